Source: an optimization exercise on an open RTL-to-GDS flow (aim: small area). Production flows keep margins and buffers that such runs may drop.
The RTL was checked by simulation tests, not by an equivalence proof against the original design.
Order is by start time. A run may have started before the one above it ended, and the first run may already hold edits.
Some runs may be left out. An edit can pass the tests and still lose a function that they never use.
Power is estimated from default activity; no workload was simulated.

## design/flow/run.sh

```bash
#!/bin/bash
# synth_recipe.tcl (not shown) runs the flow's synth.tcl, then flattens the netlist and writes it again
# the make line also repeats each setting of config.mk as NAME=value (left out here)
make -C /OpenROAD-flow-scripts/flow DESIGN_CONFIG=/design/flow/config.mk WORK_HOME=/design/flow/orfs CLKGATE_MAP_FILE= SYNTH_SCRIPT=/design/flow/synth_recipe.tcl finish
```

## design/flow/config.mk

```make
export PLATFORM = sky130hd
export DESIGN_NAME = proc
export DESIGN_NICKNAME = proc
export VERILOG_FILES = /design/flow/design.v
export SDC_FILE = /design/flow/constraint.sdc
export NUM_CORES = 4
export LEC_CHECK = 0
export CAP_MARGIN = 20
export CELL_PAD_IN_SITES_DETAIL_PLACEMENT = 1
export CELL_PAD_IN_SITES_GLOBAL_PLACEMENT = 2
export CORE_MARGIN = 2
export CORE_UTILIZATION = 30
export PLACE_DENSITY = 0.5
export SLEW_MARGIN = 20
```

## design/flow/constraint.sdc

```tcl
create_clock -name core_clock -period 18.0 [get_ports {clk}]
set_input_delay 3.6000 -clock core_clock [delete_from_list [all_inputs] [get_ports {clk}]]
set_output_delay 3.6000 -clock core_clock [all_outputs]
set_load 0.01 [all_outputs]
```

## design/flow/design.v

```verilog
module ALUControl(ALUOp, SpecOps, ALUControl, err);
input[3:0] ALUOp;
input[1:0] SpecOps;
output reg[13:0] ALUControl;
output reg err;
always @ (ALUOp, SpecOps)
casex({ALUOp, SpecOps})
6'b0000_??: begin
ALUControl = 14'b00000000000000;
err = 1'b0;
end
6'b0001_??: begin
ALUControl = 14'b00000110110000;
err = 1'b0;
end
6'b0010_??: begin
ALUControl = 14'b00000111110110;
err = 1'b0;
end
6'b0011_??: begin
ALUControl = 14'b00000101110000;
err = 1'b0;
end
6'b0100_00: begin
ALUControl = 14'b00000010110000;
err = 1'b0;
end
6'b0100_01: begin
ALUControl = 14'b10000010110000;
err = 1'b0;
end
6'b0100_10: begin
ALUControl = 14'b00000100110000;
err = 1'b0;
end
6'b0100_11: begin
ALUControl = 14'b01000011110000;
err = 1'b0;
end
6'b0101_00: begin
ALUControl = 14'b00000000110000;
err = 1'b0;
end
6'b0101_01: begin
ALUControl = 14'b00000000110100;
err = 1'b0;
end
6'b0101_10: begin
ALUControl = 14'b00000000111000;
err = 1'b0;
end
6'b0101_11: begin
ALUControl = 14'b00000000111100;
err = 1'b0;
end
6'b0110_??: begin
ALUControl = 14'b00100000010000;
err = 1'b0;
end
6'b0111_??: begin
ALUControl = 14'b00101000010000;
err = 1'b0;
end
6'b1000_??: begin
ALUControl = 14'b00111000010000;
err = 1'b0;
end
6'b1001_??: begin
ALUControl = 14'b00110000010000;
err = 1'b0;
end
6'b1010_??: begin
ALUControl = 14'b00000001110000;
err = 1'b0;
end
6'b1011_??: begin
ALUControl = 14'b10000000010000;
err = 1'b0;
end
6'b1100_??: begin
ALUControl = 14'b10011000100001;
err = 1'b0;
end
6'b1101_??: begin
ALUControl = 14'b10000000100000;
err = 1'b0;
end
6'b1110_??: begin
ALUControl = 14'b00100010110000;
err = 1'b0;
end
default: begin
ALUControl = 14'b00000000000000;
err = 1'b1;
end
endcase
endmodule
module Alu (
	A,
	B,
	AluControl,
	Flag,
	Out);
input [15:0] A,B;
input [13:0] AluControl;
output [15:0] Out;
output Flag;
wire [15:0] ATwosComp0,ATwosComp1, AluInput1;
assign ATwosComp0 = ~A;
fulladder16 TwoCompAdd (.A(ATwosComp0), .B(16'd1),.SUM(ATwosComp1));
mux2_1 AluInput1Mux [15:0] (.InA(A), .InB(ATwosComp1), .S(AluControl[13]), .Out(AluInput1));
wire [15:0] BOnesComp,AluInput2;
assign BOnesComp = ~B;
mux2_1 AluInput2Mux [15:0] (.InA(B), .InB(BOnesComp), .S(AluControl[12]), .Out(AluInput2));
wire [3:0] ShifterCntWire;
wire [15:0] ShifterOut;
mux2_1 ShifterCntMux [3:0] (.InA(AluInput2[3:0]), .InB(4'b1000), .S(AluControl[1]), .Out(ShifterCntWire));
shifter AluShifter (.In(AluInput1),.Cnt(ShifterCntWire),.Op(AluControl[3:2]),.Out(ShifterOut));
wire [15:0] CLAInputBMuxOut, CLASum;
wire CLACout, CLAOverflow;
mux2_1 CLAInputBMux [15:0] (.InA(AluInput2), .InB(16'b0000_0000_0000_0000), .S(AluControl[11]), .Out(CLAInputBMuxOut));
CLA_16_bit AluCLA (.A(AluInput1), .B(CLAInputBMuxOut), .Cin(1'b0), .sign(1'b1), .Sum(CLASum), .Cout(CLACout), .OFL(CLAOverflow));
wire [15:0] AndAluInput1and2;
assign AndAluInput1and2 = AluInput1 & AluInput2;
wire [15:0] XorAluInput1and2;
assign XorAluInput1and2 = AluInput1 ^ AluInput2;
wire [15:0] OrAluInput2andShifterOut, AluInput2LSB8;
assign AluInput2LSB8 = {8'b0000_0000,AluInput2[7:0]};
assign OrAluInput2andShifterOut = AluInput2LSB8 | ShifterOut;
wire [15:0] BTROut;
BTR AluBTR (.A(AluInput1),.B(BTROut));
wire EQ, NEQ, GE, LT, SelFlagMuxOut;
assign LT = CLASum[15]; 
assign GE = ~CLASum[15];
assign EQ = ~|CLASum[15:0];
assign NEQ = ~EQ;
mux4_1 selFlagMux (.InA(EQ), .InB(NEQ), .InC(GE), .InD(LT), .S(AluControl[10:9]), .Out(SelFlagMuxOut));
assign Flag = SelFlagMuxOut;
wire LE;
assign LE = ~LT | EQ;
wire LT2;
assign LT2 = NEQ & GE;
mux2_1 LT2SelMux	(.InA(LT2), .InB(~(AluInput1[15] & AluInput2[15])), .S(AluInput1[15] & AluInput2[15]), .Out(LT2SelMuxOut));
mux2_1 LESelMux	(.InA(LE), .InB(~(AluInput1[15] & AluInput2[15])), .S(AluInput1[15] & AluInput2[15]), .Out(LESelMuxOut));
mux2_1 LT2SelMux2	(.InA(LT2SelMuxOut), .InB(~AluInput1[15] & ~AluInput2[15] & NEQ), .S(~AluInput1[15] & ~AluInput2[15] & NEQ), .Out(LT2SelMuxOut2));
mux2_1 LESelMux2	(.InA(LESelMuxOut), .InB(~AluInput1[15] & ~AluInput2[15]), .S(~AluInput1[15] & ~AluInput2[15]), .Out(LESelMuxOut2));
mux2_1 LT2SelMux3	(.InA(LT2SelMuxOut2), .InB(A[15] & AluInput1[15] & NEQ), .S(A[15] & AluInput1[15] & NEQ), .Out(LT2SelMuxOut3));
mux2_1 LESelMux3	(.InA(LESelMuxOut2), .InB(A[15] & AluInput1[15] & CLASum[15]), .S(A[15] & AluInput1[15] & CLASum[15]), .Out(LESelMuxOut3));
wire SL;
mux2_1 SLMux (.InA(LESelMuxOut3), .InB(LT2SelMuxOut3), .S(AluControl[0]), .Out(SL));
wire [15:0] SelFuncMuxOut;
wire [15:0] CLACout16;
assign CLACout16 = {{15'b000000000000000}, CLACout};
mux8_1 SelFuncMux (.InA(ShifterOut),.InB(CLACout16),.InC(CLASum),.InD(AndAluInput1and2), .InE(XorAluInput1and2), .InF(BTROut), .InG(AluInput2), .InH(OrAluInput2andShifterOut), .S(AluControl[8:6]), .Out(SelFuncMuxOut));
mux4_1 AluOutMux [15:0] (.InA(1'b0), .InB({{15{1'd0}},SelFlagMuxOut}), .InC({{15{1'd0}},SL}), .InD(SelFuncMuxOut), .S(AluControl[5:4]), .Out(Out));
endmodule
module BTR(
	A,
	B
	);
input [15:0] A;
output [15:0] B;
assign B = {A[0],A[1],A[2],A[3],A[4],A[5],A[6],A[7],A[8],A[9],A[10],A[11],A[12],A[13],A[14],A[15]};
endmodule
module CLA_4_bit(output [3:0] S,output Cout,PG,GG,input [3:0] A,B,input Cin);
    wire [3:0] C,P,G;
    assign G = A & B;  
    assign P = A ^ B;  
    assign C[0] = Cin;
    assign C[1] = G[0] | (P[0] & C[0]);
    assign C[2] = G[1] | (P[1] & G[0]) | (P[1] & P[0] & C[0]);
    assign C[3] = G[2] | (P[2] & G[1]) | (P[2] & P[1] & G[0]) |             (P[2] & P[1] & P[0] & C[0]);
    assign Cout = G[3] | (P[3] & G[2]) | (P[3] & P[2] & G[1]) | (P[3] & P[2] & P[1] & G[0]) |(P[3] & P[2] & P[1] & P[0] & C[0]);
    assign S = P ^ C;
    assign PG = P[3] & P[2] & P[1] & P[0];
    assign GG = G[3] | (P[3] & G[2]) | (P[3] & P[2] & G[1]) | (P[3] & P[2] & P[1] & G[0]);
endmodule
module CLA_16_bit(input [15:0] A,B,input Cin, input sign, output [15:0] Sum,output Cout, output OFL);
wire c3,p3,g3, c7,p7,g7, c11,p11,g11, p15,g15;  
CLA_4_bit CLA1(Sum[3:0],c3,p3,g3,A[3:0],B[3:0],Cin);
CLA_4_bit CLA2(Sum[7:4],c7,p7,g7,A[7:4],B[7:4],c3);
CLA_4_bit CLA3(Sum[11:8],c11,p11,g11,A[11:8],B[11:8],c7);
CLA_4_bit CLA4(Sum[15:12],Cout,p15,g15,A[15:12],B[15:12],c11);
assign OFL = ((A[15]&B[15])^Sum[15]);
endmodule
module	DataForwardingUnit( RegWrite_EM, Rd_EM, Rs_DE, Rt_DE, forwardA,forwardB, RegWrite_MW, Rd_MW, Rs_EM, RsV_EM, Rs_MW, RsV_MW, ReadMem_EM,RsV_DE,RdV_EM,RtV_DE, RdV_MW);
input wire [2:0] Rd_EM, Rs_DE, Rt_DE, Rd_MW, Rs_EM, Rs_MW;
input wire RegWrite_EM, RegWrite_MW, ReadMem_EM, RsV_EM, RsV_MW,RsV_DE,RdV_EM,RtV_DE, RdV_MW;
output wire [1:0] forwardA,forwardB;
wire RsMatchEM, RtMatchEM, RsMatchMW,RtMatchMW;
assign RsMatchEM = (RegWrite_EM & (Rs_DE==Rd_EM) & RsV_DE & RdV_EM) ? 1 : 0;
assign RtMatchEM = (RegWrite_EM & (Rt_DE==Rd_EM) & RtV_DE & RdV_EM) ? 1 : 0;
assign RsMatchMW = (RegWrite_MW & (Rs_DE==Rd_MW) & RsV_DE & RdV_MW) ? 1 : 0;
assign RtMatchMW = (RegWrite_MW & (Rt_DE==Rd_MW) & RtV_DE & RdV_MW) ? 1 : 0;
assign LoadEM = (ReadMem_EM & RegWrite_EM & RsV_EM & (Rs_DE==Rs_EM)) ? 1 : 0;
assign forwardA = (LoadEM)? 2'b11 : (RsMatchEM) ? 2'b10 : (RsMatchMW) ? 2'b01 : 2'b00; 
assign forwardB = (RtMatchEM) ? 2'b10 : (RtMatchMW) ? 2'b01 : 2'b00;
endmodule
module HazardDetectionUnit(
	input MemToRegE,  
	input [2:0] RsD,  
	input [2:0] RtD,  
	input [2:0] RdE,  
	input [2:0] RdM,  
	input [2:0] RdWB, 
	input [2:0] RsE,
	input [2:0] RtE,
	input [2:0] RsM,
	input [2:0] RsWB,
	input RsVM,
	input MemToRegM,  
	input MemToRegWB,
	input MemReadE,
	input MemReadM,
	input MemReadWB,
	input MemWriteE,
	input MemWriteM,
	input MemWriteWB,
	input RsVD,  
	input RtVD,  
	input RdVE,  
	input RdVM,  
	input RdVWB,  
	input RsVE,
	input RtVE,
	input RsVWB,
	input BranchD,
	input BranchE,
	input JumpD,
	input JumpE,
	input BranchEF,
	input RegWriteM,
	input WriteRegE,
	input DataMemStall,
	output StallF,
	output StallD,
	output FlushE,
	output BranchNOPF,  
	output BranchTaken	
);
wire RAWStall, LWStall1;
assign RAWStall = LWStall1; 
assign LWStall1 = ((MemReadE | MemReadM));
assign StallF = RAWStall | JumpD | DataMemStall;  
assign StallD = RAWStall | BranchTaken | DataMemStall;
assign FlushE = RAWStall | BranchTaken;
assign BranchNOPF = JumpD | JumpE;
assign BranchTaken = BranchEF;
endmodule
module I_Decode(
	PCInc_DEq,
	ReadData1_DEq,
	ReadData2_DEq,
	ALUControl_DEq,
	JumpR_DEq,
	Jump_DEq,
	Branch_DEq,
	MemWrite_DEq,
	MemRead_DEq,
	MemToReg_DEq,
	Halt_DEq,
	WriteRegOutq,
	WriteRegEnOutq,
	Rs_D,
	Rt_D,
	Rs_DEq,
	Rt_DEq,
	Rd_E,
	RsV,
	RtV,
	RdV,
	RsV_DEq,
	RtV_DEq,
	err,
	Branch_DEd,
	Jump_DEd,
	AluSrc_DEq,
	AluSrc2_DEq,
	AluSrc3_DEq,
	Imm16_DEq,
	Inst_DEq,
	clk,
	rst,
	PCInc_F,
	WriteData_W,
	Inst_F,
	WriteRegIn,
	WriteRegEnIn,
	Inst_F_Valid,
	Flush_E,
	DataMemStall
	);
input WriteRegEnIn, Inst_F_Valid, Flush_E, clk, rst,DataMemStall;
input[15:0] PCInc_F, WriteData_W, Inst_F;
input[2:0] WriteRegIn;
output[15:0]   PCInc_DEq,Imm16_DEq, ReadData2_DEq, ReadData1_DEq,Inst_DEq;
output[13:0] ALUControl_DEq;
output[2:0] WriteRegOutq, Rs_D, Rt_D, Rd_E, Rs_DEq, Rt_DEq;
output JumpR_DEq, Jump_DEq, Branch_DEq, MemWrite_DEq, MemRead_DEq, MemToReg_DEq, Halt_DEq, WriteRegEnOutq, RsV, RtV, RdV, err, Jump_DEd, Branch_DEd, AluSrc_DEq, AluSrc2_DEq, AluSrc3_DEq, RsV_DEq, RtV_DEq;
wire[15:0] ReadData1, ReadData2, Imm16_D, SLBIExtRes, PCInc_D, ReadData2_D, ReadData1_D,  PCInc_DEd, Imm16_DEd, ReadData2_DEd, ReadData1_DEd,Inst_DEd, PCInc_DEd1, Imm16_DEd1, ReadData2_DEd1, ReadData1_DEd1,Inst_DEd1;
wire[13:0] ALUControl_D, ALUControl_DEd, ALUControl_DEd1;
wire[2:0] WriteRegOut, Rd_D, WriteRegOutd, Rs_E_temp, Rt_E_temp, Rs_Ed,Rt_Ed, WriteRegOutd1,Rs_Ed1,Rt_Ed1,Rd_D_temp;
wire[3:0] ALUOp;
wire[1:0] RegDst, ImmSel, ALUSpecSel1, ALUSpecSel1Res, ALUSpecSel2Res;
wire AluSrc_D, AluSrc2_D, AluSrc3_D, SLBIExt, ALUSpecSel2, JumpR_D, Jump_D, Branch_D, MemWrite_D, MemRead_D,MemToReg_D, Halt_D, WriteRegEnOut, JumpR_DEd, MemWrite_DEd, MemRead_DEd, MemToReg_DEd, Halt_DEd,RdV_temp,WriteRegEnOutd,AluSrc_DEd, AluSrc2_DEd, AluSrc3_DEd,RsV_DEd,RtV_DEd,RdV_d, errReg, errALU, AluSrc_DEd1, AluSrc2_DEd1, AluSrc3_DEd1, JumpR_DEd1, Jump_DEd1, Branch_DEd1, MemWrite_DEd1, MemRead_DEd1, MemToReg_DEd1, Halt_DEd1, WriteRegEnOutd1, RdV_d1,RsV_DEd1,RtV_DEd1;
wire [4:0] opCode;
wire Inst_F_ValidW = Inst_F_Valid;
assign err = errReg | errALU;
mux2_1 opCodeMux [4:0] (.InA(5'b00001),.InB(Inst_F[15:11]),.S(Inst_F_ValidW),.Out(opCode));  
control Control (.OpCode(opCode), .RegDst(RegDst), .MemRead(MemRead_D), .MemToReg(MemToReg_D), .AluOp(ALUOp), .MemWrite(MemWrite_D), .AluSrc(AluSrc_D), .AluSrc2(AluSrc2_D), .AluSrc3(AluSrc3_D), .RegWrite(WriteRegEnOut), .Jump(Jump_D), .Branch(Branch_D), .JumpR(JumpR_D), .Halt(Halt_D), .ImmSel(ImmSel[1:0]), .SLBIExt(SLBIExt), .AluSpecSel1(ALUSpecSel1), .AluSpecSel2(ALUSpecSel2));
mux4_1 RegDSTMux[2:0] (.InA(Inst_F[7:5]), .InB(Inst_F[10:8]), .InC(Inst_F[4:2]), .InD(3'b111), .S(RegDst[1:0]), .Out(WriteRegOut));
mux4_1 ImmSelMux[15:0] (.InA(SLBIExtRes[15:0]), .InB({11'd0,Inst_F[4:0]}), .InC({{11{Inst_F[4]}},Inst_F[4:0]}), .InD({12'd0,Inst_F[3:0]}), .S(ImmSel[1:0]), .Out(Imm16_D[15:0]));
mux4_1 ALUSpecSel1Mux[1:0] (.InA(2'b00), .InB(2'b01), .InC(2'b10), .InD(2'b11), .S(ALUSpecSel1[1:0]), .Out(ALUSpecSel1Res[1:0])); 
mux2_1 SBLIExtMux[15:0] (.InA({{8{Inst_F[7]}},Inst_F[7:0]}), .InB({8'd0, Inst_F[7:0]}), .S(SLBIExt), .Out(SLBIExtRes));
mux2_1 ALUSpecSel2Mux[1:0] (.InA(Inst_F[1:0]), .InB(ALUSpecSel1Res[1:0]), .S(ALUSpecSel2), .Out(ALUSpecSel2Res[1:0]));
rf_bypass Registers (.read1data(ReadData1), .read2data(ReadData2), .err(errReg), .clk(clk), .rst(rst), .read1regsel(Inst_F[10:8]), .read2regsel(Inst_F[7:5]), .writeregsel(WriteRegIn), .writedata(WriteData_W), .write(WriteRegEnIn & ~DataMemStall));
ALUControl ALUCont (.ALUOp(ALUOp), .SpecOps(ALUSpecSel2Res[1:0]), .ALUControl(ALUControl_D), .err(errALU));
RegIdentifier RegID (.Inst(Inst_F), .Rs(Rs_D), .Rt(Rt_D), .Rd(Rd_D), .RsV(RsV1), .RtV(RtV1), .RdV(RdV_temp));
assign RsV = RsV1;
assign RtV = RtV1;
assign PCInc_D = PCInc_F;
assign ReadData2_D = ReadData2;
assign ReadData1_D = ReadData1;
assign Rs_E_temp = Rs_D;
assign Rt_E_temp = Rt_D;
mux2_1 DE_StallMux[116:0] (
	.InA({PCInc_D, AluSrc_D, AluSrc2_D, AluSrc3_D, Imm16_D, ReadData2_D, ReadData1_D,ALUControl_D, JumpR_D, Jump_D, Branch_D, MemWrite_D, MemRead_D, MemToReg_D, Halt_D, WriteRegOut, 			WriteRegEnOut,RdV_temp,Rs_E_temp,Rt_E_temp,RsV1,RtV1,Inst_F}), 
	.InB(117'd0), 
	.S(Flush_E), 
	.Out({PCInc_DEd1, AluSrc_DEd1, AluSrc2_DEd1, AluSrc3_DEd1, Imm16_DEd1, ReadData2_DEd1,ReadData1_DEd1,
	ALUControl_DEd1, JumpR_DEd1, Jump_DEd1, Branch_DEd1, MemWrite_DEd1, MemRead_DEd1, MemToReg_DEd1, Halt_DEd1, WriteRegOutd1, WriteRegEnOutd1,RdV_d1,Rs_Ed1,Rt_Ed1,RsV_DEd1,RtV_DEd1,Inst_DEd1}));
mux2_1 DE_DataMemStall[119:0] (
	.InA({PCInc_DEd1, AluSrc_DEd1, AluSrc2_DEd1, AluSrc3_DEd1, Imm16_DEd1, ReadData2_DEd1, ReadData1_DEd1,
	ALUControl_DEd1, JumpR_DEd1, Jump_DEd1, Branch_DEd1, MemWrite_DEd1, MemRead_DEd1, MemToReg_DEd1, Halt_DEd1, WriteRegOutd1, WriteRegEnOutd1, RdV_d1,Rs_Ed1,Rt_Ed1,RsV_DEd1,RtV_DEd1,Inst_DEd1,Rd_D}),
	.InB({PCInc_DEq, AluSrc_DEq, AluSrc2_DEq, AluSrc3_DEq, Imm16_DEq, ReadData2_DEq, ReadData1_DEq,
	ALUControl_DEq, JumpR_DEq, Jump_DEq, Branch_DEq, MemWrite_DEq, MemRead_DEq, MemToReg_DEq, Halt_DEq, WriteRegOutq, WriteRegEnOutq, RdV,Rs_DEq,Rt_DEq,RsV_DEq,RtV_DEq,Inst_DEq,Rd_E}),
	.S(DataMemStall),
	.Out({PCInc_DEd, AluSrc_DEd, AluSrc2_DEd, AluSrc3_DEd, Imm16_DEd, ReadData2_DEd, ReadData1_DEd,
	ALUControl_DEd, JumpR_DEd, Jump_DEd, Branch_DEd, MemWrite_DEd, MemRead_DEd, MemToReg_DEd, Halt_DEd, WriteRegOutd, WriteRegEnOutd, RdV_d,Rs_Ed,Rt_Ed,RsV_DEd,RtV_DEd,Inst_DEd,Rd_D_temp}));
dff Decode_Execute_dff[119:0] (
	.q({PCInc_DEq, AluSrc_DEq, AluSrc2_DEq, AluSrc3_DEq, Imm16_DEq, ReadData2_DEq, ReadData1_DEq,
	ALUControl_DEq, JumpR_DEq, Jump_DEq, Branch_DEq, MemWrite_DEq, MemRead_DEq, MemToReg_DEq, Halt_DEq, WriteRegOutq, WriteRegEnOutq, RdV,Rs_DEq,Rt_DEq,RsV_DEq,RtV_DEq,Inst_DEq, Rd_E}),
	.d({PCInc_DEd, AluSrc_DEd, AluSrc2_DEd, AluSrc3_DEd, Imm16_DEd, ReadData2_DEd, ReadData1_DEd,
	ALUControl_DEd, JumpR_DEd, Jump_DEd, Branch_DEd, MemWrite_DEd, MemRead_DEd, MemToReg_DEd, Halt_DEd, WriteRegOutd, WriteRegEnOutd, RdV_d,Rs_Ed,Rt_Ed,RsV_DEd,RtV_DEd,Inst_DEd, Rd_D_temp}),
	.clk(clk),
	.rst(rst));
endmodule
module I_Execute(
	NextPC_E,
	AluResult_EMq,
	AluInput2ForwardMuxOutq,
	MemWrite_EMq,
	MemRead_EMq,
	MemToReg_EMq,
	Halt_EMq,
	WriteReg_EMq,
	WriteRegEn_EMq,
	Rd_EMq,
	RdV_EMq,
	err,
	BranchEF,
	Rs_M,
	RsV_M,
	Rs_E,
	RsV_E,
	JumpReg_D,
	JumpImm_D,
	PCInc_D,
	ReadData1_D,
	ReadData2_D,
	Imm16_D,
	AluSrc_D,
	AluSrc2_D, 
	AluSrc3_D,
	AluControl_D,
	JumpR_D,
	Jump_D,
	Branch_D,
	MemWrite_D,
	MemRead_D,
	MemToReg_D,
	Halt_D,
	WriteRegIn,
	WriteRegEnIn,
	RdIn,
	RdVIn,
	AluResultM,
	AluResultWB,
	clk,
	rst,
	Inst_D,
	WriteData_W, 
	ALUResult_E, 
	Rt_E,
	WriteReg_MW,
	Rd_MW,
	Rs_MW,
	RsV_MW,
	DataMemStall,
	RtV_E,
	RdV_M,
	RdV_WB
);
input [15:0] Inst_D,PCInc_D,ReadData2_D, Imm16_D, ReadData1_D,AluResultWB,AluResultM, WriteData_W, ALUResult_E;
input [13:0] AluControl_D;
input [2:0] WriteRegIn, RdIn, Rs_E, Rt_E, Rd_MW, Rs_MW;
input JumpR_D,Jump_D,Branch_D,MemWrite_D,MemRead_D,MemToReg_D,Halt_D, WriteRegEnIn, RdVIn, clk, rst, AluSrc_D,AluSrc2_D, AluSrc3_D, RsV_E, WriteReg_MW, RsV_MW,DataMemStall,RtV_E,RdV_M,RdV_WB;
output[15:0] JumpReg_D,JumpImm_D,NextPC_E,AluResult_EMq,AluInput2ForwardMuxOutq;
output[2:0] WriteReg_EMq, Rd_EMq, Rs_M;
output MemWrite_EMq,MemRead_EMq,MemToReg_EMq, Halt_EMq, WriteRegEn_EMq, RdV_EMq, err, RsV_M;
output BranchEF;
wire Flag;
wire [1:0] ForwardA, ForwardB;
wire [15:0] PCBranch_D, AluResult_E, AluInput1ForwardMuxOut, AluInput2ForwardMuxOut;
wire [15:0] AluResult_E_temp, AluInput2ForwardMuxOut_temp;
wire MemWrite_E_temp, MemRead_E_temp, MemToReg_E_temp, Halt_E_temp, WriteRegEnIn_temp,RdVIn_temp,RsV_E_temp; 
wire [2:0] WriteRegIn_temp, RdIn_temp, Rs_E_temp;
assign MemWrite_E = MemWrite_D;
assign MemRead_E = MemRead_D;
assign MemToReg_E = MemToReg_D;
assign Halt_E = Halt_D;
assign WriteRegOut = WriteRegIn;
assign WriteRegEnOut = WriteRegEnIn;
assign RdOut = RdIn;
assign RdVOut = RdVIn;
assign err = 1'b0;
wire [15:0] Source1toSource3, AluInput1, AluInput2,sign_extended11_16;
mux2_1 ALUSource[15:0] (.InA(AluInput2ForwardMuxOut), .InB(Imm16_D), .S(AluSrc_D), .Out(Source1toSource3));
mux2_1 ALUSource2[15:0] (.InA(AluInput1ForwardMuxOut), .InB(PCInc_D), .S(AluSrc2_D), .Out(AluInput1));
mux2_1 ALUSource3[15:0] (.InA(Source1toSource3), .InB(16'd0), .S(AluSrc3_D), .Out(AluInput2));
SignExtend11_16 sign_extender11_16(.in(Inst_D[10:0]), .out(sign_extended11_16)); 
fulladder16 Adder1( .A(sign_extended11_16), .B(PCInc_D), .SUM(JumpImm_D));
fulladder16 Adder2( .A(Imm16_D), .B(AluInput1ForwardMuxOut), .SUM(JumpReg_D));
fulladder16 Adder3( .A(PCInc_D), .B(Imm16_D), .SUM(PCBranch_D));
Alu ALU (.A(AluInput1), .B(AluInput2), .AluControl(AluControl_D), .Flag(Flag), .Out(AluResult_E));
assign BranchEF = Branch_D && Flag;
wire [15:0] BranchMuxOut;
mux2_1 BranchMux [15:0] (.InA(PCInc_D),.InB(PCBranch_D), .S(BranchEF), .Out(BranchMuxOut));
wire [15:0] JumpMuxOut;
mux2_1 JumpRMux [15:0] (.InA(JumpImm_D), .InB(JumpReg_D), .S(JumpR_D), .Out(JumpMuxOut));
mux2_1 BranchOrJumpMux [15:0] (.InA(BranchMuxOut), .InB(JumpMuxOut), .S(Jump_D), .Out(NextPC_E));
DataForwardingUnit DFU (.RegWrite_EM(WriteRegEn_EMq), .Rd_EM(Rd_EMq), .Rs_DE(Rs_E), .Rt_DE(Rt_E), .RegWrite_MW(WriteReg_MW), .Rd_MW(Rd_MW), .forwardA(ForwardA), .forwardB(ForwardB), .Rs_EM(Rs_M), .RsV_EM(RsV_M), .Rs_MW(Rs_MW), .RsV_MW(RsV_MW), .ReadMem_EM(MemRead_E),.RsV_DE(RsV_E),.RdV_EM(RdV_M),.RtV_DE(RtV_E), .RdV_MW(RdV_WB));
mux4_1 ALUIn1ForwardMux [15:0] (.InA(ReadData1_D), .InB(WriteData_W), .InC(ALUResult_E), .InD(AluResultM), .S(ForwardA[1:0]), .Out(AluInput1ForwardMuxOut));
mux4_1 ALUIn2ForwardMux [15:0] (.InA(ReadData2_D), .InB(WriteData_W), .InC(ALUResult_E), .InD(16'd0), .S(ForwardB[1:0]), .Out(AluInput2ForwardMuxOut));
mux2_1 ExStallMux [47:0] (
	.InA({AluResult_E, AluInput2ForwardMuxOut, MemWrite_E, MemRead_E, MemToReg_E, Halt_E, WriteRegIn, WriteRegEnIn, RdIn, RdVIn, Rs_E, RsV_E}), 
	.InB({AluResult_EMq, AluInput2ForwardMuxOutq, MemWrite_EMq, MemRead_EMq, MemToReg_EMq, Halt_EMq, WriteReg_EMq, WriteRegEn_EMq, Rd_EMq, RdV_EMq,Rs_M,RsV_M}), 
	.S(DataMemStall), 
	.Out({AluResult_E_temp, AluInput2ForwardMuxOut_temp, MemWrite_E_temp, MemRead_E_temp, MemToReg_E_temp, Halt_E_temp, WriteRegIn_temp, WriteRegEnIn_temp, RdIn_temp, RdVIn_temp, Rs_E_temp, RsV_E_temp}));
dff Execute_Memory_dff[47:0] (
	.q({AluResult_EMq, AluInput2ForwardMuxOutq, MemWrite_EMq, MemRead_EMq, MemToReg_EMq, Halt_EMq, WriteReg_EMq, WriteRegEn_EMq, Rd_EMq, RdV_EMq,Rs_M,RsV_M}),
	.d({AluResult_E_temp, AluInput2ForwardMuxOut_temp, MemWrite_E_temp, MemRead_E_temp, MemToReg_E_temp, Halt_E_temp, WriteRegIn_temp, WriteRegEnIn_temp, RdIn_temp, RdVIn_temp, Rs_E_temp, RsV_E_temp}),
	.clk(clk),
	.rst(rst));
endmodule
module I_Fetch(
	err,
	PCInc_FDq,
	Inst_FDq,
	Inst_F_Validq,
	NextPC_E,
	Stall_F,
	Branch,
	Jump,
	clk,
	rst,
	BranchNOPF,
	Stall_D,
	DataMemStall,
	imem_addr,
	imem_wdata,
	imem_wr,
	imem_rd,
	imem_rdata
	);
input [15:0] NextPC_E;
input Stall_F, Branch, Jump, clk, rst, BranchNOPF, Stall_D, DataMemStall;
output [15:0] PCInc_FDq, Inst_FDq;
output err, Inst_F_Validq;
output [15:0] imem_addr, imem_wdata;
output imem_wr, imem_rd;
input [15:0] imem_rdata;
wire [15:0] PC, PC_Dff, PC_MuxOut, PC_Temp, Inst_F,Inst_F_Temp,Inst_F_Temp2, PCInc_F, PCInc_FDd, Inst_FDd,Inst_FDd_temp,NextPC_E2,NextPC_E3,NextPC_E4,NextPC_E5,NextPC_E6,PC_Dff_temp;
wire Inst_F_Validd;
wire CacheHit,Done,InstMemStall,valid,cacheBranch,cacheBranch2,cacheBranch3,cacheBranch4,cacheBranch5,cacheBranch6,cacheBranch7, DataMemStall_q,specialSignal,specialSignal2,specialSignal3,specialSignal4,specialSignal5,specialSignal6;
assign Inst_F_Validd = 1'b1;
assign cacheBranch = (Branch & InstMemStall) | (Jump & InstMemStall);
fulladder16 Adder1( .A(PC), .B(16'd2), .SUM(PCInc_F));
mem_system InstrMemory (.DataOut(Inst_F), .Done(Done), .Stall(InstMemStall), .CacheHit(CacheHit), .err(err), .Addr(PC_Temp), .DataIn(16'b0), .Rd(1'b1), .Wr(1'b0), .createdump(1'b0), .clk(clk), .rst(rst),.valid(valid), .mem_addr(imem_addr), .mem_wdata(imem_wdata), .mem_wr(imem_wr), .mem_rd(imem_rd), .mem_rdata(imem_rdata));
dff PC_reg [15:0] (.q(PC[15:0]), .d(PC_Dff[15:0]), .clk(clk), .rst(rst));
mux2_1 PCMux1 [15:0] (.InA(PCInc_FDd), .InB(NextPC_E), .S((Branch | Jump)), .Out(PC_MuxOut));
mux2_1 PCMux2 [15:0] (.InA(PC_MuxOut), .InB(PC), .S((Stall_F & ~Branch) | (InstMemStall & ~Branch & ~Jump) | (~startDffOut) | (~CacheHit & ~valid & ~Jump & ~Branch) | cacheBranch6), .Out(PC_Dff_temp));
mux2_1 PCMux4 [15:0] (.InA(PC_Dff_temp), .InB(NextPC_E6), .S(specialSignal6), .Out(PC_Dff));
 mux2_1 PCMux3 [15:0] (.InA(PC), .InB(16'b0), .S(cacheBranch | cacheBranch2 | cacheBranch3 |
cacheBranch4 | cacheBranch5 | cacheBranch6), .Out(PC_Temp));
mux2_1 Inst_F_Stall_Mux [15:0] (.InA(16'b0000100000000000), .InB(Inst_F), .S(StartDff2Out), .Out(Inst_F_Temp));
mux2_1 Inst_F_Stall_Mux2 [15:0] (.InA(16'b0000100000000000), .InB(Inst_F_Temp), .S(valid), .Out(Inst_F_Temp2));
mux4_1 FD_StallMux[15:0] (.InA(Inst_F_Temp2), .InB(Inst_FDq), .InC(16'b0000100000000000), .InD(Inst_FDq), .S({BranchNOPF,(Stall_D | InstMemStall)}), .Out(Inst_FDd_temp));
mux2_1 FD_StallMux3[15:0] (.InA(Inst_FDd_temp), .InB(16'b0000100000000000), .S((Branch | (InstMemStall & ~Stall_D)) | cacheBranch6), .Out(Inst_FDd));
mux2_1 FD_StallMux2[15:0] (.InA(PCInc_F), .InB(PCInc_FDq), .S((Stall_D | InstMemStall) | (~CacheHit & ~valid)), .Out(PCInc_FDd));
dff DataMemStall_dff (
	.q(DataMemStall_q),
	.d(DataMemStall),
	.clk(clk),
	.rst(rst));
dff Fetch_Decode_dff[32:0] (
	.q({PCInc_FDq, Inst_FDq,Inst_F_Validq}),
	.d({PCInc_FDd, Inst_FDd,Inst_F_Validd}),
	.clk(clk),
	.rst(rst));
dff start_dff (
	.q(startDffOut),
	.d(1'b1),
	.clk(clk),
	.rst(rst));
dff start_dff2 (
	.q(StartDff2Out),
	.d(startDffOut),
	.clk(clk),
	.rst(rst));
dff branch_stall_dff0 (
	.q(cacheBranch2),
	.d(cacheBranch),
	.clk(clk),
	.rst(rst));
dff branch_stall_dff1 (
	.q(cacheBranch3),
	.d(cacheBranch2),
	.clk(clk),
	.rst(rst));
dff branch_stall_dff2 (
	.q(cacheBranch4),
	.d(cacheBranch3),
	.clk(clk),
	.rst(rst));
dff branch_stall_dff3 (
	.q(cacheBranch5),
	.d(cacheBranch4),
	.clk(clk),
	.rst(rst));
dff branch_stall_dff4 (
	.q(cacheBranch6),
	.d(cacheBranch5),
	.clk(clk),
	.rst(rst));
dff branch_stall_dff5 (
	.q(cacheBranch7),
	.d(cacheBranch6),
	.clk(clk),
	.rst(rst));
assign specialSignal = DataMemStall_q & Jump & cacheBranch6 & cacheBranch5 & cacheBranch4 & cacheBranch3 & cacheBranch2 & ~cacheBranch & Done & ~DataMemStall & ~CacheHit;
dff branch_stall2_dff1 [16:0] (
	.q({specialSignal2,NextPC_E2}),
	.d({specialSignal,NextPC_E}),
	.clk(clk),
	.rst(rst));
dff branch_stall2_dff2 [16:0] (
	.q({specialSignal3,NextPC_E3}),
	.d({specialSignal2,NextPC_E2}),
	.clk(clk),
	.rst(rst));
dff branch_stall2_dff3 [16:0] (
	.q({specialSignal4,NextPC_E4}),
	.d({specialSignal3,NextPC_E3}),
	.clk(clk),
	.rst(rst));
dff branch_stall2_dff4 [16:0] (
	.q({specialSignal5,NextPC_E5}),
	.d({specialSignal4,NextPC_E4}),
	.clk(clk),
	.rst(rst));
dff branch_stall2_dff5 [16:0] (
	.q({specialSignal6,NextPC_E6}),
	.d({specialSignal5,NextPC_E5}),
	.clk(clk),
	.rst(rst));
endmodule
module I_Memory(
	MemReadData_M,
	AluResult_M,
	MemToReg_M,
	WriteRegOut,
	WriteRegEnOut,
	Halt_W,
	Rd_M,
	RdV_M,
	MemRead_M,
	Rs_WB,
	RsV_WB,
	MemWrite_M,
	err,
	DataMemStall,
	AluResult_E,
	ReadData2_E,
	MemWrite_E,
	MemRead_E,
	MemToReg_E,
	Halt_E,
	WriteRegIn,
	WriteRegEnIn,
	Halt_WIn,
	Rs_M,
	RsV_M,
	Rd_EM,
	RdV_EM,
	clk,
	rst,
	dmem_addr,
	dmem_wdata,
	dmem_wr,
	dmem_rd,
	dmem_rdata
);
input [15:0] AluResult_E,ReadData2_E;
input 	MemWrite_E,MemRead_E,MemToReg_E, Halt_E, WriteRegEnIn, Halt_WIn, clk, rst, RsV_M, RdV_EM;
input [2:0] WriteRegIn, Rs_M, Rd_EM;
output[15:0] MemReadData_M,AluResult_M;
output MemToReg_M, WriteRegEnOut, Halt_W, err,RdV_M,RsV_WB,MemRead_M,MemWrite_M,DataMemStall;
output [2:0] WriteRegOut, Rd_M,Rs_WB;
output [15:0] dmem_addr, dmem_wdata;
output dmem_wr, dmem_rd;
input [15:0] dmem_rdata;
wire [15:0] MemReadData_M_Temp, MemReadData_M_Temp_dffd, MemReadData_M_Temp_dffq,MemReadData_M_Temp2;
wire [15:0]MemReadData_M_Tempd, AluResult_Ed;
wire [2:0] WriteRegInd,Rd_EMd,Rs_Md;
wire MemToReg_Ed,WriteRegEnInd,Halt_Ed,RdV_EMd,MemRead_Ed,MemWrite_Ed,RsV_Md,valid;
wire Done,CacheHit;
wire MemToReg_M_dup, MemToReg_Ed_dup;  
wire [15:0] AluResult_E_hold,ReadData2_E_hold,AluResult_E_mem,ReadData2_E_mem,AluResult_E_loop,ReadData2_E_loop;
wire MemWrite_E_hold,MemRead_E_hold, Halt_E_hold, Halt_WIn_hold,MemWrite_E_mem,MemRead_E_mem, Halt_E_mem, Halt_WIn_mem,MemWrite_E_loop,MemRead_E_loop, Halt_E_loop, Halt_WIn_loop;
mux2_1 DataMemInMux2[35:0] (.InA({AluResult_E,ReadData2_E,MemWrite_E,MemRead_E, Halt_E, Halt_WIn}), .InB({AluResult_E_hold,ReadData2_E_hold,MemWrite_E_hold,MemRead_E_hold, Halt_E_hold, Halt_WIn_hold}),.S(DataMemStall), .Out({AluResult_E_loop,ReadData2_E_loop,MemWrite_E_loop,MemRead_E_loop, Halt_E_loop, Halt_WIn_loop}));
dff Hold_stall_dff[35:0] (
	.q({AluResult_E_hold,ReadData2_E_hold,MemWrite_E_hold,MemRead_E_hold, Halt_E_hold, Halt_WIn_hold}),
	.d({AluResult_E_loop,ReadData2_E_loop,MemWrite_E_loop,MemRead_E_loop, Halt_E_loop, Halt_WIn_loop}),
	.clk(clk),
	.rst(rst));
mux2_1 DataMemInMux[35:0] (.InA({AluResult_E,ReadData2_E,MemWrite_E,MemRead_E, Halt_E, Halt_WIn}), .InB({AluResult_E_hold,ReadData2_E_hold,MemWrite_E_hold,MemRead_E_hold, Halt_E_hold, Halt_WIn_hold}),.S(DataMemStall), .Out({AluResult_E_mem,ReadData2_E_mem,MemWrite_E_mem,MemRead_E_mem, Halt_E_mem, Halt_WIn_mem}));
mem_system DataMemory (.DataOut(MemReadData_M_Temp), .Done(Done), .Stall(DataMemStall), .CacheHit(CacheHit), .err(err), .Addr(AluResult_E_mem), .DataIn(ReadData2_E_mem), .Rd(MemRead_E_mem), .Wr(MemWrite_E_mem & ~Halt_E_mem), .createdump(Halt_WIn_mem), .clk(clk), .rst(rst), .valid(valid), .mem_addr(dmem_addr), .mem_wdata(dmem_wdata), .mem_wr(dmem_wr), .mem_rd(dmem_rd), .mem_rdata(dmem_rdata));
dff Memory_Write_dff[48:0] (
	.q({MemReadData_M, AluResult_M, MemToReg_M, WriteRegOut, WriteRegEnOut, Halt_W,Rd_M,RdV_M,MemToReg_M_dup,MemRead_M,MemWrite_M,Rs_WB,RsV_WB}),
	.d({MemReadData_M_Tempd, AluResult_Ed, MemToReg_Ed, WriteRegInd, WriteRegEnInd, Halt_Ed,Rd_EMd,RdV_EMd,MemToReg_Ed_dup,MemRead_Ed,MemWrite_Ed,Rs_Md,RsV_Md}),
	.clk(clk),
	.rst(rst));
mux2_1 DataMemStallMux[48:0] (.InA({MemReadData_M_Temp, AluResult_E, MemToReg_E, WriteRegIn, WriteRegEnIn, Halt_E,Rd_EM,RdV_EM,MemToReg_E,MemRead_E,MemWrite_E,Rs_M,RsV_M}), .InB({MemReadData_M, AluResult_M, MemToReg_M, WriteRegOut, WriteRegEnOut, Halt_W,Rd_M,RdV_M,MemToReg_M_dup,MemRead_M,MemWrite_M,Rs_WB,RsV_WB}),.S(DataMemStall), .Out({MemReadData_M_Temp2, AluResult_Ed, MemToReg_Ed, WriteRegInd, WriteRegEnInd, Halt_Ed,Rd_EMd,RdV_EMd,MemToReg_Ed_dup,MemRead_Ed,MemWrite_Ed,Rs_Md,RsV_Md}));
mux2_1 done_value_Mux[15:0] (.InA(MemReadData_M_Temp2), .InB(MemReadData_M_Temp),.S(DataMemStall&valid), .Out(MemReadData_M_Tempd));
endmodule
module I_WriteBack(
	WriteData_W,
	WriteRegOut,
	WriteRegEnOut,
	Halt_Out,
	MemReadData_M,
	AluResult_M,
	MemToReg_M,
	WriteRegIn,
	WriteRegEnIn,
	Halt_W
);
input [15:0] 	MemReadData_M, AluResult_M;
input 	MemToReg_M, WriteRegEnIn, Halt_W;
input [2:0] WriteRegIn;
output[15:0] WriteData_W;
output[2:0] WriteRegOut;
output WriteRegEnOut, Halt_Out;
assign WriteRegOut = WriteRegIn;
assign WriteRegEnOut = WriteRegEnIn;
assign Halt_Out = Halt_W;
mux2_1 WBMux [15:0] (.InA(AluResult_M), .InB(MemReadData_M), .S(MemToReg_M), .Out(WriteData_W));
endmodule
module Rotate_Rshifter (In, Cnt, Out);
   input [15:0] In;
   input [3:0]  Cnt;
   output [15:0] Out;
   wire [15:0] First_Out, Second_Out, Third_Out;
mux2_1 MUX1[15:0] (In[15:0], {In[0], In[15:1]}, Cnt[0], First_Out[15:0]);
mux2_1 MUX2[15:0] (First_Out[15:0], {First_Out[1:0], First_Out[15:2]}, Cnt[1], Second_Out[15:0]);
mux2_1 MUX3[15:0] (Second_Out[15:0], {Second_Out[3:0], Second_Out[15:4]}, Cnt[2], Third_Out[15:0]);
mux2_1 MUX4[15:0] (Third_Out[15:0], {Third_Out[7:0], Third_Out[15:8]}, Cnt[3], Out[15:0]);
endmodule
module RegIdentifier(Inst, Rs, Rt, Rd, RsV, RtV, RdV);
input [15:0] Inst;
output reg [2:0] Rs, Rt, Rd;
output reg RsV, RtV, RdV;
always @ (Inst)
case(Inst[15:11])
5'b00000: begin
Rs = 3'b000; 
Rt = 3'b000;
Rd = 3'b000;
RsV = 1'b0;
RtV = 1'b0;
RdV = 1'b0;
end
5'b00001: begin
Rs = 3'b000;
Rt = 3'b000;
Rd = 3'b000;
RsV = 1'b0;
RtV = 1'b0;
RdV = 1'b0;
end
5'b00010: begin
Rs = 3'b000;
Rt = 3'b000;
Rd = 3'b000;
RsV = 1'b0;
RtV = 1'b0;
RdV = 1'b0;
end
5'b00011: begin  
Rs = 3'b000;
Rt = 3'b000;
Rd = 3'b000;
RsV = 1'b0;
RtV = 1'b0;
RdV = 1'b0;
end
5'b00100: begin
Rs = 3'b000;
Rt = 3'b000;
Rd = 3'b000;
RsV = 1'b0;
RtV = 1'b0;
RdV = 1'b0;
end
5'b00101: begin  
Rs = Inst[10:8];
Rt = 3'b000;
Rd = 3'b000;
RsV = 1'b1;
RtV = 1'b0;
RdV = 1'b0;
end
5'b00110: begin  
Rs = 3'b000;
Rt = 3'b111;
Rd = 3'b111;   
RsV = 1'b0;
RtV = 1'b1;
RdV = 1'b1;
end
5'b00111: begin   
Rs = Inst[10:8];
Rt = 3'b111;
Rd = 3'b111;     
RsV = 1'b1;
RtV = 1'b1;
RdV = 1'b1;
end
5'b01000: begin
Rs = Inst[10:8];
Rt = 3'b000;
Rd = Inst[7:5];
RsV = 1'b1;
RtV = 1'b0;
RdV = 1'b1;
end
5'b01001: begin
Rs = Inst[10:8];
Rt = 3'b000;
Rd = Inst[7:5];
RsV = 1'b1;
RtV = 1'b0;
RdV = 1'b1;
end
5'b01010: begin
Rs = Inst[10:8];
Rt = 3'b000;
Rd = Inst[7:5];
RsV = 1'b1;
RtV = 1'b0;
RdV = 1'b1;
end
5'b01011: begin
Rs = Inst[10:8];
Rt = 3'b000;
Rd = Inst[7:5];
RsV = 1'b1;
RtV = 1'b0;
RdV = 1'b1;
end
5'b01100: begin  
Rs = Inst[10:8];
Rt = 3'b000;
Rd = 3'b000;
RsV = 1'b1;
RtV = 1'b0;
RdV = 1'b0;
end
5'b01101: begin
Rs = Inst[10:8];
Rt = 3'b000;
Rd = 3'b000;
RsV = 1'b1;
RtV = 1'b0;
RdV = 1'b0;
end
5'b01110: begin
Rs = Inst[10:8];
Rt = 3'b000;
Rd = 3'b000;
RsV = 1'b1;
RtV = 1'b0;
RdV = 1'b0;
end
5'b01111: begin
Rs = Inst[10:8];
Rt = 3'b000;
Rd = 3'b000;
RsV = 1'b1;
RtV = 1'b0;
RdV = 1'b0;
end
5'b10000: begin 
Rs = Inst[10:8];
Rt = Inst[7:5];
Rd = Inst[7:5];
RsV = 1'b1;
RtV = 1'b1;
RdV = 1'b1;
end
5'b10001: begin  
Rs = Inst[10:8];
Rt = Inst[7:5];
Rd = Inst[7:5];
RsV = 1'b1;
RtV = 1'b1;
RdV = 1'b1;
end
5'b10010: begin 
Rs = Inst[10:8];
Rt = 3'b000;
Rd = Inst[10:8];
RsV = 1'b1;
RtV = 1'b0;
RdV = 1'b1;
end
5'b10011: begin 
Rs = Inst[10:8];
Rt = Inst[7:5];
Rd = Inst[10:8]; 
RsV = 1'b1;
RtV = 1'b1;
RdV = 1'b1;
end
5'b10100: begin
Rs = Inst[10:8];
Rt = 3'b000;
Rd = Inst[7:5];
RsV = 1'b1;
RtV = 1'b0;
RdV = 1'b1;
end
5'b10101: begin
Rs = Inst[10:8];
Rt = 3'b000;
Rd = Inst[7:5];
RsV = 1'b1;
RtV = 1'b0;
RdV = 1'b1;
end
5'b10110: begin
Rs = Inst[10:8];
Rt = 3'b000;
Rd = Inst[7:5];
RsV = 1'b1;
RtV = 1'b0;
RdV = 1'b1;
end
5'b10111: begin
Rs = Inst[10:8];
Rt = 3'b000;
Rd = Inst[7:5];
RsV = 1'b1;
RtV = 1'b0;
RdV = 1'b1;
end
5'b11000: begin  
Rs = 3'b000;
Rt = 3'b000;
Rd = Inst[10:8];
RsV = 1'b0;
RtV = 1'b0;
RdV = 1'b1;
end
5'b11001: begin  
Rs = Inst[10:8];
Rt = 3'b000;
Rd = Inst[4:2];
RsV = 1'b1;
RtV = 1'b0;
RdV = 1'b1;
end
5'b11010: begin
Rs = Inst[10:8];
Rt = Inst[7:5];
Rd = Inst[4:2];
RsV = 1'b1;
RtV = 1'b1;
RdV = 1'b1;
end
5'b11011: begin
Rs = Inst[10:8];
Rt = Inst[7:5];
Rd = Inst[4:2];
RsV = 1'b1;
RtV = 1'b1;
RdV = 1'b1;
end
5'b11100: begin
Rs = Inst[10:8];
Rt = Inst[7:5];
Rd = Inst[4:2];
RsV = 1'b1;
RtV = 1'b1;
RdV = 1'b1;
end
5'b11101: begin
Rs = Inst[10:8];
Rt = Inst[7:5];
Rd = Inst[4:2];
RsV = 1'b1;
RtV = 1'b1;
RdV = 1'b1;
end
5'b11110: begin
Rs = Inst[10:8];
Rt = Inst[7:5];
Rd = Inst[4:2];
RsV = 1'b1;
RtV = 1'b1;
RdV = 1'b1;
end
5'b11111: begin
Rs = Inst[10:8];
Rt = Inst[7:5];
Rd = Inst[4:2];
RsV = 1'b1;
RtV = 1'b1;
RdV = 1'b1;
end
default: begin
Rs = 3'b000;
Rt = 3'b000;
Rd = 3'b000;
RsV = 1'b0;
RtV = 1'b0;
RdV = 1'b0;
end
endcase
endmodule
module fulladder4( A, B, C, SUM, CO);
input [3:0] A, B;
input C;
output [3:0] SUM;
output CO;
wire int1, int2, int3;
adder ADD1(A[0], B[0], C, SUM[0], int1);
adder ADD2(A[1], B[1], int1, SUM[1], int2);
adder ADD3(A[2], B[2], int2, SUM[2], int3);
adder ADD4(A[3], B[3], int3, SUM[3], CO);
endmodule
module fulladder16( A, B, SUM);
input [15:0] A, B;
output [15:0] SUM;
wire int1, int2, int3, CO;
fulladder4 ADD1(A[3:0], B[3:0],1'b0, SUM[3:0], int1);
fulladder4 ADD2(A[7:4], B[7:4], int1, SUM[7:4], int2);
fulladder4 ADD3(A[11:8], B[11:8], int2, SUM[11:8], int3);
fulladder4 ADD4(A[15:12], B[15:12], int3, SUM[15:12], CO);
endmodule
module SignExtend11_16 (in, out);
input[10:0] in;
output[15:0] out;
assign out = {{5{in[10]}},in[10:0]};
endmodule
module adder(A, B, Cin, S, Cout);
input A, B, Cin;
output S, Cout;
wire int1, int2, int3, int4, int5, int6;
xor2 XOR1 (A, B, int1);
xor2 XOR2 (int1, Cin, S);
nand2 NAND1 (Cin, int1, int2);
nand2 NAND2 (A, B, int3);
nor2  NOR1  (int4, int5, int6);
not1 NOT1 (int2, int4);
not1 NOT2 (int3, int5);
not1 NOT3 (int6, Cout);
endmodule
module cache #(
              parameter cache_id = 0,   
              parameter IW = 4,         
              parameter TW = 13 - IW    
              ) (
              input enable,
              input clk,
              input rst,
              input createdump,
              input [TW-1:0] tag_in,
              input [IW-1:0] index,
              input [2:0] offset,
              input [15:0] data_in,
              input comp,
              input write,
              input valid_in,
              output [TW-1:0] tag_out,
              output [15:0] data_out,
              output hit,
              output dirty,
              output valid,
              output err
              );
   wire [4:0]        ram0_id = (cache_id<<3) + 0;  
   wire [4:0]        ram1_id = (cache_id<<3) + 1;
   wire [4:0]        ram2_id = (cache_id<<3) + 2;
   wire [4:0]        ram3_id = (cache_id<<3) + 3;
   wire [4:0]        ram4_id = (cache_id<<3) + 4;
   wire [4:0]        ram5_id = (cache_id<<3) + 5;
   wire [15:0]       w0, w1, w2, w3;
   assign            go = enable & ~rst;
   assign            match = (tag_in == tag_out);
   assign            err = offset[0];  
   assign            wr_word0 = go & write & ~offset[2] & ~offset[1] & (match | ~comp);
   assign            wr_word1 = go & write & ~offset[2] &  offset[1] & (match | ~comp);
   assign            wr_word2 = go & write &  offset[2] & ~offset[1] & (match | ~comp);
   assign            wr_word3 = go & write &  offset[2] &  offset[1] & (match | ~comp);
   assign            wr_dirty = go & write & (match | ~comp);
   assign            wr_tag   = go & write & ~comp;
   assign            wr_valid = go & write & ~comp;
   assign            dirty_in = comp;   
   memc #(16, IW) mem_w0 (w0,      index, data_in,  wr_word0, clk, rst, createdump, ram0_id);
   memc #(16, IW) mem_w1 (w1,      index, data_in,  wr_word1, clk, rst, createdump, ram1_id);
   memc #(16, IW) mem_w2 (w2,      index, data_in,  wr_word2, clk, rst, createdump, ram2_id);
   memc #(16, IW) mem_w3 (w3,      index, data_in,  wr_word3, clk, rst, createdump, ram3_id);
   memc #(TW, IW) mem_tg (tag_out, index, tag_in,   wr_tag,   clk, rst, createdump, ram4_id);
   memc #( 1, IW) mem_dr (dirtybit,index, dirty_in, wr_dirty, clk, rst, createdump, ram5_id);
   memv #(IW)  mem_vl (validbit,index, valid_in, wr_valid, clk, rst, createdump, ram0_id);
   assign            hit = go & match;
   assign            dirty = go & (~write | (comp & ~match)) & dirtybit;
   assign            data_out = (write | ~go)? 16'h0000 :
                     offset[2] ? (offset[1] ? w3 : w2) : (offset[1] ? w1 : w0) ;
   assign            valid = go & validbit & (~write | comp);
endmodule
module cache_2way #(
              parameter mem_type = 0,
              parameter IW = 4,         
              parameter TW = 13 - IW    
              ) (
              input enable,
              input clk,
              input rst,
              input createdump,
              input [TW-1:0] tag_in,
              input [IW-1:0] index,
              input [2:0] offset,
              input [15:0] data_in,
              input comp,
              input write,
              input valid_in,
              output [TW-1:0] tag_out,
              output [15:0] data_out,
              output hit,
              output dirty,
              output valid,
              output err
              );
   wire 	     A;
   wire              A_now;
   wire 	     v0;
   wire 	     v1;
   wire 	     d0;
   wire 	     d1;
   wire 	     vw;
   wire [TW-1:0]     c0_tag_out;
   wire [TW-1:0]     c1_tag_out;
   wire [15:0] 	     c0_data_out;
   wire [15:0] 	     c1_data_out;
   wire 	     c0_hit;
   wire 	     c1_hit;
   wire 	     c0_err;
   wire 	     c1_err;
   wire [15:0] 	     comp_data_out;
   wire 	     v0_ffed;
   wire 	     v1_ffed;
   dffe victim_way(
		.d(~vw),
		.q(vw),
		.en(comp & hit & valid),
		.clk(clk),
		.rst(rst)
		);
   dffe v0_ff(
      	   .d(v0),
	   .q(v0_ffed),
	   .en(comp),
	   .clk(clk),
	   .rst(rst)
	   );
   dffe v1_ff(
      	   .d(v1),
	   .q(v1_ffed),
	   .en(comp),
	   .clk(clk),
	   .rst(rst)
	   );
   assign A = (v0_ffed & vw) | (v0_ffed & ~v1_ffed);
   assign A_now = (v0 & vw) | (v0 & ~v1);
   cache #(0 + mem_type, IW) c0(
      .enable(comp ? enable : ~A),
      .clk(clk),
      .rst(rst),
      .createdump(createdump),
      .tag_in(tag_in),
      .index(index),
      .offset(offset),
      .data_in(data_in),
      .comp(comp),
      .write(write),
      .valid_in(valid_in),
      .tag_out(c0_tag_out),
      .data_out(c0_data_out),
      .hit(c0_hit),
      .dirty(d0),
      .valid(v0),
      .err(c0_err)
   );
   cache #(2 + mem_type, IW) c1(
      .enable(comp ? enable : A),
      .clk(clk),
      .rst(rst),
      .createdump(createdump),
      .tag_in(tag_in),
      .index(index),
      .offset(offset),
      .data_in(data_in),
      .comp(comp),
      .write(write),
      .valid_in(valid_in),
      .tag_out(c1_tag_out),
      .data_out(c1_data_out),
      .hit(c1_hit),
      .dirty(d1),
      .valid(v1),
      .err(c1_err)
   );
   assign err = (c0_err | c1_err) & enable;
   assign hit = c0_hit | c1_hit;
   assign valid = (c0_hit & v0) | (c1_hit & v1);
   assign dirty = A_now ? d1 : d0;
   assign tag_out = A ? c1_tag_out : c0_tag_out;
   assign comp_data_out = (c0_data_out & {16{c0_hit & v0}}) | (c1_data_out & {16{c1_hit & v1}});
   assign data_out = comp ? comp_data_out : (A ? c1_data_out : c0_data_out);
endmodule
module control(OpCode, RegDst, MemRead, MemToReg, AluOp, MemWrite, AluSrc, AluSrc2, AluSrc3, RegWrite, Jump, Branch, JumpR, Halt, ImmSel, SLBIExt, AluSpecSel1, AluSpecSel2);
input[4:0] OpCode;
output reg[1:0] RegDst, ImmSel, AluSpecSel1;
output reg MemRead, MemToReg, MemWrite, AluSrc, AluSrc2, AluSrc3, RegWrite, Jump, Branch, JumpR, Halt, SLBIExt, AluSpecSel2;
output reg[3:0] AluOp;
always @ (OpCode)
case(OpCode)
5'b00000: begin
RegDst = 2'b00;
MemRead = 1'b0;
MemToReg = 1'b0;
AluOp = 4'b0000;
MemWrite = 1'b0;
AluSrc = 1'b0;
AluSrc2 = 1'b0;
AluSrc3 = 1'b0;
RegWrite = 1'b0;
Jump = 1'b0;
Branch =1'b0;
JumpR = 1'b0;
Halt = 1'b1;
ImmSel = 2'b00;
SLBIExt = 1'b0;
AluSpecSel1 = 2'b00;
AluSpecSel2 = 1'b0;
end
5'b00001: begin
RegDst = 2'b00;
MemRead = 1'b0;
MemToReg = 1'b0;
AluOp = 4'b0000;
MemWrite = 1'b0;
AluSrc = 1'b0;
AluSrc2 = 1'b0;
AluSrc3 = 1'b0;
RegWrite = 1'b0;
Jump = 1'b0;
Branch =1'b0;
JumpR = 1'b0;
Halt = 1'b0;
ImmSel = 2'b00;
SLBIExt = 1'b0;
AluSpecSel1 = 2'b00;
AluSpecSel2 = 1'b0;
end
5'b00100: begin
RegDst = 2'b00;
MemRead = 1'b0;
MemToReg = 1'b0;
AluOp = 4'b0000;
MemWrite = 1'b0;
AluSrc = 1'b0;
AluSrc2 = 1'b0;
AluSrc3 = 1'b0;
RegWrite = 1'b0;
Jump = 1'b1;
Branch =1'b0;
JumpR = 1'b0;
Halt = 1'b0;
ImmSel = 2'b00;
SLBIExt = 1'b0;
AluSpecSel1 = 2'b00;
AluSpecSel2 = 1'b0;
end
5'b00101: begin
RegDst = 2'b00;
MemRead = 1'b0;
MemToReg = 1'b0;
AluOp = 4'b0000;
MemWrite = 1'b0;
AluSrc = 1'b0;
AluSrc2 = 1'b0;
AluSrc3 = 1'b0;
RegWrite = 1'b0;
Jump = 1'b1;
Branch =1'b0;
JumpR = 1'b1;
Halt = 1'b0;
ImmSel = 2'b00;
SLBIExt = 1'b0;
AluSpecSel1 = 2'b00;
AluSpecSel2 = 1'b0;
end
5'b00110: begin
RegDst = 2'b11;
MemRead = 1'b0;
MemToReg = 1'b0;
AluOp = 4'b1110;
MemWrite = 1'b0;
AluSrc = 1'b0;
AluSrc2 = 1'b1;
AluSrc3 = 1'b1;
RegWrite = 1'b1;
Jump = 1'b1;
Branch =1'b0;
JumpR = 1'b0;
Halt = 1'b0;
ImmSel = 2'b00;
SLBIExt = 1'b0;
AluSpecSel1 = 2'b00;
AluSpecSel2 = 1'b0;
end
5'b00111: begin
RegDst = 2'b11;
MemRead = 1'b0;
MemToReg = 1'b0;
AluOp = 4'b1110;
MemWrite = 1'b0;
AluSrc = 1'b0;
AluSrc2 = 1'b1;
AluSrc3 = 1'b1;
RegWrite = 1'b1;
Jump = 1'b1;
Branch =1'b0;
JumpR = 1'b1;
Halt = 1'b0;
ImmSel = 2'b00;
SLBIExt = 1'b0;
AluSpecSel1 = 2'b00;
AluSpecSel2 = 1'b0;
end
5'b01000: begin
RegDst = 2'b00;
MemRead = 1'b0;
MemToReg = 1'b0;
AluOp = 4'b0100;
MemWrite = 1'b0;
AluSrc = 1'b1;
AluSrc2 = 1'b0;
AluSrc3 = 1'b0;
RegWrite = 1'b1;
Jump = 1'b0;
Branch =1'b0;
JumpR = 1'b0;
Halt = 1'b0;
ImmSel = 2'b10;
SLBIExt = 1'b0;
AluSpecSel1 = 2'b00;
AluSpecSel2 = 1'b1;
end
5'b01001: begin
RegDst = 2'b00;
MemRead = 1'b0;
MemToReg = 1'b0;
AluOp = 4'b0100;
MemWrite = 1'b0;
AluSrc = 1'b1;
AluSrc2 = 1'b0;
AluSrc3 = 1'b0;
RegWrite = 1'b1;
Jump = 1'b0;
Branch =1'b0;
JumpR = 1'b0;
Halt = 1'b0;
ImmSel = 2'b10;
SLBIExt = 1'b0;
AluSpecSel1 = 2'b01;
AluSpecSel2 = 1'b1;
end
5'b01010: begin
RegDst = 2'b00;
MemRead = 1'b0;
MemToReg = 1'b0;
AluOp = 4'b0100;
MemWrite = 1'b0;
AluSrc = 1'b1;
AluSrc2 = 1'b0;
AluSrc3 = 1'b0;
RegWrite = 1'b1;
Jump = 1'b0;
Branch =1'b0;
JumpR = 1'b0;
Halt = 1'b0;
ImmSel = 2'b01;
SLBIExt = 1'b0;
AluSpecSel1 = 2'b10;
AluSpecSel2 = 1'b1;
end
5'b01011: begin
RegDst = 2'b00;
MemRead = 1'b0;
MemToReg = 1'b0;
AluOp = 4'b0100;
MemWrite = 1'b0;
AluSrc = 1'b1;
AluSrc2 = 1'b0;
AluSrc3 = 1'b0;
RegWrite = 1'b1;
Jump = 1'b0;
Branch =1'b0;
JumpR = 1'b0;
Halt = 1'b0;
ImmSel = 2'b01;
SLBIExt = 1'b0;
AluSpecSel1 = 2'b11;
AluSpecSel2 = 1'b1;
end
5'b01100: begin
RegDst = 2'b00;
MemRead = 1'b0;
MemToReg = 1'b0;
AluOp = 4'b0110;
MemWrite = 1'b0;
AluSrc = 1'b0;
AluSrc2 = 1'b0;
AluSrc3 = 1'b0;
RegWrite = 1'b0;
Jump = 1'b0;
Branch =1'b1;
JumpR = 1'b0;
Halt = 1'b0;
ImmSel = 2'b00;
SLBIExt = 1'b0;
AluSpecSel1 = 2'b00;
AluSpecSel2 = 1'b0;
end
5'b01101: begin
RegDst = 2'b00;
MemRead = 1'b0;
MemToReg = 1'b0;
AluOp = 4'b0111;
MemWrite = 1'b0;
AluSrc = 1'b0;
AluSrc2 = 1'b0;
AluSrc3 = 1'b0;
RegWrite = 1'b0;
Jump = 1'b0;
Branch =1'b1;
JumpR = 1'b0;
Halt = 1'b0;
ImmSel = 2'b00;
SLBIExt = 1'b0;
AluSpecSel1 = 2'b00;
AluSpecSel2 = 1'b0;
end
5'b01110: begin
RegDst = 2'b00;
MemRead = 1'b0;
MemToReg = 1'b0;
AluOp = 4'b1000;
MemWrite = 1'b0;
AluSrc = 1'b0;
AluSrc2 = 1'b0;
AluSrc3 = 1'b0;
RegWrite = 1'b0;
Jump = 1'b0;
Branch =1'b1;
JumpR = 1'b0;
Halt = 1'b0;
ImmSel = 2'b00;
SLBIExt = 1'b0;
AluSpecSel1 = 2'b00;
AluSpecSel2 = 1'b0;
end
5'b01111: begin
RegDst = 2'b00;
MemRead = 1'b0;
MemToReg = 1'b0;
AluOp = 4'b1001;
MemWrite = 1'b0;
AluSrc = 1'b0;
AluSrc2 = 1'b0;
AluSrc3 = 1'b0;
RegWrite = 1'b0;
Jump = 1'b0;
Branch =1'b1;
JumpR = 1'b0;
Halt = 1'b0;
ImmSel = 2'b00;
SLBIExt = 1'b0;
AluSpecSel1 = 2'b00;
AluSpecSel2 = 1'b0;
end
5'b10000: begin
RegDst = 2'b00;
MemRead = 1'b0;
MemToReg = 1'b0;
AluOp = 4'b0100;
MemWrite = 1'b1;
AluSrc = 1'b1;
AluSrc2 = 1'b0;
AluSrc3 = 1'b0;
RegWrite = 1'b0;
Jump = 1'b0;
Branch =1'b0;
JumpR = 1'b0;
Halt = 1'b0;
ImmSel = 2'b10;
SLBIExt = 1'b0;
AluSpecSel1 = 2'b00;
AluSpecSel2 = 1'b1;
end
5'b10001: begin
RegDst = 2'b00;
MemRead = 1'b1;
MemToReg = 1'b1;
AluOp = 4'b0100;
MemWrite = 1'b0;
AluSrc = 1'b1;
AluSrc2 = 1'b0;
AluSrc3 = 1'b0;
RegWrite = 1'b1;
Jump = 1'b0;
Branch =1'b0;
JumpR = 1'b0;
Halt = 1'b0;
ImmSel = 2'b10;
SLBIExt = 1'b0;
AluSpecSel1 = 2'b00;
AluSpecSel2 = 1'b1;
end
5'b10010: begin
RegDst = 2'b01;
MemRead = 1'b0;
MemToReg = 1'b0;
AluOp = 4'b0010;
MemWrite = 1'b0;
AluSrc = 1'b1;
AluSrc2 = 1'b0;
AluSrc3 = 1'b0;
RegWrite = 1'b1;
Jump = 1'b0;
Branch =1'b0;
JumpR = 1'b0;
Halt = 1'b0;
ImmSel = 2'b00;
SLBIExt = 1'b1;
AluSpecSel1 = 2'b00;
AluSpecSel2 = 1'b0;
end
5'b10011: begin
RegDst = 2'b01;
MemRead = 1'b0;
MemToReg = 1'b0;
AluOp = 4'b0100;
MemWrite = 1'b1;
AluSrc = 1'b1;
AluSrc2 = 1'b0;
AluSrc3 = 1'b0;
RegWrite = 1'b1;
Jump = 1'b0;
Branch =1'b0;
JumpR = 1'b0;
Halt = 1'b0;
ImmSel = 2'b10;
SLBIExt = 1'b0;
AluSpecSel1 = 2'b00;
AluSpecSel2 = 1'b1;
end
5'b10100: begin
RegDst = 2'b00;
MemRead = 1'b0;
MemToReg = 1'b0;
AluOp = 4'b0101;
MemWrite = 1'b0;
AluSrc = 1'b1;
AluSrc2 = 1'b0;
AluSrc3 = 1'b0;
RegWrite = 1'b1;
Jump = 1'b0;
Branch =1'b0;
JumpR = 1'b0;
Halt = 1'b0;
ImmSel = 2'b11;
SLBIExt = 1'b0;
AluSpecSel1 = 2'b00;
AluSpecSel2 = 1'b1;
end
5'b10101: begin
RegDst = 2'b00;
MemRead = 1'b0;
MemToReg = 1'b0;
AluOp = 4'b0101;
MemWrite = 1'b0;
AluSrc = 1'b1;
AluSrc2 = 1'b0;
AluSrc3 = 1'b0;
RegWrite = 1'b1;
Jump = 1'b0;
Branch =1'b0;
JumpR = 1'b0;
Halt = 1'b0;
ImmSel = 2'b11;
SLBIExt = 1'b0;
AluSpecSel1 = 2'b01;
AluSpecSel2 = 1'b1;
end
5'b10110: begin
RegDst = 2'b00;
MemRead = 1'b0;
MemToReg = 1'b0;
AluOp = 4'b0101;
MemWrite = 1'b0;
AluSrc = 1'b1;
AluSrc2 = 1'b0;
AluSrc3 = 1'b0;
RegWrite = 1'b1;
Jump = 1'b0;
Branch =1'b0;
JumpR = 1'b0;
Halt = 1'b0;
ImmSel = 2'b11;
SLBIExt = 1'b0;
AluSpecSel1 = 2'b10;
AluSpecSel2 = 1'b1;
end
5'b10111: begin
RegDst = 2'b00;
MemRead = 1'b0;
MemToReg = 1'b0;
AluOp = 4'b0101;
MemWrite = 1'b0;
AluSrc = 1'b1;
AluSrc2 = 1'b0;
AluSrc3 = 1'b0;
RegWrite = 1'b1;
Jump = 1'b0;
Branch =1'b0;
JumpR = 1'b0;
Halt = 1'b0;
ImmSel = 2'b11;
SLBIExt = 1'b0;
AluSpecSel1 = 2'b11;
AluSpecSel2 = 1'b1;
end
5'b11000: begin
RegDst = 2'b01;
MemRead = 1'b0;
MemToReg = 1'b0;
AluOp = 4'b0001;
MemWrite = 1'b0;
AluSrc = 1'b1;
AluSrc2 = 1'b0;
AluSrc3 = 1'b0;
RegWrite = 1'b1;
Jump = 1'b0;
Branch =1'b0;
JumpR = 1'b0;
Halt = 1'b0;
ImmSel = 2'b00;
SLBIExt = 1'b0;
AluSpecSel1 = 2'b00;
AluSpecSel2 = 1'b0;
end
5'b11001: begin
RegDst = 2'b10;
MemRead = 1'b0;
MemToReg = 1'b0;
AluOp = 4'b0011;
MemWrite = 1'b0;
AluSrc = 1'b0;
AluSrc2 = 1'b0;
AluSrc3 = 1'b0;
RegWrite = 1'b1;
Jump = 1'b0;
Branch =1'b0;
JumpR = 1'b0;
Halt = 1'b0;
ImmSel = 2'b00;
SLBIExt = 1'b0;
AluSpecSel1 = 2'b00;
AluSpecSel2 = 1'b0;
end
5'b11010: begin
RegDst = 2'b10;
MemRead = 1'b0;
MemToReg = 1'b0;
AluOp = 4'b0101;
MemWrite = 1'b0;
AluSrc = 1'b0;
AluSrc2 = 1'b0;
AluSrc3 = 1'b0;
RegWrite = 1'b1;
Jump = 1'b0;
Branch =1'b0;
JumpR = 1'b0;
Halt = 1'b0;
ImmSel = 2'b00;
SLBIExt = 1'b0;
AluSpecSel1 = 2'b00;
AluSpecSel2 = 1'b0;
end
5'b11011: begin
RegDst = 2'b10;
MemRead = 1'b0;
MemToReg = 1'b0;
AluOp = 4'b0100;
MemWrite = 1'b0;
AluSrc = 1'b0;
AluSrc2 = 1'b0;
AluSrc3 = 1'b0;
RegWrite = 1'b1;
Jump = 1'b0;
Branch =1'b0;
JumpR = 1'b0;
Halt = 1'b0;
ImmSel = 2'b00;
SLBIExt = 1'b0;
AluSpecSel1 = 2'b00;
AluSpecSel2 = 1'b0;
end
5'b11100: begin
RegDst = 2'b10;
MemRead = 1'b0;
MemToReg = 1'b0;
AluOp = 4'b1011;
MemWrite = 1'b0;
AluSrc = 1'b0;
AluSrc2 = 1'b0;
AluSrc3 = 1'b0;
RegWrite = 1'b1;
Jump = 1'b0;
Branch =1'b0;
JumpR = 1'b0;
Halt = 1'b0;
ImmSel = 2'b00;
SLBIExt = 1'b0;
AluSpecSel1 = 2'b00;
AluSpecSel2 = 1'b0;
end
5'b11101: begin
RegDst = 2'b10;
MemRead = 1'b0;
MemToReg = 1'b0;
AluOp = 4'b1100;
MemWrite = 1'b0;
AluSrc = 1'b0;
AluSrc2 = 1'b0;
AluSrc3 = 1'b0;
RegWrite = 1'b1;
Jump = 1'b0;
Branch =1'b0;
JumpR = 1'b0;
Halt = 1'b0;
ImmSel = 2'b00;
SLBIExt = 1'b0;
AluSpecSel1 = 2'b00;
AluSpecSel2 = 1'b0;
end
5'b11110: begin
RegDst = 2'b10;
MemRead = 1'b0;
MemToReg = 1'b0;
AluOp = 4'b1101;
MemWrite = 1'b0;
AluSrc = 1'b0;
AluSrc2 = 1'b0;
AluSrc3 = 1'b0;
RegWrite = 1'b1;
Jump = 1'b0;
Branch =1'b0;
JumpR = 1'b0;
Halt = 1'b0;
ImmSel = 2'b00;
SLBIExt = 1'b0;
AluSpecSel1 = 2'b00;
AluSpecSel2 = 1'b0;
end
5'b11111: begin
RegDst = 2'b10;
MemRead = 1'b0;
MemToReg = 1'b0;
AluOp = 4'b1010;
MemWrite = 1'b0;
AluSrc = 1'b0;
AluSrc2 = 1'b0;
AluSrc3 = 1'b0;
RegWrite = 1'b1;
Jump = 1'b0;
Branch =1'b0;
JumpR = 1'b0;
Halt = 1'b0;
ImmSel = 2'b00;
SLBIExt = 1'b0;
AluSpecSel1 = 2'b00;
AluSpecSel2 = 1'b0;
end
default: begin
RegDst = 1'b0;
MemRead = 1'b0;
MemToReg = 1'b0;
AluOp = 4'b0000;
MemWrite = 1'b0;
AluSrc = 1'b0;
AluSrc2 = 1'b0;
AluSrc3 = 1'b0;
RegWrite = 1'b0;
Jump = 1'b0;
Branch =1'b0;
JumpR = 1'b0;
Halt = 1'b0;
ImmSel = 2'b00;
SLBIExt = 1'b0;
AluSpecSel1 = 2'b00;
AluSpecSel2 = 1'b0;
end
endcase
endmodule
module decoder3_8 (in,out, sel);
input [2:0] in;
input sel;
output [7:0] out;
wire [7:0] wOut;
assign wOut  =  	(in == 3'b000 ) ? 8'b0000_0001 : 
(in == 3'b001 ) ? 8'b0000_0010 : 
(in == 3'b010 ) ? 8'b0000_0100 : 
(in == 3'b011 ) ? 8'b0000_1000 : 
(in == 3'b100 ) ? 8'b0001_0000 : 
(in == 3'b101 ) ? 8'b0010_0000 : 
(in == 3'b110 ) ? 8'b0100_0000 : 
(in == 3'b111 ) ? 8'b1000_0000 : 8'h00;
mux2_1 selMux [7:0] (.InA(8'b0000_0000),.InB(wOut[7:0]), .S(sel), .Out(out));
endmodule
module dff (q, d, clk, rst);
    output         q;
    input          d;
    input          clk;
    input          rst;
    reg            state;
    assign q = state;
    always @(posedge clk) begin
      state <= rst? 1'b0 : d;
    end
endmodule
module dffe (q, d, en, clk, rst);
    input d;
    input en;
    input clk;
    input rst;
    output q;
    wire  de;
    assign de = en ? d : q;
    dff flop(
        .q(q),
        .d(de),
        .clk(clk),
        .rst(rst)
    );
endmodule
module Rotate_Lshifter (In, Cnt, Out);
   input [15:0] In;
   input [3:0]  Cnt;
   output [15:0] Out;
   wire [15:0] First_Out, Second_Out, Third_Out;
mux2_1 MUX1[15:0] (In[15:0], {In[14:0], In[15]}, Cnt[0], First_Out[15:0]);
mux2_1 MUX2[15:0] (First_Out[15:0], {First_Out[13:0], First_Out[15:14]}, Cnt[1], Second_Out[15:0]);
mux2_1 MUX3[15:0] (Second_Out[15:0], {Second_Out[11:0], Second_Out[15:12]}, Cnt[2], Third_Out[15:0]);
mux2_1 MUX4[15:0] (Third_Out[15:0], {Third_Out[7:0], Third_Out[15:8]}, Cnt[3], Out[15:0]);
endmodule
module Shift_Lshifter (In, Cnt, Out);
   input [15:0] In;
   input [3:0]  Cnt;
   output [15:0] Out;
   wire [15:0] First_Out, Second_Out, Third_Out;
mux2_1 MUX1[15:0] (In[15:0], {In[14:0], 1'd0}, Cnt[0], First_Out[15:0]);
mux2_1 MUX2[15:0] (First_Out[15:0], {First_Out[13:0], {2{1'b0}}}, Cnt[1], Second_Out[15:0]);
mux2_1 MUX3[15:0] (Second_Out[15:0], {Second_Out[11:0], {4{1'b0}}}, Cnt[2], Third_Out[15:0]);
mux2_1 MUX4[15:0] (Third_Out[15:0], {Third_Out[7:0], {8{1'b0}}}, Cnt[3], Out[15:0]);
endmodule
module mem_system( 
   DataOut, Done, Stall, CacheHit, err, 
   Addr, DataIn, Rd, Wr, createdump, clk, rst,valid,
   mem_addr, mem_wdata, mem_wr, mem_rd, mem_rdata
   );
   input [15:0] Addr;
   input [15:0] DataIn;
   input        Rd;
   input        Wr;
   input        createdump;
   input        clk;
   input        rst;
   output [15:0] DataOut;
   output Done;
   output Stall;
   output CacheHit;
   output err;
   output valid;
   output [15:0] mem_addr;
   output [15:0] mem_wdata;
   output        mem_wr;
   output        mem_rd;
   input  [15:0] mem_rdata;
   parameter mem_type = 0;
   parameter IW = 4;           
   localparam TW = 13 - IW;    
   wire          cache_ctrl_over;
   wire   [1:0]  cache_offset;
   wire   [TW-1:0] cache_tag_out;
   wire          cache_err;
   wire          ctrl_err;
   wire          cache_wr;
   wire          hit;
   wire          valid;
   wire          dirty;
   wire          comp;
   wire   [1:0]  mem_offset;
   wire          mem_addr_sel;
   wire   [15:0] mem_data_out;
   wire          mem_rd;
   wire          mem_wr;
   assign mem_addr = mem_addr_sel ?
            {Addr[15:3], mem_offset, 1'b0}
          : {cache_tag_out, Addr[IW+2:3], mem_offset, 1'b0};
   assign mem_wdata    = DataOut;
   assign mem_data_out = mem_rdata;
   cache_2way #(0 + mem_type, IW) c0(
      .enable(Wr | Rd),
      .clk(clk),
      .rst(rst),
      .createdump(createdump),
      .tag_in(Addr[15:IW+3]),
      .index(Addr[IW+2:3]),
      .offset(cache_ctrl_over ? {cache_offset, 1'b0} : Addr[2:0]),
      .data_in(cache_ctrl_over ? mem_data_out : DataIn),
      .comp(comp),
      .write(cache_ctrl_over ? cache_wr : Wr),
      .valid_in(1'b1),
      .tag_out(cache_tag_out),
      .data_out(DataOut),
      .hit(hit),
      .dirty(dirty),
      .valid(valid),
      .err(cache_err)
   );
   mem_system_ctrl ctrl0(
      .clk(clk),
      .rst(rst),
      .wr(Wr),
      .rd(Rd),
      .hit(hit & valid),
      .dirty(dirty),
      .cache_ctrl_over(cache_ctrl_over),
      .cache_offset(cache_offset),
      .comp(comp),
      .cache_wr(cache_wr),
      .mem_addr_sel(mem_addr_sel),
      .mem_offset(mem_offset),
      .stall(Stall),
      .mem_wr(mem_wr),
      .mem_rd(mem_rd),
      .done(Done),
      .cache_hit(CacheHit),
      .err(ctrl_err)
   );
   assign err = cache_err | ctrl_err;
endmodule  
module mem_system_ctrl(clk,rst,wr,rd,hit,
                       cache_ctrl_over,cache_offset,comp,cache_wr,done,cache_hit,
                       mem_addr_sel,mem_offset,stall,err,dirty,mem_wr,mem_rd);
   input         clk;
   input         rst;
   input         wr;
   input         rd;
   input         hit;
   input         dirty;
   output        cache_ctrl_over;
   output  [1:0] cache_offset;
   output        comp;
   output        cache_wr;
   output        mem_addr_sel;
   output  [1:0] mem_offset;
   output        stall;
   output        mem_rd;
   output        mem_wr;
   output        err;
   output        done;
   output        cache_hit;
   wire    [3:0] state;
   wire    [3:0] next_state;
   statereg   state_reg(.state          (state),
                        .next_state     (next_state),
                        .clk            (clk),
                        .rst            (rst)
   );
   statelogic state_log(.wr             (wr),
                        .rd             (rd),
                        .hit            (hit),
                        .dirty          (dirty),
                        .state          (state),
                        .next_state     (next_state),
                        .cache_ctrl_over(cache_ctrl_over),
                        .cache_offset   (cache_offset),
                        .comp           (comp),
                        .cache_wr       (cache_wr),
                        .mem_addr_sel   (mem_addr_sel),
                        .mem_offset     (mem_offset),
                        .stall          (stall),
                        .mem_wr         (mem_wr),
                        .mem_rd         (mem_rd),
			.done           (done),
			.cache_hit      (cache_hit),
                        .err            (err)
   );
endmodule
module memc (data_out, addr, data_in, write, clk, rst, createdump, file_id);
   parameter Size = 1;
   parameter IW = 4;
   output [Size-1:0] data_out;
   input [IW-1:0]    addr;
   input [Size-1:0]  data_in;
   input             write;
   input             clk;
   input             rst;
   input             createdump;
   input [4:0]       file_id;
   reg [Size-1:0]    mem [0:(1<<IW)-1];
   integer           i;
   assign            data_out = (write | rst)? 0 : mem[addr];
   always @(posedge clk) begin
      if (rst) begin
         for (i=0; i<(1<<IW); i=i+1) begin
            mem[i] <= 0;
         end
      end
      if (!rst && write) mem[addr] <= data_in;
   end
endmodule
module memv (data_out, addr, data_in, write, clk, rst, createdump, file_id);
   parameter IW = 4;
   output data_out;
   input [IW-1:0] addr;
   input       data_in;
   input       write;
   input       clk;
   input       rst;
   input       createdump;
   input [4:0] file_id;
   reg         mem [0:(1<<IW)-1];
   integer     i;
   assign      data_out = (write | rst)? 0 : mem[addr];
   always @(posedge clk) begin
      if (rst) begin
         for (i=0; i<(1<<IW); i=i+1) begin
            mem[i] <= 1'b0;  
         end
      end
      if (!rst && write) mem[addr] <= data_in;
   end
endmodule
module mux2_1 (InA, InB, S, Out);
input InA;
input InB;
input S;
output Out;
wire int1, int2, int3;
nand2 NAND1 (InA,int1,int2);
nand2 NAND2 (S,InB,int3);
nand2 NAND3 (int2,int3,Out);
not1 notGate (S,int1);
endmodule
module mux4_1 (InA, InB, InC, InD, S, Out);
input InA;
input InB;
input InC;
input InD;
input [1:0] S;
output Out;
wire int1, int2;
mux2_1 MUX1 (InA, InB, S[0], int1);
mux2_1 MUX2 (InC, InD, S[0], int2);
mux2_1 MUX3 (int1, int2, S[1], Out);
endmodule
module mux8_1 (InA, InB, InC, InD, InE, InF, InG, InH, S, Out);
input[15:0] InA, InB, InC, InD, InE, InF, InG, InH;
input[2:0] S;
output[15:0] Out;
wire[15:0] out1, out2;
mux4_1 mux41 [15:0] (.InA(InA), .InB(InB), .InC(InC), .InD(InD), .S(S[1:0]), .Out(out1));
mux4_1 mux42 [15:0] (.InA(InE), .InB(InF), .InC(InG), .InD(InH), .S(S[1:0]), .Out(out2));
mux2_1 mux21 [15:0] (.InA(out1), .InB(out2), .S(S[2]), .Out(Out));
endmodule
module nand2 (in1,in2,out);
input in1,in2;
output out;
assign out = ~(in1 & in2);
endmodule
module nor2 (in1,in2,out);
input in1,in2;
output out;
assign out = ~(in1 | in2);
endmodule
module not1 (in1,out);
input in1;
output out;
assign out = ~in1;
endmodule
module reg_16bit(input [15:0] In, input clk, input rst, input en, output [15:0] out);
wire [15:0] muxToReg;
mux2_1 mux0 (.InA(out[0]), .InB(In[0]), .S(en), .Out(muxToReg[0]));
dff dff0(.q(out[0]), .d(muxToReg[0]),.clk(clk), .rst(rst));
mux2_1 mux1 (.InA(out[1]), .InB(In[1]), .S(en), .Out(muxToReg[1]));
dff dff1(.q(out[1]), .d(muxToReg[1]),.clk(clk), .rst(rst));
mux2_1 mux2 (.InA(out[2]), .InB(In[2]), .S(en), .Out(muxToReg[2]));
dff dff2(.q(out[2]), .d(muxToReg[2]),.clk(clk), .rst(rst));
mux2_1 mux3 (.InA(out[3]), .InB(In[3]), .S(en), .Out(muxToReg[3]));
dff dff3(.q(out[3]), .d(muxToReg[3]),.clk(clk), .rst(rst));
mux2_1 mux4 (.InA(out[4]), .InB(In[4]), .S(en), .Out(muxToReg[4]));
dff dff4(.q(out[4]), .d(muxToReg[4]),.clk(clk), .rst(rst));
mux2_1 mux5 (.InA(out[5]), .InB(In[5]), .S(en), .Out(muxToReg[5]));
dff dff5(.q(out[5]), .d(muxToReg[5]),.clk(clk), .rst(rst));
mux2_1 mux6 (.InA(out[6]), .InB(In[6]), .S(en), .Out(muxToReg[6]));
dff dff6(.q(out[6]), .d(muxToReg[6]),.clk(clk), .rst(rst));
mux2_1 mux7 (.InA(out[7]), .InB(In[7]), .S(en), .Out(muxToReg[7]));
dff dff7(.q(out[7]), .d(muxToReg[7]),.clk(clk), .rst(rst));
mux2_1 mux8 (.InA(out[8]), .InB(In[8]), .S(en), .Out(muxToReg[8]));
dff dff8(.q(out[8]), .d(muxToReg[8]),.clk(clk), .rst(rst));
mux2_1 mux9 (.InA(out[9]), .InB(In[9]), .S(en), .Out(muxToReg[9]));
dff dff9(.q(out[9]), .d(muxToReg[9]),.clk(clk), .rst(rst));
mux2_1 mux10 (.InA(out[10]), .InB(In[10]), .S(en), .Out(muxToReg[10]));
dff dff10(.q(out[10]), .d(muxToReg[10]),.clk(clk), .rst(rst));
mux2_1 mux11 (.InA(out[11]), .InB(In[11]), .S(en), .Out(muxToReg[11]));
dff dff11(.q(out[11]), .d(muxToReg[11]),.clk(clk), .rst(rst));
mux2_1 mux12 (.InA(out[12]), .InB(In[12]), .S(en), .Out(muxToReg[12]));
dff dff12(.q(out[12]), .d(muxToReg[12]),.clk(clk), .rst(rst));
mux2_1 mux13 (.InA(out[13]), .InB(In[13]), .S(en), .Out(muxToReg[13]));
dff dff13(.q(out[13]), .d(muxToReg[13]),.clk(clk), .rst(rst));
mux2_1 mux14 (.InA(out[14]), .InB(In[14]), .S(en), .Out(muxToReg[14]));
dff dff14(.q(out[14]), .d(muxToReg[14]),.clk(clk), .rst(rst));
mux2_1 mux15 (.InA(out[15]), .InB(In[15]), .S(en), .Out(muxToReg[15]));
dff dff15(.q(out[15]), .d(muxToReg[15]),.clk(clk), .rst(rst));
endmodule
module rf (
           read1data, read2data, err,
           clk, rst, read1regsel, read2regsel, writeregsel, writedata, write
           );
   input clk, rst;
   input [2:0] read1regsel;
   input [2:0] read2regsel;
   input [2:0] writeregsel;
   input [15:0] writedata;
   input        write;
   output [15:0] read1data;
   output [15:0] read2data;
   output        err;
   assign err = 1'b0;
   wire [15:0] regOut0, regOut1,regOut2,regOut3,regOut4,regOut5,regOut6,regOut7;
   wire [7:0] en;
   reg_16bit R0 (.In(writedata), .clk(clk), .rst(rst), .en(en[0]), .out(regOut0));
   reg_16bit R1 (.In(writedata), .clk(clk), .rst(rst), .en(en[1]), .out(regOut1));
   reg_16bit R2 (.In(writedata), .clk(clk), .rst(rst), .en(en[2]), .out(regOut2));
   reg_16bit R3 (.In(writedata), .clk(clk), .rst(rst), .en(en[3]), .out(regOut3));
   reg_16bit R4 (.In(writedata), .clk(clk), .rst(rst), .en(en[4]), .out(regOut4));
   reg_16bit R5 (.In(writedata), .clk(clk), .rst(rst), .en(en[5]), .out(regOut5));
   reg_16bit R6 (.In(writedata), .clk(clk), .rst(rst), .en(en[6]), .out(regOut6));
   reg_16bit R7 (.In(writedata), .clk(clk), .rst(rst), .en(en[7]), .out(regOut7));
   decoder3_8 enDecoder(writeregsel,en, write);
   mux8_1 muxRead1Data (.InA(regOut0), .InB(regOut1), .InC(regOut2), .InD(regOut3), .InE(regOut4), .InF(regOut5), .InG(regOut6), .InH(regOut7), .S(read1regsel), .Out(read1data));    
   mux8_1 muxRead2Data (.InA(regOut0), .InB(regOut1), .InC(regOut2), .InD(regOut3), .InE(regOut4), .InF(regOut5), .InG(regOut6), .InH(regOut7), .S(read2regsel), .Out(read2data));
endmodule
module rf_bypass (
           read1data, read2data, err,
           clk, rst, read1regsel, read2regsel, writeregsel, writedata, write
           );
   input clk, rst;
   input [2:0] read1regsel;
   input [2:0] read2regsel;
   input [2:0] writeregsel;
   input [15:0] writedata;
   input        write;
   output [15:0] read1data;
   output [15:0] read2data;
   output        err;
	wire [15:0] r1, r2;
	wire sel1, sel2;
   rf RF(.read1data(r1), .read2data(r2), .err(err), .clk(clk), .rst(rst), 
   			.read1regsel(read1regsel), .read2regsel(read2regsel), .writeregsel(writeregsel), 
   			.writedata(writedata), .write(write));
   assign sel1 = (read1regsel == writeregsel) & write;
   assign sel2 = (read2regsel == writeregsel) & write; 
   mux2_1 MUX1 [15:0](.InA(r1[15:0]), .InB(writedata[15:0]), .S(sel1), .Out(read1data[15:0]));
   mux2_1 MUX2 [15:0](.InA(r2[15:0]), .InB(writedata[15:0]), .S(sel2), .Out(read2data[15:0]));
endmodule
module Logical_Rshifter (In, Cnt, Out);
   input [15:0] In;
   input [3:0]  Cnt;
   output [15:0] Out;
   wire [15:0] First_Out, Second_Out, Third_Out;
mux2_1 MUX1[15:0] (In[15:0], {1'd0, In[15:1]}, Cnt[0], First_Out[15:0]);
mux2_1 MUX2[15:0] (First_Out[15:0], {{2{1'd0}}, First_Out[15:2]}, Cnt[1], Second_Out[15:0]);
mux2_1 MUX3[15:0] (Second_Out[15:0], {{4{1'd0}}, Second_Out[15:4]}, Cnt[2], Third_Out[15:0]);
mux2_1 MUX4[15:0] (Third_Out[15:0], {{8{1'd0}}, Third_Out[15:8]}, Cnt[3], Out[15:0]);
endmodule
module shifter (In, Cnt, Op, Out);
   input [15:0] In;
   input [3:0]  Cnt;
   input [1:0]  Op;
   output [15:0] Out;
   wire[15:0] out1, out2, out3, out4;
Rotate_Lshifter ROTATE_L (In[15:0], Cnt[3:0], out1[15:0]);
Shift_Lshifter SHIFT_L (In[15:0], Cnt[3:0], out2[15:0]);
Rotate_Rshifter ROR (In[15:0], Cnt[3:0], out3[15:0]);
Logical_Rshifter LOGICAL_R (In[15:0], Cnt[3:0], out4[15:0]);
mux4_1 MUX_FINAL[15:0] (out1[15:0], out2[15:0], out3[15:0], out4[15:0], Op[1:0], Out[15:0]);
endmodule
module statelogic(wr,rd,hit,dirty,state,
                  next_state,cache_ctrl_over,cache_offset,comp,done,cache_hit,
                  cache_wr,mem_addr_sel,mem_offset,stall,mem_wr,mem_rd,err);
   input         wr;
   input         rd;
   input         hit;
   input         dirty;
   input   [3:0] state;
   output reg [3:0] next_state;
   output        cache_ctrl_over;
   output  [1:0] cache_offset;
   output        comp;
   output        cache_wr;
   output        mem_addr_sel;
   output  [1:0] mem_offset;
   output        stall;
   output        mem_wr;
   output        mem_rd;
   output        done;
   output        cache_hit;
   output reg    err;
   always @(state,wr,rd,hit,dirty)
      begin
         err = 1'b0;
         casex({state,wr,rd,hit,dirty})
            8'b0000_0_0_?_?:
               next_state <= 4'b0000;
            8'b0000_?_?_1_?:
               next_state <= 4'b0000;
            8'b0000_1_?_0_1:
               next_state <= 4'b0001;
            8'b0000_?_1_0_1:
               next_state <= 4'b0001;
            8'b0000_1_?_0_0:
               next_state <= 4'b0101;
            8'b0000_?_1_0_0:
               next_state <= 4'b0101;
            8'b0001_?_?_?_?:
               next_state <= 4'b0010;
            8'b0010_?_?_?_?:
               next_state <= 4'b0011;
            8'b0011_?_?_?_?:
               next_state <= 4'b0100;
            8'b0100_?_?_?_?:
               next_state <= 4'b0101;
            8'b0101_?_?_?_?:
               next_state <= 4'b0110;
            8'b0110_?_?_?_?:
               next_state <= 4'b0111;
            8'b0111_?_?_?_?:
               next_state <= 4'b1000;
            8'b1000_?_?_?_?:
               next_state <= 4'b1001;
            8'b1001_?_?_?_?:
               next_state <= 4'b1010;
            8'b1010_?_?_?_?:
               next_state <= 4'b1011;
	    8'b1011_?_?_?_?:
               next_state <= 4'b1100;
            8'b1100_0_0_?_?:
               next_state <= 4'b0000;
            8'b1100_?_?_1_?:
               next_state <= 4'b0000;
            8'b1100_1_?_0_1:
               next_state <= 4'b0001;
            8'b1100_?_1_0_1:
               next_state <= 4'b0001;
            8'b1100_1_?_0_0:
               next_state <= 4'b0101;
            8'b1100_?_1_0_0:
               next_state <= 4'b0101;
            default: begin
               next_state <= 4'b1111;
               err = 1'b1;
            end
         endcase
      end
   assign cache_ctrl_over = (state == 4'h1)|(state == 4'h2)|
                            (state == 4'h3)|(state == 4'h4)| 
                            (state == 4'h7)|(state == 4'h8)| 
                            (state == 4'h9)|(state == 4'hA);
   assign cache_offset[1] = (state == 4'h3)|(state == 4'h4)| 
                            (state == 4'h9)|(state == 4'hA);
   assign cache_offset[0] = (state == 4'h2)|(state == 4'h4)|
                            (state == 4'h8)|(state == 4'hA);
   assign comp            = (state == 4'h0)|(state == 4'hB)|
                            (state == 4'hC);
   assign cache_wr        = (state != 4'h1)&(state != 4'h2)&
                            (state != 4'h3)&(state != 4'h4);
   assign mem_addr_sel    = (state == 4'h5)|(state == 4'h6)|
                            (state == 4'h7)|(state == 4'h8);
   assign mem_offset[1]   = (state == 4'h3)|(state == 4'h4)|
                            (state == 4'h7)|(state == 4'h8);
   assign mem_offset[0]   = (state == 4'h2)|(state == 4'h4)|
                            (state == 4'h6)|(state == 4'h8);
   assign stall           = (state != 4'h0)&(state != 4'hC);
   assign mem_wr          = (state == 4'h1)|(state == 4'h2)|
                            (state == 4'h3)|(state == 4'h4);
   assign mem_rd          = (state == 4'h5)|(state == 4'h6)|
                            (state == 4'h7)|(state == 4'h8); 
   assign done            = ((state == 4'h0)&hit)
                              |(state == 4'hC);
   assign cache_hit       = ((state == 4'h0)&hit);
endmodule
module statereg (clk,rst,next_state,state);
   input         clk;
   input         rst;
   input   [3:0] next_state;
   output  [3:0] state;
   dff state_flops[3:0] (.d  (next_state),
                         .q  (state),
                         .clk(clk),
                         .rst(rst)
   );
endmodule
module xor2 (in1,in2,out);
input in1,in2;
output out;
assign out = in1 ^ in2;
endmodule
module proc ( 
   err, 
   imem_addr, imem_wdata, imem_wr, imem_rd,
   dmem_addr, dmem_wdata, dmem_wr, dmem_rd,
   clk, rst, imem_rdata, dmem_rdata
   );
   input clk;
   input rst;
   output err;
   output [15:0] imem_addr, imem_wdata;
   output        imem_wr, imem_rd;
   input  [15:0] imem_rdata;
   output [15:0] dmem_addr, dmem_wdata;
   output        dmem_wr, dmem_rd;
   input  [15:0] dmem_rdata;
wire[15:0] PCInc_FDq, Inst_FDq, NextPC_EF, JumpReg_DE, JumpImm_DE, PCInc_DE,
	 ReadData2_DE, ReadData1_DE,  WriteData_WD, ALUResult_EM, AluInput2ForwardMuxOut_EM,
		MemReadData_MWq, ALUResult_MWq, Imm16_D,Inst_D;
wire [13:0] ALUControl_DE; 
wire 	JumpR_DE, Jump_DE, Branch_DE,Jump_D, Branch_D, MemWrite_DE, MemRead_DE, MemToReg_DE, Halt_DE, MemWrite_EM,
		MemRead_EM, MemToReg_EM, Halt_EM, Stall_D, Flush_E, BranchNOPF;
wire [2:0] WriteReg_DE, WriteReg_EM, WriteReg_MWq, WriteReg_WD, Rs_D, Rt_D, Rd_E, Rd_EM,Rd_MWq, Rs_E,Rt_E,Rs_M,Rs_WB;
wire WriteRegEn_DE, WriteRegEn_EM, WriteRegEn_MWq, WriteRegEn_WD, Stall_F, RsV_DE, RtV_DE, RdV_DE, RdV_EM, Inst_F_Validq, Halt_MWq, Halt_WM, BranchEF, AluSrc_D, AluSrc2_D, AluSrc3_D,RdV_MWq,MemWrite_MWq,BranchTaken,RsV_M,RsV_WB, errF, errD, errE, errM,DataMemStall;
assign err = errF | errD | errE | errM;
I_Fetch IF (
	.err(errF),
	.PCInc_FDq(PCInc_FDq),
	.Inst_FDq(Inst_FDq),
	.Inst_F_Validq(Inst_F_Validq),  
	.NextPC_E(NextPC_EF),
	.Stall_F(Stall_F),
	.Branch(BranchTaken),
	.Jump(Jump_DE),
	.clk(clk),
	.rst(rst),
	.BranchNOPF(BranchNOPF),
	.Stall_D(Stall_D),
	.DataMemStall(DataMemStall),
	.imem_addr(imem_addr),
	.imem_wdata(imem_wdata),
	.imem_wr(imem_wr),
	.imem_rd(imem_rd),
	.imem_rdata(imem_rdata)
	);
I_Decode ID (
	.PCInc_DEq(PCInc_DE),
	.ReadData1_DEq(ReadData1_DE),
	.ReadData2_DEq(ReadData2_DE),
	.ALUControl_DEq(ALUControl_DE),
	.JumpR_DEq(JumpR_DE),
	.Jump_DEq(Jump_DE),
	.Branch_DEq(Branch_DE),
	.MemWrite_DEq(MemWrite_DE),
	.MemRead_DEq(MemRead_DE),
	.MemToReg_DEq(MemToReg_DE),
	.Halt_DEq(Halt_DE),
	.WriteRegOutq(WriteReg_DE),
	.WriteRegEnOutq(WriteRegEn_DE),
	.Rs_D(Rs_D),
	.Rt_D(Rt_D),
	.Rd_E(Rd_E),
	.Rs_DEq(Rs_E),
	.Rt_DEq(Rt_E), 
	.RsV(RsV_E),
	.RtV(RtV),
	.RdV(RdV_DE),
	.RsV_DEq(RsV_DE),
	.RtV_DEq(RtV_DE),	
	.err(errD),
	.Branch_DEd(Branch_D),
	.Jump_DEd(Jump_D),
	.AluSrc_DEq(AluSrc_D), 
	.AluSrc2_DEq(AluSrc2_D),
	.AluSrc3_DEq(AluSrc3_D),
 	.Imm16_DEq(Imm16_D),
	.Inst_DEq(Inst_D),
	.PCInc_F(PCInc_FDq),
	.WriteData_W(WriteData_WD),
	.Inst_F(Inst_FDq),
	.WriteRegIn(WriteReg_WD),
	.WriteRegEnIn(WriteRegEn_WD),
	.Inst_F_Valid(Inst_F_Validq),
	.clk(clk),
	.rst(rst),
	.Flush_E(Flush_E),
	.DataMemStall(DataMemStall)
	);
I_Execute EX (
	.NextPC_E(NextPC_EF),
	.AluResult_EMq(ALUResult_EM),
	.AluInput2ForwardMuxOutq(AluInput2ForwardMuxOut_EM),
	.MemWrite_EMq(MemWrite_EM),
	.MemRead_EMq(MemRead_EM),
	.MemToReg_EMq(MemToReg_EM),
	.Halt_EMq(Halt_EM),
	.WriteReg_EMq(WriteReg_EM),
	.WriteRegEn_EMq(WriteRegEn_EM),
	.Rd_EMq(Rd_EM),
	.RdV_EMq(RdV_EM),
	.err(errE),
	.BranchEF(BranchEF),
	.Rs_M(Rs_M),
	.RsV_M(RsV_M),
	.JumpReg_D(JumpReg_DE),
	.JumpImm_D(JumpImm_DE),
	.PCInc_D(PCInc_DE),
	.ReadData1_D(ReadData1_DE),
	.ReadData2_D(ReadData2_DE),
	.AluControl_D(ALUControl_DE),
	.JumpR_D(JumpR_DE),
	.Jump_D(Jump_DE),
	.Branch_D(Branch_DE),
	.MemWrite_D(MemWrite_DE),
	.MemRead_D(MemRead_DE),
	.MemToReg_D(MemToReg_DE),
	.Halt_D(Halt_DE),
	.WriteRegIn(WriteReg_DE),
	.WriteRegEnIn(WriteRegEn_DE),
	.RdIn(Rd_E),
	.RdVIn(RdV_DE),
	.AluSrc_D(AluSrc_D),
	.AluSrc2_D(AluSrc2_D),
	.AluSrc3_D(AluSrc3_D),
	.Imm16_D(Imm16_D),
	.AluResultWB(ALUResult_MWq),
	.AluResultM(ALUResult_EM),
	.clk(clk),
	.rst(rst),
	.Inst_D(Inst_D),
	.Rs_E(Rs_E),
	.RsV_E(RsV_DE),
	.WriteData_W(WriteData_WD), 
	.ALUResult_E(ALUResult_EM), 
	.Rt_E(Rt_E),
	.WriteReg_MW(WriteRegEn_MWq),
	.Rd_MW(Rd_MWq),
	.Rs_MW(Rs_WB),
	.RsV_MW(RsV_WB),
	.DataMemStall(DataMemStall),
	.RtV_E(RtV_DE),
	.RdV_M(RdV_EM),
	.RdV_WB(RdV_MWq)
);
I_Memory MEM (
	.MemReadData_M(MemReadData_MWq),
	.AluResult_M(ALUResult_MWq),
	.MemToReg_M(MemToReg_MWq),
	.WriteRegOut(WriteReg_MWq),
	.WriteRegEnOut(WriteRegEn_MWq),
	.Halt_W(Halt_MWq),
	.Rd_M(Rd_MWq),
	.RdV_M(RdV_MWq),
	.MemRead_M(MemRead_MWq),
	.Rs_WB(Rs_WB),
	.RsV_WB(RsV_WB),
	.MemWrite_M(MemWrite_MWq),
	.err(errM),
	.DataMemStall(DataMemStall),
	.AluResult_E(ALUResult_EM),
	.ReadData2_E(AluInput2ForwardMuxOut_EM),
	.MemWrite_E(MemWrite_EM),
	.MemRead_E(MemRead_EM),
	.MemToReg_E(MemToReg_EM),
	.Halt_E(Halt_EM),
	.WriteRegIn(WriteReg_EM),
	.WriteRegEnIn(WriteRegEn_EM),
	.Halt_WIn(Halt_WM),
	.Rs_M(Rs_M),
	.RsV_M(RsV_M),
	.Rd_EM(Rd_EM),
	.RdV_EM(RdV_EM),
	.clk(clk),
	.rst(rst),
	.dmem_addr(dmem_addr),
	.dmem_wdata(dmem_wdata),
	.dmem_wr(dmem_wr),
	.dmem_rd(dmem_rd),
	.dmem_rdata(dmem_rdata)
);
I_WriteBack WB (
	.WriteData_W(WriteData_WD),
	.WriteRegOut(WriteReg_WD),
	.WriteRegEnOut(WriteRegEn_WD),
	.Halt_Out(Halt_WM),
	.MemReadData_M(MemReadData_MWq),
	.AluResult_M(ALUResult_MWq),
	.MemToReg_M(MemToReg_MWq),
	.WriteRegIn(WriteReg_MWq),
	.WriteRegEnIn(WriteRegEn_MWq),
	.Halt_W(Halt_MWq)
);
HazardDetectionUnit hdu(
	.MemToRegE(MemToReg_DE),  
	.RsD(Rs_D),  
	.RtD(Rt_D),  
	.RdE(Rd_E),  
	.RdM(Rd_EM),  
	.RdWB(Rd_MWq),  
	.RsE(Rs_E),
	.RtE(Rt_E),
	.RsM(Rs_M),
	.RsVM(RsV_M),
	.RsWB(Rs_WB),
	.RsVWB(RsV_WB),
	.MemToRegM(MemToReg_EM),  
	.MemToRegWB(MemToReg_MWq),
	.MemReadE(MemRead_DE),
	.MemReadM(MemRead_EM),
	.MemReadWB(MemRead_MWq),
	.MemWriteE(MemWrite_DE),
	.MemWriteM(MemWrite_EM),
	.MemWriteWB(MemWrite_MWq),
	.RegWriteM(WriteRegEn_EM),
	.RsVD(RsV_DE),  
	.RtVD(RtV_DE),  
	.RdVE(RdV_DE),  
	.RdVM(RdV_EM),  
	.RdVWB(RdV_MWq),  
	.RsVE(RsV_DE),
	.RtVE(RtV_DE),
	.WriteRegE(WriteRegEn_DE),
	.BranchD(Branch_D),
	.BranchE(Branch_DE),
	.BranchEF(BranchEF),
	.JumpD(Jump_D),
	.JumpE(Jump_DE),
	.StallF(Stall_F),
	.StallD(Stall_D),
	.FlushE(Flush_E),
	.BranchNOPF(BranchNOPF), 
	.BranchTaken(BranchTaken),
	.DataMemStall(DataMemStall)
	);
endmodule  
```

==> results of run 1 <==
-- worst reg2reg max path, delay by kind of cell (launching register included) --
family | cells | cell delay, ns
buffers and inverters | 6 | 1.71
multiplexers | 3 | 1.17
XOR/XNOR | 1 | 0.12
adder cells (fa/ha/maj) | 13 | 2.97
AO/OA/AOI/OAI | 7 | 1.64
flip-flops | 1 | 0.46
AND/OR/NAND/NOR | 8 | 4.80
-- power breakdown --
group          switching (mW)  internal, mW  total, mW
sequential              0.156          13.8       14.0
combinational            5.72         0.992       6.72
clock                    5.71          7.27       13.0
-- per-layer routing --
metal / up-vias / global-route usage / routed length, um
li1: 78700 / - / -
met1: 94600 / 0.375 / 508000
met2: 4073 / 0.414 / 497000
met3: 1018 / 0.0274 / 46300
met4: 6 / 0.0521 / 24300
met5: - / 0 / 47
-- Yosys cell counts (17+ instances only) --
cell,count
sky130_fd_sc_hd__a211oi_1,229
sky130_fd_sc_hd__a21oi_1,334
sky130_fd_sc_hd__a222oi_1,35
sky130_fd_sc_hd__a22o_1,135
sky130_fd_sc_hd__a22oi_1,189
sky130_fd_sc_hd__a311oi_1,448
sky130_fd_sc_hd__a31oi_1,71
sky130_fd_sc_hd__a32o_1,25
sky130_fd_sc_hd__and2_1,24
sky130_fd_sc_hd__and3_1,192
sky130_fd_sc_hd__buf_1,164
sky130_fd_sc_hd__buf_2,80
sky130_fd_sc_hd__buf_4,48
sky130_fd_sc_hd__clkbuf_1,1855
sky130_fd_sc_hd__dfxtp_1,576
sky130_fd_sc_hd__edfxtp_1,4736
sky130_fd_sc_hd__fa_1,46
sky130_fd_sc_hd__ha_1,64
sky130_fd_sc_hd__inv_1,161
sky130_fd_sc_hd__mux2_2,108
sky130_fd_sc_hd__mux2i_1,618
sky130_fd_sc_hd__mux4_2,118
sky130_fd_sc_hd__nand2_1,3973
sky130_fd_sc_hd__nand2b_1,30
sky130_fd_sc_hd__nand3_1,1232
sky130_fd_sc_hd__nand3b_1,17
sky130_fd_sc_hd__nand4_1,44
sky130_fd_sc_hd__nor2_1,5283
sky130_fd_sc_hd__nor2b_1,121
sky130_fd_sc_hd__nor3_1,70
sky130_fd_sc_hd__nor4_1,35
sky130_fd_sc_hd__o211ai_1,49
sky130_fd_sc_hd__o21a_1,36
sky130_fd_sc_hd__o21ai_0,334
sky130_fd_sc_hd__o21ai_1,32
sky130_fd_sc_hd__o221ai_1,460
sky130_fd_sc_hd__o22ai_1,89
sky130_fd_sc_hd__o311ai_0,20
sky130_fd_sc_hd__o31ai_1,54
sky130_fd_sc_hd__or2_2,22
sky130_fd_sc_hd__or3_1,18
sky130_fd_sc_hd__or4_1,29
sky130_fd_sc_hd__xnor2_1,50
sky130_fd_sc_hd__xor2_1,39
-- repair_timing --
item                                    in CTS  in global routing
pin swaps                                    0                  2
gates resized for setup                      6                 12
cloned                                       0                  1
endpoints found under the setup margin       7                 16
buffers inserted                             0                  4
hold endpoints to repair                     0                  0
-- path summary, 6_finish.rpt --
path / cells after the start / slack [ns] / from / endpoint
setup reg to reg: 38 / 4.77 / flip-flop / IF.InstrMemory.c0.c0.mem_w1.mem[11][11]$_SDFFCE_PN0P_
setup / recovery: 39 / 0.41 / flip-flop / imem_wdata[8]
hold reg to reg: 1 / 0.43 / IF.branch_stall2_dff1[10].state$_SDFF_PP0_ / IF.branch_stall2_dff2[10].state$_SDFF_PP0_
hold / removal: 1 / 0.43 / IF.branch_stall2_dff1[10].state$_SDFF_PP0_ / IF.branch_stall2_dff2[10].state$_SDFF_PP0_
-- metrics by stage --
stage          hold WS [ns]  cell area, um^2
6_report              0.430           275000
5_1_grt               0.447           275000
4_1_cts               0.432           275000
3_5_place_dp          0.424           254000
3_3_place_gp          0.415           254000
2_1_floorplan         0.414           241000
-- final cells by class --
type / instances / area share
clock inverters: 339 / 0.0107
diodes: 9 / 0.0000819
repair buffers: 791 / 0.0249
flip-flops and latches: 5312 / 0.559
inverters: 171 / 0.00248
multi-input cells: 15000 / 0.290
clock buffers: 855 / 0.0638
well taps: 10600 / 0.0482
-- cells by family after synthesis --
family	Yosys count
simple gates	11100
flops	5312
compound gates	2751
buf+inv	2326
mux	845
fa+ha+maj	110
xor+xnor	89
other cells	1
==> run summary, run 1 <==
The number of buffers and inverters on the critical path is 7. After synthesis, the largest family of logic cells by area is simple AND/OR/NAND/NOR gates. The total count of hold-check failures in the final report came out at 0. The first global-routing pass estimated ~1500000 um of wire.

The final period demand of the worst path came out at ~18 ns. The placement row count came out at 329. The share of the synthesized area in compound gates (AO/OA/AOI/OAI) came to 0.0853. Dividing the final minimum period by the clock period gives 0.977. The pre-CTS worst setup slack came out at 1.20 ns. For this run, the leading register cell type out of synthesis is sky130_fd_sc_hd__edfxtp_1. TritonCTS built the clock tree. Broken down by cell family, the worst path's largest delay share belongs to compound AO/OA/AOI/OAI gates. The delay of the slowest cell on the worst path came out at 0.90 ns. The combined area of the multi-input logic cells is 0.0799 mm^2. The basic-gate share of the synthesized area counting and, or, nand and nor cells is 0.187.

The count of nets left with antenna violations once routing finished came out at 0. In this run, post-CTS hold repair placed 0 buffers. The setup TNS is 0 ns. The share of synthesized flip-flops with an asynchronous set or reset came out at 0. The worst vdd rail ir drop came out at around 180 uV. The number of antenna violations at the first check in global routing is 80.

After synthesis, the cell types taking the most area are sky130_fd_sc_hd__edfxtp_1, sky130_fd_sc_hd__nor2_1, sky130_fd_sc_hd__nand2_1, sky130_fd_sc_hd__dfxtp_1, sky130_fd_sc_hd__clkbuf_1. The achievable frequency came out at between 0.05 and 0.06 GHz. The die width is 900 um. Setup violations remaining at the end of the flow were counted as 0. The half-perimeter wire length after detailed placement is 683000 um.

Of the total synthesized cell area, the portion taken by XOR and XNOR cells is 0.00323. The clock transition at the registers of the reported paths is 0.07 ns. The post-route clock skew came out at 0.0937 ns. The number of cells in the design after placement came out at 31800. The worst hold path belongs to the class reg2reg. The largest net degree at the start of global routing came out at about 160. The leakage dissipation is 92.9 nW.

The maximum clock path buffer count came out at 4. The buffer type at the clock tree root is sky130_fd_sc_hd__clkbuf_16. The y dimension of the die came out at 900 um. Across every metal layer, demand over resource in global routing totals 0.257. STA classifies the critical path endpoint as an output port. The number of remaining DRC errors is 0. The final layout net count came out at between 20000 and 25000.

The worst setup path is launched from a flip-flop. The routed length per placed instance came out at 32.6 um. Of the post-synthesis cell area, the dominant cell type holds 0.590.

The number of search-and-repair iterations in the first detailed-routing pass is 6. The utilization of the core after routing came out at 0.343. The via count of the first global-routing pass came out at ~180k. The cell count after synthesis came out at 22600. The critical path is of the reg2out type. The library cell occupying the most area in the post-synthesis netlist is sky130_fd_sc_hd__edfxtp_1. For this design the ratio of total power to cell area is ~120 mW/mm^2. The number of fill cells came out at 87200. The number of vias per cell is between 5 and 6. The share of the yosys chip area belonging to registers is 0.638.

The run finished with no timing, DRC or antenna violations. The number of H-tree branching levels is 6. For this run, the number of Yosys warnings is 56. In this run, synthesis produced a sequential element count of 5312. At the worst endpoint, the arrival time is 13.99 ns. The footprint of the flip-flops and latches came out at 0.154 mm^2.

Setup repair after global routing left no endpoint under its margin. The initial utilization of the core area, before any placement, comes to 0.301. The final-report max-slew violation count came out at 0. The core area is 0.802 mm^2. The detailed router placed 178000 vias in this run. The global placement routability congestion is around 0.84. The count of buffers added on input and output ports is 100. The number of top-level pins came out at 103. The netlist area before placement is 0.241 mm^2. The fraction of layout cells with a size suffix above 1 came out at 0.0940. The die covers 0.811 mm^2. Across all setup checks in the final design, the least slack found is 0.412 ns. Yosys mapped a number of flops with a built-in enable equal to 4736. The slowest stage of the critical path belongs to the cell sky130_fd_sc_hd__o221ai_1. The initial detailed-routing violation count is around 16000. Leaving out fill and tap cells, the most frequent cell in the layout is sky130_fd_sc_hd__nor2_1.

The clock buffer count from CTS came out at 661. The largest fanout of any net on the critical path is just over 90. The synthesis-to-layout area growth came out at 14.1%.

The max-capacitance violation count came out at 0. The final wirelength is 1080000 um. The post-synthesis share of cell area spent on full adders, half adders and majority gates came out at 0.00714.

The max-slew headroom at the worst pin came out at 0.164. The overall power is roughly 34 mW. In this design, the critical path's most frequently occurring cell is sky130_fd_sc_hd__ha_1. The worst-margin pin slew came out at 1.25 ns. The clock insertion delay at the later pin of the skew report is 1.14 ns. The mean instance size in the synthesized netlist is 10.7 um^2. The number of different library cells in the post-synthesis netlist came out at 106. The count of non-filler cells in the finished layout came out at 33000.

The worst path required time is 14.40 ns. The top cell types in the final layout, fill and taps aside, are sky130_fd_sc_hd__nor2_1, sky130_fd_sc_hd__edfxtp_1, sky130_fd_sc_hd__nand2_1. Counting every sink on the clock net gives approximately 5300. The mux share of post-synthesis cell area came out at 0.0418. The total overflow left after global routing is 0.
==> inputs of run 2 (changes only) <==
--- a/design/flow/design.v
+++ b/design/flow/design.v
@@ -488,3 +488,3 @@
 fulladder16 Adder1( .A(PC), .B(16'd2), .SUM(PCInc_F));
-mem_system InstrMemory (.DataOut(Inst_F), .Done(Done), .Stall(InstMemStall), .CacheHit(CacheHit), .err(err), .Addr(PC_Temp), .DataIn(16'b0), .Rd(1'b1), .Wr(1'b0), .createdump(1'b0), .clk(clk), .rst(rst),.valid(valid), .mem_addr(imem_addr), .mem_wdata(imem_wdata), .mem_wr(imem_wr), .mem_rd(imem_rd), .mem_rdata(imem_rdata));
+mem_system #(.HAS_DIRTY(0)) InstrMemory (.DataOut(Inst_F), .Done(Done), .Stall(InstMemStall), .CacheHit(CacheHit), .err(err), .Addr(PC_Temp), .DataIn(16'b0), .Rd(1'b1), .Wr(1'b0), .createdump(1'b0), .clk(clk), .rst(rst),.valid(valid), .mem_addr(imem_addr), .mem_wdata(imem_wdata), .mem_wr(imem_wr), .mem_rd(imem_rd), .mem_rdata(imem_rdata));
 dff PC_reg [15:0] (.q(PC[15:0]), .d(PC_Dff[15:0]), .clk(clk), .rst(rst));
@@ -989,56 +989,2 @@
 endmodule
-module cache #(
-              parameter cache_id = 0,   
-              parameter IW = 4,         
-              parameter TW = 13 - IW    
-              ) (
-              input enable,
-              input clk,
-              input rst,
-              input createdump,
-              input [TW-1:0] tag_in,
-              input [IW-1:0] index,
-              input [2:0] offset,
-              input [15:0] data_in,
-              input comp,
-              input write,
-              input valid_in,
-              output [TW-1:0] tag_out,
-              output [15:0] data_out,
-              output hit,
-              output dirty,
-              output valid,
-              output err
-              );
-   wire [4:0]        ram0_id = (cache_id<<3) + 0;  
-   wire [4:0]        ram1_id = (cache_id<<3) + 1;
-   wire [4:0]        ram2_id = (cache_id<<3) + 2;
-   wire [4:0]        ram3_id = (cache_id<<3) + 3;
-   wire [4:0]        ram4_id = (cache_id<<3) + 4;
-   wire [4:0]        ram5_id = (cache_id<<3) + 5;
-   wire [15:0]       w0, w1, w2, w3;
-   assign            go = enable & ~rst;
-   assign            match = (tag_in == tag_out);
-   assign            err = offset[0];  
-   assign            wr_word0 = go & write & ~offset[2] & ~offset[1] & (match | ~comp);
-   assign            wr_word1 = go & write & ~offset[2] &  offset[1] & (match | ~comp);
-   assign            wr_word2 = go & write &  offset[2] & ~offset[1] & (match | ~comp);
-   assign            wr_word3 = go & write &  offset[2] &  offset[1] & (match | ~comp);
-   assign            wr_dirty = go & write & (match | ~comp);
-   assign            wr_tag   = go & write & ~comp;
-   assign            wr_valid = go & write & ~comp;
-   assign            dirty_in = comp;   
-   memc #(16, IW) mem_w0 (w0,      index, data_in,  wr_word0, clk, rst, createdump, ram0_id);
-   memc #(16, IW) mem_w1 (w1,      index, data_in,  wr_word1, clk, rst, createdump, ram1_id);
-   memc #(16, IW) mem_w2 (w2,      index, data_in,  wr_word2, clk, rst, createdump, ram2_id);
-   memc #(16, IW) mem_w3 (w3,      index, data_in,  wr_word3, clk, rst, createdump, ram3_id);
-   memc #(TW, IW) mem_tg (tag_out, index, tag_in,   wr_tag,   clk, rst, createdump, ram4_id);
-   memc #( 1, IW) mem_dr (dirtybit,index, dirty_in, wr_dirty, clk, rst, createdump, ram5_id);
-   memv #(IW)  mem_vl (validbit,index, valid_in, wr_valid, clk, rst, createdump, ram0_id);
-   assign            hit = go & match;
-   assign            dirty = go & (~write | (comp & ~match)) & dirtybit;
-   assign            data_out = (write | ~go)? 16'h0000 :
-                     offset[2] ? (offset[1] ? w3 : w2) : (offset[1] ? w1 : w0) ;
-   assign            valid = go & validbit & (~write | comp);
-endmodule
 module cache_2way #(
@@ -1046,3 +992,4 @@
               parameter IW = 4,         
-              parameter TW = 13 - IW    
+              parameter TW = 13 - IW,   
+              parameter HAS_DIRTY = 1   
               ) (
@@ -1066,88 +1013,92 @@
               );
-   wire 	     A;
-   wire              A_now;
-   wire 	     v0;
-   wire 	     v1;
-   wire 	     d0;
-   wire 	     d1;
-   wire 	     vw;
-   wire [TW-1:0]     c0_tag_out;
-   wire [TW-1:0]     c1_tag_out;
-   wire [15:0] 	     c0_data_out;
-   wire [15:0] 	     c1_data_out;
-   wire 	     c0_hit;
-   wire 	     c1_hit;
-   wire 	     c0_err;
-   wire 	     c1_err;
-   wire [15:0] 	     comp_data_out;
-   wire 	     v0_ffed;
-   wire 	     v1_ffed;
-   dffe victim_way(
-		.d(~vw),
-		.q(vw),
-		.en(comp & hit & valid),
-		.clk(clk),
-		.rst(rst)
-		);
-   dffe v0_ff(
-      	   .d(v0),
-	   .q(v0_ffed),
-	   .en(comp),
-	   .clk(clk),
-	   .rst(rst)
-	   );
-   dffe v1_ff(
-      	   .d(v1),
-	   .q(v1_ffed),
-	   .en(comp),
-	   .clk(clk),
-	   .rst(rst)
-	   );
-   assign A = (v0_ffed & vw) | (v0_ffed & ~v1_ffed);
-   assign A_now = (v0 & vw) | (v0 & ~v1);
-   cache #(0 + mem_type, IW) c0(
-      .enable(comp ? enable : ~A),
-      .clk(clk),
-      .rst(rst),
-      .createdump(createdump),
-      .tag_in(tag_in),
-      .index(index),
-      .offset(offset),
-      .data_in(data_in),
-      .comp(comp),
-      .write(write),
-      .valid_in(valid_in),
-      .tag_out(c0_tag_out),
-      .data_out(c0_data_out),
-      .hit(c0_hit),
-      .dirty(d0),
-      .valid(v0),
-      .err(c0_err)
-   );
-   cache #(2 + mem_type, IW) c1(
-      .enable(comp ? enable : A),
-      .clk(clk),
-      .rst(rst),
-      .createdump(createdump),
-      .tag_in(tag_in),
-      .index(index),
-      .offset(offset),
-      .data_in(data_in),
-      .comp(comp),
-      .write(write),
-      .valid_in(valid_in),
-      .tag_out(c1_tag_out),
-      .data_out(c1_data_out),
-      .hit(c1_hit),
-      .dirty(d1),
-      .valid(v1),
-      .err(c1_err)
-   );
-   assign err = (c0_err | c1_err) & enable;
-   assign hit = c0_hit | c1_hit;
-   assign valid = (c0_hit & v0) | (c1_hit & v1);
+   localparam NS = 1 << IW;
+   reg [15:0]   dat0 [0:4*NS-1];
+   reg [15:0]   dat1 [0:4*NS-1];
+   reg [TW-1:0] tg0 [0:NS-1];
+   reg [TW-1:0] tg1 [0:NS-1];
+   reg [NS-1:0] vl0, vl1, dr0, dr1;
+   reg          vw, v0_ffed, v1_ffed;
+   wire [NS-1:0]   ssel = {{(NS-1){1'b0}}, 1'b1} << index;
+   wire [3:0]      wsel = 4'b0001 << offset[2:1];
+   wire [4*NS-1:0] lsel = {{(4*NS-1){1'b0}}, 1'b1} << {index, offset[2:1]};
+   reg [TW-1:0] tr0, tr1;
+   reg [15:0]   x0, x1;
+   integer i;
+   always @* begin
+      tr0 = 0; tr1 = 0; x0 = 0; x1 = 0;
+      for (i = 0; i < NS; i = i + 1) begin
+         tr0 = tr0 | (tg0[i] & {TW{ssel[i]}});
+         tr1 = tr1 | (tg1[i] & {TW{ssel[i]}});
+      end
+      for (i = 0; i < 4*NS; i = i + 1) begin
+         x0 = x0 | (dat0[i] & {16{lsel[i]}});
+         x1 = x1 | (dat1[i] & {16{lsel[i]}});
+      end
+   end
+   wire vr0 = |(vl0 & ssel);
+   wire vr1 = |(vl1 & ssel);
+   wire dr0r = HAS_DIRTY ? |(dr0 & ssel) : 1'b0;
+   wire dr1r = HAS_DIRTY ? |(dr1 & ssel) : 1'b0;
+   wire A = v0_ffed & (vw | ~v1_ffed);
+   wire go0 = (comp ? enable : ~A) & ~rst;
+   wire go1 = (comp ? enable : A) & ~rst;
+   wire wtag0 = go0 & write & ~comp;
+   wire wtag1 = go1 & write & ~comp;
+   wire [TW-1:0] to0 = (wtag0 | rst) ? {TW{1'b0}} : tr0;
+   wire [TW-1:0] to1 = (wtag1 | rst) ? {TW{1'b0}} : tr1;
+   wire match0 = (tag_in == to0);
+   wire match1 = (tag_in == to1);
+   wire wdat0 = go0 & write & (match0 | ~comp);
+   wire wdat1 = go1 & write & (match1 | ~comp);
+   wire hit0 = go0 & match0;
+   wire hit1 = go1 & match1;
+   wire v0 = go0 & (~write | comp) & vr0;
+   wire v1 = go1 & (~write | comp) & vr1;
+   wire d0 = go0 & (~write | (comp & ~match0)) & dr0r;
+   wire d1 = go1 & (~write | (comp & ~match1)) & dr1r;
+   wire g0 = ~write & go0 & (~comp | (match0 & vr0));
+   wire g1 = ~write & go1 & (~comp | (match1 & vr1));
+   assign data_out = (x0 & {16{g0}}) | (x1 & {16{g1}});
+   assign err = offset[0] & enable;
+   assign hit = hit0 | hit1;
+   assign valid = (hit0 & v0) | (hit1 & v1);
+   wire A_now = v0 & (vw | ~v1);
    assign dirty = A_now ? d1 : d0;
-   assign tag_out = A ? c1_tag_out : c0_tag_out;
-   assign comp_data_out = (c0_data_out & {16{c0_hit & v0}}) | (c1_data_out & {16{c1_hit & v1}});
-   assign data_out = comp ? comp_data_out : (A ? c1_data_out : c0_data_out);
+   assign tag_out = A ? to1 : to0;
+   always @(posedge clk) begin
+      if (rst) begin
+         vw <= 1'b0; v0_ffed <= 1'b0; v1_ffed <= 1'b0;
+      end else begin
+         if (comp & hit & valid) vw <= ~vw;
+         if (comp) begin
+            v0_ffed <= v0;
+            v1_ffed <= v1;
+         end
+      end
+   end
+   wire [15:0]   din_r = rst ? 16'h0000 : data_in;
+   wire [TW-1:0] tin_r = rst ? {TW{1'b0}} : tag_in;
+   wire          vin_r = ~rst & valid_in;
+   wire          din_d = ~rst & comp;
+   integer j;
+   always @(posedge clk) begin
+      for (j = 0; j < 4*NS; j = j + 1) begin
+         if (rst | (wdat0 & lsel[j])) dat0[j] <= din_r;
+         if (rst | (wdat1 & lsel[j])) dat1[j] <= din_r;
+      end
+      for (j = 0; j < NS; j = j + 1) begin
+         if (rst | (wtag0 & ssel[j])) begin
+            tg0[j] <= tin_r;
+            vl0[j] <= vin_r;
+         end
+         if (rst | (wtag1 & ssel[j])) begin
+            tg1[j] <= tin_r;
+            vl1[j] <= vin_r;
+         end
+         if (HAS_DIRTY) begin
+            if (rst | (wdat0 & ssel[j])) dr0[j] <= din_d;
+            if (rst | (wdat1 & ssel[j])) dr1[j] <= din_d;
+         end
+      end
+   end
 endmodule
@@ -1837,2 +1788,3 @@
    parameter IW = 4;           
+   parameter HAS_DIRTY = 1;    
    localparam TW = 13 - IW;    
@@ -1858,3 +1810,3 @@
    assign mem_data_out = mem_rdata;
-   cache_2way #(0 + mem_type, IW) c0(
+   cache_2way #(0 + mem_type, IW, 13 - IW, HAS_DIRTY) c0(
       .enable(Wr | Rd),
@@ -1947,47 +1899,2 @@
 endmodule
-module memc (data_out, addr, data_in, write, clk, rst, createdump, file_id);
-   parameter Size = 1;
-   parameter IW = 4;
-   output [Size-1:0] data_out;
-   input [IW-1:0]    addr;
-   input [Size-1:0]  data_in;
-   input             write;
-   input             clk;
-   input             rst;
-   input             createdump;
-   input [4:0]       file_id;
-   reg [Size-1:0]    mem [0:(1<<IW)-1];
-   integer           i;
-   assign            data_out = (write | rst)? 0 : mem[addr];
-   always @(posedge clk) begin
-      if (rst) begin
-         for (i=0; i<(1<<IW); i=i+1) begin
-            mem[i] <= 0;
-         end
-      end
-      if (!rst && write) mem[addr] <= data_in;
-   end
-endmodule
-module memv (data_out, addr, data_in, write, clk, rst, createdump, file_id);
-   parameter IW = 4;
-   output data_out;
-   input [IW-1:0] addr;
-   input       data_in;
-   input       write;
-   input       clk;
-   input       rst;
-   input       createdump;
-   input [4:0] file_id;
-   reg         mem [0:(1<<IW)-1];
-   integer     i;
-   assign      data_out = (write | rst)? 0 : mem[addr];
-   always @(posedge clk) begin
-      if (rst) begin
-         for (i=0; i<(1<<IW); i=i+1) begin
-            mem[i] <= 1'b0;  
-         end
-      end
-      if (!rst && write) mem[addr] <= data_in;
-   end
-endmodule
 module mux2_1 (InA, InB, S, Out);
==> run summary, run 2 <==
The final layout net count is 13800 (was 22000). The effective utilization at floorplan is 0.301 (about the same). The achievable frequency is 0.0578 GHz (was 0.0569 GHz). The fraction of the cycle the final worst path needs came out at 0.962 (was 0.977). The number of setup violations in the final report came out at 0 (unchanged). The class of the tightest hold or removal check is reg2reg (unchanged). The die width is 828 um (was 900 um). The total count of hold-check failures in the final report was 0 (unchanged). The leading cell type by number of instances after synthesis is sky130_fd_sc_hd__edfxtp_1 (was sky130_fd_sc_hd__nor2_1). The instance count of the mapped netlist came out at 13100 (was 22600). The number of top-level pins was 103 (unchanged). The global-route wire length before repair is 1340000 um (was 1500000 um). The number of flops mapped to enable cells by yosys came out at 4768 (was 4736).

The die area is 0.686 mm^2 (was 0.811 mm^2). The pre-CTS worst setup slack was 1.16 ns (was 1.20 ns). The quantity of I/O buffers inserted on ports is 100 (unchanged). RSZ-0062 raised after global routing: no (unchanged). The sum of overflow across all layers after global routing was 0 (unchanged). The final instance area is 0.240 mm^2 (was 0.275 mm^2). The library cell appearing most often on the critical path is sky130_fd_sc_hd__ha_1 (unchanged). The number of H-tree branching levels came out at 6 (unchanged). The number of cells in the design after placement came to 22000 (was 31800). The overall power came to 34.7 mW (was 33.7 mW). Status: complete, no violations (unchanged). The clock tree from TritonCTS was yes (unchanged). The final period demand of the worst path is 17.31 ns (was 17.59 ns). The worst path required time is 14.40 ns (about the same).

The detailed-routed wire length on met3 is 78000 um (was 46300 um). The share of the yosys chip area belonging to registers came to 0.753 (was 0.638). The fraction of layout cells with a size suffix above 1 came out at 0.160 (was 0.0940).

The netlist area before placement came out at 0.204 mm^2 (was 0.241 mm^2). The class of the most critical setup path was reg2out (unchanged). The post-route clock skew is 0.0931 ns (was 0.0937 ns). The library cell occupying the most area in the post-synthesis netlist is sky130_fd_sc_hd__edfxtp_1 (unchanged). The synthesis-to-layout area growth came out at 18.0% (was 14.1%). The type of destination of the critical path is an output port (unchanged). The number of search-and-repair iterations in the first detailed-routing pass came out at 6 (unchanged). The placement row count is 302 (was 329). The final-report max-slew violation count is 0 (unchanged). The buffer type at the clock tree root is sky130_fd_sc_hd__clkbuf_16 (unchanged).

The total routed wire length on the met1 layer is 425000 um (was 508000 um). The areal power density over the cells is 144 mW/mm^2 (was 122 mW/mm^2). The highest layer used for signal routing was met5 (unchanged). The Yosys warning count came out at 38 (was 56).

The mean instance size in the synthesized netlist is 15.6 um^2 (was 10.7 um^2). The worst vdd rail ir drop was 116 uV (was 176 uV). The type of origin of the critical path is a flip-flop (unchanged). The count of antenna-violating nets left after detailed routing was 0 (unchanged). The maximum clock path buffer count came out at 4 (unchanged). The combined area of the multi-input logic cells came out at 0.0487 mm^2 (was 0.0799 mm^2).

The max-slew headroom at the worst pin is 0.178 (was 0.164). The via count is 140000 (was 178000). The largest net degree at the start of global routing came to 93 (was 164).

The delay of the slowest cell on the worst path is 0.89 ns (was 0.90 ns). The detailed route wirelength on metal2 came out at 477000 um (was 497000 um). The largest fanout of any net on the critical path is 33 (was 92). The global-route usage over all layers came to 0.285 (was 0.257). The setup TNS came to 0 ns (unchanged).

The placed standard-cell area came out at 0.221 mm^2 (was 0.254 mm^2). The footprint of the flip-flops and latches came out at 0.153 mm^2 (was 0.154 mm^2). Most frequent cells in the layout: sky130_fd_sc_hd__edfxtp_1, sky130_fd_sc_hd__a22oi_1, sky130_fd_sc_hd__buf_4 (was sky130_fd_sc_hd__nor2_1, sky130_fd_sc_hd__edfxtp_1, sky130_fd_sc_hd__nand2_1). The number of different library cells in the post-synthesis netlist is 95 (was 106). The number of synthesized register bits came to 5280 (was 5312).

The via count of the first global-routing pass is 137000 (was 178000). The slowest cell on the critical path is sky130_fd_sc_hd__a2111oi_2 (was sky130_fd_sc_hd__o221ai_1). Biggest area contributors in the synthesized netlist: sky130_fd_sc_hd__edfxtp_1, sky130_fd_sc_hd__dfxtp_1, sky130_fd_sc_hd__a22o_1, sky130_fd_sc_hd__a22oi_1, sky130_fd_sc_hd__a221oi_1 (was sky130_fd_sc_hd__edfxtp_1, sky130_fd_sc_hd__nor2_1, sky130_fd_sc_hd__nand2_1, sky130_fd_sc_hd__dfxtp_1, sky130_fd_sc_hd__clkbuf_1). The clock transition at the registers of the reported paths is 0.06 ns (was 0.07 ns). The number of antenna violations at the first check in global routing is 84 (was 80). The leakage dissipation came out at 81.0 nW (was 92.9 nW). The number of vias per cell is 6.07 (was 5.40). The max-capacitance violation count is 0 (unchanged). The final worst setup slack is 0.685 ns (was 0.412 ns). The number of fill cells came out at 68300 (was 87200).

The core area came out at 0.676 mm^2 (was 0.802 mm^2). The count of non-filler cells in the finished layout came out at 23100 (was 33000). The data arrival time of the critical path came to 13.71 ns (was 13.99 ns). The y dimension of the die came out at 828 um (was 900 um). The clock insertion delay at the later pin of the skew report came to 1.12 ns (was 1.14 ns).

The main flop type after synthesis was sky130_fd_sc_hd__edfxtp_1 (unchanged). The kind of cell adding the most delay to the critical path was simple AND/OR/NAND/NOR gates (was compound AO/OA/AOI/OAI gates). The number of clock sinks seen by CTS is 5280 (was 5312).

The final wirelength came out at 1020000 um (was 1080000 um). The initial detailed-routing violation count is 20600 (was 16300). The share of synthesized flip-flops with an asynchronous set or reset is 0 (unchanged). The number of remaining DRC errors came out at 0 (unchanged).

The worst-margin pin slew came to 1.23 ns (was 1.25 ns). The share of Yosys cell area claimed by the top area cell type is 0.703 (was 0.590). The routed length per placed instance came to 43.9 um (was 32.6 um).

Leading cell types by count after synthesis: sky130_fd_sc_hd__edfxtp_1, sky130_fd_sc_hd__nor2_1, sky130_fd_sc_hd__a22oi_1 (was sky130_fd_sc_hd__nor2_1, sky130_fd_sc_hd__edfxtp_1, sky130_fd_sc_hd__nand2_1). The most common library cell in the layout ignoring fill and taps was sky130_fd_sc_hd__edfxtp_1 (was sky130_fd_sc_hd__nor2_1). The critical path buffer and inverter count is 6 (was 7). The clock buffer count from CTS is 602 (was 661). The global placement routability congestion came to 0.854 (was 0.843). The half-perimeter wire length after detailed placement came out at 620000 um (was 683000 um).
==> run 2: cell count changes after synthesis, moves of 637 or more <==
cell,delta
sky130_fd_sc_hd__a221oi_1,+671
sky130_fd_sc_hd__a22o_1,+637
sky130_fd_sc_hd__a22oi_1,+661
sky130_fd_sc_hd__clkbuf_1,-1112
sky130_fd_sc_hd__nand2_1,-3189
sky130_fd_sc_hd__nand3_1,-1076
sky130_fd_sc_hd__nor2_1,-4333
==> run 2: through the flow <==
step	hold slack [ns]	utilization
6_report	0.433	0.355
5_1_grt	0.452	0.355
4_1_cts	0.439	0.355
3_5_place_dp	0.425	0.327
3_3_place_gp	0.418	0.326
2_1_floorplan	0.414	-
==> run 2: worst paths after layout <==
path	start	endpoint	slack, ns	cells past startpoint
max	flip-flop	imem_wdata[12]	0.69	44
min	IF.branch_stall2_dff1[0].state$_SDFF_PP0_	IF.branch_stall2_dff2[0].state$_SDFF_PP0_	0.43	1
max reg2reg	flip-flop	IF.Fetch_Decode_dff[13].state$_SDFF_PP0_	5.47	45
min reg2reg	IF.branch_stall2_dff1[0].state$_SDFF_PP0_	IF.branch_stall2_dff2[0].state$_SDFF_PP0_	0.43	1
==> run 2: kinds of logic after synthesis <==
group,count (synthesis),share of synthesized area
mux,212,0.0148
xor+xnor,81,0.00348
compound gates,3549,0.136
simple gates,2786,0.0635
other cells,1,0.0000184
flops,5280,0.753
buf+inv,1056,0.0207
fa+ha+maj,111,0.00851
==> run 2: what timing repair did <==
item | 4_1_cts | 5_1_grt
endpoints found under the setup margin | 2 | 15
gates cloned | 0 | 1
pin swaps | 0 | 5
buffers inserted | 0 | 3
hold buffers | 0 | 0
gates resized for setup | 2 | 11
==> run 2: per-layer routing <==
metal | vias up | global-route usage
met4 | 34 | 0.0845
met3 | 1507 | 0.0427
met5 | - | 0
met1 | 77200 | 0.393
met2 | 7395 | 0.465
li1 | 54400 | -
==> run 2: cell type report <==
cell class | instances | area share
multi-input combinational | 6742 | 0.202
sequential | 5280 | 0.638
inverter | 134 | 0.00212
antenna | 17 | 0.000177
clock inverter | 322 | 0.0124
tap | 8968 | 0.0467
clock buffer | 774 | 0.0671
timing repair buffer | 905 | 0.0308
==> run 2: power breakdown <==
part | internal [mW] | total [mW] | leakage [nW] | switching, mW
clock network | 6.91 | 12.2 | 9.31 | 5.31
registers | 16.2 | 16.7 | 51.6 | 0.501
logic | 0.909 | 5.77 | 20.2 | 4.87
total | 24.0 | 34.7 | 81.0 | 10.7
==> inputs of run 3 (changes only) <==
--- a/design/flow/design.v
+++ b/design/flow/design.v
@@ -433,3 +433,5 @@
 fulladder16 Adder2( .A(Imm16_D), .B(AluInput1ForwardMuxOut), .SUM(JumpReg_D));
-fulladder16 Adder3( .A(PCInc_D), .B(Imm16_D), .SUM(PCBranch_D));
+wire [15:0] PCRelOffset = Jump_D ? sign_extended11_16 : Imm16_D;
+wire [15:0] PCRel_D;
+fulladder16 Adder3( .A(PCInc_D), .B(PCRelOffset), .SUM(PCRel_D));
 Alu ALU (.A(AluInput1), .B(AluInput2), .AluControl(AluControl_D), .Flag(Flag), .Out(AluResult_E));
@@ -437,5 +439,5 @@
 wire [15:0] BranchMuxOut;
-mux2_1 BranchMux [15:0] (.InA(PCInc_D),.InB(PCBranch_D), .S(BranchEF), .Out(BranchMuxOut));
+mux2_1 BranchMux [15:0] (.InA(PCInc_D),.InB(PCRel_D), .S(BranchEF), .Out(BranchMuxOut));
 wire [15:0] JumpMuxOut;
-mux2_1 JumpRMux [15:0] (.InA(JumpImm_D), .InB(JumpReg_D), .S(JumpR_D), .Out(JumpMuxOut));
+mux2_1 JumpRMux [15:0] (.InA(PCRel_D), .InB(JumpReg_D), .S(JumpR_D), .Out(JumpMuxOut));
 mux2_1 BranchOrJumpMux [15:0] (.InA(BranchMuxOut), .InB(JumpMuxOut), .S(Jump_D), .Out(NextPC_E));
@@ -488,3 +490,4 @@
 fulladder16 Adder1( .A(PC), .B(16'd2), .SUM(PCInc_F));
-mem_system #(.HAS_DIRTY(0)) InstrMemory (.DataOut(Inst_F), .Done(Done), .Stall(InstMemStall), .CacheHit(CacheHit), .err(err), .Addr(PC_Temp), .DataIn(16'b0), .Rd(1'b1), .Wr(1'b0), .createdump(1'b0), .clk(clk), .rst(rst),.valid(valid), .mem_addr(imem_addr), .mem_wdata(imem_wdata), .mem_wr(imem_wr), .mem_rd(imem_rd), .mem_rdata(imem_rdata));
+assign imem_wdata = 16'h0000;
+mem_system #(.HAS_DIRTY(0)) InstrMemory (.DataOut(Inst_F), .Done(Done), .Stall(InstMemStall), .CacheHit(CacheHit), .err(err), .Addr(PC_Temp), .DataIn(16'b0), .Rd(1'b1), .Wr(1'b0), .createdump(1'b0), .clk(clk), .rst(rst),.valid(valid), .mem_addr(imem_addr), .mem_wdata(), .mem_wr(imem_wr), .mem_rd(imem_rd), .mem_rdata(imem_rdata));
 dff PC_reg [15:0] (.q(PC[15:0]), .d(PC_Dff[15:0]), .clk(clk), .rst(rst));
@@ -551,27 +554,11 @@
 assign specialSignal = DataMemStall_q & Jump & cacheBranch6 & cacheBranch5 & cacheBranch4 & cacheBranch3 & cacheBranch2 & ~cacheBranch & Done & ~DataMemStall & ~CacheHit;
-dff branch_stall2_dff1 [16:0] (
-	.q({specialSignal2,NextPC_E2}),
-	.d({specialSignal,NextPC_E}),
-	.clk(clk),
-	.rst(rst));
-dff branch_stall2_dff2 [16:0] (
-	.q({specialSignal3,NextPC_E3}),
-	.d({specialSignal2,NextPC_E2}),
-	.clk(clk),
-	.rst(rst));
-dff branch_stall2_dff3 [16:0] (
-	.q({specialSignal4,NextPC_E4}),
-	.d({specialSignal3,NextPC_E3}),
-	.clk(clk),
-	.rst(rst));
-dff branch_stall2_dff4 [16:0] (
-	.q({specialSignal5,NextPC_E5}),
-	.d({specialSignal4,NextPC_E4}),
-	.clk(clk),
-	.rst(rst));
-dff branch_stall2_dff5 [16:0] (
-	.q({specialSignal6,NextPC_E6}),
-	.d({specialSignal5,NextPC_E5}),
-	.clk(clk),
-	.rst(rst));
+dff branch_stall2_dff1 (.q(specialSignal2), .d(specialSignal),  .clk(clk), .rst(rst));
+dff branch_stall2_dff2 (.q(specialSignal3), .d(specialSignal2), .clk(clk), .rst(rst));
+dff branch_stall2_dff3 (.q(specialSignal4), .d(specialSignal3), .clk(clk), .rst(rst));
+dff branch_stall2_dff4 (.q(specialSignal5), .d(specialSignal4), .clk(clk), .rst(rst));
+dff branch_stall2_dff5 (.q(specialSignal6), .d(specialSignal5), .clk(clk), .rst(rst));
+reg [15:0] NextPC_hold;
+always @(posedge clk)
+	if (specialSignal) NextPC_hold <= NextPC_E;
+assign NextPC_E6 = NextPC_hold;
 endmodule
@@ -669,12 +656,2 @@
 endmodule
-module Rotate_Rshifter (In, Cnt, Out);
-   input [15:0] In;
-   input [3:0]  Cnt;
-   output [15:0] Out;
-   wire [15:0] First_Out, Second_Out, Third_Out;
-mux2_1 MUX1[15:0] (In[15:0], {In[0], In[15:1]}, Cnt[0], First_Out[15:0]);
-mux2_1 MUX2[15:0] (First_Out[15:0], {First_Out[1:0], First_Out[15:2]}, Cnt[1], Second_Out[15:0]);
-mux2_1 MUX3[15:0] (Second_Out[15:0], {Second_Out[3:0], Second_Out[15:4]}, Cnt[2], Third_Out[15:0]);
-mux2_1 MUX4[15:0] (Third_Out[15:0], {Third_Out[7:0], Third_Out[15:8]}, Cnt[3], Out[15:0]);
-endmodule
 module RegIdentifier(Inst, Rs, Rt, Rd, RsV, RtV, RdV);
@@ -1743,22 +1720,2 @@
 endmodule
-module Rotate_Lshifter (In, Cnt, Out);
-   input [15:0] In;
-   input [3:0]  Cnt;
-   output [15:0] Out;
-   wire [15:0] First_Out, Second_Out, Third_Out;
-mux2_1 MUX1[15:0] (In[15:0], {In[14:0], In[15]}, Cnt[0], First_Out[15:0]);
-mux2_1 MUX2[15:0] (First_Out[15:0], {First_Out[13:0], First_Out[15:14]}, Cnt[1], Second_Out[15:0]);
-mux2_1 MUX3[15:0] (Second_Out[15:0], {Second_Out[11:0], Second_Out[15:12]}, Cnt[2], Third_Out[15:0]);
-mux2_1 MUX4[15:0] (Third_Out[15:0], {Third_Out[7:0], Third_Out[15:8]}, Cnt[3], Out[15:0]);
-endmodule
-module Shift_Lshifter (In, Cnt, Out);
-   input [15:0] In;
-   input [3:0]  Cnt;
-   output [15:0] Out;
-   wire [15:0] First_Out, Second_Out, Third_Out;
-mux2_1 MUX1[15:0] (In[15:0], {In[14:0], 1'd0}, Cnt[0], First_Out[15:0]);
-mux2_1 MUX2[15:0] (First_Out[15:0], {First_Out[13:0], {2{1'b0}}}, Cnt[1], Second_Out[15:0]);
-mux2_1 MUX3[15:0] (Second_Out[15:0], {Second_Out[11:0], {4{1'b0}}}, Cnt[2], Third_Out[15:0]);
-mux2_1 MUX4[15:0] (Third_Out[15:0], {Third_Out[7:0], {8{1'b0}}}, Cnt[3], Out[15:0]);
-endmodule
 module mem_system( 
@@ -1805,3 +1762,3 @@
    wire          mem_wr;
-   assign mem_addr = mem_addr_sel ?
+   assign mem_addr = (mem_addr_sel || HAS_DIRTY == 0) ?
             {Addr[15:3], mem_offset, 1'b0}
@@ -1997,10 +1954,10 @@
    wire [7:0] en;
-   reg_16bit R0 (.In(writedata), .clk(clk), .rst(rst), .en(en[0]), .out(regOut0));
-   reg_16bit R1 (.In(writedata), .clk(clk), .rst(rst), .en(en[1]), .out(regOut1));
-   reg_16bit R2 (.In(writedata), .clk(clk), .rst(rst), .en(en[2]), .out(regOut2));
-   reg_16bit R3 (.In(writedata), .clk(clk), .rst(rst), .en(en[3]), .out(regOut3));
-   reg_16bit R4 (.In(writedata), .clk(clk), .rst(rst), .en(en[4]), .out(regOut4));
-   reg_16bit R5 (.In(writedata), .clk(clk), .rst(rst), .en(en[5]), .out(regOut5));
-   reg_16bit R6 (.In(writedata), .clk(clk), .rst(rst), .en(en[6]), .out(regOut6));
-   reg_16bit R7 (.In(writedata), .clk(clk), .rst(rst), .en(en[7]), .out(regOut7));
+   reg [15:0] r [0:7];
+   wire [15:0] wd_r = rst ? 16'h0000 : writedata;
+   integer i;
+   always @(posedge clk)
+      for (i = 0; i < 8; i = i + 1)
+         if (rst | en[i]) r[i] <= wd_r;
+   assign regOut0 = r[0]; assign regOut1 = r[1]; assign regOut2 = r[2]; assign regOut3 = r[3];
+   assign regOut4 = r[4]; assign regOut5 = r[5]; assign regOut6 = r[6]; assign regOut7 = r[7];
    decoder3_8 enDecoder(writeregsel,en, write);
@@ -2032,12 +1989,2 @@
 endmodule
-module Logical_Rshifter (In, Cnt, Out);
-   input [15:0] In;
-   input [3:0]  Cnt;
-   output [15:0] Out;
-   wire [15:0] First_Out, Second_Out, Third_Out;
-mux2_1 MUX1[15:0] (In[15:0], {1'd0, In[15:1]}, Cnt[0], First_Out[15:0]);
-mux2_1 MUX2[15:0] (First_Out[15:0], {{2{1'd0}}, First_Out[15:2]}, Cnt[1], Second_Out[15:0]);
-mux2_1 MUX3[15:0] (Second_Out[15:0], {{4{1'd0}}, Second_Out[15:4]}, Cnt[2], Third_Out[15:0]);
-mux2_1 MUX4[15:0] (Third_Out[15:0], {{8{1'd0}}, Third_Out[15:8]}, Cnt[3], Out[15:0]);
-endmodule
 module shifter (In, Cnt, Op, Out);
@@ -2047,8 +1994,9 @@
    output [15:0] Out;
-   wire[15:0] out1, out2, out3, out4;
-Rotate_Lshifter ROTATE_L (In[15:0], Cnt[3:0], out1[15:0]);
-Shift_Lshifter SHIFT_L (In[15:0], Cnt[3:0], out2[15:0]);
-Rotate_Rshifter ROR (In[15:0], Cnt[3:0], out3[15:0]);
-Logical_Rshifter LOGICAL_R (In[15:0], Cnt[3:0], out4[15:0]);
-mux4_1 MUX_FINAL[15:0] (out1[15:0], out2[15:0], out3[15:0], out4[15:0], Op[1:0], Out[15:0]);
+   wire [3:0]  r = Op[1] ? Cnt : (4'd0 - Cnt);
+   wire [31:0] dbl = {In, In} >> r;
+   wire [15:0] rot = dbl[15:0];
+   wire [15:0] keep_l = 16'hffff << Cnt;    
+   wire [15:0] keep_r = 16'hffff >> Cnt;    
+   assign Out = (Op == 2'b01) ? (rot & keep_l) :
+                (Op == 2'b11) ? (rot & keep_r) : rot;
 endmodule
==> design/flow/flow/run.sh (new file) <==
#!/bin/bash
# The standard layout with three changes to how it is made:
#  - synthesis maps logic with an ABC script that trades delay for area
#    (&nf -R 1000); registers are mapped before ABC, so they are the
#    standard synthesis's;
#  - clock tree synthesis inserts no dummy loads;
#  - after global routing, cells off the critical paths are downsized
#    (RECOVER_POWER), then repair_design runs as usual.
set -euo pipefail
W=$(pwd)
rm -rf "$W/orfs_scripts"
cp -r "$FLOW_HOME/scripts" "$W/orfs_scripts"
cp "$W/flow/abc_area_relaxed.script" "$W/orfs_scripts/abc_speed.script"
export SCRIPTS_DIR="$W/orfs_scripts"
export CTS_ARGS="-sink_clustering_enable -repair_clock_nets -sink_clustering_size 25 -sink_clustering_max_diameter 80 -buf_list sky130_fd_sc_hd__clkbuf_16 -dont_use_dummy_load"
export RECOVER_POWER=100
bash "$W/standard.sh" synth > "$W/synth.log" 2>&1
bash "$W/standard.sh" > "$W/layout.log" 2>&1
==> design/flow/flow/abc_area_relaxed.script (new file) <==
&get -n
&st
&syn2
&dch
&nf -R 1000 -p
&put
buffer -c
topo
stime -c
upsize -c
dnsize -c
==> design/flow/standard.sh (new file) <==
#!/bin/bash
# synth_recipe.tcl (not shown) runs the flow's synth.tcl, then flattens the netlist and writes it again
# the make line also repeats each setting of config.mk as NAME=value (left out here)
make -C /OpenROAD-flow-scripts/flow DESIGN_CONFIG=/design/flow/config.mk WORK_HOME=/design/flow/orfs CLKGATE_MAP_FILE= SYNTH_SCRIPT=/design/flow/synth_recipe.tcl "${@:-finish}"
==> design/flow/config.mk (replaced) <==
export PLATFORM = sky130hd
export DESIGN_NAME = proc
export DESIGN_NICKNAME = proc
export VERILOG_FILES = /design/flow/design.v
export SDC_FILE = /design/flow/constraint.sdc
export NUM_CORES = 4
export LEC_CHECK = 0
export CAP_MARGIN = 10
export CELL_PAD_IN_SITES_DETAIL_PLACEMENT = 0
export CELL_PAD_IN_SITES_GLOBAL_PLACEMENT = 0
export CORE_MARGIN = 2
export CORE_UTILIZATION = 60
export CTS_BUF_LIST = sky130_fd_sc_hd__clkbuf_16
export CTS_CLUSTER_DIAMETER = 80
export CTS_CLUSTER_SIZE = 25
export PLACE_DENSITY = 0.72
export SLEW_MARGIN = 10
removed: design/flow/run.sh
==> run summary, run 3 <==
The type of origin of the critical path is a flip-flop (unchanged). The instance count of the mapped netlist is 11900 (was 13100). The part of the power in combinational logic came to 0.174 (was 0.167). The sum of overflow across all layers after global routing is 0 (unchanged). The areal power density over the cells was 130 mW/mm^2 (was 144 mW/mm^2).

The total internal power was 19.3 mW (was 24.0 mW). The number of H-tree branching levels came out at 4 (was 6). The number of cells in the design after placement is 16000 (was 22000). The routed length per placed instance came out at 36.6 um (was 43.9 um). The sequential group power came to 16.6 mW (was 16.7 mW). The beginning of the worst hold path is IF.branch_stall2_dff1.state$_SDFF_PP0_ (was IF.branch_stall2_dff1[0].state$_SDFF_PP0_). The global placement routability congestion is 1.02 (was 0.854). The largest net degree at the start of global routing came out at 108 (was 93). The leakage dissipation came out at 69.3 nW (was 81.0 nW). The global-route wire length before repair came to 838000 um (was 1340000 um). The data arrival time of the critical path came out at 17.25 ns (was 13.71 ns). The minimum hold slack was 0.451 ns (was 0.433 ns). The clock tree from TritonCTS was yes (unchanged).

The Yosys warning count is 41 (was 38). The share of synthesized flip-flops with an asynchronous set or reset came out at 0 (unchanged). The number of different library cells in the post-synthesis netlist came to 92 (was 95).

The largest power group is registers (unchanged). The clock transition at the registers of the reported paths is 0.10 ns (was 0.06 ns). The placed standard-cell area came to 0.204 mm^2 (was 0.221 mm^2).

The number of antenna violations at the first check in global routing came out at 43 (was 84). The number of vias per cell came out at 7.32 (was 6.07). The achievable frequency came out at 0.0607 GHz (was 0.0578 GHz). The number of clock sinks seen by CTS is 5216 (was 5280). The max-capacitance violation count came out at 141 (was 0). The library cell appearing most often on the critical path was sky130_fd_sc_hd__ha_1 (unchanged). The fraction of the cycle the final worst path needs came out at 0.916 (was 0.962). The leading cell type by number of instances after synthesis was sky130_fd_sc_hd__edfxtp_1 (unchanged). The number of synthesized register bits came out at 5216 (was 5280). The maximum clock path buffer count came out at 4 (unchanged).

The largest fanout of any net on the critical path was 38 (was 33). The share of the yosys chip area belonging to registers is 0.782 (was 0.753). The via count came out at 119000 (was 140000).

The class of the most critical setup path was reg2reg (was reg2out). The core area was 0.327 mm^2 (was 0.676 mm^2). The die area is 0.332 mm^2 (was 0.686 mm^2). The number of fill cells came out at 22700 (was 68300). RSZ-0062 raised after global routing: no (unchanged). The worst reg2reg path endpoint is IF.Fetch_Decode_dff[13].state$_SDFF_PP0_ (unchanged). The number of search-and-repair iterations in the first detailed-routing pass came out at 10 (was 6).

The setup TNS came out at 0 ns (unchanged). The mean instance size in the synthesized netlist is 16.5 um^2 (was 15.6 um^2). The number of hold-repair buffers added at the cts stage was 0 (unchanged). The global-route usage over all layers came to 0.354 (was 0.285). The number of top-level pins is 103 (unchanged). The slack of the worst reg-to-reg path came out at 1.51 ns (was 5.47 ns).

The clock insertion delay at the later pin of the skew report came out at 1.01 ns (was 1.12 ns). The fraction of layout cells with a size suffix above 1 was 0.0571 (was 0.160). The number of setup violations in the final report came out at 0 (unchanged). The final-report max-slew violation count is 6571 (was 0).

The critical path endpoint was IF.Fetch_Decode_dff[13].state$_SDFF_PP0_ (was imem_wdata[12]). The final period demand of the worst path is 16.49 ns (was 17.31 ns). The total count of hold-check failures in the final report is 0 (unchanged).

The library cell occupying the most area in the post-synthesis netlist is sky130_fd_sc_hd__edfxtp_1 (unchanged). The y dimension of the die is 576 um (was 828 um). The number of gates resized after cts was 0 (was 2). The die width is 576 um (was 828 um). The utilization of the core after routing came out at 0.639 (was 0.355). Status: complete, but fails checks (was complete, no violations). The worst hold path depth is 1 (unchanged). The class of the tightest hold or removal check is reg2reg (unchanged). The worst-margin pin slew came out at 6.48 ns (was 1.23 ns). The via count of the first global-routing pass came out at 111000 (was 137000).

The path length in cells of the critical path is 52 (was 44). Biggest area contributors in the synthesized netlist: sky130_fd_sc_hd__edfxtp_1, sky130_fd_sc_hd__a222oi_1, sky130_fd_sc_hd__dfxtp_1, sky130_fd_sc_hd__a22oi_1, sky130_fd_sc_hd__nand2_1 (was sky130_fd_sc_hd__edfxtp_1, sky130_fd_sc_hd__dfxtp_1, sky130_fd_sc_hd__a22o_1, sky130_fd_sc_hd__a22oi_1, sky130_fd_sc_hd__a221oi_1). The clock network fraction of total power came out at 0.216 (was 0.353). The quantity of I/O buffers inserted on ports came to 84 (was 100).

The kind of cell adding the most delay to the critical path is simple AND/OR/NAND/NOR gates (unchanged). The net load switching power came out at 7.88 mW (was 10.7 mW). The clock buffer count from CTS is 240 (was 602). The initial detailed-routing violation count is 23100 (was 20600). The worst path required time is 18.77 ns (was 14.40 ns). The half-perimeter wire length after detailed placement came out at 376000 um (was 620000 um). The slowest cell on the critical path is sky130_fd_sc_hd__nand2b_1 (was sky130_fd_sc_hd__a2111oi_2). The type of destination of the critical path is a flip-flop (was output port). The worst vdd rail ir drop came to 109 uV (was 116 uV). The netlist area before placement came out at 0.196 mm^2 (was 0.204 mm^2).

The number of remaining DRC errors was 0 (unchanged). The placement row count came out at 210 (was 302). The delay of the slowest cell on the worst path came to 1.09 ns (was 0.89 ns). The count of antenna-violating nets left after detailed routing came to 0 (unchanged).

Leading cell types by count after synthesis: sky130_fd_sc_hd__edfxtp_1, sky130_fd_sc_hd__nand2_1, sky130_fd_sc_hd__a222oi_1 (was sky130_fd_sc_hd__edfxtp_1, sky130_fd_sc_hd__nor2_1, sky130_fd_sc_hd__a22oi_1). The final layout net count was 12100 (was 13800). The number of flops mapped to enable cells by yosys came out at 4912 (was 4768). The most common library cell in the layout ignoring fill and taps was sky130_fd_sc_hd__edfxtp_1 (unchanged). The sequential group share of total power came out at 0.610 (was 0.481). The switching power share of the total is 0.290 (was 0.308). The final wirelength is 596000 um (was 1020000 um).

The buffer type at the clock tree root is sky130_fd_sc_hd__clkbuf_16 (unchanged). The max-slew headroom at the worst pin came out at -3.32 (was 0.178). The cell count of the worst reg-to-reg path is 52 (was 45).

The power dissipated in combinational cells is 4.75 mW (was 5.77 mW). The share of Yosys cell area claimed by the top area cell type was 0.751 (was 0.703). The critical path buffer and inverter count came out at 6 (unchanged). The synthesis-to-layout area growth came out at 6.22% (was 18.0%). The count of non-filler cells in the finished layout is 16300 (was 23100). The post-CTS setup-driven buffer insertion count came out at 0 (unchanged). Most frequent cells in the layout: sky130_fd_sc_hd__edfxtp_1, sky130_fd_sc_hd__nand2_1, sky130_fd_sc_hd__a222oi_1 (was sky130_fd_sc_hd__edfxtp_1, sky130_fd_sc_hd__a22oi_1, sky130_fd_sc_hd__buf_4). The violated checks flagged are max-capacitance violations, max-slew violations. The effective utilization at floorplan came out at 0.602 (was 0.301). The terminating pin of the worst hold path is IF.branch_stall2_dff2.state$_SDFF_PP0_ (was IF.branch_stall2_dff2[0].state$_SDFF_PP0_). The final instance area came to 0.209 mm^2 (was 0.240 mm^2). The post-route clock skew came out at 0.156 ns (was 0.0931 ns). The main flop type after synthesis is sky130_fd_sc_hd__edfxtp_1 (unchanged). The power dissipated in the clock network came out at 5.87 mW (was 12.2 mW).
==> run 3: changes by cell type after synthesis, moves of 135 or more <==
cell / delta
sky130_fd_sc_hd__a211oi_1: -135
sky130_fd_sc_hd__a221oi_1: -493
sky130_fd_sc_hd__a222oi_1: +763
sky130_fd_sc_hd__a22o_1: -473
sky130_fd_sc_hd__a22oi_1: -217
sky130_fd_sc_hd__clkbuf_1: -160
sky130_fd_sc_hd__dfxtp_1: -208
sky130_fd_sc_hd__edfxtp_1: +144
sky130_fd_sc_hd__nand2_1: +190
sky130_fd_sc_hd__nor2_1: -136
==> run 3: layer usage <==
layer,wire length [um],share of wire,global-route usage,vias to the layer above
met4,30000,0.050,0.145,46
li1,-,-,-,48500
met3,88600,0.15,0.0997,1329
met1,211000,0.35,0.496,60000
met5,378,0.00063,0.00158,-
met2,266000,0.45,0.527,9346
==> run 3: area by class of cell <==
cell class / instances / area, um^2 / share of cell area
repair buffers: 566 / 3390 / 0.0162
flip-flops and latches: 5216 / 154000 / 0.736
diodes: 31 / 77.6 / 0.000372
inverters: 95 / 364 / 0.00174
well taps: 4346 / 5440 / 0.0261
multi-input cells: 5804 / 39900 / 0.191
clock buffers: 240 / 6010 / 0.0288
==> run 3: cell families (layout without fill, tap and decap cells) <==
family	Yosys count	after routing	share of synthesized area
compound gates	2769	2769	0.114
xor+xnor	90	90	0.00401
fa+ha+maj	100	100	0.00759
buf+inv	890	901	0.0187
flops	5216	5216	0.782
mux	146	146	0.0115
other cells	1	49	0.0000191
simple gates	2681	2681	0.0626
==> run 3: power by group through the flow <==
| stage | Combinational (mW) | Clock [mW] | Sequential, mW |
|---|---|---|---|
| floorplan | 2.32 | 0 | 16.7 |
| detailed placement | 4.73 | 0 | 16.7 |
| CTS | 4.73 | 5.86 | 16.4 |
| global placement | 4.62 | 0 | 16.6 |
==> run 3: how the worst min path moves through the flow <==
stage / from / to / slack, ns / depth (start not counted)
floorplan: IF.branch_stall2_dff1.state$_SDFF_PP0_ / IF.branch_stall2_dff2.state$_SDFF_PP0_ / 0.41 / 1
global placement: IF.branch_stall2_dff2.state$_SDFF_PP0_ / IF.branch_stall2_dff3.state$_SDFF_PP0_ / 0.42 / 1
CTS: IF.branch_stall2_dff3.state$_SDFF_PP0_ / IF.branch_stall2_dff4.state$_SDFF_PP0_ / 0.45 / 1
detailed placement: IF.branch_stall2_dff3.state$_SDFF_PP0_ / IF.branch_stall2_dff4.state$_SDFF_PP0_ / 0.43 / 1
==> run 3: metrics by stage <==
step,power (mW),worst slack [ns]
floorplan,19.0,6.54
global placement,21.2,3.25
detailed placement,21.4,3.20
CTS,27.0,2.94
global route,27.9,1.03
finish,27.2,1.51

separate check: timing with driven ports:
Ports are ideal in the flow. The routed layouts listed here were re-timed in OpenROAD.
Step 1 assumes that a clkbuf_16 drives the clock port and a buf_2 every other input.
Step 2 also shifts input and output timing later by t, the mid clock arrival at the registers, as if the neighbouring blocks saw the same clock.
Three values: no drivers, after step 1, after step 2; two values: the first two.
run	t, ns	setup slack, ns	hold slack, ns
run 1	1.228	0.412 / 0.280 / 1.507	0.430 / 0.430 / 0.430
run 2	1.203	0.685 / 0.555 / 1.757	0.433 / 0.433 / 0.433
run 3	1.030	1.514 / 1.514 / 1.404	0.451 / 0.451 / 0.451
The setup slack of run 3, which loses most, moves by 0.000 ns with the drivers and by -0.110 ns with both steps.
